Source: an optimization exercise on an open RTL-to-GDS flow (aim: small area). Production flows keep margins and buffers that such runs may drop. RTL that was checked went through simulation tests only; none was proved equivalent to the original. Order is by start time. A run may have started before the one above it ended, and the first run may already hold edits. Not every run is shown, and edits may drop behaviour that the tests do not exercise. Only the layout flow was run in runs 3 to 6; the RTL was not checked for function there.

===== flow/design.v =====
module control_pid #(
	parameter int KP = 100,
	parameter int KI = 1,
	parameter int KD = 10
)(
	input logic clk,
	input logic rst_n,
	input logic [11:0] gtob_out,   
	input logic [11:0] position_b_out,            
	output logic [17:0] duty_out     
);
	logic signed [31:0] error;
	logic signed [31:0] last_error;
	logic signed [31:0] control_val;
	logic signed [31:0] integral;
	logic signed [31:0] derivative;
	localparam signed [31:0] MIN_DUTY = 32'd50000;  
	localparam signed [31:0] OFFSET = 32'd75000;  
	localparam signed [31:0] MAX_DUTY= 32'd100000;  
	always_ff @(posedge clk or negedge rst_n) begin
		if(!rst_n) begin
			error <= 0;
			integral <= 0;
			last_error <= 0;
			derivative <= 0;
			control_val <= 0;
			duty_out <= 18'd0;  
		end else begin 
			error <= $signed({1'b0, gtob_out}) - $signed({1'b0, position_b_out});
			integral <= integral + error;   
			derivative <= error - last_error;    
			last_error <= error;    
			control_val <= OFFSET + (KP * error) + (KI * integral) + (KD * derivative);   
			if (control_val > MAX_DUTY)   
				duty_out <= MAX_DUTY;
			else if (control_val < MIN_DUTY)
				duty_out <= MIN_DUTY;
			else
				duty_out <= control_val[17:0];
		end
	end
endmodule
module current_process#(
	parameter [11:0] CURRENT_MAX = 12'd2500,  
	parameter TIME_LIMIT = 1000000  
)(
	input logic clk,
	input logic rst_n,
	input logic [11:0] current_b_out,
	output logic current_high
);
	logic [($clog2(TIME_LIMIT + 1))-1 : 0] time_current_high;
	always_ff @(posedge clk or negedge rst_n) begin
		if(!rst_n) begin
			time_current_high <= 0;
			current_high <= 1'b0;
		end else begin
			if (current_b_out > CURRENT_MAX) begin
				if(TIME_LIMIT > time_current_high) begin
					time_current_high <= time_current_high + 1'b1;
					current_high <= 1'b0;
				end else begin
					current_high <= 1'b1;
				end
			end else begin
				time_current_high <= '0;
				current_high <= 1'b0;
			end
		end
	end
endmodule
module mux(
	input logic current_high,
	input logic [17:0] duty_out,
	output logic [17:0] pwm_in
);
	always_comb begin
		if (current_high)
			pwm_in = 18'b0;
		else
			pwm_in = duty_out;
	end
endmodule
module pwm #(
	parameter CLK_IN = 50_000_000,  
	parameter FREQ_SERVO = 50      
)(
	input logic clk,          
	input logic rst_n,        
       	input logic [17:0] duty,  
	output logic pwm_out      
);
	localparam TOTAL_PERIOD = CLK_IN/FREQ_SERVO;   
	logic [19:0] counter;  
	always_ff@(posedge clk or negedge rst_n)begin
		if (!rst_n) begin                    
			counter <= '0;
		end else begin
			if (counter < TOTAL_PERIOD - 1)begin
				counter <= counter + 1;
			end else begin
				counter <= '0;
			end
         	end
	end
	assign pwm_out = (counter < duty);  
endmodule
module top_servo(
	input logic clk,
	input logic rst_n,
	input logic [11:0] target_pos,        
	input logic [11:0] measured_pos,      
	input logic [11:0] measured_current,  
	output logic pwm_out,
	output logic [17:0] duty,             
	output logic current_high             
);
	logic [11:0] gtob_out;
	logic [11:0] position_b_out;
	logic [11:0] current_b_out;
	logic [17:0] duty_out;
	logic [17:0] pwm_in;
	assign gtob_out = target_pos;
	assign position_b_out = measured_pos;
	assign current_b_out = measured_current;
	assign duty = pwm_in;
	control_pid pid_top(
		.clk(clk),
		.rst_n(rst_n),
		.gtob_out(gtob_out),
		.position_b_out(position_b_out),
		.duty_out(duty_out)
	);
	mux mux_top(
		.current_high(current_high),
		.duty_out(duty_out),
		.pwm_in(pwm_in)
	);
	pwm pwm_top(
		.clk(clk),
		.rst_n(rst_n),
		.duty(pwm_in),
		.pwm_out(pwm_out)
	);
	current_process current_process_top(
		.clk(clk),
		.rst_n(rst_n),
		.current_b_out(current_b_out),
		.current_high(current_high)
	);
endmodule

===== flow/run.sh =====
#!/bin/bash
# synth_recipe.tcl (not shown) runs the flow's synth.tcl, then flattens the netlist and writes it again
# the make line also repeats each setting of config.mk as NAME=value (left out here)
make -C /OpenROAD-flow-scripts/flow DESIGN_CONFIG=/design/flow/config.mk WORK_HOME=/design/flow/orfs CLKGATE_MAP_FILE= SYNTH_SCRIPT=/design/flow/synth_recipe.tcl finish

===== flow/config.mk =====
export PLATFORM = sky130hd
export DESIGN_NAME = top_servo
export DESIGN_NICKNAME = top_servo
export VERILOG_FILES = /design/flow/design.v
export SDC_FILE = /design/flow/constraint.sdc
export NUM_CORES = 4
export LEC_CHECK = 0
export CAP_MARGIN = 20
export CORE_MARGIN = 2
export CORE_UTILIZATION = 40
export SLEW_MARGIN = 20

===== flow/constraint.sdc =====
create_clock -name core_clock -period 20.0 [get_ports {clk}]
set_input_delay 4.0000 -clock core_clock [delete_from_list [all_inputs] [get_ports {clk}]]
set_output_delay 4.0000 -clock core_clock [all_outputs]
set_load 0.01 [all_outputs]

==> results of run 1 <==
-- registers in the layout, summed over array words and instances, names as in the netlist --
name / flops
current_process_top.current_high: 1
current_process_top.time_current_high: 20
pid_top.control_val: 32
pid_top.derivative: 31
pid_top.duty_out: 18
pid_top.error: 13
pid_top.integral: 32
pid_top.last_error: 13
pwm_top.counter: 20
-- critical path, stage by stage, from the launching register on --
cell,delay (ns)
dfrtp_1,0.53
nand2b_1,0.24
ha_1,0.29
a21o_1,0.16
a21o_1,0.17
a21o_1,0.18
a211oi_1,0.25
nor3_1,0.09
nor2_1,0.19
o21ai_1,0.09
a31oi_1,0.17
clkdlybuf4s50_1,0.55
-- cell families after synthesis --
group           share of synthesized area
fa+ha+maj                           0.268
xor+xnor                           0.0852
simple gates                        0.130
mux                              0.000698
buf+inv                            0.0466
other cells                      0.000261
compound gates                      0.156
flops                               0.314
-- stage by stage --
stage	area, um^2	hold WS (ns)	setup slack (ns)	utilization	cells
5_1_grt	16000	0.451	12.47	0.452	2033
2_1_floorplan	14300	0.360	13.77	-	1494
4_1_cts	16000	0.444	12.57	0.452	2033
3_3_place_gp	15500	0.413	13.14	0.436	2001
6_report	16000	0.428	12.64	0.452	2033
3_5_place_dp	15500	0.413	13.09	0.436	2001
-- how the worst max path moves through the flow --
stage / startpoint / endpoint / slack [ns] / cells past startpoint
floorplan: pid_top.error[30] / pid_top.control_val[31] / 13.77 / 25
global placement: current_process_top.current_high / pwm_out / 13.14 / 11
detailed placement: current_process_top.current_high / pwm_out / 13.09 / 11
CTS: current_process_top.current_high / pwm_out / 12.57 / 11
global route: current_process_top.current_high / pwm_out / 12.47 / 11
finish: current_process_top.current_high / pwm_out / 12.64 / 11
-- layout by cell type, fill, tap and decap left out, types with 40 or more instances in the layout --
| cell type | synthesis | layout |
|---|---|---|
| a21o_1 | 40 | 40 |
| a21oi_1 | 96 | 96 |
| clkdlybuf4s50_1 | 0 | 56 |
| dfrtp_1 | 180 | 180 |
| fa_1 | 48 | 48 |
| ha_1 | 230 | 230 |
| inv_1 | 162 | 162 |
| nand2_1 | 68 | 68 |
| nor2_1 | 118 | 118 |
| o21ai_0 | 44 | 44 |
| xnor2_1 | 80 | 80 |
| xor2_1 | 57 | 57 |
-- layer usage --
layer  track usage  share of wire  vias to the layer above
li1              -              -                     5327
met1         0.208           0.50                     4917
met2         0.263           0.47                      120
met3        0.0267          0.024                       26
met4        0.0424          0.014                        0
met5             0              0                        -
-- final cells by class --
cell class	count	area, um^2	area share
sequential	180	4500	0.281
inverter	162	608	0.0379
timing repair buffer	62	609	0.0380
tap	461	577	0.0359
clock inverter	15	141	0.00881
clock buffer	17	425	0.0265
multi-input combinational	1136	9180	0.572
==> results by group, run 1 <==
Yosys
  – Syn avg cell area: 9.60 um^2
  – Post-synthesis sequential area ratio: 0.314
  – #FFs+latches synth: 180
  – Area leader, netlist: dfrtp_1
  – Main synth FF type: dfrtp_1
  – Syn nets: 1810
  – Synth cell count leaders: 230 x ha_1, 180 x dfrtp_1, 162 x inv_1
  – Synth top area share: 0.314
  – Post-synth EDFFs: 0
  – Synth area leaders: dfrtp_1 31%, ha_1 20%, fa_1 6.7%
  – Asr flop ratio synth: 1.00
  – Cells after Synth: 1494
  – Cell Area, Synth: 0.0143 mm^2
  – Most common cell in the netlist: ha_1
  – YS warnings: 4
  – Yosys cell types: 72

Worst setup path
  – Critical Path End Type: output port
  – Worst R2R Setup Slack: 13.43 ns
  – CP max FO: 20
  – FF-to-FF Start: pid_top.error[2]
  – Crit Path Category: flop to output port
  – Worst reg2reg path depth: 24
  – Critical Path AT: 3.36 ns
  – Setup crit start kind: flop
  – Crit Reg-Reg Endpoint: pid_top.control_val[31]
  – Data required, critical path: 16.00 ns

Detailed routing
  – Routed Antenna Nets: 0
  – Wire per inst: 13.8 um
  – Vias per cell: 5.11
  – Initial DRC count: 387
  – First-pass iteration count of the detailed router: 5
  – # DRC: 0
  – Final wirelength: 28100 um
  – Vias: 10390

STA
  – Slew margin rel.: 0.407
  – Setup Viol. Count Final: 0
  – RSZ-0062 raised after global routing: false
  – Slew Viols, Final: 0
  – Final Hold Fails: 0
  – Setup TNS: 0 ns
  – Tmin final: 7.36 ns
  – Fmax achieved: 136 MHz
  – Period Utilization, post-route: 0.368
  – Worst Max-Slew Pin Slew: 0.889 ns
  – Worst Clk Skew: 0.0222 ns

Clock network
  – CTS tree: built
  – Post-cts sizing count: 0
  – Clock transition at path regs: 0.08 ns
  – Num CTS Buffers: 17
  – Post-CTS Hold Buffers: 0
  – Clock buffer depth: 2
  – Clock root cell: clkbuf_16
  – Setup Buffers After CTS: 0
  – Clk latency of the worst-skew pair: 0.46 ns
  – H-tree Lvls: 4
  – Clk sinks: 180

Layout
  – Share of cells above drive strength 1: 0.0375
  – Diode count: 0
  – Fill cells: 3428
  – Area Overhead vs Synth: 11.8%
  – Fin nets: 1875

Floorplan
  – Starting Density: 0.404
  – Die outline width: 193 um
  – Chip height: 193 um
  – Core footprint: 0.0355 mm^2
  – Die area: 0.0374 mm^2
  – Ports: 58
  – Row cnt: 69

Placement
  – Port Buffers: 57
  – Dpl hpwl: 22500 um
  – Routability cong.: 0.839

Outcome
  – Status: complete, no violations

Global route
  – Initial antenna violation count: 0
  – Vias in the first global route: 10530
  – First-pass GRT wire length: 48700 um
  – Global-route usage over all layers: 0.157
  – Largest net degree at the start of global routing: 73
  – GR Overflow Total: 0

Min path
  – Hold_sp: pid_top.integral[0]
  – WHS Path Cells: 0
  – Hold EP: pid_top.control_val[0]
  – Worst Hold Class: flop to flop

Run
  – Max_cap viols: 0
Power of run 1 is left out: the tool's default activity adds up to more than one toggle a clock period on the data nets, which glitch-free logic cannot reach.
==> inputs of run 2 (changes only) <==
==> flow/design.v (replaced) <==
module rc_add #(parameter int W = 8) (
	input  logic [W-1:0] a,
	input  logic [W-1:0] b,
	input  logic         ci,
	output logic [W-1:0] s
);
	logic [W:0] c;
	assign c[0] = ci;
	for (genvar i = 0; i < W; i++) begin : g
		assign s[i]   = a[i] ^ b[i] ^ c[i];
		assign c[i+1] = (a[i] & b[i]) | (a[i] & c[i]) | (b[i] & c[i]);
	end
endmodule
module cs_add #(parameter int W = 8) (
	input  logic [W-1:0] a,
	input  logic [W-1:0] b,
	input  logic [W-1:0] c,
	output logic [W-1:0] s,
	output logic [W-1:0] cy
);
	assign s  = a ^ b ^ c;
	assign cy = (a & b) | (a & c) | (b & c);
endmodule
module control_pid (
	input  logic        clk,
	input  logic        rst_n,
	input  logic [11:0] gtob_out,         
	input  logic [11:0] position_b_out,   
	output logic [16:0] duty_out          
);
	localparam logic [31:0] ACC0 = 32'hfff9a502;    
	localparam logic [12:0] X0   = 13'h1000;        
	logic [12:0] x1, x2, x3, x4;
	logic [31:0] acc;
	logic [12:0] xin;
	rc_add #(13) u_xin (.a({1'b0, gtob_out}), .b({1'b0, ~position_b_out}), .ci(1'b1), .s(xin));
	logic [16:0] s1, c1, s2, c2, yu;
	cs_add #(17) u_y1 (.a({1'b0, x2, 3'b0}), .b({3'b0, x2, 1'b0}), .c({4'b0, x3}), .s(s1), .cy(c1));
	cs_add #(17) u_y2 (.a(s1), .b({c1[15:0], 1'b0}), .c({4'b0, ~x4}), .s(s2), .cy(c2));
	rc_add #(17) u_y3 (.a(s2), .b({c2[15:0], 1'b0}), .ci(1'b0), .s(yu));
	logic [31:0] s3, c3, ctl;
	cs_add #(32) u_c1 (.a(acc), .b({12'b0, yu, 3'b0}), .c({14'b0, yu, 1'b0}), .s(s3), .cy(c3));
	rc_add #(32) u_c2 (.a(s3), .b({c3[30:0], 1'b0}), .ci(1'b0), .s(ctl));
	logic [31:0] acc_sum;
	rc_add #(32) u_acc (.a(acc), .b({{20{~x2[12]}}, x2[11:0]}), .ci(1'b0), .s(acc_sum));
	wire first = ~(duty_out[16] | duty_out[15]);
	wire hi = $signed(ctl) > 32'sd100000;
	wire lo = $signed(ctl) < 32'sd50000;
	always_ff @(posedge clk or negedge rst_n) begin
		if (!rst_n) begin
			x1 <= X0;
			x2 <= X0;
			x3 <= X0;
			x4 <= X0;
			acc <= ACC0;
			duty_out <= '0;
		end else begin
			x1 <= xin;
			x2 <= x1;
			x3 <= x2;
			x4 <= x3;
			acc <= acc_sum;
			if (first || lo)
				duty_out <= 17'd50000;
			else if (hi)
				duty_out <= 17'd100000;
			else
				duty_out <= ctl[16:0];
		end
	end
endmodule
module current_process #(
	parameter [11:0] CURRENT_MAX = 12'd2500,
	parameter [19:0] LFSR_1M = 20'h875ea
)(
	input  logic        clk,
	input  logic        rst_n,
	input  logic [11:0] current_b_out,
	output logic        current_high
);
	logic [19:0] lfsr;
	wire over = current_b_out > CURRENT_MAX;
	wire fb = ~(lfsr[19] ^ lfsr[16]);
	always_ff @(posedge clk or negedge rst_n) begin
		if (!rst_n) begin
			lfsr <= '0;
			current_high <= 1'b0;
		end else begin
			lfsr <= over ? {lfsr[18:0], fb} : 20'd0;
			current_high <= over & (current_high | (lfsr == LFSR_1M));
		end
	end
endmodule
module mux (
	input  logic        current_high,
	input  logic [16:0] duty_out,
	output logic [17:0] pwm_in
);
	assign pwm_in = current_high ? 18'd0 : {1'b0, duty_out};
endmodule
module pwm (
	input  logic        clk,
	input  logic        rst_n,
	input  logic        current_high,
	input  logic [16:0] duty,
	output logic        pwm_out
);
	logic [19:0] counter;
	logic [19:0] inc;
	logic [20:0] c;
	logic [17:0] b;
	assign c[0] = 1'b1;
	for (genvar i = 0; i < 20; i++) begin : g_inc
		assign inc[i] = counter[i] ^ c[i];
		assign c[i+1] = counter[i] & c[i];
	end
	wire wrap = &{counter[19:16], counter[14], counter[9], counter[5:0]};
	always_ff @(posedge clk or negedge rst_n) begin
		if (!rst_n)
			counter <= '0;
		else if (wrap)
			counter <= '0;
		else
			counter <= inc;
	end
	assign b[0] = 1'b0;
	for (genvar i = 0; i < 17; i++) begin : g_cmp
		assign b[i+1] = (~counter[i] & duty[i]) | (~counter[i] & b[i]) | (duty[i] & b[i]);
	end
	assign pwm_out = ~current_high & ~|counter[19:17] & b[17];
endmodule
module top_servo(
	input logic clk,
	input logic rst_n,
	input logic [11:0] target_pos,        
	input logic [11:0] measured_pos,      
	input logic [11:0] measured_current,  
	output logic pwm_out,
	output logic [17:0] duty,             
	output logic current_high             
);
	logic [16:0] duty_out;
	control_pid pid_top(
		.clk(clk),
		.rst_n(rst_n),
		.gtob_out(target_pos),
		.position_b_out(measured_pos),
		.duty_out(duty_out)
	);
	mux mux_top(
		.current_high(current_high),
		.duty_out(duty_out),
		.pwm_in(duty)
	);
	pwm pwm_top(
		.clk(clk),
		.rst_n(rst_n),
		.current_high(current_high),
		.duty(duty_out),
		.pwm_out(pwm_out)
	);
	current_process current_process_top(
		.clk(clk),
		.rst_n(rst_n),
		.current_b_out(measured_current),
		.current_high(current_high)
	);
endmodule
==> run 2 against run 1 <==
Against the previous run:
- still clean on timing, DRC and antenna
- synthesized cell count shrank 58%
- clock skew shrank 0.015 ns
- synthesized area shrank 44%
- critical path depth grew 33
- global-route usage shrank 2.3 points
- critical endpoint is now pid_top.duty_out[1]
- largest cell class unchanged
==> results by group, run 2 <==
Clock network
  – Clock root cell: clkbuf_16
  – Clock transition at path regs: 0.06 ns
  – H-tree Lvls: 4
  – Clk latency of the worst-skew pair: 0.41 ns
  – Clock buffer depth: 2
  – Setup Buffers After CTS: 0
  – Post-cts sizing count: 0
  – Num CTS Buffers: 17
  – Post-CTS Hold Buffers: 0
  – Clk sinks: 142
  – CTS tree: built

Layout
  – Top Registers: pid_top.acc: 32 flops, current_process_top.lfsr: 20 flops, pwm_top.counter: 20 flops
  – Largest Register: pid_top.acc
  – Share of cells above drive strength 1: 0.0919
  – Commonest non-fill, non-tap cell in the layout: inv_1
  – Area Overhead vs Synth: 19.0%
  – Most frequent cells in the layout: 159 x inv_1, 119 x dfrtp_1, 109 x fa_1, 55 x clkdlybuf4s50_1, 43 x ha_1
  – Max FFs per register: 32
  – Area of the multi-input gates: 0.00381 mm^2
  – Fin nets: 884
  – Fill cells: 1762
  – Register area: 0.00358 mm^2
  – Diode count: 0
  – Post-route insts no fill: 972

Yosys
  – Cell Area, Synth: 0.00801 mm^2
  – Main synth FF type: dfrtp_1
  – Syn nets: 815
  – YS warnings: 3
  – Synth top area share: 0.372
  – Post-synth EDFFs: 0
  – Area leader, netlist: dfrtp_1
  – #FFs+latches synth: 142
  – Synth area leaders: dfrtp_1 37%, fa_1 27%, dfstp_2 7.5%
  – Asr flop ratio synth: 1.00
  – Synth cell count leaders: 159 x inv_1, 119 x dfrtp_1, 109 x fa_1
  – Most common cell in the netlist: inv_1
  – Syn avg cell area: 12.8 um^2
  – Cells after Synth: 625
  – Post-synthesis sequential area ratio: 0.447
  – Yosys cell types: 48

Worst setup path
  – Most used cell, CP: fa_1
  – Origin of the worst setup path: pid_top.x2[1]
  – Critical Path End Type: flop
  – Critical Path AT: 12.87 ns
  – FF-to-FF Start: pid_top.x2[1]
  – Max stage delay cell, worst path: fa_1
  – Worst reg2reg path depth: 44
  – Crit Path Category: flop to flop
  – Crit Reg-Reg Endpoint: pid_top.duty_out[1]
  – Worst R2R Setup Slack: 7.48 ns
  – Data required, critical path: 20.35 ns
  – Worst path bufs/invs: 6
  – Max stage delay on crit path: 0.56 ns
  – CP max FO: 6
  – CP top delay family: adder cells
  – Setup crit start kind: flop

Min path
  – Worst Hold Class: flop to flop
  – Hold EP: pid_top.x2[8]
  – Hold_sp: pid_top.x1[8]
  – WHS Path Cells: 0

Floorplan
  – Row cnt: 51
  – Core footprint: 0.0195 mm^2
  – Ports: 58
  – Starting Density: 0.410
  – Die area: 0.0212 mm^2
  – Die outline width: 146 um
  – Chip height: 146 um

Global route
  – First-pass GRT wire length: 23000 um
  – Initial antenna violation count: 0
  – Largest net degree at the start of global routing: 88
  – Global Route met1 Usage: 0.169
  – GR Overflow Total: 0
  – Vias in the first global route: 4866
  – Met2 global-route usage: 0.227
  – Grt met3 use: 0.0326
  – Global-route usage over all layers: 0.134
  – GR peak layer: met2

STA
  – Slew Viols, Final: 0
  – Setup TNS: 0 ns
  – Fmax achieved: 79.9 MHz
  – Final Worst Setup Slack: 7.48 ns
  – Hold slack: 0.345 ns
  – Worst Max-Slew Pin Slew: 0.800 ns
  – Final Hold Fails: 0
  – Worst Clk Skew: 0.00766 ns
  – Period Utilization, post-route: 0.626
  – Setup Viol. Count Final: 0
  – Slew margin rel.: 0.467
  – Tmin final: 12.52 ns
  – RSZ-0062 raised after global routing: false

Detailed routing
  – Vias: 4416
  – Wire per inst: 13.2 um
  – Final wirelength: 12800 um
  – Vias per cell: 4.54
  – First-pass iteration count of the detailed router: 4
  – Initial DRC count: 159
  – Routed Antenna Nets: 0
  – # DRC: 0

Placement
  – Routability cong.: 0.756
  – Dpl hpwl: 9880 um
  – Worst slack at placement: 7.42 ns
  – Port Buffers: 56
  – Placed cells: 940

Run
  – Max_cap viols: 0

Outcome
  – Status: complete, no violations
[run 2: cell families (layout without fill, tap and decap cells)]
family | Yosys count | count (layout) | share of synthesized area
compound gates | 34 | 34 | 0.0311
xor+xnor | 4 | 4 | 0.00437
fa+ha+maj | 159 | 159 | 0.349
buf+inv | 166 | 248 | 0.0784
flops | 142 | 142 | 0.447
other cells | 1 | 1 | 0.000468
simple gates | 119 | 119 | 0.0897
[run 2: worst max path at each step]
stage,cells after the start,slack [ns],endpoint
6_report,44,7.48,pid_top.duty_out[1]
5_1_grt,44,6.83,pid_top.duty_out[2]
4_1_cts,44,7.42,pid_top.duty_out[2]
3_5_place_dp,44,7.42,pid_top.duty_out[2]
3_3_place_gp,44,7.70,pid_top.duty_out[1]
2_1_floorplan,44,8.04,pid_top.duty_out[0]
[run 2: through the flow]
stage | utilization | cell area, um^2
floorplan | - | 8010
global placement | 0.455 | 8880
detailed placement | 0.455 | 8890
CTS | 0.488 | 9530
global route | 0.488 | 9530
finish | 0.488 | 9530
[run 2: layout make-up]
cell class | instances | share of cell area
multi-input cells | 317 | 0.400
flip-flops and latches | 142 | 0.376
inverters | 159 | 0.0626
repair buffers | 57 | 0.0597
clock buffers | 18 | 0.0461
well taps | 265 | 0.0348
clock inverters | 14 | 0.0214
[run 2: per-layer routing]
| metal | part of all wire | wire, um | vias up |
|---|---|---|---|
| met1 | 0.44 | 5630 | 2281 |
| li1 | - | - | 2031 |
| met2 | 0.50 | 6460 | 83 |
| met3 | 0.037 | 481 | 21 |
| met5 | 0 | 0 | - |
| met4 | 0.021 | 266 | 0 |
Power of run 2 is left out for the same reason.
==> inputs of run 3 (changes only) <==
--- a/flow/design.v
+++ b/flow/design.v
@@ -1,23 +1,19 @@
-module rc_add #(parameter int W = 8) (
-	input  logic [W-1:0] a,
-	input  logic [W-1:0] b,
-	input  logic         ci,
-	output logic [W-1:0] s
-);
-	logic [W:0] c;
-	assign c[0] = ci;
-	for (genvar i = 0; i < W; i++) begin : g
-		assign s[i]   = a[i] ^ b[i] ^ c[i];
-		assign c[i+1] = (a[i] & b[i]) | (a[i] & c[i]) | (b[i] & c[i]);
-	end
-endmodule
-module cs_add #(parameter int W = 8) (
-	input  logic [W-1:0] a,
-	input  logic [W-1:0] b,
-	input  logic [W-1:0] c,
-	output logic [W-1:0] s,
-	output logic [W-1:0] cy
+module fa (
+	input  logic a,
+	input  logic b,
+	input  logic c,
+	output logic s,
+	output logic co
 );
 	assign s  = a ^ b ^ c;
-	assign cy = (a & b) | (a & c) | (b & c);
+	assign co = (a & b) | (a & c) | (b & c);
+endmodule
+module ha (
+	input  logic a,
+	input  logic b,
+	output logic s,
+	output logic co
+);
+	assign s  = a ^ b;
+	assign co = a & b;
 endmodule
@@ -31,3 +27,2 @@
 	localparam logic [31:0] ACC0 = 32'hfff9a502;    
-	localparam logic [12:0] X0   = 13'h1000;        
 	logic [12:0] x1, x2, x3, x4;
@@ -35,21 +30,75 @@
 	logic [12:0] xin;
-	rc_add #(13) u_xin (.a({1'b0, gtob_out}), .b({1'b0, ~position_b_out}), .ci(1'b1), .s(xin));
-	logic [16:0] s1, c1, s2, c2, yu;
-	cs_add #(17) u_y1 (.a({1'b0, x2, 3'b0}), .b({3'b0, x2, 1'b0}), .c({4'b0, x3}), .s(s1), .cy(c1));
-	cs_add #(17) u_y2 (.a(s1), .b({c1[15:0], 1'b0}), .c({4'b0, ~x4}), .s(s2), .cy(c2));
-	rc_add #(17) u_y3 (.a(s2), .b({c2[15:0], 1'b0}), .ci(1'b0), .s(yu));
-	logic [31:0] s3, c3, ctl;
-	cs_add #(32) u_c1 (.a(acc), .b({12'b0, yu, 3'b0}), .c({14'b0, yu, 1'b0}), .s(s3), .cy(c3));
-	rc_add #(32) u_c2 (.a(s3), .b({c3[30:0], 1'b0}), .ci(1'b0), .s(ctl));
+	logic [12:0] cx;
+	assign xin[0] = gtob_out[0] ^ position_b_out[0];
+	assign cx[1]  = gtob_out[0] | ~position_b_out[0];
+	for (genvar i = 1; i < 12; i++) begin : g_xin
+		fa u (.a(gtob_out[i]), .b(~position_b_out[i]), .c(cx[i]), .s(xin[i]), .co(cx[i+1]));
+	end
+	assign xin[12] = ~cx[12];
+	wire [12:0] x2u = {~x2[12], x2[11:0]};
+	wire [12:0] x3u = {~x3[12], x3[11:0]};
+	wire [12:0] x4n = {x4[12], ~x4[11:0]};
+	logic [13:0] p;
+	logic [13:0] cp;
+	ha u_p0 (.a(x3u[0]), .b(x4n[0]), .s(p[0]), .co(cp[1]));
+	for (genvar i = 1; i < 13; i++) begin : g_p
+		fa u (.a(x3u[i]), .b(x4n[i]), .c(cp[i]), .s(p[i]), .co(cp[i+1]));
+	end
+	assign p[13] = cp[13];
+	logic [15:0] r;
+	logic [15:0] cr;
+	assign r[1:0] = x2u[1:0];
+	ha u_r2 (.a(x2u[2]), .b(x2u[0]), .s(r[2]), .co(cr[3]));
+	for (genvar i = 3; i < 13; i++) begin : g_r
+		fa u (.a(x2u[i]), .b(x2u[i-2]), .c(cr[i]), .s(r[i]), .co(cr[i+1]));
+	end
+	ha u_r13 (.a(x2u[11]), .b(cr[13]), .s(r[13]), .co(cr[14]));
+	ha u_r14 (.a(x2u[12]), .b(cr[14]), .s(r[14]), .co(cr[15]));
+	assign r[15] = cr[15];
+	logic [16:0] yu;
+	logic [16:0] cy;
+	assign yu[0] = p[0];
+	ha u_y1 (.a(p[1]), .b(r[0]), .s(yu[1]), .co(cy[2]));
+	for (genvar i = 2; i < 14; i++) begin : g_y
+		fa u (.a(p[i]), .b(r[i-1]), .c(cy[i]), .s(yu[i]), .co(cy[i+1]));
+	end
+	ha u_y14 (.a(r[13]), .b(cy[14]), .s(yu[14]), .co(cy[15]));
+	ha u_y15 (.a(r[14]), .b(cy[15]), .s(yu[15]), .co(cy[16]));
+	assign yu[16] = r[15] ^ cy[16];
+	logic [18:0] q;
+	logic [18:0] cq;
+	assign q[1:0] = yu[1:0];
+	ha u_q2 (.a(yu[2]), .b(yu[0]), .s(q[2]), .co(cq[3]));
+	for (genvar i = 3; i < 17; i++) begin : g_q
+		fa u (.a(yu[i]), .b(yu[i-2]), .c(cq[i]), .s(q[i]), .co(cq[i+1]));
+	end
+	ha u_q17 (.a(yu[15]), .b(cq[17]), .s(q[17]), .co(cq[18]));
+	assign q[18] = yu[16] ^ cq[18];
+	logic [19:0] ctl;
+	logic [20:0] cc;
+	assign ctl[0] = acc[0];
+	ha u_c1 (.a(acc[1]), .b(q[0]), .s(ctl[1]), .co(cc[2]));
+	for (genvar i = 2; i < 20; i++) begin : g_c
+		fa u (.a(acc[i]), .b(q[i-1]), .c(cc[i]), .s(ctl[i]), .co(cc[i+1]));
+	end
+	wire hi_ones = &acc[30:20];
+	wire hi_zero = cc[20] ? (hi_ones & acc[31]) : ~|acc[31:20];
+	wire neg     = acc[31] ^ (cc[20] & hi_ones);
+	wire mid     = hi_zero & ~|ctl[19:17];      
+	wire hi = ~neg & (~mid | (ctl[16:0] > 17'd100000));
+	wire lo = neg | (mid & (ctl[16:0] < 17'd50000));
 	logic [31:0] acc_sum;
-	rc_add #(32) u_acc (.a(acc), .b({{20{~x2[12]}}, x2[11:0]}), .ci(1'b0), .s(acc_sum));
+	logic [31:0] ca;
+	ha u_a0 (.a(acc[0]), .b(x2[0]), .s(acc_sum[0]), .co(ca[1]));
+	for (genvar i = 1; i < 31; i++) begin : g_a
+		fa u (.a(acc[i]), .b(x2[i < 13 ? i : 12]), .c(ca[i]), .s(acc_sum[i]), .co(ca[i+1]));
+	end
+	assign acc_sum[31] = acc[31] ^ x2[12] ^ ca[31];
 	wire first = ~(duty_out[16] | duty_out[15]);
-	wire hi = $signed(ctl) > 32'sd100000;
-	wire lo = $signed(ctl) < 32'sd50000;
 	always_ff @(posedge clk or negedge rst_n) begin
 		if (!rst_n) begin
-			x1 <= X0;
-			x2 <= X0;
-			x3 <= X0;
-			x4 <= X0;
+			x1 <= '0;
+			x2 <= '0;
+			x3 <= '0;
+			x4 <= '0;
 			acc <= ACC0;
@@ -111,8 +160,9 @@
 	logic [17:0] b;
-	assign c[0] = 1'b1;
-	for (genvar i = 0; i < 20; i++) begin : g_inc
-		assign inc[i] = counter[i] ^ c[i];
-		assign c[i+1] = counter[i] & c[i];
-	end
-	wire wrap = &{counter[19:16], counter[14], counter[9], counter[5:0]};
+	assign inc[0] = ~counter[0];
+	assign c[1] = counter[0];
+	for (genvar i = 1; i < 20; i++) begin : g_inc
+		ha u (.a(counter[i]), .b(c[i]), .s(inc[i]), .co(c[i+1]));
+	end
+	wire wrap = &{counter[19:16], counter[14], counter[9], c[6]};
+	localparam logic [19:0] WRAP_INC = 20'd1000000;
 	always_ff @(posedge clk or negedge rst_n) begin
@@ -120,6 +170,4 @@
 			counter <= '0;
-		else if (wrap)
-			counter <= '0;
 		else
-			counter <= inc;
+			counter <= inc & ~({20{wrap}} & WRAP_INC);
 	end
--- a/flow/config.mk
+++ b/flow/config.mk
@@ -11 +11,2 @@
 export SLEW_MARGIN = 20
+export SYNTH_HIERARCHICAL = 1
==> run 3 against run 2 <==
Against the previous run:
- hold slack barely moved
- sequential share of layout area is 2.6 points higher
- non-clock buffer count is 1 higher
- global-route usage fell by 0.14 points
- synthesized area is 6.4% lower
- critical endpoint is now pid_top.acc[31]
- still clean on timing, DRC and antenna
- first-iteration DRC count fell by 41%
- largest cell class unchanged
==> results by group, run 3 <==
Yosys
  – #FFs+latches synth: 142
  – Simple-Gate Fraction of Synth Area: 0.101
  – Compound-cell area share of the yosys netlist: 0.0341
  – Asr flop ratio synth: 1.00
  – Synth top area share: 0.411
  – Main synth FF type: dfrtp_1
  – Post-Synth Adder-Cell Area: 0.343
  – Syn nets: 678
  – Cell Area, Synth: 0.00749 mm^2
  – Synth area leaders: dfrtp_1 41%, fa_1 29%, dfstp_2 6.7%
  – Cells after Synth: 502
  – Post-synthesis sequential area ratio: 0.477
  – YS warnings: 9
  – Area leader, netlist: dfrtp_1
  – Most common cell in the netlist: dfrtp_1
  – Yosys cell types: 49
  – Syn avg cell area: 14.9 um^2
  – Synth cell count leaders: 123 x dfrtp_1, 107 x fa_1, 57 x inv_1
  – Post-synthesis mux area share: 0
  – Post-synth EDFFs: 0
  – Main combinational cell family by area after synthesis: adder cells
  – Post-Synth XOR/XNOR Area: 0.00701

Clock network
  – Clk latency of the worst-skew pair: 0.42 ns
  – Setup Buffers After CTS: 0
  – Num CTS Buffers: 17
  – Post-cts sizing count: 0
  – Post-CTS Hold Buffers: 0
  – Clk sinks: 142
  – CTS tree: built
  – Clock buffer depth: 2
  – H-tree Lvls: 4
  – Clock root cell: clkbuf_16
  – Clock transition at path regs: 0.06 ns

Layout
  – Area Overhead vs Synth: 18.9%
  – Final core utilization: 0.481
  – Share of cells above drive strength 1: 0.148
  – Commonest non-fill, non-tap cell in the layout: dfrtp_1
  – Fin nets: 749
  – Largest Register: pid_top.acc
  – Most frequent cells in the layout: 123 x dfrtp_1, 107 x fa_1, 57 x inv_1, 55 x clkdlybuf4s50_1, 31 x ha_1
  – Finished Cell Area: 0.00891 mm^2
  – Max FFs per register: 32
  – Diode count: 0
  – Top Registers: pid_top.acc: 32 flops, current_process_top.lfsr: 20 flops, pwm_top.counter: 20 flops

Detailed routing
  – Vias: 3857
  – Final wirelength: 11300 um
  – Wire per inst: 13.8 um
  – Initial DRC count: 94
  – Routed Antenna Nets: 0
  – # DRC: 0
  – First-pass iteration count of the detailed router: 5
  – Vias per cell: 4.70

Placement
  – DP Area: 0.00830 mm^2
  – Routability cong.: 0.762
  – Port Buffers: 56
  – Dpl hpwl: 8930 um

Min path
  – Worst Hold Class: flop to flop

Worst setup path
  – Critical Path End Type: flop
  – Setup crit start kind: flop
  – Max stage delay cell, worst path: dfrtp_1
  – Most used cell, CP: fa_1
  – Critical Path AT: 13.11 ns
  – CP max FO: 4
  – Crit Path Category: flop to flop
  – Max stage delay on crit path: 0.41 ns
  – Data required, critical path: 20.34 ns

Global route
  – GR Overflow Total: 0
  – Largest net degree at the start of global routing: 85
  – Vias in the first global route: 4249
  – Global-route usage over all layers: 0.132
  – Initial antenna violation count: 0
  – First-pass GRT wire length: 20400 um

STA
  – Slew Viols, Final: 0
  – Worst Max-Slew Pin Slew: 0.708 ns
  – Fmax achieved: 78.3 MHz
  – Worst Clk Skew: 0.0115 ns
  – Setup TNS: 0 ns
  – Tmin final: 12.77 ns
  – Period Utilization, post-route: 0.639
  – Slew margin rel.: 0.524
  – Final Hold Fails: 0
  – RSZ-0062 raised after global routing: false
  – Setup Viol. Count Final: 0

Floorplan
  – Die area: 0.0198 mm^2
  – Starting Density: 0.405
  – Die outline width: 141 um
  – Chip height: 141 um
  – Core footprint: 0.0185 mm^2
  – Row cnt: 50
  – Ports: 58

Run
  – Max_cap viols: 0

Outcome
  – Status: complete, no violations
-- run 3: changes by cell type after synthesis, sizes merged, moves of 8 or more --
cell | previous run | this run
inv | 159 | 57
and2 | 25 | 0
ha | 43 | 31
nor2b | 32 | 41
and2b | 0 | 8
o21ai | 5 | 13
-- run 3: final timing paths --
path | from | to | cells past startpoint | slack (ns)
worst max-delay path | pid_top.x2[0] | pid_top.acc[31] | 33 | 7.23
worst min-delay path | pid_top.x1[4] | pid_top.x2[4] | 0 | 0.35
worst max register to register | pid_top.x2[0] | pid_top.acc[31] | 33 | 7.23
worst min register to register | pid_top.x1[4] | pid_top.x2[4] | 0 | 0.35
max in group asynchronous | rst_n | pid_top.x3[10] | 2 | 15.39
min in group asynchronous | rst_n | pwm_top.counter[0] | 1 | 3.54
-- run 3: cell type report --
cell class,count,area (um^2)
Timing Repair Buffer,58,581
Fill cell,1626,9610
Inverter,57,214
Clock inverter,13,164
Tap cell,234,293
Clock buffer,19,433
Sequential cell,142,3580
Multi-Input combinational cell,297,3650
-- run 3: cell families after synthesis --
| group | count (synthesis) |
|---|---|
| DFF | 142 |
| and+or+nand+nor | 111 |
| AOI/OAI and AO/OA | 37 |
| xor gates and xnor gates | 6 |
| buffers and inverters | 63 |
| adders and majority gates | 142 |
| other | 1 |
-- run 3: stage by stage --
stage / setup WS, ns / hold slack (ns) / cells
after floorplan: 7.66 / 0.331 / 502
after global placement: 7.41 / 0.332 / 788
after detailed placement: 7.22 / 0.335 / 788
after CTS: 7.17 / 0.346 / 820
after global routing: 6.77 / 0.351 / 820
final: 7.23 / 0.345 / 820
-- run 3: Yosys stat by module (local to each module, per instance), a selection --
module | times used | flops+latches | area, um^2 | cells
control_pid | 1 | 101 | 3110 | 204
pwm | 1 | 20 | 883 | 81
current_process | 1 | 21 | 841 | 60
mux | 1 | 0 | 146 | 20
fa | 107 | 0 | 20.0 | 1
ha | 30 | 0 | 12.5 | 1
-- run 3: worst max-delay path, delay by kind of cell (launching register included) --
kind	cells	cell delay, ns
adder cells (fa/ha/maj)	31	11.96
flip-flops	1	0.41
XOR/XNOR	2	0.31
-- run 3: layer usage --
| metal | global-route usage | up-vias | part of all wire |
|---|---|---|---|
| met5 | 0 | - | 0 |
| met4 | 0.0479 | 0 | 0.012 |
| met3 | 0.0387 | 10 | 0.030 |
| met2 | 0.215 | 51 | 0.51 |
| met1 | 0.171 | 2018 | 0.44 |
| li1 | - | 1778 | - |
Power of run 3 is left out for the same reason.
==> inputs of run 4 (changes only) <==
==> flow/flow/run.sh (new file) <==
#!/bin/bash
# Standard ORFS layout (standard.sh, unchanged synthesis) with two changes:
#  - port buffers are buf_1 cells instead of the default pick
#  - clock tree synthesis inserts no dummy balancing loads
set -euo pipefail
export BUFFER_PORTS_ARGS="-buffer_cell sky130_fd_sc_hd__buf_1"
export CTS_ARGS="-sink_clustering_enable -repair_clock_nets -dont_use_dummy_load"
bash standard.sh > standard.log 2>&1
==> flow/standard.sh (new file) <==
#!/bin/bash
# synth_recipe.tcl (not shown) runs the flow's synth.tcl, then flattens the netlist and writes it again
# the make line also repeats each setting of config.mk as NAME=value (left out here)
make -C /OpenROAD-flow-scripts/flow DESIGN_CONFIG=/design/flow/config.mk WORK_HOME=/design/flow/orfs CLKGATE_MAP_FILE= SYNTH_SCRIPT=/design/flow/synth_recipe.tcl "${@:-finish}"
removed: flow/run.sh
==> run 4 against run 3 <==
Against the previous run:
- synthesized area unchanged
- setup slack lost 0.029 ns
- non-clock buffer count is the same
- routed wire length is 1.2% lower
- flip-flop and latch count unchanged
- count of clock-buffer cells in the layout is 2 lower
- core utilization is 2.8 points lower
- final cell count shrank 1.8%
- via count decreased by 2.2%
- global-route usage down 0.38 points
- critical endpoint unchanged
==> results by group, run 4 <==
Outcome
  – Status: complete, no violations

Worst setup path
  – Critical Path End Type: flop
  – Worst reg2reg path depth: 33
  – Crit Reg-Reg Endpoint: pid_top.acc[31]
  – Max stage delay on crit path: 0.41 ns
  – Most used cell, CP: fa_1
  – Data required, critical path: 20.34 ns
  – Worst path bufs/invs: 0
  – Critical Path AT: 13.14 ns
  – Worst R2R Setup Slack: 7.20 ns
  – Crit Path Category: flop to flop
  – CP max FO: 4
  – CP top delay family: adder cells
  – Setup crit start kind: flop
  – Max stage delay cell, worst path: dfrtp_1
  – FF-to-FF Start: pid_top.x2[0]

Clock network
  – Post-CTS Hold Buffers: 0
  – Clk latency of the worst-skew pair: 0.42 ns
  – Post-cts sizing count: 0
  – Clock root cell: clkbuf_16
  – CTS tree: built
  – Clock transition at path regs: 0.06 ns
  – Clock buffer depth: 2
  – H-tree Lvls: 4
  – Clk sinks: 142
  – Num CTS Buffers: 17
  – Setup Buffers After CTS: 0

Min path
  – WHS Path Cells: 0
  – Hold EP: pid_top.x2[12]
  – Hold_sp: pid_top.x1[12]
  – Worst Hold Class: flop to flop

STA
  – Slew margin rel.: 0.480
  – Tmin final: 12.80 ns
  – Fmax achieved: 78.1 MHz
  – Setup TNS: 0 ns
  – Worst Max-Slew Pin Slew: 0.780 ns
  – Slew Viols, Final: 0
  – Final Hold Fails: 0
  – Worst Clk Skew: 0.0210 ns
  – Period Utilization, post-route: 0.640
  – Setup Viol. Count Final: 0
  – RSZ-0062 raised after global routing: false

Floorplan
  – Die area: 0.0198 mm^2
  – Ports: 58
  – Die outline width: 141 um
  – Chip height: 141 um
  – Starting Density: 0.405
  – Core footprint: 0.0185 mm^2
  – Row cnt: 50

Placement
  – Dpl hpwl: 8780 um
  – Port Buffers: 56
  – Routability cong.: 0.742

Global route
  – Global Route met1 Usage: 0.169
  – GR peak layer: met2
  – First-pass GRT wire length: 20000 um
  – Largest net degree at the start of global routing: 85
  – GR Overflow Total: 0
  – Grt met3 use: 0.0350
  – Met2 global-route usage: 0.206
  – Initial antenna violation count: 0
  – Vias in the first global route: 4294
  – Global-route usage over all layers: 0.129

Yosys
  – Asr flop ratio synth: 1.00
  – YS warnings: 9
  – Cells after Synth: 502
  – Area leader, netlist: dfrtp_1
  – Main synth FF type: dfrtp_1
  – Synth cell count leaders: 123 x dfrtp_1, 107 x fa_1, 57 x inv_1
  – #FFs+latches synth: 142
  – Post-synth EDFFs: 0
  – Syn nets: 678
  – Cell Area, Synth: 0.00749 mm^2
  – Post-synthesis sequential area ratio: 0.477
  – Synth area leaders: dfrtp_1 41%, fa_1 29%, dfstp_2 6.7%
  – Synth top area share: 0.411
  – Syn avg cell area: 14.9 um^2
  – Most common cell in the netlist: dfrtp_1
  – Yosys cell types: 49

Layout
  – Fill cells: 1653
  – Largest Register: pid_top.acc
  – Area Overhead vs Synth: 11.9%
  – Most frequent cells in the layout: 123 x dfrtp_1, 107 x fa_1, 57 x inv_1, 55 x buf_1, 31 x ha_1
  – Max FFs per register: 32
  – Fin nets: 749
  – Share of cells above drive strength 1: 0.130
  – Commonest non-fill, non-tap cell in the layout: dfrtp_1
  – Diode count: 0
  – Top Registers: pid_top.acc: 32 flops, current_process_top.lfsr: 20 flops, pwm_top.counter: 20 flops

Detailed routing
  – Initial DRC count: 143
  – Vias: 3773
  – Final wirelength: 11200 um
  – Routed Antenna Nets: 0
  – Wire per inst: 13.9 um
  – # DRC: 0
  – First-pass iteration count of the detailed router: 4
  – Vias per cell: 4.69

Run
  – Max_cap viols: 0
-- run 4: cell counts after synthesis --
No cell type changed its count.
-- run 4: per-module statistics from Yosys (local to each module, per instance), excerpt --
module | times used | cells | cell area, um^2 | flip-flops and latches
ha | 30 | 1 | 12.5 | 0
mux | 1 | 20 | 146 | 0
fa | 107 | 1 | 20.0 | 0
control_pid | 1 | 204 | 3110 | 101
current_process | 1 | 60 | 841 | 21
pwm | 1 | 81 | 883 | 20
-- run 4: layer usage --
| metal | up-vias | share of wire |
|---|---|---|
| met1 | 1941 | 0.46 |
| li1 | 1761 | - |
| met3 | 15 | 0.031 |
| met2 | 56 | 0.49 |
| met5 | - | 0 |
| met4 | 0 | 0.015 |
-- run 4: worst register-to-register path: cells and delay by family, from the launching register on --
family     cells  cell delay, ns
fa+ha+maj     31           12.02
flops          1            0.41
xor+xnor       2            0.31
-- run 4: kinds of logic after synthesis --
kind of cell | Yosys count | synth area share
simple gates | 111 | 0.101
buf+inv | 63 | 0.0371
fa+ha+maj | 142 | 0.343
xor+xnor | 6 | 0.00701
flops | 142 | 0.477
other cells | 1 | 0.000500
compound gates | 37 | 0.0341
-- run 4: area by class of cell --
cell class	count	area [um^2]	share of cell area
Multi-Input combinational cell	297	3650	0.435
Inverter	57	214	0.0255
Sequential cell	142	3580	0.426
Tap cell	234	293	0.0349
Clock buffer	17	425	0.0507
Timing Repair Buffer	58	233	0.0277
-- run 4: how the worst max path moves through the flow --
stage                              start              end  slack (ns)  depth (start not counted)
after global placement     pid_top.x2[0]  pid_top.acc[31]        7.43                         33
final                      pid_top.x2[0]  pid_top.acc[31]        7.20                         33
after CTS                  pid_top.x2[0]  pid_top.acc[31]        7.17                         33
after floorplan            pid_top.x2[0]  pid_top.acc[31]        7.66                         33
after global routing       pid_top.x2[0]  pid_top.acc[31]        6.75                         33
after detailed placement  pid_top.acc[0]  pid_top.acc[31]        7.20                         33
-- run 4: metrics by stage --
| stage | cells | utilization | hold WS, ns | instance area (um^2) | worst slack [ns] |
|---|---|---|---|---|---|
| 6_report | 805 | 0.453 | 0.334 | 8390 | 7.20 |
| 5_1_grt | 805 | 0.453 | 0.352 | 8390 | 6.75 |
| 4_1_cts | 805 | 0.453 | 0.342 | 8380 | 7.17 |
| 3_5_place_dp | 788 | 0.430 | 0.335 | 7950 | 7.20 |
| 3_3_place_gp | 788 | 0.430 | 0.333 | 7950 | 7.43 |
| 2_1_floorplan | 502 | - | 0.331 | 7490 | 7.66 |
Power of run 4 is left out for the same reason.
==> inputs of run 5 (changes only) <==
--- a/flow/design.v
+++ b/flow/design.v
@@ -24,3 +24,3 @@
 	input  logic [11:0] position_b_out,   
-	output logic [16:0] duty_out          
+	output logic [16:0] duty_n            
 );
@@ -96,3 +96,3 @@
 	assign acc_sum[31] = acc[31] ^ x2[12] ^ ca[31];
-	wire first = ~(duty_out[16] | duty_out[15]);
+	wire first = duty_n[16] & duty_n[15];
 	always_ff @(posedge clk or negedge rst_n) begin
@@ -104,3 +104,3 @@
 			acc <= ACC0;
-			duty_out <= '0;
+			duty_n <= '1;
 		end else begin
@@ -112,7 +112,7 @@
 			if (first || lo)
-				duty_out <= 17'd50000;
+				duty_n <= ~17'd50000;
 			else if (hi)
-				duty_out <= 17'd100000;
+				duty_n <= ~17'd100000;
 			else
-				duty_out <= ctl[16:0];
+				duty_n <= ~ctl[16:0];
 		end
@@ -129,11 +129,14 @@
 );
-	logic [19:0] lfsr;
+	localparam logic [19:0] ODD = 20'haaaaa;
+	logic [19:0] st;
+	wire  [19:0] lfsr = st ^ ODD;
 	wire over = current_b_out > CURRENT_MAX;
 	wire fb = ~(lfsr[19] ^ lfsr[16]);
+	wire [19:0] lfsr_next = over ? {lfsr[18:0], fb} : 20'd0;
 	always_ff @(posedge clk or negedge rst_n) begin
 		if (!rst_n) begin
-			lfsr <= '0;
+			st <= ODD;
 			current_high <= 1'b0;
 		end else begin
-			lfsr <= over ? {lfsr[18:0], fb} : 20'd0;
+			st <= lfsr_next ^ ODD;
 			current_high <= over & (current_high | (lfsr == LFSR_1M));
@@ -144,6 +147,6 @@
 	input  logic        current_high,
-	input  logic [16:0] duty_out,
+	input  logic [16:0] duty_n,           
 	output logic [17:0] pwm_in
 );
-	assign pwm_in = current_high ? 18'd0 : {1'b0, duty_out};
+	assign pwm_in = {1'b0, ~(duty_n | {17{current_high}})};
 endmodule
@@ -153,3 +156,3 @@
 	input  logic        current_high,
-	input  logic [16:0] duty,
+	input  logic [16:0] duty_n,           
 	output logic        pwm_out
@@ -173,2 +176,3 @@
 	end
+	wire [16:0] duty = ~duty_n;
 	assign b[0] = 1'b0;
@@ -189,3 +193,3 @@
 );
-	logic [16:0] duty_out;
+	logic [16:0] duty_n;
 	control_pid pid_top(
@@ -195,3 +199,3 @@
 		.position_b_out(measured_pos),
-		.duty_out(duty_out)
+		.duty_n(duty_n)
 	);
@@ -199,3 +203,3 @@
 		.current_high(current_high),
-		.duty_out(duty_out),
+		.duty_n(duty_n),
 		.pwm_in(duty)
@@ -206,3 +210,3 @@
 		.current_high(current_high),
-		.duty(duty_out),
+		.duty_n(duty_n),
 		.pwm_out(pwm_out)
==> flow/flow/run.sh (replaced) <==
#!/bin/bash
set -euo pipefail
export BUFFER_PORTS_ARGS="-buffer_cell sky130_fd_sc_hd__buf_1"
export CTS_ARGS="-sink_clustering_enable -repair_clock_nets -dont_use_dummy_load -buf_list sky130_fd_sc_hd__clkbuf_8"
bash standard.sh > standard.log 2>&1
==> run 5 against run 4 <==
Against the previous run:
- setup slack got worse by 0.010 ns
- highest routed layer unchanged
- core utilization shrank 0.66 points
- global-route usage increased by 0.11 points
==> results by group, run 5 <==
Yosys
  – Cells after Synth: 478
  – Synth cell count leaders: 107 x fa_1, 96 x dfrtp_1, 46 x dfstp_2
  – Syn avg cell area: 15.2 um^2
  – Cell Area, Synth: 0.00728 mm^2
  – Most common cell in the netlist: fa_1
  – Main synth FF type: dfrtp_1
  – Area leader, netlist: dfrtp_1
  – Synth top area share: 0.330
  – Yosys cell types: 57
  – Syn nets: 654
  – Asr flop ratio synth: 1.00
  – Synth area leaders: dfrtp_1 33%, fa_1 29%, dfstp_2 17%
  – Post-synth EDFFs: 0
  – #FFs+latches synth: 142
  – YS warnings: 9
  – Post-synthesis sequential area ratio: 0.496

Global route
  – Global-route usage over all layers: 0.130
  – Largest net degree at the start of global routing: 74
  – Initial antenna violation count: 0
  – Vias in the first global route: 4187
  – First-pass GRT wire length: 19900 um
  – GR Overflow Total: 0

Floorplan
  – Chip height: 139 um
  – Die outline width: 139 um
  – Core footprint: 0.0179 mm^2
  – Row cnt: 49
  – Starting Density: 0.407
  – Ports: 58
  – Die area: 0.0193 mm^2

Worst setup path
  – Data required, critical path: 20.36 ns
  – CP endpoint: pid_top.acc[31]
  – Critical Path End Type: flop
  – Crit Reg-Reg Endpoint: pid_top.acc[31]
  – Worst path bufs/invs: 0
  – Setup crit start kind: flop
  – Max stage delay cell, worst path: dfrtp_1
  – CP max FO: 4
  – Max stage delay on crit path: 0.42 ns
  – Crit. path cell count: 33
  – Most used cell, CP: fa_1
  – Worst R2R Setup Slack: 7.19 ns
  – Critical Path AT: 13.17 ns
  – CP top delay family: adder cells
  – Origin of the worst setup path: pid_top.x2[0]
  – Worst reg2reg path depth: 33
  – FF-to-FF Start: pid_top.x2[0]
  – Crit Path Category: flop to flop

Layout
  – Most frequent cells in the layout: 107 x fa_1, 96 x dfrtp_1, 55 x buf_1, 46 x dfstp_2, 34 x nor2_1
  – Fin nets: 724
  – Largest Register: pid_top.acc
  – Max FFs per register: 32
  – Top Registers: pid_top.acc: 32 flops, current_process_top.st: 20 flops, pwm_top.counter: 20 flops
  – Commonest non-fill, non-tap cell in the layout: fa_1
  – Area Overhead vs Synth: 9.70%
  – Share of cells above drive strength 1: 0.143
  – Diode count: 0

Clock network
  – Clk sinks: 142
  – Clock transition at path regs: 0.06 ns
  – Clock buffer depth: 2
  – H-tree Lvls: 4
  – Clk latency of the worst-skew pair: 0.44 ns
  – CTS tree: built
  – Num CTS Buffers: 17
  – Clock root cell: clkbuf_8
  – Post-cts sizing count: 0
  – Setup Buffers After CTS: 0
  – Post-CTS Hold Buffers: 0

STA
  – Worst Max-Slew Pin Slew: 0.813 ns
  – Setup TNS: 0 ns
  – Slew margin rel.: 0.458
  – Final Hold Fails: 0
  – Slew Viols, Final: 0
  – Setup Viol. Count Final: 0
  – RSZ-0062 raised after global routing: false
  – Period Utilization, post-route: 0.640
  – Fmax achieved: 78.1 MHz
  – Worst Clk Skew: 0.0237 ns
  – Tmin final: 12.81 ns

Detailed routing
  – # DRC: 0
  – Initial DRC count: 178
  – Wire per inst: 14.1 um
  – Vias per cell: 4.83
  – Vias: 3743
  – Final wirelength: 10900 um
  – First-pass iteration count of the detailed router: 4
  – Routed Antenna Nets: 0

Placement
  – Dpl hpwl: 8700 um
  – Port Buffers: 56
  – Routability cong.: 0.741

Min path
  – WHS Path Cells: 0
  – Worst Hold Class: flop to flop

Outcome
  – Status: complete, no violations

Run
  – Max_cap viols: 0
-- run 5: routing by layer --
| layer | vias to the layer above | part of all wire | global-route usage |
|---|---|---|---|
| li1 | 1714 | - | - |
| met1 | 1926 | 0.45 | 0.176 |
| met2 | 89 | 0.49 | 0.198 |
| met3 | 14 | 0.039 | 0.0338 |
| met4 | 0 | 0.017 | 0.0611 |
| met5 | - | 0 | 0 |
-- run 5: layout make-up --
class / count / area [um^2]
Fill cell: 1604 / 9910
Sequential cell: 142 / 3610
Multi-Input combinational cell: 296 / 3490
Tap cell: 229 / 287
Timing Repair Buffer: 59 / 249
Clock buffer: 17 / 234
Inverter: 32 / 120
-- run 5: cells by family (layout without fill, tap and decap cells) --
logic type      Yosys count  count (layout)  synth area share
compound gates           51              51            0.0503
xor+xnor                  6               6           0.00721
simple gates            100             100            0.0739
other cells               1               1          0.000515
fa+ha+maj               138             138             0.347
buf+inv                  40             108            0.0251
flops                   142             142             0.496
-- run 5: modules after synthesis (local to each module, per instance), excerpt --
module           cells  copies in the design  flops+latches  cell area, um^2
ha                   1                    30              0             12.5
control_pid        191                     1            101             3120
fa                   1                   107              0             20.0
pwm                 66                     1             20              788
mux                 21                     1              0              101
current_process     63                     1             21              757
-- run 5: through the flow --
| step | setup slack [ns] | std cells | hold slack (ns) | util | area [um^2] |
|---|---|---|---|---|---|
| after global routing | 6.71 | 775 | 0.342 | 0.446 | 7990 |
| final | 7.19 | 775 | 0.333 | 0.446 | 7990 |
| after global placement | 7.40 | 757 | 0.333 | 0.432 | 7740 |
| after floorplan | 7.66 | 478 | 0.331 | - | 7280 |
| after CTS | 7.18 | 774 | 0.340 | 0.445 | 7970 |
| after detailed placement | 7.21 | 757 | 0.335 | 0.432 | 7740 |
-- run 5: worst min path at each step --
stage | slack [ns] | end | start
final | 0.33 | pid_top.x2[4] | pid_top.x1[4]
after global placement | 0.33 | pid_top.x2[12] | pid_top.x1[12]
after detailed placement | 0.33 | pid_top.x2[2] | pid_top.x1[2]
after global routing | 0.34 | pid_top.x2[5] | pid_top.x1[5]
after CTS | 0.34 | pid_top.x2[4] | pid_top.x1[4]
after floorplan | 0.33 | pid_top.x2[0] | pid_top.x1[0]
Power of run 5 is left out for the same reason.
==> inputs of run 6 (changes only) <==
==> flow/flow/run.sh (replaced) <==
#!/bin/bash
set -euo pipefail
export BUFFER_PORTS_ARGS="-buffer_cell sky130_fd_sc_hd__buf_1"
export CTS_ARGS="-sink_clustering_enable -repair_clock_nets -dont_use_dummy_load -buf_list sky130_fd_sc_hd__clkbuf_4 -root_buf sky130_fd_sc_hd__clkbuf_8 -sink_clustering_size 10"
bash standard.sh > standard.log 2>&1
==> run 6 against run 5 <==
Against the previous run:
- core utilization fell by 0.56 points
- routed wire length down 0.82%
- fmax hardly changed
- critical path depth stayed put
- die area stayed put
- still clean
- flip-flop and latch count is the same
- synthesized area is the same
- design area down 1.3%
==> results by group, run 6 <==
Layout
  – Commonest non-fill, non-tap cell in the layout: fa_1
  – Max FFs per register: 32
  – Largest Register: pid_top.acc
  – Fill cells: 1618
  – Area Overhead vs Synth: 8.33%
  – Diode count: 0
  – Most frequent cells in the layout: 107 x fa_1, 96 x dfrtp_1, 55 x buf_1, 46 x dfstp_2, 34 x nor2_1
  – Fin nets: 724
  – Top Registers: pid_top.acc: 32 flops, current_process_top.st: 20 flops, pwm_top.counter: 20 flops
  – Share of cells above drive strength 1: 0.143
  – Finished Cell Area: 0.00789 mm^2

Clock network
  – Num CTS Buffers: 17
  – Clock transition at path regs: 0.10 ns
  – Clk latency of the worst-skew pair: 0.42 ns
  – H-tree Lvls: 4
  – Clock root cell: clkbuf_8
  – Clock buffer depth: 2
  – Post-CTS Hold Buffers: 0
  – Clk sinks: 142
  – Post-cts sizing count: 0
  – CTS tree: built
  – Setup Buffers After CTS: 0

Worst setup path
  – Max stage delay cell, worst path: dfrtp_1
  – Crit Path Category: flop to flop
  – Data required, critical path: 20.33 ns
  – CP max FO: 3
  – Critical Path AT: 13.15 ns
  – Critical Path End Type: flop
  – FF-to-FF Start: pid_top.acc[0]
  – Most used cell, CP: fa_1
  – Max stage delay on crit path: 0.42 ns
  – Setup crit start kind: flop
  – Origin of the worst setup path: pid_top.acc[0]

Floorplan
  – Core footprint: 0.0179 mm^2
  – Ports: 58
  – Row cnt: 49
  – Starting Density: 0.407
  – Die area: 0.0193 mm^2
  – Die outline width: 139 um
  – Chip height: 139 um

Placement
  – Routability cong.: 0.741
  – Port Buffers: 56
  – Dpl hpwl: 8700 um
  – DP Area: 0.00774 mm^2

Yosys
  – #FFs+latches synth: 142
  – Synth top area share: 0.330
  – Synth area leaders: dfrtp_1 33%, fa_1 29%, dfstp_2 17%
  – Asr flop ratio synth: 1.00
  – Area leader, netlist: dfrtp_1
  – Main synth FF type: dfrtp_1
  – Most common cell in the netlist: fa_1
  – Synth cell count leaders: 107 x fa_1, 96 x dfrtp_1, 46 x dfstp_2
  – Yosys cell types: 57
  – Cells after Synth: 478
  – YS warnings: 9
  – Syn nets: 654
  – Post-synthesis sequential area ratio: 0.496
  – Cell Area, Synth: 0.00728 mm^2
  – Syn avg cell area: 15.2 um^2
  – Post-synth EDFFs: 0

Detailed routing
  – # DRC: 0
  – Final wirelength: 10900 um
  – Initial DRC count: 178
  – Vias: 3743
  – Vias per cell: 4.83
  – Routed Antenna Nets: 0
  – Wire per inst: 14.0 um
  – First-pass iteration count of the detailed router: 5

STA
  – Slew Viols, Final: 0
  – Hold slack: 0.335 ns
  – Setup Viol. Count Final: 0
  – Fmax achieved: 78.1 MHz
  – Worst Max-Slew Pin Slew: 0.814 ns
  – Final Hold Fails: 0
  – Slew margin rel.: 0.457
  – Period Utilization, post-route: 0.641
  – RSZ-0062 raised after global routing: false
  – Setup TNS: 0 ns
  – Tmin final: 12.81 ns
  – Worst Clk Skew: 0.0360 ns

Min path
  – Worst Hold Class: flop to flop
  – Hold_sp: pid_top.x1[4]

Outcome
  – Status: complete, no violations

Global route
  – Vias in the first global route: 4209
  – Global-route usage over all layers: 0.129
  – GR Overflow Total: 0
  – Largest net degree at the start of global routing: 74
  – Initial antenna violation count: 0
  – First-pass GRT wire length: 19900 um

Run
  – Max_cap viols: 0
## run 6: cell count changes in the layout (fill, tap and decap cells not counted)
cell,change
clkbuf_8,-16
clkbuf_4,+16
## run 6: cell families (layout without fill, tap and decap cells)
logic type,Yosys count,count (layout),synth area share
flip-flops,142,142,0.496
adder cells (fa/ha/maj),138,138,0.347
AND/OR/NAND/NOR,100,100,0.0739
AO/OA/AOI/OAI,51,51,0.0503
buffers and inverters,40,108,0.0251
XOR/XNOR,6,6,0.00721
other,1,1,0.000515
## run 6: layout make-up
class	count	area, um^2	area share
clock buffer	17	134	0.0170
inverter	32	120	0.0152
multi-input combinational	296	3490	0.442
sequential	142	3610	0.458
tap	229	287	0.0363
timing repair buffer	59	249	0.0316
## run 6: per-module statistics from Yosys, one instance, submodules excluded, excerpt
module	cell area (um^2)	cells inside	flip-flops and latches	times used
control_pid	3120	191	101	1
current_process	757	63	21	1
fa	20.0	1	0	107
ha	12.5	1	0	30
mux	101	21	0	1
pwm	788	66	20	1
## run 6: metal layers
| metal | vias to the layer above | share of wire | GRT usage |
|---|---|---|---|
| met3 | 17 | 0.041 | 0.0383 |
| met5 | - | 0 | 0 |
| met1 | 1922 | 0.46 | 0.175 |
| li1 | 1715 | - | - |
| met4 | 0 | 0.020 | 0.0537 |
| met2 | 89 | 0.48 | 0.197 |
## run 6: metrics by stage
step / instances / worst slack [ns] / util
5_1_grt: 775 / 6.70 / 0.441
3_5_place_dp: 757 / 7.21 / 0.432
6_report: 775 / 7.19 / 0.441
3_3_place_gp: 757 / 7.40 / 0.432
2_1_floorplan: 478 / 7.66 / -
4_1_cts: 774 / 7.17 / 0.440
## run 6: path summary, 6_finish.rpt
kind,end,slack [ns],cells after the start
min reg2reg,pid_top.x2[4],0.33,0
max,pid_top.acc[31],7.19,33
max in group asynchronous,current_process_top.st[12],15.23,2
min,pid_top.x2[4],0.33,0
min in group asynchronous,pid_top.x3[0],3.57,1
max reg2reg,pid_top.acc[31],7.19,33
## run 6: critical path: cells and delay by family, from the launching register on
kind	cells	cell delay, ns
adder cells (fa/ha/maj)	31	12.02
flip-flops	1	0.42
XOR/XNOR	2	0.31
Power of run 6 is left out for the same reason.
==> inputs of run 7 (changes only) <==
--- a/flow/design.v
+++ b/flow/design.v
@@ -19,9 +19,18 @@
 endmodule
-module control_pid (
-	input  logic        clk,
-	input  logic        rst_n,
-	input  logic [11:0] gtob_out,         
-	input  logic [11:0] position_b_out,   
-	output logic [16:0] duty_n            
+module top_servo(
+	input logic clk,
+	input logic rst_n,
+	input logic [11:0] target_pos,
+	input logic [11:0] measured_pos,
+	input logic [11:0] measured_current,
+	output logic pwm_out,
+	output logic [17:0] duty,
+	output logic current_high
 );
+	wire [11:0] gtob_out = target_pos;
+	wire [11:0] position_b_out = measured_pos;
+	wire [11:0] current_b_out = measured_current;
+	logic [16:0] duty_n;
+	localparam [11:0] CURRENT_MAX = 12'd2500;
+	localparam [19:0] LFSR_1M = 20'h875ea;
 	localparam logic [31:0] ACC0 = 32'hfff9a502;    
@@ -119,12 +128,2 @@
 	end
-endmodule
-module current_process #(
-	parameter [11:0] CURRENT_MAX = 12'd2500,
-	parameter [19:0] LFSR_1M = 20'h875ea
-)(
-	input  logic        clk,
-	input  logic        rst_n,
-	input  logic [11:0] current_b_out,
-	output logic        current_high
-);
 	localparam logic [19:0] ODD = 20'haaaaa;
@@ -144,17 +143,2 @@
 	end
-endmodule
-module mux (
-	input  logic        current_high,
-	input  logic [16:0] duty_n,           
-	output logic [17:0] pwm_in
-);
-	assign pwm_in = {1'b0, ~(duty_n | {17{current_high}})};
-endmodule
-module pwm (
-	input  logic        clk,
-	input  logic        rst_n,
-	input  logic        current_high,
-	input  logic [16:0] duty_n,           
-	output logic        pwm_out
-);
 	logic [19:0] counter;
@@ -176,45 +160,9 @@
 	end
-	wire [16:0] duty = ~duty_n;
+	wire [16:0] dutyp = ~duty_n;
 	assign b[0] = 1'b0;
 	for (genvar i = 0; i < 17; i++) begin : g_cmp
-		assign b[i+1] = (~counter[i] & duty[i]) | (~counter[i] & b[i]) | (duty[i] & b[i]);
+		assign b[i+1] = (~counter[i] & dutyp[i]) | (~counter[i] & b[i]) | (dutyp[i] & b[i]);
 	end
 	assign pwm_out = ~current_high & ~|counter[19:17] & b[17];
+	assign duty = {1'b0, ~(duty_n | {17{current_high}})};
 endmodule
-module top_servo(
-	input logic clk,
-	input logic rst_n,
-	input logic [11:0] target_pos,        
-	input logic [11:0] measured_pos,      
-	input logic [11:0] measured_current,  
-	output logic pwm_out,
-	output logic [17:0] duty,             
-	output logic current_high             
-);
-	logic [16:0] duty_n;
-	control_pid pid_top(
-		.clk(clk),
-		.rst_n(rst_n),
-		.gtob_out(target_pos),
-		.position_b_out(measured_pos),
-		.duty_n(duty_n)
-	);
-	mux mux_top(
-		.current_high(current_high),
-		.duty_n(duty_n),
-		.pwm_in(duty)
-	);
-	pwm pwm_top(
-		.clk(clk),
-		.rst_n(rst_n),
-		.current_high(current_high),
-		.duty_n(duty_n),
-		.pwm_out(pwm_out)
-	);
-	current_process current_process_top(
-		.clk(clk),
-		.rst_n(rst_n),
-		.current_b_out(measured_current),
-		.current_high(current_high)
-	);
-endmodule
==> flow/flow/run.sh (replaced) <==
#!/bin/bash
# Standard ORFS layout (standard.sh, unchanged synthesis) with these changes:
#  - port buffers are buf_1 cells instead of the default pick
#  - clock tree synthesis uses clkbuf_8 and inserts no dummy balancing loads
# make's full output goes to standard.log in the work folder; each ORFS step
# also keeps its own log under orfs/logs/.
set -euo pipefail
export BUFFER_PORTS_ARGS="-buffer_cell sky130_fd_sc_hd__buf_1"
export CTS_ARGS="-sink_clustering_enable -repair_clock_nets -dont_use_dummy_load -buf_list sky130_fd_sc_hd__clkbuf_8"
bash standard.sh > standard.log 2>&1
==> run 7 against run 6 <==
Against the previous run:
- count of clock-buffer cells in the layout did not move
- still clean
- register-to-register slack worse by 0.02 ns
- largest cell class unchanged
- first-iteration DRC count is 24% lower
- hold slack lost 0.00088 ns
- core utilization increased by 0.49 points
- highest routed layer unchanged
==> results by group, run 7 <==
Outcome
  – Status: complete, no violations

Worst setup path
  – Critical Path End Type: flop
  – Max stage delay cell, worst path: dfrtp_1
  – FF-to-FF Start: x2[0]
  – CP max FO: 4
  – Data required, critical path: 20.36 ns
  – Crit Path Category: flop to flop
  – Setup crit start kind: flop
  – Origin of the worst setup path: x2[0]
  – Critical Path AT: 13.19 ns
  – Most used cell, CP: fa_1
  – Max stage delay on crit path: 0.44 ns

Clock network
  – CTS tree: built
  – Setup Buffers After CTS: 0
  – H-tree Lvls: 4
  – Post-cts sizing count: 0
  – Num CTS Buffers: 17
  – Post-CTS Hold Buffers: 0
  – Clk sinks: 142
  – Clock transition at path regs: 0.07 ns
  – Clock root cell: clkbuf_8
  – Clock buffer depth: 2
  – Clk latency of the worst-skew pair: 0.44 ns

Detailed routing
  – Routed Antenna Nets: 0
  – # DRC: 0
  – Vias per cell: 4.77
  – Vias: 3704
  – Initial DRC count: 135
  – Wire per inst: 14.1 um
  – First-pass iteration count of the detailed router: 4
  – Final wirelength: 10900 um

Layout
  – Diode count: 0
  – Max FFs per register: 32
  – Fin nets: 725
  – Area Overhead vs Synth: 10.2%
  – Commonest non-fill, non-tap cell in the layout: fa_1
  – Largest Register: acc
  – Share of cells above drive strength 1: 0.132
  – Most frequent cells in the layout: 107 x fa_1, 96 x dfrtp_1, 55 x buf_1, 46 x dfstp_2, 35 x nor2_1
  – Fill cells: 1614
  – Finished Cell Area: 0.00792 mm^2
  – Top Registers: acc: 32 flops, counter: 20 flops, st: 20 flops

Yosys
  – Synth cell count leaders: 107 x fa_1, 96 x dfrtp_1, 46 x dfstp_2
  – Syn nets: 652
  – Yosys cell types: 45
  – Synth area leaders: dfrtp_1 33%, fa_1 30%, dfstp_2 17%
  – Cell Area, Synth: 0.00719 mm^2
  – Most common cell in the netlist: fa_1
  – Syn avg cell area: 15.1 um^2
  – Main synth FF type: dfrtp_1
  – Post-synth EDFFs: 0
  – #FFs+latches synth: 142
  – YS warnings: 7
  – Post-synthesis sequential area ratio: 0.502
  – Asr flop ratio synth: 1.00
  – Synth top area share: 0.334
  – Cells after Synth: 476
  – Area leader, netlist: dfrtp_1

STA
  – Slew Viols, Final: 0
  – Final Hold Fails: 0
  – Worst Clk Skew: 0.0228 ns
  – Period Utilization, post-route: 0.641
  – Worst Max-Slew Pin Slew: 0.933 ns
  – Setup Viol. Count Final: 0
  – Tmin final: 12.83 ns
  – Fmax achieved: 78.0 MHz
  – Hold slack: 0.334 ns
  – Final Worst Setup Slack: 7.17 ns
  – Setup TNS: 0 ns
  – RSZ-0062 raised after global routing: false
  – Slew margin rel.: 0.378

Global route
  – GR Overflow Total: 0
  – Largest net degree at the start of global routing: 74
  – Global-route usage over all layers: 0.129
  – Vias in the first global route: 4076
  – First-pass GRT wire length: 19700 um
  – Initial antenna violation count: 0

Floorplan
  – Row cnt: 49
  – Ports: 58
  – Starting Density: 0.404
  – Core footprint: 0.0178 mm^2
  – Die area: 0.0191 mm^2
  – Chip height: 138 um
  – Die outline width: 138 um

Min path
  – Hold_sp: x1[8]
  – Worst Hold Class: flop to flop

Placement
  – Dpl hpwl: 8620 um
  – DP Area: 0.00769 mm^2
  – Worst slack at placement: 7.22 ns
  – Routability cong.: 0.785
  – Port Buffers: 56

Run
  – Max_cap viols: 0
[run 7: through the flow]
step	cells	util
after floorplan	476	-
after global placement	759	0.433
after detailed placement	759	0.433
after CTS	776	0.446
after global routing	776	0.446
final	776	0.446
[run 7: cell type report]
type                    count  area [um^2]  area share
repair buffers             59          236      0.0298
inverters                  32          120      0.0152
multi-input cells         297         3440       0.434
flip-flops and latches    142         3610       0.456
well taps                 229          287      0.0362
clock buffers              17          234      0.0295
[run 7: worst max-delay path, delay by kind of cell, from the launching register on]
family / cells / cell delay (ns)
adder cells (fa/ha/maj): 31 / 12.01
flip-flops: 1 / 0.44
XOR/XNOR: 2 / 0.32
[run 7: cell families after synthesis]
family | share of synthesized area
fa+ha+maj | 0.355
buf+inv | 0.0198
compound gates | 0.0520
other cells | 0.000522
simple gates | 0.0633
flops | 0.502
xor+xnor | 0.00731
[run 7: routing by layer]
| layer | up-vias | global-route usage | wire length (um) |
|---|---|---|---|
| li1 | 1712 | - | - |
| met1 | 1918 | 0.183 | 5180 |
| met2 | 65 | 0.196 | 5160 |
| met3 | 9 | 0.0402 | 446 |
| met4 | 0 | 0.0354 | 133 |
| met5 | - | 0 | 0 |
[run 7: Yosys stat by module, one instance, submodules excluded]
| module | copies in the design | cells | area, um^2 |
|---|---|---|---|
| fa | 107 | 1 | 20.0 |
| ha | 30 | 1 | 12.5 |
| top_servo | 1 | 339 | 4670 |
[run 7: path summary, 6_finish.rpt]
| kind | depth (start not counted) | slack [ns] | end |
|---|---|---|---|
| hold / removal | 0 | 0.33 | x2[8] |
| min in group asynchronous | 1 | 3.73 | acc[17] |
| max in group asynchronous | 2 | 14.84 | x3[12] |
| hold reg to reg | 0 | 0.33 | x2[8] |
| setup / recovery | 33 | 7.17 | acc[31] |
| setup reg to reg | 33 | 7.17 | acc[31] |
Power of run 7 is left out for the same reason.
==> inputs of run 8 (changes only) <==
--- a/flow/flow/run.sh
+++ b/flow/flow/run.sh
@@ -8,3 +8,3 @@
 export BUFFER_PORTS_ARGS="-buffer_cell sky130_fd_sc_hd__buf_1"
-export CTS_ARGS="-sink_clustering_enable -repair_clock_nets -dont_use_dummy_load -buf_list sky130_fd_sc_hd__clkbuf_8"
+export CTS_ARGS="-sink_clustering_enable -repair_clock_nets -dont_use_dummy_load -buf_list sky130_fd_sc_hd__clkbuf_4 -root_buf sky130_fd_sc_hd__clkbuf_8 -sink_clustering_size 10"
 bash standard.sh > standard.log 2>&1
--- a/flow/config.mk
+++ b/flow/config.mk
@@ -9,3 +9,3 @@
 export CORE_MARGIN = 2
-export CORE_UTILIZATION = 40
+export CORE_UTILIZATION = 60
 export SLEW_MARGIN = 20
==> run 8 against run 7 <==
Against the previous run:
- final cell count decreased by 11%
- global-route usage rose by 6.2 points
- count of clock-buffer cells in the layout unchanged
- routed wire length fell by 3.1%
- via count increased by 1.8%
- critical endpoint unchanged
==> results by group, run 8 <==
Worst setup path
  – CP top delay family: adder cells
  – FF-to-FF Start: acc[0]
  – Crit. path cell count: 33
  – Worst path bufs/invs: 0
  – Crit Reg-Reg Endpoint: acc[31]
  – Setup crit start kind: flop
  – CP max FO: 3
  – Worst R2R Setup Slack: 7.26 ns
  – Data required, critical path: 20.32 ns
  – Max stage delay cell, worst path: fa_1
  – Max stage delay on crit path: 0.43 ns
  – Critical Path AT: 13.06 ns
  – Worst reg2reg path depth: 33
  – Critical Path End Type: flop
  – Most used cell, CP: fa_1
  – Crit Path Category: flop to flop

Layout
  – Finished Cell Area: 0.00774 mm^2
  – Max FFs per register: 32
  – Diode count: 0
  – Area Overhead vs Synth: 7.71%
  – Share of cells above drive strength 1: 0.133
  – Post-route insts no fill: 691
  – Fin nets: 726
  – Commonest non-fill, non-tap cell in the layout: fa_1
  – Largest Register: acc
  – Top Registers: acc: 32 flops, counter: 20 flops, st: 20 flops
  – Most frequent cells in the layout: 107 x fa_1, 96 x dfrtp_1, 55 x buf_1, 46 x dfstp_2, 35 x nor2_1

STA
  – RSZ-0062 raised after global routing: false
  – Slew margin rel.: 0.455
  – Tmin final: 12.74 ns
  – Period Utilization, post-route: 0.637
  – Worst Clk Skew: 0.0338 ns
  – Slew Viols, Final: 0
  – Setup Viol. Count Final: 0
  – Worst Max-Slew Pin Slew: 0.818 ns
  – Setup TNS: 0 ns
  – Fmax achieved: 78.5 MHz
  – Final Hold Fails: 0

Yosys
  – Area leader, netlist: dfrtp_1
  – Cells after Synth: 476
  – Post-synthesis sequential area ratio: 0.502
  – YS warnings: 7
  – Synth cell count leaders: 107 x fa_1, 96 x dfrtp_1, 46 x dfstp_2
  – #FFs+latches synth: 142
  – Most common cell in the netlist: fa_1
  – Syn nets: 652
  – Cell Area, Synth: 0.00719 mm^2
  – Syn avg cell area: 15.1 um^2
  – Post-synth EDFFs: 0
  – Asr flop ratio synth: 1.00
  – Yosys cell types: 45
  – Main synth FF type: dfrtp_1
  – Synth top area share: 0.334
  – Synth area leaders: dfrtp_1 33%, fa_1 30%, dfstp_2 17%

Global route
  – GR Overflow Total: 0
  – Largest net degree at the start of global routing: 75
  – First-pass GRT wire length: 18800 um
  – Initial antenna violation count: 0
  – Vias in the first global route: 4046
  – Global-route usage over all layers: 0.191

Min path
  – WHS Path Cells: 0
  – Hold EP: x2[4]
  – Worst Hold Class: flop to flop
  – Hold_sp: x1[4]

Clock network
  – Num CTS Buffers: 17
  – Clock transition at path regs: 0.11 ns
  – Clk sinks: 142
  – Clock root cell: clkbuf_8
  – Post-cts sizing count: 0
  – Clock buffer depth: 2
  – Post-CTS Hold Buffers: 0
  – Setup Buffers After CTS: 0
  – H-tree Lvls: 4
  – CTS tree: built
  – Clk latency of the worst-skew pair: 0.41 ns

Floorplan
  – Die outline width: 113 um
  – Chip height: 113 um
  – Starting Density: 0.622
  – Core footprint: 0.0116 mm^2
  – Die area: 0.0129 mm^2
  – Row cnt: 39
  – Ports: 58

Detailed routing
  – Wire per inst: 15.3 um
  – Routed Antenna Nets: 0
  – Final wirelength: 10600 um
  – Vias: 3772
  – First-pass iteration count of the detailed router: 4
  – # DRC: 0
  – Initial DRC count: 167
  – Vias per cell: 5.46

Placement
  – Dpl hpwl: 8440 um
  – Placed cells: 673
  – Port Buffers: 56
  – DP Area: 0.00758 mm^2
  – Routability cong.: 0.802

Outcome
  – Status: complete, no violations

Run
  – Max_cap viols: 0
==> run 8: worst max path at each step <==
stage / from / endpoint
final: acc[0] / acc[31]
after global routing: acc[0] / acc[31]
after CTS: acc[0] / acc[31]
after detailed placement: x2[0] / acc[31]
after global placement: x2[0] / acc[31]
after floorplan: x2[0] / acc[31]
==> run 8: final cells by class <==
cell class / count / area (um^2)
flip-flops and latches: 142 / 3610
clock buffers: 17 / 134
inverters: 32 / 120
fillers: 873 / 3820
well taps: 143 / 179
multi-input cells: 297 / 3440
repair buffers: 60 / 264
==> run 8: worst register-to-register path: cells and delay by family, from the launching register on <==
| family | cells | cell delay, ns |
|---|---|---|
| xor gates and xnor gates | 2 | 0.31 |
| adders and majority gates | 31 | 11.94 |
| DFF | 1 | 0.41 |
==> run 8: cell families (layout without fill, tap and decap cells) <==
logic type	count (synthesis)	count (layout)	share of synthesized area
simple gates	94	94	0.0633
fa+ha+maj	140	140	0.355
other cells	1	1	0.000522
buf+inv	37	109	0.0198
flops	142	142	0.502
xor+xnor	6	6	0.00731
compound gates	56	56	0.0520
==> run 8: Yosys stat by module (local to each module, per instance) <==
module / flip-flops and latches / times used
top_servo: 142 / 1
fa: 0 / 107
ha: 0 / 30
==> run 8: layer usage <==
metal	track usage	wire length (um)	vias up
li1	-	-	1711
met1	0.268	4800	1967
met2	0.295	5180	80
met3	0.0505	408	14
met4	0.0724	189	0
met5	0	0	-
==> run 8: through the flow <==
step,setup WS [ns],hold WS (ns),util
floorplan,7.66,0.331,-
global placement,7.43,0.334,0.656
detailed placement,7.24,0.337,0.656
CTS,7.21,0.352,0.667
global route,6.77,0.365,0.670
finish,7.26,0.343,0.670
Power of run 8 is left out for the same reason.
==> inputs of run 9 (changes only) <==
--- a/flow/flow/run.sh
+++ b/flow/flow/run.sh
@@ -8,3 +8,3 @@
 export BUFFER_PORTS_ARGS="-buffer_cell sky130_fd_sc_hd__buf_1"
-export CTS_ARGS="-sink_clustering_enable -repair_clock_nets -dont_use_dummy_load -buf_list sky130_fd_sc_hd__clkbuf_4 -root_buf sky130_fd_sc_hd__clkbuf_8 -sink_clustering_size 10"
+export CTS_ARGS="-sink_clustering_enable -repair_clock_nets -dont_use_dummy_load -buf_list sky130_fd_sc_hd__clkbuf_8 -sink_clustering_size 25 -sink_clustering_max_diameter 60"
 bash standard.sh > standard.log 2>&1
==> run 9 against run 8 <==
Against the previous run:
- fmax rose by 0.14%
- die area unchanged
- critical path depth did not move
- flip-flop and latch count unchanged
- global-route usage rose by 0.20 points
- core utilization increased by 0.87 points
- hold slack gained 0.0059 ns
- synthesized cell count is the same
- register-to-register slack better by 0.02 ns
- design area grew 1.3%
- setup slack improved by 0.018 ns
==> results by group, run 9 <==
Detailed routing
  – First-pass iteration count of the detailed router: 4
  – Met3 WL: 382 um
  – Initial DRC count: 165
  – Vias per cell: 5.44
  – Vias: 3756
  – Top layer reached by signal wires: met4
  – # DRC: 0
  – Wire per inst: 15.5 um
  – Met2 Wirelength: 5250 um
  – Final wirelength: 10700 um
  – Routed Antenna Nets: 0
  – M1 WL: 4860 um

Layout
  – Most frequent cells in the layout: 107 x fa_1, 96 x dfrtp_1, 55 x buf_1, 46 x dfstp_2, 35 x nor2_1
  – Max FFs per register: 32
  – Register area: 0.00361 mm^2
  – Area of the multi-input gates: 0.00344 mm^2
  – Post-route insts no fill: 691
  – Largest Register: acc
  – Area Overhead vs Synth: 9.10%
  – Top Registers: acc: 32 flops, counter: 20 flops, st: 20 flops
  – Commonest non-fill, non-tap cell in the layout: fa_1
  – Share of cells above drive strength 1: 0.133
  – Diode count: 0
  – Fill cells: 870
  – Fin nets: 726

Yosys
  – Yosys cell types: 45
  – YS warnings: 7
  – Post-synth EDFFs: 0
  – Syn nets: 652
  – Synth top area share: 0.334
  – Asr flop ratio synth: 1.00
  – #FFs+latches synth: 142
  – Cells after Synth: 476
  – Synth area leaders: dfrtp_1 33%, fa_1 30%, dfstp_2 17%
  – Syn avg cell area: 15.1 um^2
  – Area leader, netlist: dfrtp_1
  – Main synth FF type: dfrtp_1
  – Synth cell count leaders: 107 x fa_1, 96 x dfrtp_1, 46 x dfstp_2
  – Most common cell in the netlist: fa_1
  – Cell Area, Synth: 0.00719 mm^2
  – Post-synthesis sequential area ratio: 0.502

Clock network
  – Post-cts sizing count: 0
  – Clk sinks: 142
  – Clock root cell: clkbuf_8
  – Num CTS Buffers: 17
  – Clock buffer depth: 2
  – Post-CTS Hold Buffers: 0
  – H-tree Lvls: 4
  – Setup Buffers After CTS: 0
  – CTS tree: built
  – Clock transition at path regs: 0.07 ns
  – Clk latency of the worst-skew pair: 0.43 ns

Worst setup path
  – Most used cell, CP: fa_1
  – Crit Reg-Reg Endpoint: acc[31]
  – Crit Path Category: flop to flop
  – FF-to-FF Start: acc[0]
  – Critical Path AT: 13.07 ns
  – Worst path bufs/invs: 0
  – Max stage delay cell, worst path: fa_1
  – Critical Path End Type: flop
  – Setup crit start kind: flop
  – Worst R2R Setup Slack: 7.28 ns
  – Origin of the worst setup path: acc[0]
  – CP top delay family: adder cells
  – CP max FO: 3
  – Data required, critical path: 20.34 ns
  – Max stage delay on crit path: 0.43 ns
  – Worst reg2reg path depth: 33

Floorplan
  – Starting Density: 0.622
  – Core footprint: 0.0116 mm^2
  – Row cnt: 39
  – Ports: 58
  – Die area: 0.0129 mm^2
  – Die outline width: 113 um
  – Chip height: 113 um

Run
  – Max_cap viols: 0

STA
  – Final Hold Fails: 0
  – Hold slack: 0.349 ns
  – Worst Clk Skew: 0.0228 ns
  – Worst Max-Slew Pin Slew: 0.813 ns
  – RSZ-0062 raised after global routing: false
  – Slew Viols, Final: 0
  – Setup TNS: 0 ns
  – Setup Viol. Count Final: 0
  – Tmin final: 12.72 ns
  – Period Utilization, post-route: 0.636
  – Slew margin rel.: 0.458
  – Fmax achieved: 78.6 MHz

Outcome
  – Status: complete, no violations

Global route
  – Largest net degree at the start of global routing: 75
  – Global-route usage over all layers: 0.193
  – GR Overflow Total: 0
  – Initial antenna violation count: 0
  – First-pass GRT wire length: 19000 um
  – Vias in the first global route: 4053

Placement
  – Placed cells: 673
  – Port Buffers: 56
  – Dpl hpwl: 8440 um
  – Routability cong.: 0.802

Min path
  – Worst Hold Class: flop to flop
  – Hold EP: x2[8]
  – WHS Path Cells: 0
  – Hold_sp: x1[8]
## run 9: cell type report
class	instances	area share
Multi-Input combinational cell	297	0.438
Inverter	32	0.0153
Sequential cell	142	0.460
Timing Repair Buffer	60	0.0337
Clock buffer	17	0.0298
Tap cell	143	0.0228
## run 9: worst reg2reg max path: cells and delay by family (launching register included)
| family | cells | cell delay [ns] |
|---|---|---|
| DFF | 1 | 0.40 |
| adders and majority gates | 31 | 11.93 |
| xor gates and xnor gates | 2 | 0.31 |
## run 9: metal layers
metal,global-route usage,up-vias
met5,0,-
met4,0.0650,0
met3,0.0584,12
met2,0.295,76
met1,0.272,1960
li1,-,1708
## run 9: worst max-delay path by stage
stage                          to  slack [ns]  cells past startpoint
after detailed placement  acc[31]        7.24                     33
final                     acc[31]        7.28                     33
after CTS                 acc[31]        7.23                     33
after floorplan           acc[31]        7.66                     33
after global placement    acc[31]        7.43                     33
after global routing      acc[31]        6.80                     33
## run 9: cell families after synthesis
group	synth area share
other	0.000522
AND/OR/NAND/NOR	0.0633
XOR/XNOR	0.00731
adder cells (fa/ha/maj)	0.355
AO/OA/AOI/OAI	0.0520
buffers and inverters	0.0198
flip-flops	0.502
## run 9: per-module statistics from Yosys (local to each module, per instance)
module	cell area, um^2	cells inside	times used	flops+latches
ha	12.5	1	30	0
top_servo	4670	339	1	142
fa	20.0	1	107	0
## run 9: stage by stage
step                      setup WS, ns  cell area, um^2  utilization
after floorplan                   7.66             7190            -
after global placement            7.43             7580        0.656
after detailed placement          7.24             7580        0.656
after CTS                         7.23             7820        0.676
after global routing              6.80             7840        0.678
final                             7.28             7840        0.678
Power of run 9 is left out for the same reason.
==> inputs of run 10 (changes only) <==
==> flow/flow/run.sh (replaced) <==
#!/bin/bash
# Standard ORFS layout (standard.sh, unchanged synthesis) with these changes:
#  - port buffers are buf_1 cells instead of the default pick
#  - clock tree synthesis uses clkbuf_4 leaves under a clkbuf_8 root, in
#    clusters of at most 10 sinks, and inserts no dummy balancing loads
# make's full output goes to standard.log in the work folder; each ORFS step
# also keeps its own log under orfs/logs/.
set -euo pipefail
export BUFFER_PORTS_ARGS="-buffer_cell sky130_fd_sc_hd__buf_1"
export CTS_ARGS="-sink_clustering_enable -repair_clock_nets -dont_use_dummy_load -buf_list sky130_fd_sc_hd__clkbuf_4 -root_buf sky130_fd_sc_hd__clkbuf_8 -sink_clustering_size 10"
bash standard.sh > standard.log 2>&1
==> run 10 against run 9 <==
Against the previous run:
- synthesized cell count unchanged
- flip-flop and latch count unchanged
- final cell count did not move
- register-to-register slack got worse by 0.02 ns
- count of clock-buffer cells in the layout is the same
- sequential share of layout area increased by 0.60 points
- non-clock buffer count unchanged
- hold slack got worse by 0.0059 ns
==> results by group, run 10 <==
Worst setup path
  – Crit Reg-Reg Endpoint: acc[31]
  – Critical Path AT: 13.06 ns
  – Max stage delay cell, worst path: fa_1
  – Most used cell, CP: fa_1
  – Critical Path End Type: flop
  – Worst reg2reg path depth: 33
  – CP max FO: 3
  – Worst R2R Setup Slack: 7.26 ns
  – Crit Path Category: flop to flop
  – Origin of the worst setup path: acc[0]
  – FF-to-FF Start: acc[0]
  – Data required, critical path: 20.32 ns
  – Max stage delay on crit path: 0.43 ns
  – Setup crit start kind: flop

Layout
  – Register area: 0.00361 mm^2
  – Area of the multi-input gates: 0.00344 mm^2
  – Share of cells above drive strength 1: 0.133
  – Max FFs per register: 32
  – Diode count: 0
  – Most frequent cells in the layout: 107 x fa_1, 96 x dfrtp_1, 55 x buf_1, 46 x dfstp_2, 35 x nor2_1
  – Commonest non-fill, non-tap cell in the layout: fa_1
  – Largest Register: acc
  – Fill cells: 873
  – Top Registers: acc: 32 flops, counter: 20 flops, st: 20 flops
  – Fin nets: 726
  – Area Overhead vs Synth: 7.71%

Placement
  – Port Buffers: 56
  – Dpl hpwl: 8440 um
  – Routability cong.: 0.802

Min path
  – WHS Path Cells: 0
  – Hold_sp: x1[4]
  – Worst Hold Class: flop to flop
  – Hold EP: x2[4]

Clock network
  – Setup Buffers After CTS: 0
  – Clock buffer depth: 2
  – CTS tree: built
  – Num CTS Buffers: 17
  – Clk sinks: 142
  – Post-cts sizing count: 0
  – H-tree Lvls: 4
  – Clock transition at path regs: 0.11 ns
  – Clock root cell: clkbuf_8
  – Clk latency of the worst-skew pair: 0.41 ns
  – Post-CTS Hold Buffers: 0

Detailed routing
  – Initial DRC count: 167
  – Routed Antenna Nets: 0
  – Vias: 3772
  – First-pass iteration count of the detailed router: 4
  – Wire per inst: 15.3 um
  – Vias per cell: 5.46
  – # DRC: 0
  – Final wirelength: 10600 um

Global route
  – Largest net degree at the start of global routing: 75
  – Global Route met1 Usage: 0.268
  – First-pass GRT wire length: 18800 um
  – Met2 global-route usage: 0.295
  – Grt met3 use: 0.0505
  – Vias in the first global route: 4046
  – Global-route usage over all layers: 0.191
  – GR peak layer: met2
  – Initial antenna violation count: 0
  – GR Overflow Total: 0

Yosys
  – Asr flop ratio synth: 1.00
  – Synth cell count leaders: 107 x fa_1, 96 x dfrtp_1, 46 x dfstp_2
  – Syn nets: 652
  – Main synth FF type: dfrtp_1
  – YS warnings: 7
  – Post-synth EDFFs: 0
  – Most common cell in the netlist: fa_1
  – #FFs+latches synth: 142
  – Cell Area, Synth: 0.00719 mm^2
  – Synth area leaders: dfrtp_1 33%, fa_1 30%, dfstp_2 17%
  – Yosys cell types: 45
  – Post-synthesis sequential area ratio: 0.502
  – Syn avg cell area: 15.1 um^2
  – Synth top area share: 0.334
  – Cells after Synth: 476
  – Area leader, netlist: dfrtp_1

Floorplan
  – Chip height: 113 um
  – Die outline width: 113 um
  – Ports: 58
  – Core footprint: 0.0116 mm^2
  – Starting Density: 0.622
  – Row cnt: 39
  – Die area: 0.0129 mm^2

STA
  – Fmax achieved: 78.5 MHz
  – Period Utilization, post-route: 0.637
  – Tmin final: 12.74 ns
  – Worst Clk Skew: 0.0338 ns
  – RSZ-0062 raised after global routing: false
  – Worst Max-Slew Pin Slew: 0.818 ns
  – Setup TNS: 0 ns
  – Slew Viols, Final: 0
  – Setup Viol. Count Final: 0
  – Slew margin rel.: 0.455
  – Final Hold Fails: 0

Run
  – Max_cap viols: 0

Outcome
  – Status: complete, no violations
-- run 10: cell counts after synthesis --
Identical to the previous run, type by type.
-- run 10: worst max path at each step --
stage          cells past startpoint      end  slack (ns)
2_1_floorplan                     33  acc[31]        7.66
3_3_place_gp                      33  acc[31]        7.43
3_5_place_dp                      33  acc[31]        7.24
4_1_cts                           33  acc[31]        7.21
5_1_grt                           33  acc[31]        6.77
6_report                          33  acc[31]        7.26
-- run 10: worst max-delay path: cells and delay by family (launching register included) --
kind,cells,cell delay [ns]
adders and majority gates,31,11.94
xor gates and xnor gates,2,0.31
DFF,1,0.41
-- run 10: logic make-up after synthesis --
| group | Yosys count | synth area share |
|---|---|---|
| compound gates | 56 | 0.0520 |
| flops | 142 | 0.502 |
| xor+xnor | 6 | 0.00731 |
| simple gates | 94 | 0.0633 |
| fa+ha+maj | 140 | 0.355 |
| other cells | 1 | 0.000522 |
| buf+inv | 37 | 0.0198 |
-- run 10: metrics by stage --
step / cells / hold WS [ns] / utilization / instance area (um^2) / worst slack, ns
2_1_floorplan: 476 / 0.331 / - / 7190 / 7.66
3_3_place_gp: 673 / 0.334 / 0.656 / 7580 / 7.43
3_5_place_dp: 673 / 0.337 / 0.656 / 7580 / 7.24
4_1_cts: 690 / 0.352 / 0.667 / 7720 / 7.21
5_1_grt: 691 / 0.365 / 0.670 / 7740 / 6.77
6_report: 691 / 0.343 / 0.670 / 7740 / 7.26
-- run 10: cell type report --
| cell class | count | share of cell area |
|---|---|---|
| Timing Repair Buffer | 60 | 0.0341 |
| Inverter | 32 | 0.0155 |
| Clock buffer | 17 | 0.0173 |
| Tap cell | 143 | 0.0231 |
| Multi-Input combinational cell | 297 | 0.444 |
| Sequential cell | 142 | 0.466 |
-- run 10: per-layer routing --
metal  vias up  share of wire
met2        80           0.49
met3        14          0.039
met4         0          0.018
met1      1967           0.45
met5         -              0
li1       1711              -
-- run 10: modules after synthesis (local to each module, per instance) --
module,cell area [um^2],times used
top_servo,4670,1
ha,12.5,30
fa,20.0,107
Power of run 10 is left out for the same reason.
==> inputs of run 11 (changes only) <==
--- a/flow/config.mk
+++ b/flow/config.mk
@@ -9,3 +9,3 @@
 export CORE_MARGIN = 2
-export CORE_UTILIZATION = 60
+export CORE_UTILIZATION = 75
 export SLEW_MARGIN = 20
==> run 11 against run 10 <==
Against the previous run:
- still clean
- setup slack worse by 0.23 ns
- sequential share of layout area rose by 0.27 points
- global-route usage increased by 7.3 points
- synthesized area is the same
- via count up 2.4%
- routed wire length up 11%
- critical path depth unchanged
- fmax fell by 1.8%
- clock skew increased by 0.011 ns
- design area shrank 0.58%
- synthesized cell count stayed put
- final cell count fell by 2.2%
- critical endpoint unchanged
==> results by group, run 11 <==
Outcome
  – Status: complete, no violations

Min path
  – Hold EP: x2[5]
  – Hold_sp: x1[5]
  – Worst Hold Class: flop to flop
  – WHS Path Cells: 0

Clock network
  – Num CTS Buffers: 17
  – Clk sinks: 142
  – Setup Buffers After CTS: 0
  – Clock root cell: clkbuf_8
  – Post-CTS Hold Buffers: 0
  – H-tree Lvls: 4
  – Clock transition at path regs: 0.12 ns
  – Post-cts sizing count: 0
  – Clk latency of the worst-skew pair: 0.41 ns
  – Clock buffer depth: 2
  – CTS tree: built

Worst setup path
  – Critical Path End Type: flop
  – Data required, critical path: 20.32 ns
  – FF-to-FF Start: acc[0]
  – Setup crit start kind: flop
  – Most used cell, CP: fa_1
  – Max stage delay on crit path: 0.42 ns
  – Max stage delay cell, worst path: dfrtp_1
  – Crit Path Category: flop to flop
  – CP max FO: 3
  – Crit Reg-Reg Endpoint: acc[31]
  – Worst reg2reg path depth: 33
  – Critical Path AT: 13.29 ns
  – Worst R2R Setup Slack: 7.03 ns

Yosys
  – Cells after Synth: 476
  – Most common cell in the netlist: fa_1
  – YS warnings: 7
  – Syn nets: 652
  – Asr flop ratio synth: 1.00
  – Post-synth EDFFs: 0
  – Main synth FF type: dfrtp_1
  – Synth area leaders: dfrtp_1 33%, fa_1 30%, dfstp_2 17%
  – Synth top area share: 0.334
  – Area leader, netlist: dfrtp_1
  – #FFs+latches synth: 142
  – Cell Area, Synth: 0.00719 mm^2
  – Synth cell count leaders: 107 x fa_1, 96 x dfrtp_1, 46 x dfstp_2
  – Yosys cell types: 45
  – Post-synthesis sequential area ratio: 0.502
  – Syn avg cell area: 15.1 um^2

Floorplan
  – Chip height: 102 um
  – Starting Density: 0.774
  – Core footprint: 0.00928 mm^2
  – Die outline width: 102 um
  – Die area: 0.0104 mm^2
  – Row cnt: 35
  – Ports: 58

Detailed routing
  – Final wirelength: 11700 um
  – Routed Antenna Nets: 0
  – Wire per inst: 17.3 um
  – Vias: 3863
  – # DRC: 0
  – Vias per cell: 5.71
  – First-pass iteration count of the detailed router: 4
  – Initial DRC count: 175

STA
  – Hold slack: 0.362 ns
  – Final Hold Fails: 0
  – Slew Viols, Final: 0
  – Tmin final: 12.97 ns
  – Slew margin rel.: 0.372
  – RSZ-0062 raised after global routing: false
  – Fmax achieved: 77.1 MHz
  – Final Worst Setup Slack: 7.03 ns
  – Worst Max-Slew Pin Slew: 0.942 ns
  – Worst Clk Skew: 0.0448 ns
  – Setup Viol. Count Final: 0
  – Period Utilization, post-route: 0.649
  – Setup TNS: 0 ns

Global route
  – Initial antenna violation count: 0
  – First-pass GRT wire length: 20000 um
  – Global-route usage over all layers: 0.264
  – Largest net degree at the start of global routing: 73
  – GR Overflow Total: 0
  – Vias in the first global route: 4238

Layout
  – Fill cells: 500
  – Largest Register: acc
  – Most frequent cells in the layout: 107 x fa_1, 96 x dfrtp_1, 55 x buf_1, 46 x dfstp_2, 35 x nor2_1
  – Fin nets: 725
  – Area Overhead vs Synth: 7.08%
  – Top Registers: acc: 32 flops, counter: 20 flops, st: 20 flops
  – Diode count: 0
  – Commonest non-fill, non-tap cell in the layout: fa_1
  – Max FFs per register: 32
  – Register area: 0.00361 mm^2
  – Share of cells above drive strength 1: 0.132
  – Area of the multi-input gates: 0.00344 mm^2

Placement
  – Dpl hpwl: 9620 um
  – Port Buffers: 56
  – Worst slack at placement: 7.02 ns
  – Routability cong.: 0.841

Run
  – Max_cap viols: 0
run 11: routing by layer:
| layer | global-route usage | vias up | wire, um |
|---|---|---|---|
| met4 | 0.0882 | 0 | 143 |
| met3 | 0.0650 | 18 | 494 |
| met2 | 0.444 | 100 | 6290 |
| met1 | 0.348 | 2028 | 4790 |
| met5 | 0 | - | 0 |
| li1 | - | 1717 | - |
run 11: per-module statistics from Yosys, one instance, submodules excluded:
module	flops+latches	area [um^2]	times used	cells inside
ha	0	12.5	30	1
fa	0	20.0	107	1
top_servo	142	4670	1	339
run 11: how the worst max path moves through the flow:
stage	start	end	cells after the start	slack [ns]
5_1_grt	acc[0]	acc[31]	33	6.57
4_1_cts	acc[0]	acc[31]	33	6.99
6_report	acc[0]	acc[31]	33	7.03
2_1_floorplan	x2[0]	acc[31]	33	7.66
3_3_place_gp	x2[0]	acc[31]	33	7.44
3_5_place_dp	acc[0]	acc[31]	33	7.02
run 11: kinds of logic (layout without fill, tap and decap cells):
family / after synthesis / after routing / synth area share
fa+ha+maj: 140 / 140 / 0.355
flops: 142 / 142 / 0.502
buf+inv: 37 / 108 / 0.0198
xor+xnor: 6 / 6 / 0.00731
other cells: 1 / 1 / 0.000522
compound gates: 56 / 56 / 0.0520
simple gates: 94 / 94 / 0.0633
run 11: area by class of cell:
cell class	count	area share
inverters	32	0.0156
well taps	129	0.0210
repair buffers	59	0.0307
multi-input cells	297	0.446
flip-flops and latches	142	0.469
clock buffers	17	0.0174
run 11: metrics by stage:
step,area (um^2),std cells,util
after floorplan,7190,476,-
after global placement,7560,659,0.815
after detailed placement,7560,659,0.815
after CTS,7700,676,0.829
after global routing,7700,676,0.829
final,7700,676,0.829
run 11: worst max-delay path, delay by kind of cell, from the launching register on:
| kind | cells | cell delay (ns) |
|---|---|---|
| XOR/XNOR | 2 | 0.33 |
| flip-flops | 1 | 0.42 |
| adder cells (fa/ha/maj) | 31 | 12.17 |
Power of run 11 is left out for the same reason.
==> inputs of run 12 (changes only) <==
==> flow/flow/run.sh (replaced) <==
#!/bin/bash
# Layout flow: the standard ORFS flow (standard.sh) with these changes:
#  - after the standard synthesis, the combinational glue logic (everything
#    but the flip-flops, adder cells and tie cells) is re-mapped by Yosys/ABC
#    with an area-oriented script (flow/remap.ys, flow/remap.abc); registers
#    keep their names and cell types
#  - port buffers are buf_1 cells instead of the default pick
#  - clock tree synthesis uses clkbuf_4 leaves under a clkbuf_8 root, in
#    clusters of at most 10 sinks, and inserts no dummy balancing loads
# Logs in the work folder: synth.log (standard synthesis), remap.log (the
# re-mapping), standard.log (the rest of the flow); each ORFS step also keeps
# its own log under orfs/logs/.
set -euo pipefail
export BUFFER_PORTS_ARGS="-buffer_cell sky130_fd_sc_hd__buf_1"
export CTS_ARGS="-sink_clustering_enable -repair_clock_nets -dont_use_dummy_load -buf_list sky130_fd_sc_hd__clkbuf_4 -root_buf sky130_fd_sc_hd__clkbuf_8 -sink_clustering_size 10"

R=orfs/results/${FLOW_PLATFORM}/top_servo/base
LIB=${FLOW_HOME}/platforms/${FLOW_PLATFORM}/lib/sky130_fd_sc_hd__tt_025C_1v80.lib
YOSYS=$(command -v yosys || true)
[[ -n "$YOSYS" ]] || YOSYS=${FLOW_HOME}/../tools/install/yosys/bin/yosys

bash standard.sh synth > synth.log 2>&1

cp "$R/1_2_yosys.v" "$R/1_2_yosys_standard.v"
sed -e "s|LIBFILE|$LIB|g" -e "s|INFILE|$R/1_2_yosys_standard.v|" \
    -e "s|OUTFILE|$R/1_2_yosys.v|" -e "s|ABCSCRIPT|$PWD/flow/remap.abc|" \
    flow/remap.ys > remap_run.ys
"$YOSYS" -s remap_run.ys > remap.log 2>&1
rm -f "$R/1_synth.odb" "$R/1_synth.sdc"

bash standard.sh > standard.log 2>&1
==> flow/flow/remap.abc (new file) <==
&get -n
&st
&dch -f
&nf -p -R 1000
&put
topo
==> flow/flow/remap.ys (new file) <==
# Re-map the combinational glue of the standard synthesis netlist with an
# area-oriented ABC script. Flip-flops, adder cells and tie cells stay as they
# are (black boxes), so every register keeps its name and cell type.
# run.sh fills in LIBFILE, INFILE, OUTFILE and ABCSCRIPT.
read_liberty -overwrite -ignore_miss_func LIBFILE
blackbox sky130_fd_sc_hd__fa_* sky130_fd_sc_hd__ha_* sky130_fd_sc_hd__df* sky130_fd_sc_hd__conb_*
read_verilog -overwrite INFILE
hierarchy -top top_servo
flatten -noscopeinfo
rename -hide w:_*_.*
opt_clean -purge
abc -liberty LIBFILE -dont_use *probe* -dont_use *lpflow* -script ABCSCRIPT
read_liberty -lib -overwrite LIBFILE
opt_clean -purge
hilomap -singleton -hicell sky130_fd_sc_hd__conb_1 HI -locell sky130_fd_sc_hd__conb_1 LO
splitnets
opt_clean -purge
insbuf -buf sky130_fd_sc_hd__buf_4 A X
opt_clean -purge
tee -o remap_check.txt check -assert
tee -o remap_stat.txt stat -liberty LIBFILE
write_verilog -noattr -noexpr -nohex -nodec OUTFILE
--- a/flow/config.mk
+++ b/flow/config.mk
@@ -9,3 +9,3 @@
 export CORE_MARGIN = 2
-export CORE_UTILIZATION = 75
+export CORE_UTILIZATION = 60
 export SLEW_MARGIN = 20
==> run 12 against run 11 <==
Against the previous run:
- fmax grew 1.4%
- hold slack got worse by 0.031 ns
- clock skew decreased by 0.011 ns
- first-iteration DRC count shrank 29%
- critical path type unchanged
==> results by group, run 12 <==
Layout
  – Commonest non-fill, non-tap cell in the layout: fa_1
  – Fin nets: 717
  – Top Registers: acc: 32 flops, counter: 20 flops, st: 20 flops
  – Largest Register: acc
  – Area Overhead vs Synth: 8.26%
  – Diode count: 0
  – Fill cells: 864
  – Max FFs per register: 32
  – Register area: 0.00361 mm^2
  – Most frequent cells in the layout: 107 x fa_1, 96 x dfrtp_1, 55 x buf_1, 46 x dfstp_2, 39 x nor2_1
  – Area of the multi-input gates: 0.00334 mm^2
  – Share of cells above drive strength 1: 0.130

Worst setup path
  – Setup crit start kind: flop
  – FF-to-FF Start: x2[0]
  – Max stage delay cell, worst path: dfrtp_1
  – Max stage delay on crit path: 0.43 ns
  – Worst reg2reg path depth: 33
  – Data required, critical path: 20.32 ns
  – Crit Reg-Reg Endpoint: acc[31]
  – Worst R2R Setup Slack: 7.20 ns
  – Critical Path AT: 13.11 ns
  – Origin of the worst setup path: x2[0]
  – Crit Path Category: flop to flop
  – Most used cell, CP: fa_1
  – CP max FO: 4
  – Critical Path End Type: flop

STA
  – Setup Viol. Count Final: 0
  – Setup TNS: 0 ns
  – Slew Viols, Final: 0
  – Slew margin rel.: 0.525
  – Final Hold Fails: 0
  – RSZ-0062 raised after global routing: false
  – Worst Max-Slew Pin Slew: 0.712 ns
  – Period Utilization, post-route: 0.640
  – Fmax achieved: 78.1 MHz
  – Worst Clk Skew: 0.0342 ns
  – Tmin final: 12.80 ns

Detailed routing
  – Initial DRC count: 124
  – Wire per inst: 14.9 um
  – Vias per cell: 5.30
  – Vias: 3616
  – First-pass iteration count of the detailed router: 4
  – Final wirelength: 10200 um
  – Routed Antenna Nets: 0
  – # DRC: 0

Clock network
  – Post-cts sizing count: 0
  – CTS tree: built
  – Clk sinks: 142
  – Num CTS Buffers: 17
  – Clock root cell: clkbuf_8
  – Clock buffer depth: 2
  – Post-CTS Hold Buffers: 0
  – H-tree Lvls: 4
  – Clock transition at path regs: 0.11 ns
  – Clk latency of the worst-skew pair: 0.41 ns
  – Setup Buffers After CTS: 0

Floorplan
  – Die area: 0.0127 mm^2
  – Ports: 58
  – Starting Density: 0.617
  – Chip height: 113 um
  – Die outline width: 113 um
  – Row cnt: 39
  – Core footprint: 0.0115 mm^2

Global route
  – Initial antenna violation count: 0
  – Largest net degree at the start of global routing: 82
  – Vias in the first global route: 3898
  – First-pass GRT wire length: 18500 um
  – Global-route usage over all layers: 0.191
  – GR Overflow Total: 0

Yosys
  – Cell Area, Synth: 0.00708 mm^2
  – YS warnings: 7
  – Syn nets: 637
  – Syn avg cell area: 15.4 um^2
  – Cells after Synth: 461

Min path
  – WHS Path Cells: 0
  – Hold_sp: x1[5]
  – Worst Hold Class: flop to flop
  – Hold EP: x2[5]

Placement
  – Port Buffers: 56
  – Routability cong.: 0.782
  – Dpl hpwl: 8170 um

Run
  – Max_cap viols: 0

Outcome
  – Status: complete, no violations
==> run 12: metal layers <==
layer	vias to the layer above	wire [um]	track usage
met5	-	0	0
met4	0	128	0.0618
met3	11	405	0.0572
met2	72	4950	0.287
met1	1857	4680	0.275
li1	1676	-	-
==> run 12: worst max-delay path, delay by kind of cell, from the launching register on <==
kind / cells / cell delay, ns
adders and majority gates: 31 / 11.93
DFF: 1 / 0.43
xor gates and xnor gates: 2 / 0.36
==> run 12: worst max-delay path by stage <==
| stage | depth (start not counted) | to | slack, ns |
|---|---|---|---|
| 6_report | 33 | acc[31] | 7.20 |
| 2_1_floorplan | 33 | acc[31] | 7.64 |
| 4_1_cts | 33 | acc[31] | 7.14 |
| 3_5_place_dp | 33 | acc[31] | 7.17 |
| 3_3_place_gp | 33 | acc[31] | 7.40 |
| 5_1_grt | 33 | acc[31] | 6.71 |
==> run 12: per-stage QoR <==
step                      setup WS [ns]  std cells  hold slack (ns)  area [um^2]   util
after global placement             7.40        664            0.331         7500  0.654
after global routing               6.71        682            0.341         7660  0.668
after detailed placement           7.17        664            0.336         7500  0.654
final                              7.20        682            0.331         7660  0.668
after CTS                          7.14        681            0.329         7630  0.666
after floorplan                    7.64        461            0.331         7080      -
==> run 12: final cells by class <==
type | instances | share of cell area
tap | 143 | 0.0234
clock buffer | 17 | 0.0175
inverter | 31 | 0.0152
timing repair buffer | 62 | 0.0364
sequential | 142 | 0.471
multi-input combinational | 287 | 0.436
Power of run 12 is left out for the same reason.
==> inputs of run 13 (changes only) <==
--- a/flow/flow/run.sh
+++ b/flow/flow/run.sh
@@ -5,3 +5,5 @@
 #    with an area-oriented script (flow/remap.ys, flow/remap.abc); registers
-#    keep their names and cell types
+#    keep their names and cell types. The ABC script is run with random seeds
+#    1..8 and the netlist with the smallest cell area is kept (first seed on
+#    a tie), so the result is deterministic.
 #  - port buffers are buf_1 cells instead of the default pick
@@ -9,5 +11,5 @@
 #    clusters of at most 10 sinks, and inserts no dummy balancing loads
-# Logs in the work folder: synth.log (standard synthesis), remap.log (the
-# re-mapping), standard.log (the rest of the flow); each ORFS step also keeps
-# its own log under orfs/logs/.
+# Logs in the work folder: synth.log (standard synthesis), remap_<seed>.log
+# (the re-mappings), standard.log (the rest of the flow); each ORFS step also
+# keeps its own log under orfs/logs/.
 set -euo pipefail
@@ -24,7 +26,24 @@
 cp "$R/1_2_yosys.v" "$R/1_2_yosys_standard.v"
-sed -e "s|LIBFILE|$LIB|g" -e "s|INFILE|$R/1_2_yosys_standard.v|" \
-    -e "s|OUTFILE|$R/1_2_yosys.v|" -e "s|ABCSCRIPT|$PWD/flow/remap.abc|" \
-    flow/remap.ys > remap_run.ys
-"$YOSYS" -s remap_run.ys > remap.log 2>&1
-rm -f "$R/1_synth.odb" "$R/1_synth.sdc"
+mkdir -p remap
+best=""
+best_area=""
+for seed in 1 2 3 4 5 6 7 8; do
+  sed -e "s|SEED|$seed|" flow/remap.abc > remap/remap_$seed.abc
+  sed -e "s|LIBFILE|$LIB|g" -e "s|INFILE|$R/1_2_yosys_standard.v|" \
+      -e "s|OUTFILE|remap/netlist_$seed.v|" -e "s|ABCSCRIPT|$PWD/remap/remap_$seed.abc|" \
+      -e "s|remap_check.txt|remap/check_$seed.txt|" -e "s|remap_stat.txt|remap/stat_$seed.txt|" \
+      flow/remap.ys > remap/remap_$seed.ys
+  if "$YOSYS" -s remap/remap_$seed.ys > remap_$seed.log 2>&1; then
+    area=$(awk '/Chip area for module/ {print $NF}' remap/stat_$seed.txt | tail -1)
+    if [[ -n "$area" ]] && { [[ -z "$best" ]] || awk -v a="$area" -v b="$best_area" 'BEGIN{exit !(a < b)}'; }; then
+      best=$seed
+      best_area=$area
+    fi
+  fi
+done
+echo "remap: seed $best, area $best_area" > remap_choice.txt
+if [[ -n "$best" ]]; then
+  cp "remap/netlist_$best.v" "$R/1_2_yosys.v"
+  rm -f "$R/1_synth.odb" "$R/1_synth.sdc"
+fi
 
==> flow/flow/remap.abc (replaced) <==
&get -n
&deepsyn -J 50 -S SEED
&dch -f
&nf -p -R 1000
&put
topo
==> run 13 against run 12 <==
Against the previous run:
- flip-flop and latch count stayed put
- clock skew is 0.0046 ns higher
- synthesized area is 1.1% lower
- global-route usage is 0.15 points lower
- critical path depth is 1 lower
- via count is 2.1% lower
- final cell count is 2.1% lower
- still clean on timing, DRC and antenna
- core utilization is 0.73 points lower
- non-clock buffer count is 2 lower
- sequential share of layout area is 0.73 points higher
- critical endpoint unchanged
- count of clock-buffer cells in the layout stayed put
- first-iteration DRC count is 41% higher
==> results by group, run 13 <==
Worst setup path
  – CP max FO: 4
  – Most used cell, CP: fa_1
  – Setup crit start kind: flop
  – Critical Path AT: 12.93 ns
  – FF-to-FF Start: x2[0]
  – CP top delay family: adder cells
  – Data required, critical path: 20.32 ns
  – Crit Path Category: flop to flop
  – Worst R2R Setup Slack: 7.39 ns
  – Worst reg2reg path depth: 32
  – Crit Reg-Reg Endpoint: acc[31]
  – Max stage delay cell, worst path: dfrtp_1
  – Worst path bufs/invs: 0
  – Max stage delay on crit path: 0.43 ns
  – Critical Path End Type: flop

Clock network
  – Clock transition at path regs: 0.10 ns
  – Clk sinks: 142
  – Post-CTS Hold Buffers: 0
  – Num CTS Buffers: 17
  – Setup Buffers After CTS: 0
  – H-tree Lvls: 4
  – Post-cts sizing count: 0
  – Clk latency of the worst-skew pair: 0.41 ns
  – Clock root cell: clkbuf_8
  – CTS tree: built
  – Clock buffer depth: 2

Layout
  – Finished Cell Area: 0.00755 mm^2
  – Share of cells above drive strength 1: 0.130
  – Top Registers: acc: 32 flops, counter: 20 flops, st: 20 flops
  – Fin nets: 703
  – Area of the multi-input gates: 0.00326 mm^2
  – Largest Register: acc
  – Most frequent cells in the layout: 107 x fa_1, 96 x dfrtp_1, 55 x buf_1, 46 x dfstp_2
  – Area Overhead vs Synth: 7.85%
  – Max FFs per register: 32
  – Diode count: 0
  – Fill cells: 836
  – Commonest non-fill, non-tap cell in the layout: fa_1
  – Register area: 0.00361 mm^2

Detailed routing
  – # DRC: 0
  – Wire per inst: 15.2 um
  – Vias per cell: 5.30
  – Final wirelength: 10200 um
  – Routed Antenna Nets: 0
  – Initial DRC count: 175
  – Vias: 3541
  – First-pass iteration count of the detailed router: 4

Floorplan
  – Row cnt: 39
  – Core footprint: 0.0114 mm^2
  – Die area: 0.0125 mm^2
  – Ports: 58
  – Chip height: 112 um
  – Die outline width: 112 um
  – Starting Density: 0.613

STA
  – Setup Viol. Count Final: 0
  – Worst Max-Slew Pin Slew: 0.932 ns
  – Slew Viols, Final: 0
  – Final Worst Setup Slack: 7.39 ns
  – Period Utilization, post-route: 0.630
  – Hold slack: 0.357 ns
  – Setup TNS: 0 ns
  – Tmin final: 12.61 ns
  – Worst Clk Skew: 0.0387 ns
  – Fmax achieved: 79.3 MHz
  – RSZ-0062 raised after global routing: false
  – Slew margin rel.: 0.379
  – Final Hold Fails: 0

Yosys
  – YS warnings: 7
  – Syn nets: 625
  – Syn avg cell area: 15.6 um^2
  – Cell Area, Synth: 0.00700 mm^2
  – Cells after Synth: 449

Global route
  – GR Overflow Total: 0
  – Global-route usage over all layers: 0.189
  – Vias in the first global route: 3921
  – Largest net degree at the start of global routing: 74
  – Initial antenna violation count: 0
  – First-pass GRT wire length: 18300 um

Placement
  – Worst slack at placement: 7.39 ns
  – DP Area: 0.00741 mm^2
  – Routability cong.: 0.755
  – Dpl hpwl: 8180 um
  – Port Buffers: 56

Run
  – Max_cap viols: 0

Min path
  – Hold_sp: x1[10]
  – WHS Path Cells: 0
  – Hold EP: x2[10]
  – Worst Hold Class: flop to flop

Outcome
  – Status: complete, no violations
## run 13: worst reg2reg max path, delay by kind of cell (launching register included)
kind / cells / cell delay, ns
flip-flops: 1 / 0.43
adder cells (fa/ha/maj): 31 / 11.98
XOR/XNOR: 1 / 0.16
## run 13: area by class of cell
| class | instances | share of cell area |
|---|---|---|
| Multi-Input combinational cell | 274 | 0.432 |
| Timing Repair Buffer | 60 | 0.0323 |
| Sequential cell | 142 | 0.479 |
| Clock buffer | 17 | 0.0177 |
| Inverter | 32 | 0.0159 |
| Tap cell | 143 | 0.0237 |
## run 13: worst max-delay path by stage
stage / start / end / slack [ns] / cells after the start
after CTS: x2[0] / acc[31] / 7.36 / 32
after global placement: x2[0] / acc[31] / 7.57 / 32
final: x2[0] / acc[31] / 7.39 / 32
after detailed placement: x2[0] / acc[31] / 7.39 / 32
after floorplan: x2[0] / acc[31] / 7.82 / 32
after global routing: x2[0] / acc[31] / 6.95 / 32
## run 13: metal layers
metal / share of wire / track usage
met1: 0.43 / 0.253
met2: 0.52 / 0.307
met3: 0.039 / 0.0566
met4: 0.011 / 0.0585
met5: 0 / 0
## run 13: metrics by stage
step                utilization  std cells
floorplan                     -        449
global placement          0.649        651
detailed placement        0.649        651
CTS                       0.661        668
global route              0.661        668
finish                    0.661        668
Power of run 13 is left out for the same reason.
==> inputs of run 14 (changes only) <==
--- a/flow/flow/run.sh
+++ b/flow/flow/run.sh
@@ -3,3 +3,3 @@
 #  - after the standard synthesis, the combinational glue logic (everything
-#    but the flip-flops, adder cells and tie cells) is re-mapped by Yosys/ABC
+#    but the flip-flops, full-adder cells and tie cells) is re-mapped by Yosys/ABC
 #    with an area-oriented script (flow/remap.ys, flow/remap.abc); registers
--- a/flow/flow/remap.ys
+++ b/flow/flow/remap.ys
@@ -1,7 +1,8 @@
 # Re-map the combinational glue of the standard synthesis netlist with an
-# area-oriented ABC script. Flip-flops, adder cells and tie cells stay as they
-# are (black boxes), so every register keeps its name and cell type.
+# area-oriented ABC script. Flip-flops, full-adder cells and tie cells stay as
+# they are (black boxes), so every register keeps its name and cell type; half
+# adders are re-mapped with the rest.
 # run.sh fills in LIBFILE, INFILE, OUTFILE and ABCSCRIPT.
 read_liberty -overwrite -ignore_miss_func LIBFILE
-blackbox sky130_fd_sc_hd__fa_* sky130_fd_sc_hd__ha_* sky130_fd_sc_hd__df* sky130_fd_sc_hd__conb_*
+blackbox sky130_fd_sc_hd__fa_* sky130_fd_sc_hd__df* sky130_fd_sc_hd__conb_*
 read_verilog -overwrite INFILE
==> run 14 against run 13 <==
Against the previous run:
- routed wire length increased by 2.1%
- setup slack got worse by 0.081 ns
- critical path depth unchanged
- synthesized area decreased by 0.45%
- critical endpoint unchanged
- largest cell class unchanged
==> results by group, run 14 <==
Outcome
  – Status: complete, no violations

Detailed routing
  – # DRC: 0
  – Vias: 3727
  – Wire per inst: 14.9 um
  – First-pass iteration count of the detailed router: 5
  – Routed Antenna Nets: 0
  – Final wirelength: 10400 um
  – Vias per cell: 5.37
  – Initial DRC count: 179

Worst setup path
  – CP endpoint: acc[31]
  – Critical Path AT: 13.02 ns
  – Worst reg2reg path depth: 32
  – Max stage delay cell, worst path: dfrtp_1
  – Critical Path End Type: flop
  – Origin of the worst setup path: acc[0]
  – Max stage delay on crit path: 0.42 ns
  – Worst R2R Setup Slack: 7.31 ns
  – Crit Path Category: flop to flop
  – CP max FO: 3
  – Crit Reg-Reg Endpoint: acc[31]
  – FF-to-FF Start: acc[0]
  – Most used cell, CP: fa_1
  – Data required, critical path: 20.34 ns
  – Setup crit start kind: flop

STA
  – Worst Max-Slew Pin Slew: 0.718 ns
  – Period Utilization, post-route: 0.634
  – Hold slack: 0.356 ns
  – Setup TNS: 0 ns
  – Fmax achieved: 78.8 MHz
  – Slew margin rel.: 0.518
  – RSZ-0062 raised after global routing: false
  – Final Hold Fails: 0
  – Setup Viol. Count Final: 0
  – Worst Clk Skew: 0.0341 ns
  – Tmin final: 12.69 ns
  – Slew Viols, Final: 0

Layout
  – Area Overhead vs Synth: 7.89%
  – Fin nets: 698
  – Diode count: 0
  – Share of cells above drive strength 1: 0.123
  – Area of the multi-input gates: 0.00325 mm^2
  – Largest Register: acc
  – Fill cells: 855
  – Most frequent cells in the layout: 107 x fa_1, 96 x dfrtp_1, 55 x buf_1, 51 x nor2_1, 46 x dfstp_2
  – Commonest non-fill, non-tap cell in the layout: fa_1
  – Register area: 0.00361 mm^2
  – Top Registers: acc: 32 flops, counter: 20 flops, st: 20 flops
  – Max FFs per register: 32

Floorplan
  – Row cnt: 39
  – Die area: 0.0125 mm^2
  – Chip height: 112 um
  – Die outline width: 112 um
  – Core footprint: 0.0114 mm^2
  – Ports: 58
  – Starting Density: 0.613

Clock network
  – Post-CTS Hold Buffers: 0
  – Clock transition at path regs: 0.12 ns
  – Num CTS Buffers: 17
  – Clock buffer depth: 2
  – Clk sinks: 142
  – Clk latency of the worst-skew pair: 0.42 ns
  – CTS tree: built
  – H-tree Lvls: 4
  – Post-cts sizing count: 0
  – Setup Buffers After CTS: 0
  – Clock root cell: clkbuf_8

Run
  – Max_cap viols: 0

Global route
  – Global Route met1 Usage: 0.273
  – Vias in the first global route: 4102
  – Grt met3 use: 0.0544
  – Initial antenna violation count: 0
  – GR Overflow Total: 0
  – First-pass GRT wire length: 18900 um
  – Met2 global-route usage: 0.299
  – Global-route usage over all layers: 0.194
  – Largest net degree at the start of global routing: 55
  – GR peak layer: met2

Yosys
  – Syn nets: 620
  – Cell Area, Synth: 0.00697 mm^2
  – Cells after Synth: 475
  – Syn avg cell area: 14.7 um^2
  – YS warnings: 7

Placement
  – Dpl hpwl: 8150 um
  – Port Buffers: 56
  – Routability cong.: 0.791

Min path
  – Worst Hold Class: flop to flop
  – Hold_sp: x1[5]
-- run 14: metal layers --
metal | vias to the layer above | routed length (um)
met3 | 11 | 446
met2 | 78 | 5050
li1 | 1701 | -
met1 | 1937 | 4730
met4 | 0 | 146
met5 | - | 0
-- run 14: cell type report --
type	instances	share of cell area
well taps	143	0.0238
multi-input cells	305	0.432
flip-flops and latches	142	0.481
inverters	27	0.0135
clock buffers	17	0.0178
repair buffers	60	0.0325
-- run 14: worst min path at each step --
| stage | endpoint | cells past startpoint |
|---|---|---|
| 3_3_place_gp | x2[5] | 0 |
| 3_5_place_dp | x2[5] | 0 |
| 6_report | x2[5] | 0 |
| 4_1_cts | x2[5] | 0 |
| 5_1_grt | x2[6] | 0 |
| 2_1_floorplan | x2[0] | 0 |
-- run 14: per-stage QoR --
stage	worst slack, ns	util	std cells	cell area, um^2
finish	7.31	0.661	694	7510
global route	6.85	0.661	694	7510
CTS	7.27	0.661	694	7510
detailed placement	7.32	0.649	677	7380
global placement	7.56	0.649	677	7380
floorplan	7.82	-	475	6970
-- run 14: worst max-delay path, delay by kind of cell, from the launching register on --
| kind | cells | cell delay [ns] |
|---|---|---|
| XOR/XNOR | 1 | 0.20 |
| flip-flops | 1 | 0.42 |
| AND/OR/NAND/NOR | 1 | 0.20 |
| adder cells (fa/ha/maj) | 30 | 11.79 |
Power of run 14 is left out for the same reason.
==> inputs of run 15 (changes only) <==
--- a/flow/config.mk
+++ b/flow/config.mk
@@ -9,3 +9,3 @@
 export CORE_MARGIN = 2
-export CORE_UTILIZATION = 60
+export CORE_UTILIZATION = 70
 export SLEW_MARGIN = 20
==> run 15 against run 14 <==
Against the previous run:
- synthesized cell count unchanged
- register-to-register slack worse by 0.08 ns
- fmax down 0.60%
==> results by group, run 15 <==
Clock network
  – CTS tree: built
  – H-tree Lvls: 4
  – Post-CTS Hold Buffers: 0
  – Post-cts sizing count: 0
  – Clk sinks: 142
  – Clock root cell: clkbuf_8
  – Clock buffer depth: 2
  – Clock transition at path regs: 0.10 ns
  – Num CTS Buffers: 17
  – Setup Buffers After CTS: 0
  – Clk latency of the worst-skew pair: 0.42 ns

Layout
  – Fin nets: 697
  – Commonest non-fill, non-tap cell in the layout: fa_1
  – Largest Register: acc
  – Area Overhead vs Synth: 7.65%
  – Finished Cell Area: 0.00750 mm^2
  – Most frequent cells in the layout: 107 x fa_1, 96 x dfrtp_1, 55 x buf_1, 51 x nor2_1, 46 x dfstp_2
  – Top Registers: acc: 32 flops, counter: 20 flops, st: 20 flops
  – Share of cells above drive strength 1: 0.122
  – Diode count: 0
  – Max FFs per register: 32

Run
  – Max_cap viols: 0

STA
  – Fmax achieved: 78.4 MHz
  – Setup Viol. Count Final: 0
  – Worst Max-Slew Pin Slew: 0.743 ns
  – Period Utilization, post-route: 0.638
  – Tmin final: 12.76 ns
  – Final Hold Fails: 0
  – Setup TNS: 0 ns
  – Slew Viols, Final: 0
  – Worst Clk Skew: 0.0318 ns
  – RSZ-0062 raised after global routing: false
  – Slew margin rel.: 0.505
  – Final Worst Setup Slack: 7.24 ns

Floorplan
  – Die area: 0.0108 mm^2
  – Ports: 58
  – Row cnt: 36
  – Die outline width: 104 um
  – Core footprint: 0.00973 mm^2
  – Chip height: 104 um
  – Starting Density: 0.716

Worst setup path
  – Crit Path Category: flop to flop
  – Worst R2R Setup Slack: 7.24 ns
  – CP max FO: 7
  – Origin of the worst setup path: x2[0]
  – CP endpoint: acc[31]
  – Critical Path End Type: flop
  – FF-to-FF Start: x2[0]
  – Most used cell, CP: fa_1
  – Data required, critical path: 20.35 ns
  – Critical Path AT: 13.11 ns
  – Worst reg2reg path depth: 32
  – Max stage delay cell, worst path: dfrtp_1
  – Setup crit start kind: flop
  – Crit Reg-Reg Endpoint: acc[31]
  – Max stage delay on crit path: 0.46 ns

Detailed routing
  – # DRC: 0
  – Vias: 3742
  – Initial DRC count: 163
  – Final wirelength: 10700 um
  – Vias per cell: 5.48
  – Routed Antenna Nets: 0
  – First-pass iteration count of the detailed router: 4
  – Wire per inst: 15.7 um

Yosys
  – Syn nets: 620
  – YS warnings: 7
  – Syn avg cell area: 14.7 um^2
  – Cell Area, Synth: 0.00697 mm^2
  – Cells after Synth: 475

Global route
  – GR Overflow Total: 0
  – Initial antenna violation count: 0
  – Global-route usage over all layers: 0.238
  – Largest net degree at the start of global routing: 85
  – First-pass GRT wire length: 19700 um
  – Vias in the first global route: 4159

Placement
  – Worst slack at placement: 7.24 ns
  – DP Area: 0.00736 mm^2
  – Dpl hpwl: 8440 um
  – Port Buffers: 56
  – Routability cong.: 0.825

Min path
  – Worst Hold Class: flop to flop

Outcome
  – Status: complete, no violations
[run 15: cell type report]
cell class                 instances  area, um^2
timing repair buffer              59         240
multi-input combinational        305        3250
fill                             601        2230
inverter                          27         101
tap                              133         166
sequential                       142        3610
clock buffer                      17         134
[run 15: worst max-delay path: cells and delay by family, from the launching register on]
kind                       cells  cell delay, ns
adders and majority gates     30           11.85
and+or+nand+nor                1            0.20
xor gates and xnor gates       1            0.16
DFF                            1            0.46
[run 15: how the worst min path moves through the flow]
stage,start,endpoint,slack [ns],depth (start not counted)
after floorplan,x1[0],x2[0],0.33,0
after detailed placement,x1[10],x2[10],0.34,0
after CTS,x1[12],x2[12],0.36,0
final,x1[12],x2[12],0.36,0
after global routing,x1[12],x2[12],0.35,0
after global placement,x1[5],x2[5],0.33,0
[run 15: per-layer routing]
layer | vias up | GRT usage | wire length (um)
li1 | 1688 | - | -
met1 | 1940 | 0.330 | 4510
met2 | 101 | 0.381 | 5610
met3 | 13 | 0.0623 | 458
met4 | 0 | 0.0782 | 125
met5 | - | 0 | 0
[run 15: through the flow]
step | std cells | hold WS (ns) | utilization
floorplan | 475 | 0.331 | -
global placement | 666 | 0.332 | 0.757
detailed placement | 666 | 0.336 | 0.757
CTS | 683 | 0.355 | 0.770
global route | 683 | 0.352 | 0.771
finish | 683 | 0.356 | 0.771
Power of run 15 is left out for the same reason.
==> inputs of run 16 (changes only) <==
--- a/flow/config.mk
+++ b/flow/config.mk
@@ -7,6 +7,6 @@
 export LEC_CHECK = 0
-export CAP_MARGIN = 20
+export CAP_MARGIN = 0
 export CORE_MARGIN = 2
-export CORE_UTILIZATION = 70
-export SLEW_MARGIN = 20
+export CORE_UTILIZATION = 60
+export SLEW_MARGIN = 0
 export SYNTH_HIERARCHICAL = 1
==> run 16 against run 15 <==
Against the previous run:
- core utilization shrank 11 points
- count of clock-buffer cells in the layout unchanged
- critical path depth is the same
- non-clock buffer count increased by 1
- hold slack is essentially flat
- critical path type unchanged
- largest cell class unchanged
==> results by group, run 16 <==
Outcome
  – Status: complete, no violations

Floorplan
  – Core footprint: 0.0114 mm^2
  – Row cnt: 39
  – Die area: 0.0125 mm^2
  – Starting Density: 0.613
  – Chip height: 112 um
  – Die outline width: 112 um
  – Ports: 58

Worst setup path
  – Critical Path End Type: flop
  – Max stage delay cell, worst path: dfrtp_1
  – CP max FO: 3
  – Critical Path AT: 13.02 ns
  – Most used cell, CP: fa_1
  – Max stage delay on crit path: 0.42 ns
  – FF-to-FF Start: acc[0]
  – Worst R2R Setup Slack: 7.31 ns
  – Worst reg2reg path depth: 32
  – Setup crit start kind: flop
  – Crit Reg-Reg Endpoint: acc[31]
  – Crit Path Category: flop to flop
  – Data required, critical path: 20.34 ns

Placement
  – DP Area: 0.00738 mm^2
  – Port Buffers: 56
  – Dpl hpwl: 8150 um
  – Routability cong.: 0.791

Layout
  – Largest Register: acc
  – Fin nets: 698
  – Finished Cell Area: 0.00751 mm^2
  – Area Overhead vs Synth: 7.89%
  – Diode count: 0
  – Commonest non-fill, non-tap cell in the layout: fa_1
  – Share of cells above drive strength 1: 0.123
  – Max FFs per register: 32
  – Most frequent cells in the layout: 107 x fa_1, 96 x dfrtp_1, 55 x buf_1, 51 x nor2_1, 46 x dfstp_2
  – Top Registers: acc: 32 flops, counter: 20 flops, st: 20 flops

Detailed routing
  – # DRC: 0
  – Vias per cell: 5.37
  – Routed Antenna Nets: 0
  – Final wirelength: 10400 um
  – Wire per inst: 14.9 um
  – Initial DRC count: 179
  – First-pass iteration count of the detailed router: 5
  – Vias: 3727

Clock network
  – Post-CTS Hold Buffers: 0
  – H-tree Lvls: 4
  – Num CTS Buffers: 17
  – Clock transition at path regs: 0.12 ns
  – Clock buffer depth: 2
  – Post-cts sizing count: 0
  – Clock root cell: clkbuf_8
  – Setup Buffers After CTS: 0
  – CTS tree: built
  – Clk sinks: 142
  – Clk latency of the worst-skew pair: 0.42 ns

Min path
  – Hold EP: x2[5]
  – WHS Path Cells: 0
  – Worst Hold Class: flop to flop
  – Hold_sp: x1[5]

Yosys
  – Syn nets: 620
  – Cells after Synth: 475
  – Syn avg cell area: 14.7 um^2
  – Cell Area, Synth: 0.00697 mm^2
  – YS warnings: 7

Run
  – Max_cap viols: 0

Global route
  – Global-route usage over all layers: 0.194
  – GR Overflow Total: 0
  – Initial antenna violation count: 0
  – Vias in the first global route: 4102
  – Largest net degree at the start of global routing: 55
  – First-pass GRT wire length: 18900 um

STA
  – Slew Viols, Final: 0
  – Tmin final: 12.69 ns
  – Setup Viol. Count Final: 0
  – Worst Clk Skew: 0.0341 ns
  – Setup TNS: 0 ns
  – Final Hold Fails: 0
  – Fmax achieved: 78.8 MHz
  – RSZ-0062 raised after global routing: false
  – Slew margin rel.: 0.518
  – Period Utilization, post-route: 0.634
  – Worst Max-Slew Pin Slew: 0.718 ns
[run 16: worst max-delay path: cells and delay by family (launching register included)]
kind,cells,cell delay [ns]
adders and majority gates,30,11.79
xor gates and xnor gates,1,0.20
DFF,1,0.42
and+or+nand+nor,1,0.20
[run 16: per-layer routing]
layer  part of all wire  wire, um  track usage
met3              0.043       446       0.0544
met1               0.46      4730        0.273
met2               0.49      5050        0.299
met5                  0         0            0
met4              0.014       146       0.0700
[run 16: worst max path at each step]
stage / from / to / slack, ns / cells after the start
6_report: acc[0] / acc[31] / 7.31 / 32
4_1_cts: acc[0] / acc[31] / 7.27 / 32
5_1_grt: x2[0] / acc[31] / 6.85 / 32
3_3_place_gp: x2[0] / acc[31] / 7.56 / 32
2_1_floorplan: x2[0] / acc[31] / 7.82 / 32
3_5_place_dp: x2[0] / acc[31] / 7.32 / 32
[run 16: area by class of cell]
class	instances	area, um^2
inverter	27	101
clock buffer	17	134
timing repair buffer	60	244
multi-input combinational	305	3250
tap	143	179
fill	855	3850
sequential	142	3610
[run 16: through the flow]
stage / hold slack, ns / worst slack [ns] / instances / util
2_1_floorplan: 0.331 / 7.82 / 475 / -
3_3_place_gp: 0.332 / 7.56 / 677 / 0.649
3_5_place_dp: 0.336 / 7.32 / 677 / 0.649
4_1_cts: 0.360 / 7.27 / 694 / 0.661
5_1_grt: 0.365 / 6.85 / 694 / 0.661
6_report: 0.356 / 7.31 / 694 / 0.661
Power of run 16 is left out for the same reason.
==> inputs of run 17 (changes only) <==
--- a/flow/design.v
+++ b/flow/design.v
@@ -34,3 +34,3 @@
 	localparam [11:0] CURRENT_MAX = 12'd2500;
-	localparam [19:0] LFSR_1M = 20'h875ea;
+	localparam [19:0] LFSR_X = 20'hc1546;
 	localparam logic [31:0] ACC0 = 32'hfff9a502;    
@@ -128,17 +128,16 @@
 	end
-	localparam logic [19:0] ODD = 20'haaaaa;
+	localparam logic [19:0] POL = 20'h55555;    
 	logic [19:0] st;
-	wire  [19:0] lfsr = st ^ ODD;
+	wire  [19:0] lfsr = st ^ POL;
 	wire over = current_b_out > CURRENT_MAX;
-	wire fb = ~(lfsr[19] ^ lfsr[16]);
-	wire [19:0] lfsr_next = over ? {lfsr[18:0], fb} : 20'd0;
+	wire low_ones = &lfsr[18:0];
+	wire fb = ~(lfsr[19] ^ lfsr[16]) | low_ones;
+	wire [19:0] lfsr_next = over ? {lfsr[18:0], fb} : LFSR_X;
 	always_ff @(posedge clk or negedge rst_n) begin
-		if (!rst_n) begin
-			st <= ODD;
-			current_high <= 1'b0;
-		end else begin
-			st <= lfsr_next ^ ODD;
-			current_high <= over & (current_high | (lfsr == LFSR_1M));
-		end
+		if (!rst_n)
+			st <= LFSR_X ^ POL;
+		else
+			st <= lfsr_next ^ POL;
 	end
+	assign current_high = low_ones & lfsr[19];
 	logic [19:0] counter;
--- a/flow/config.mk
+++ b/flow/config.mk
@@ -7,6 +7,6 @@
 export LEC_CHECK = 0
-export CAP_MARGIN = 0
+export CAP_MARGIN = 20
 export CORE_MARGIN = 2
 export CORE_UTILIZATION = 60
-export SLEW_MARGIN = 0
+export SLEW_MARGIN = 20
 export SYNTH_HIERARCHICAL = 1
==> run 17 against run 16 <==
Against the previous run:
- still clean
- non-clock buffer count did not move
- fmax rose by 0.15%
- synthesized cell count fell by 1.7%
- design area fell by 0.55%
- via count fell by 1.7%
- clock skew fell by 0.0096 ns
- global-route usage fell by 0.65 points
- core utilization fell by 0.080 points
- critical path type unchanged
- critical endpoint unchanged
- largest cell class unchanged
==> results by group, run 17 <==
Yosys
  – Syn nets: 612
  – YS warnings: 7
  – Cells after Synth: 467
  – Syn avg cell area: 14.8 um^2
  – Cell Area, Synth: 0.00692 mm^2

Worst setup path
  – CP top delay family: adder cells
  – Critical Path AT: 12.99 ns
  – Max stage delay on crit path: 0.45 ns
  – Worst R2R Setup Slack: 7.33 ns
  – Most used cell, CP: fa_1
  – CP max FO: 7
  – Data required, critical path: 20.32 ns
  – FF-to-FF Start: x2[0]
  – Worst reg2reg path depth: 32
  – Worst path bufs/invs: 0
  – Max stage delay cell, worst path: dfrtp_1
  – Crit Reg-Reg Endpoint: acc[31]
  – Setup crit start kind: flop
  – Crit Path Category: flop to flop
  – Critical Path End Type: flop

Layout
  – Max FFs per register: 32
  – Diode count: 0
  – Commonest non-fill, non-tap cell in the layout: fa_1
  – Fin nets: 690
  – Top Registers: acc: 32 flops, counter: 20 flops, st: 20 flops
  – Share of cells above drive strength 1: 0.118
  – Area Overhead vs Synth: 7.99%
  – Most frequent cells in the layout: 107 x fa_1, 99 x dfrtp_1, 55 x buf_1, 54 x nor2_1, 42 x dfstp_2
  – Largest Register: acc
  – Fill cells: 831

Clock network
  – Clk latency of the worst-skew pair: 0.41 ns
  – H-tree Lvls: 4
  – Clock transition at path regs: 0.11 ns
  – Clock root cell: clkbuf_8
  – Clk sinks: 141
  – Setup Buffers After CTS: 0
  – Clock buffer depth: 2
  – Num CTS Buffers: 17
  – Post-CTS Hold Buffers: 0
  – Post-cts sizing count: 0
  – CTS tree: built

Floorplan
  – Starting Density: 0.611
  – Ports: 58
  – Die outline width: 111 um
  – Core footprint: 0.0113 mm^2
  – Die area: 0.0124 mm^2
  – Row cnt: 39
  – Chip height: 111 um

STA
  – Fmax achieved: 78.9 MHz
  – Slew margin rel.: 0.384
  – Period Utilization, post-route: 0.633
  – Worst Clk Skew: 0.0246 ns
  – Final Hold Fails: 0
  – RSZ-0062 raised after global routing: false
  – Setup Viol. Count Final: 0
  – Setup TNS: 0 ns
  – Worst Max-Slew Pin Slew: 0.924 ns
  – Tmin final: 12.67 ns
  – Slew Viols, Final: 0

Placement
  – Routability cong.: 0.801
  – Dpl hpwl: 7960 um
  – Port Buffers: 56

Min path
  – WHS Path Cells: 0
  – Worst Hold Class: flop to flop
  – Hold EP: x2[8]
  – Hold_sp: x1[8]

Outcome
  – Status: complete, no violations

Detailed routing
  – Vias: 3664
  – First-pass iteration count of the detailed router: 4
  – Initial DRC count: 157
  – Wire per inst: 14.6 um
  – Final wirelength: 9990 um
  – Vias per cell: 5.34
  – Routed Antenna Nets: 0
  – # DRC: 0

Global route
  – First-pass GRT wire length: 18300 um
  – GR Overflow Total: 0
  – Largest net degree at the start of global routing: 84
  – Initial antenna violation count: 0
  – Vias in the first global route: 4011
  – Global-route usage over all layers: 0.188

Run
  – Max_cap viols: 0
run 17: metal layers:
metal / vias up / global-route usage / share of wire / routed length [um]
met5: - / 0 / 0 / 0
met4: 0 / 0.0626 / 0.012 / 121
li1: 1691 / - / - / -
met1: 1879 / 0.267 / 0.45 / 4530
met3: 10 / 0.0550 / 0.046 / 463
met2: 84 / 0.289 / 0.49 / 4880
run 17: final cells by class:
cell class	instances	area (um^2)	area share
Sequential cell	141	3580	0.479
Multi-Input combinational cell	298	3230	0.432
Timing Repair Buffer	60	248	0.0331
Tap cell	143	179	0.0239
Clock buffer	17	134	0.0179
Inverter	27	101	0.0136
run 17: worst max path at each step:
stage / from / end / cells past startpoint
after detailed placement: x2[0] / acc[31] / 32
after floorplan: x2[0] / acc[31] / 32
after global routing: x2[0] / acc[31] / 32
after global placement: x2[0] / acc[31] / 32
after CTS: x2[0] / acc[31] / 32
final: x2[0] / acc[31] / 32
run 17: metrics by stage:
step                instance area (um^2)  hold WS, ns  instances  setup slack [ns]   util
floorplan                           6920        0.331        467              7.82      -
global placement                    7340        0.332        669              7.56  0.648
detailed placement                  7340        0.337        669              7.37  0.648
CTS                                 7470        0.360        686              7.30  0.660
global route                        7470        0.368        686              6.83  0.660
finish                              7470        0.352        686              7.33  0.660
Power of run 17 is left out for the same reason.
==> inputs of run 18 (changes only) <==
--- a/flow/flow/run.sh
+++ b/flow/flow/run.sh
@@ -9,3 +9,3 @@
 #  - port buffers are buf_1 cells instead of the default pick
-#  - clock tree synthesis uses clkbuf_4 leaves under a clkbuf_8 root, in
+#  - clock tree synthesis uses clkbuf_4 buffers (root and leaves), in
 #    clusters of at most 10 sinks, and inserts no dummy balancing loads
@@ -16,3 +16,3 @@
 export BUFFER_PORTS_ARGS="-buffer_cell sky130_fd_sc_hd__buf_1"
-export CTS_ARGS="-sink_clustering_enable -repair_clock_nets -dont_use_dummy_load -buf_list sky130_fd_sc_hd__clkbuf_4 -root_buf sky130_fd_sc_hd__clkbuf_8 -sink_clustering_size 10"
+export CTS_ARGS="-sink_clustering_enable -repair_clock_nets -dont_use_dummy_load -buf_list sky130_fd_sc_hd__clkbuf_4 -root_buf sky130_fd_sc_hd__clkbuf_4 -sink_clustering_size 10"
 
==> run 18 against run 17 <==
Against the previous run:
- still clean
- critical path type unchanged
- critical endpoint unchanged
- core utilization is 0.055 points lower
- design area hardly changed
- global-route usage hardly changed
==> results by group, run 18 <==
Worst setup path
  – Most used cell, CP: fa_1
  – Worst R2R Setup Slack: 7.33 ns
  – Critical Path End Type: flop
  – CP top delay family: adder cells
  – Max stage delay cell, worst path: dfrtp_1
  – Crit Path Category: flop to flop
  – Worst reg2reg path depth: 32
  – Critical Path AT: 13.10 ns
  – Crit. path cell count: 32
  – FF-to-FF Start: x2[0]
  – Origin of the worst setup path: x2[0]
  – Crit Reg-Reg Endpoint: acc[31]
  – Setup crit start kind: flop
  – Worst path bufs/invs: 0
  – Max stage delay on crit path: 0.45 ns
  – Data required, critical path: 20.43 ns
  – CP max FO: 7
  – CP endpoint: acc[31]

Global route
  – Global Route met1 Usage: 0.267
  – Global-route usage over all layers: 0.188
  – Vias in the first global route: 4011
  – Largest net degree at the start of global routing: 84
  – Grt met3 use: 0.0566
  – GR Overflow Total: 0
  – GR peak layer: met2
  – First-pass GRT wire length: 18300 um
  – Initial antenna violation count: 0
  – Met2 global-route usage: 0.289

STA
  – Tmin final: 12.67 ns
  – Slew Viols, Final: 0
  – Setup TNS: 0 ns
  – Period Utilization, post-route: 0.634
  – Final Hold Fails: 0
  – Setup Viol. Count Final: 0
  – Slew margin rel.: 0.384
  – RSZ-0062 raised after global routing: false
  – Worst Clk Skew: 0.0247 ns
  – Fmax achieved: 78.9 MHz
  – Worst Max-Slew Pin Slew: 0.924 ns

Placement
  – Routability cong.: 0.801
  – Port Buffers: 56
  – Placed cells: 669
  – DP Area: 0.00734 mm^2
  – Dpl hpwl: 7960 um

Layout
  – Largest Register: acc
  – Commonest non-fill, non-tap cell in the layout: fa_1
  – Top Registers: acc: 32 flops, counter: 20 flops, st: 20 flops
  – Fin nets: 690
  – Finished Cell Area: 0.00747 mm^2
  – Area Overhead vs Synth: 7.90%
  – Diode count: 0
  – Most frequent cells in the layout: 107 x fa_1, 99 x dfrtp_1, 55 x buf_1, 54 x nor2_1, 42 x dfstp_2
  – Max FFs per register: 32
  – Share of cells above drive strength 1: 0.118
  – Post-route insts no fill: 686
  – Fill cells: 832

Detailed routing
  – Initial DRC count: 150
  – # DRC: 0
  – Wire per inst: 14.6 um
  – Routed Antenna Nets: 0
  – Vias: 3668
  – Final wirelength: 10000 um
  – Vias per cell: 5.35
  – First-pass iteration count of the detailed router: 4

Clock network
  – Setup Buffers After CTS: 0
  – Clk sinks: 141
  – Clk latency of the worst-skew pair: 0.51 ns
  – H-tree Lvls: 4
  – Post-cts sizing count: 0
  – CTS tree: built
  – Clock transition at path regs: 0.11 ns
  – Clock buffer depth: 2
  – Num CTS Buffers: 17
  – Clock root cell: clkbuf_4
  – Post-CTS Hold Buffers: 0

Floorplan
  – Die area: 0.0124 mm^2
  – Chip height: 111 um
  – Die outline width: 111 um
  – Core footprint: 0.0113 mm^2
  – Starting Density: 0.611
  – Row cnt: 39
  – Ports: 58

Run
  – Max_cap viols: 0

Min path
  – Worst Hold Class: flop to flop

Yosys
  – Syn nets: 612
  – Syn avg cell area: 14.8 um^2
  – YS warnings: 7
  – Cell Area, Synth: 0.00692 mm^2
  – Cells after Synth: 467

Outcome
  – Status: complete, no violations
run 18: area by class of cell:
cell class                 instances  area (um^2)  area share
timing repair buffer              60          248      0.0332
clock buffer                      17          128      0.0171
tap                              143          179      0.0240
sequential                       141         3580       0.480
multi-input combinational        298         3230       0.433
inverter                          27          101      0.0136
run 18: worst register-to-register path: cells and delay by family (launching register included):
family	cells	cell delay (ns)
flip-flops	1	0.45
XOR/XNOR	1	0.16
adder cells (fa/ha/maj)	30	11.79
AND/OR/NAND/NOR	1	0.19
run 18: worst min-delay path by stage:
| stage | from | end | cells after the start |
|---|---|---|---|
| floorplan | x1[0] | x2[0] | 0 |
| global placement | x1[5] | x2[5] | 0 |
| detailed placement | x1[7] | x2[7] | 0 |
| CTS | x1[7] | x2[7] | 0 |
| global route | x1[7] | x2[7] | 0 |
| finish | x1[8] | x2[8] | 0 |
run 18: stage by stage:
| step | hold slack (ns) | setup slack [ns] | utilization |
|---|---|---|---|
| detailed placement | 0.337 | 7.37 | 0.648 |
| floorplan | 0.331 | 7.82 | - |
| finish | 0.352 | 7.33 | 0.660 |
| CTS | 0.361 | 7.29 | 0.659 |
| global route | 0.368 | 6.83 | 0.660 |
| global placement | 0.332 | 7.56 | 0.648 |
run 18: layer usage:
layer,routed length [um],share of wire
met1,4520,0.45
met4,123,0.012
met2,4880,0.49
met5,0,0
met3,475,0.047
Power of run 18 is left out for the same reason.
==> inputs of run 19 (changes only) <==
--- a/flow/config.mk
+++ b/flow/config.mk
@@ -9,3 +9,3 @@
 export CORE_MARGIN = 2
-export CORE_UTILIZATION = 60
+export CORE_UTILIZATION = 70
 export SLEW_MARGIN = 20
==> run 19 against run 18 <==
Against the previous run:
- first-iteration DRC count decreased by 11%
- final cell count fell by 1.5%
- die area fell by 14%
==> results by group, run 19 <==
Clock network
  – Clock buffer depth: 2
  – Clock transition at path regs: 0.10 ns
  – CTS tree: built
  – Post-cts sizing count: 0
  – Post-CTS Hold Buffers: 0
  – Num CTS Buffers: 17
  – Setup Buffers After CTS: 0
  – Clk latency of the worst-skew pair: 0.52 ns
  – Clk sinks: 141
  – Clock root cell: clkbuf_4
  – H-tree Lvls: 4

STA
  – Worst Max-Slew Pin Slew: 0.918 ns
  – Period Utilization, post-route: 0.639
  – RSZ-0062 raised after global routing: false
  – Worst Clk Skew: 0.0355 ns
  – Setup TNS: 0 ns
  – Tmin final: 12.77 ns
  – Setup Viol. Count Final: 0
  – Slew Viols, Final: 0
  – Final Hold Fails: 0
  – Slew margin rel.: 0.388
  – Fmax achieved: 78.3 MHz

Worst setup path
  – Crit Path Category: flop to flop
  – Worst reg2reg path depth: 32
  – Critical Path End Type: flop
  – Critical Path AT: 13.21 ns
  – Max stage delay on crit path: 0.44 ns
  – Crit Reg-Reg Endpoint: acc[31]
  – CP max FO: 7
  – Most used cell, CP: fa_1
  – Worst R2R Setup Slack: 7.23 ns
  – Max stage delay cell, worst path: dfrtp_1
  – Data required, critical path: 20.44 ns
  – FF-to-FF Start: x2[0]
  – Setup crit start kind: flop

Global route
  – Initial antenna violation count: 0
  – First-pass GRT wire length: 18500 um
  – Largest net degree at the start of global routing: 83
  – Vias in the first global route: 3991
  – GR Overflow Total: 0
  – Global-route usage over all layers: 0.238

Floorplan
  – Die area: 0.0107 mm^2
  – Core footprint: 0.00968 mm^2
  – Chip height: 103 um
  – Row cnt: 36
  – Ports: 58
  – Die outline width: 103 um
  – Starting Density: 0.715

Yosys
  – Syn nets: 612
  – Cells after Synth: 467
  – Cell Area, Synth: 0.00692 mm^2
  – YS warnings: 7
  – Syn avg cell area: 14.8 um^2

Detailed routing
  – Vias: 3746
  – First-pass iteration count of the detailed router: 4
  – Initial DRC count: 133
  – Met2 Wirelength: 5450 um
  – Wire per inst: 15.9 um
  – Met3 WL: 539 um
  – Vias per cell: 5.54
  – Top layer reached by signal wires: met4
  – Final wirelength: 10700 um
  – M1 WL: 4540 um
  – Routed Antenna Nets: 0
  – # DRC: 0

Placement
  – Port Buffers: 56
  – Routability cong.: 0.804
  – Dpl hpwl: 8480 um

Layout
  – Share of cells above drive strength 1: 0.118
  – Most frequent cells in the layout: 107 x fa_1, 99 x dfrtp_1, 55 x buf_1, 54 x nor2_1, 42 x dfstp_2
  – Top Registers: acc: 32 flops, counter: 20 flops, st: 20 flops
  – Max FFs per register: 32
  – Diode count: 0
  – Commonest non-fill, non-tap cell in the layout: fa_1
  – Largest Register: acc
  – Area Overhead vs Synth: 7.96%
  – Fin nets: 690

Outcome
  – Status: complete, no violations

Min path
  – Hold_sp: x1[3]
  – Hold EP: x2[3]
  – WHS Path Cells: 0
  – Worst Hold Class: flop to flop

Run
  – Max_cap viols: 0
## run 19: worst max path at each step
stage	start	slack [ns]	cells after the start	endpoint
after floorplan	x2[0]	7.82	32	acc[31]
after global placement	x2[0]	7.59	32	acc[31]
after detailed placement	x2[0]	7.22	32	acc[31]
after CTS	x2[0]	7.20	32	acc[31]
after global routing	x2[0]	6.81	32	acc[31]
final	x2[0]	7.23	32	acc[31]
## run 19: per-stage QoR
stage	instance area (um^2)	worst slack, ns	std cells	util	hold WS, ns
after detailed placement	7320	7.22	658	0.755	0.336
after global placement	7320	7.59	658	0.755	0.332
after global routing	7470	6.81	676	0.771	0.358
final	7470	7.23	676	0.771	0.345
after CTS	7440	7.20	675	0.769	0.351
after floorplan	6920	7.82	467	-	0.331
## run 19: final cells by class
cell class,count,area (um^2)
clock buffers,17,128
fillers,609,2210
inverters,27,101
multi-input cells,298,3230
flip-flops and latches,141,3580
well taps,133,166
repair buffers,60,264
## run 19: worst max-delay path, delay by kind of cell, from the launching register on
| kind | cells | cell delay, ns |
|---|---|---|
| xor gates and xnor gates | 1 | 0.16 |
| adders and majority gates | 30 | 11.92 |
| DFF | 1 | 0.44 |
| and+or+nand+nor | 1 | 0.20 |
## run 19: per-layer routing
metal | track usage | vias up
met5 | 0 | -
met3 | 0.0753 | 20
met2 | 0.378 | 111
li1 | - | 1685
met1 | 0.321 | 1930
met4 | 0.0850 | 0
Power of run 19 is left out for the same reason.

[separate check: timing with driven ports]
How much do the figures lean on ideal ports? The routed layouts below were timed once more, with nothing changed but the port constraints.
Step 1 assumes that a clkbuf_16 drives the clock port and a buf_2 every other input.
Step 2 times the ports against the registers' clock, not the clock port: input delays grow and output delays shrink by t, the midpoint of the rising clock arrivals with the driver on.
Slacks: ideal ports / drivers / drivers and shift; pairs: ideal ports / drivers.
| run | shift t [ns] | setup WS [ns] | worst setup path after step 2 | worst register clock-pin slew, ns |
|---|---|---|---|---|
| run 1 | 0.495 | 12.635 / 12.589 / 13.084 | register to output | 0.08 / 0.08 |
| run 2 | 0.455 | 7.481 / 7.481 / 7.481 | register to register | 0.06 / 0.06 |
| run 3 | 0.452 | 7.230 / 7.230 / 7.230 | register to register | 0.06 / 0.06 |
| run 4 | 0.452 | 7.201 / 7.201 / 7.201 | register to register | 0.06 / 0.06 |
| run 5 | 0.468 | 7.190 / 7.190 / 7.190 | register to register | 0.08 / 0.08 |
| run 6 | 0.443 | 7.188 / 7.188 / 7.188 | register to register | 0.12 / 0.12 |
| run 7 | 0.463 | 7.172 / 7.172 / 7.172 | register to register | 0.08 / 0.08 |
| run 8 | 0.432 | 7.259 / 7.259 / 7.259 | register to register | 0.11 / 0.11 |
| run 9 | 0.452 | 7.277 / 7.277 / 7.277 | register to register | 0.08 / 0.08 |
| run 10 | 0.432 | 7.259 / 7.259 / 7.259 | register to register | 0.11 / 0.11 |
| run 11 | 0.424 | 7.027 / 7.027 / 7.027 | register to register | 0.12 / 0.12 |
| run 12 | 0.428 | 7.202 / 7.202 / 7.202 | register to register | 0.11 / 0.11 |
| run 13 | 0.426 | 7.395 / 7.395 / 7.395 | register to register | 0.11 / 0.11 |
| run 14 | 0.441 | 7.314 / 7.314 / 7.314 | register to register | 0.12 / 0.12 |
| run 15 | 0.439 | 7.237 / 7.237 / 7.237 | register to register | 0.11 / 0.11 |
| run 16 | 0.441 | 7.314 / 7.314 / 7.314 | register to register | 0.12 / 0.12 |
| run 17 | 0.424 | 7.333 / 7.333 / 7.333 | register to register | 0.11 / 0.11 |
| run 18 | 0.526 | 7.329 / 7.329 / 7.329 | register to register | 0.11 / 0.11 |
| run 19 | 0.534 | 7.227 / 7.227 / 7.227 | register to register | 0.12 / 0.12 |
After both steps setup and hold are still met in every run listed.
